Context: an optimization exercise on an open-source flow, tuned for small area. The choices shown serve that exercise and are no tape-out recipe. Where RTL was checked, it was by simulation tests only, not by an equivalence proof against the original. Order is by start time. A run may have started before the one above it ended, and the first run may already hold edits. Some runs may be left out. An edit can pass the tests and still lose a function that they never use. The RTL of runs 1, 4, 5 and 11 was laid out without a check of its function. Power is estimated from default activity; no workload was simulated. No driver is modelled on the clock port, so clocking that relies on it looks cheaper here than on a real chip.

===== flow/config.mk =====
export PLATFORM = sky130hd
export DESIGN_NAME = busmux
export DESIGN_NICKNAME = busmux
export VERILOG_FILES = /design/flow/design.v
export SDC_FILE = /design/flow/constraint.sdc
export NUM_CORES = 4
export LEC_CHECK = 0
export CAP_MARGIN = 20
export CORE_MARGIN = 2
export CORE_UTILIZATION = 40
export SLEW_MARGIN = 20

===== flow/run.sh =====
#!/bin/bash
# synth_recipe.tcl (not shown) runs the flow's synth.tcl, then flattens the netlist and writes it again
# the make line also repeats each setting of config.mk as NAME=value (left out here)
make -C /OpenROAD-flow-scripts/flow DESIGN_CONFIG=/design/flow/config.mk WORK_HOME=/design/flow/orfs CLKGATE_MAP_FILE= SYNTH_SCRIPT=/design/flow/synth_recipe.tcl finish

===== flow/constraint.sdc =====
create_clock -name core_clock -period 6.0 [get_ports {i_clk}]
set_input_delay 1.2000 -clock core_clock [delete_from_list [all_inputs] [get_ports {i_clk}]]
set_output_delay 1.2000 -clock core_clock [all_outputs]
set_load 0.01 [all_outputs]

===== flow/design.v =====
module tworegs #(
    parameter DATAW = 8
) (
    input  wire               i_clk,
    input  wire               i_rst,
    input  wire               i_we,
    input  wire [7:0]         i_addr,
    input  wire [(DATAW-1):0] i_data,
    output wire [(DATAW-1):0] o_data,
    output wire               o_xor
);
    reg [(DATAW-1):0] reg0;
    reg [(DATAW-1):0] reg1;
    reg [(DATAW-1):0] r_data;
    assign o_data[(DATAW-1):0] = r_data[(DATAW-1):0];
    assign o_xor = ^{reg1, reg0};
    always @(posedge i_clk) begin
        if (i_rst) begin
            reg0 <= 32'h0;
            reg1 <= 32'h0;
        end
        else if (i_we) begin
            case(i_addr[0])
            2'h0: reg0 <= i_data;
            2'h1: reg1 <= i_data;
            default: begin end
            endcase
        end
    end
    always @(posedge i_clk) begin
        case(i_addr[0])
        2'h0:    r_data <= reg0;
        default: r_data <= reg1;
        endcase
    end
endmodule
module threeregs #(
    parameter DATAW = 8
) (
    input  wire               i_clk,
    input  wire               i_rst,
    input  wire               i_we,
    input  wire [7:0]         i_addr,
    input  wire [(DATAW-1):0] i_data,
    output wire [(DATAW-1):0] o_data,
    output wire               o_xor
);
    reg [(DATAW-1):0] reg0;
    reg [(DATAW-1):0] reg1;
    reg [(DATAW-1):0] reg2;
    reg [(DATAW-1):0] r_data;
    assign o_data[(DATAW-1):0] = r_data[(DATAW-1):0];
    assign o_xor = ^{reg2, reg1, reg0};
    always @(posedge i_clk) begin
        if (i_rst) begin
            reg0 <= 32'h0;
            reg1 <= 32'h0;
            reg2 <= 32'h0;
        end
        else if (i_we) begin
            case(i_addr[1:0])
            2'h0: reg0 <= i_data;
            2'h1: reg1 <= i_data;
            2'h2: reg2 <= i_data;
            default: begin end
            endcase
        end
    end
    always @(posedge i_clk) begin
        case(i_addr[1:0])
        2'h0:    r_data <= reg0;
        2'h1:    r_data <= reg1;
        default: r_data <= reg2;
        endcase
    end
endmodule
module fourregs #(
    parameter DATAW = 8
) (
    input  wire               i_clk,
    input  wire               i_rst,
    input  wire               i_we,
    input  wire [7:0]         i_addr,
    input  wire [(DATAW-1):0] i_data,
    output wire [(DATAW-1):0] o_data,
    output wire               o_xor
);
    reg [(DATAW-1):0] reg0;
    reg [(DATAW-1):0] reg1;
    reg [(DATAW-1):0] reg2;
    reg [(DATAW-1):0] reg3;
    reg [(DATAW-1):0] r_data;
    assign o_data[(DATAW-1):0] = r_data[(DATAW-1):0];
    assign o_xor = ^{reg3, reg2, reg1, reg0};
    always @(posedge i_clk) begin
        if (i_rst) begin
            reg0 <= 32'h0;
            reg1 <= 32'h0;
            reg2 <= 32'h0;
            reg3 <= 32'h0;
        end
        else if (i_we) begin
            case(i_addr[1:0])
            2'h0: reg0 <= i_data;
            2'h1: reg1 <= i_data;
            2'h2: reg2 <= i_data;
            2'h3: reg3 <= i_data;
            default: begin end
            endcase
        end
    end
    always @(posedge i_clk) begin
        case(i_addr[1:0])
        2'h0:    r_data <= reg0;
        2'h1:    r_data <= reg1;
        2'h2:    r_data <= reg2;
        default: r_data <= reg3;
        endcase
    end
endmodule
module fiveregs #(
    parameter DATAW = 8
) (
    input  wire               i_clk,
    input  wire               i_rst,
    input  wire               i_we,
    input  wire [7:0]         i_addr,
    input  wire [(DATAW-1):0] i_data,
    output wire [(DATAW-1):0] o_data,
    output wire               o_xor
);
    reg [(DATAW-1):0] reg0;
    reg [(DATAW-1):0] reg1;
    reg [(DATAW-1):0] reg2;
    reg [(DATAW-1):0] reg3;
    reg [(DATAW-1):0] reg4;
    reg [(DATAW-1):0] r_data;
    assign o_data[(DATAW-1):0] = r_data[(DATAW-1):0];
    assign o_xor = ^{reg4, reg3, reg2, reg1, reg0};
    always @(posedge i_clk) begin
        if (i_rst) begin
            reg0 <= 32'h0;
            reg1 <= 32'h0;
            reg2 <= 32'h0;
            reg3 <= 32'h0;
            reg4 <= 32'h0;
        end
        else if (i_we) begin
            case(i_addr[2:0])
            3'h0: reg0 <= i_data;
            3'h1: reg1 <= i_data;
            3'h2: reg2 <= i_data;
            3'h3: reg3 <= i_data;
            3'h4: reg4 <= i_data;
            default: begin end
            endcase
        end
    end
    always @(posedge i_clk) begin
        case(i_addr[2:0])
        3'h0:    r_data <= reg0;
        3'h1:    r_data <= reg1;
        3'h2:    r_data <= reg2;
        3'h3:    r_data <= reg3;
        default: r_data <= reg4;
        endcase
    end
endmodule
module busmux #(
    parameter DATAW = 32
) (
    input  wire               i_clk,
    input  wire               i_rst,
    input  wire               i_stb,
    input  wire               i_we,
    input  wire [7:0]         i_addr,
    input  wire [(DATAW-1):0] i_data,
    output wire               o_ack,
    output wire [(DATAW-1):0] o_data, 
    output wire               o_xor
);
    wire [(DATAW-1):0] r2_data;
    wire [(DATAW-1):0] r3_data;
    wire [(DATAW-1):0] r4_data;
    wire [(DATAW-1):0] r5_data;
    wire              xor2;
    wire              xor3;
    wire              xor4;
    wire              xor5;
    reg               r2_we;
    reg               r3_we;
    reg               r4_we;
    reg               r5_we;
    reg               r_stb;
    reg               r_ack;
    reg [(DATAW-1):0] r_data;
    assign o_ack = r_ack;
    assign o_data = r_data;
    assign o_xor = ^{xor5, xor4, xor3, xor2};
    tworegs #(.DATAW(DATAW)) r2 (
        .i_clk (i_clk),
        .i_rst (i_rst),
        .i_we  (r2_we),
        .i_addr (i_addr),
        .i_data (i_data),
        .o_data (r2_data),
        .o_xor (xor2)
    );
    threeregs #(.DATAW(DATAW)) r3 (
        .i_clk (i_clk),
        .i_rst (i_rst),
        .i_we  (r3_we),
        .i_addr (i_addr),
        .i_data (i_data),
        .o_data (r3_data),
        .o_xor (xor3)
    );
    fourregs #(.DATAW(DATAW)) r4 (
        .i_clk (i_clk),
        .i_rst (i_rst),
        .i_we  (r4_we),
        .i_addr (i_addr),
        .i_data (i_data),
        .o_data (r4_data),
        .o_xor (xor4)
    );
    fiveregs #(.DATAW(DATAW)) r5 (
        .i_clk (i_clk),
        .i_rst (i_rst),
        .i_we  (r5_we),
        .i_addr (i_addr),
        .i_data (i_data),
        .o_data (r5_data),
        .o_xor (xor5)
    );
    always @(posedge i_clk) begin
        if (i_stb && i_we) begin
            r2_we <= (i_addr[6:4]==3'h0);
            r3_we <= (i_addr[6:4]==3'h1);
            r4_we <= (i_addr[6:4]==3'h2);
            r5_we <= (i_addr[6:4]==3'h3);
        end else begin
            r2_we <= 1'b0;
            r3_we <= 1'b0;
            r4_we <= 1'b0;
            r5_we <= 1'b0;
        end
    end
    always @(posedge i_clk) begin
        case(i_addr[6:4])
        3'h0:    r_data <= r2_data;
        3'h1:    r_data <= r3_data;
        3'h2:    r_data <= r4_data;
        default: r_data <= r5_data;
        endcase
    end   
    always @(posedge i_clk) begin
        r_stb <= i_stb;
    end
    always @(posedge i_clk) begin
        if (!r_ack) begin
            r_ack <= r_stb;
        end else begin
            r_ack <= 1'b0;
        end
    end
endmodule

==> impl_summary.txt, run 1 <==
----------------------------------------------------
[Run status]
  Outcome ... timing/DRC/antenna clean

[STA]
  Final cycle utilization of the critical path ... 88.3%
  Max-Slew Margin vs Limit ... 23.1%
  Final setup viols ... 0
  Worst Tran Pin Value ... 1.15 ns
  Sum of negative setup slack ... 0 ns
  Skew final ... 0.0169 ns
  Achievable clock frequency ... 189 MHz
  Unrepaired setup endpoints after global routing ... no
  Final worst slack ... 0.702 ns
  Shortest clock period the worst path allows after layout ... 5.30 ns
  Final Slew Violations ... 0
  Post-Route Hold Slack ... 0.412 ns
  Final hold viol count ... 0

[Logic synthesis]
  Mean instance size in the synthesized netlist ... 8.75 sq um
  Sequential area share after synthesis ... 45.9%
  Post-synthesis instance area ... 26800 sq um
  Warnings from Yosys ... 5
  Gate Count Post-Synth ... 3064
  Flip-flop and latch count after synthesis ... 614
  Library cells used by synthesis ... 24
  Net count after synthesis ... 3108

[Global routing]
  Antenna violations before repair ... 6
  Wire length of the first global-routing pass ... 127000 um
  Total grt overflow ... 0
  Via count of the first global-routing pass ... 20100
  Overall fraction of global-route tracks in use ... 24.0%
  Pin count of the biggest net entering global routing ... 168

[Route]
  Ratio of routed vias to standard cells ... 5.41
  Router iterations before antenna repair ... 7
  Drt wl/cell ... 21.6 um
  # DRC ... 0
  Total Wirelength ... 84300 um
  Initial detailed-routing violation count ... 2136
  Count of vias placed by the detailed router ... 21200
  Post-route ant nets ... 0

[Clock tree]
  Post-CTS resize count ... 0
  Clock Latency Late Sink ... 0.60 ns
  Count of clock tree sinks ... 614
  CTS H-tree depth ... 3
  Num CTS Buffers ... 67
  Hold_buf cts ... 0
  Total setup buffers inserted after CTS ... 0
  Maximum root-to-sink buffer count ... 3
  Clock tree from TritonCTS ... yes
  Clock edge transition at the registers on the reported setup and hold paths ... 0.06 ns
  Clock root buffer ... sky130_fd_sc_hd__clkbuf_16

[Min path]
  Tightest Hold Check Type ... flop to flop

[Setup path]
  Critical Path AT ... 4.10 ns
  CP max FO ... 3
  Critical path start-end classification ... flop to output port
  Most repeated library cell on the critical path ... sky130_fd_sc_hd__xnor2_1
  Type of destination of the critical path ... output port
  Crit path max-delay cell type ... sky130_fd_sc_hd__clkdlybuf4s50_1
  Kind of launch point of the worst setup path ... flop
  Buf/Inv on CP ... 1
  Largest incremental delay on the critical path ... 0.59 ns
  Data required time of the critical path ... 4.80 ns
  Crit-path cells ... xor2_1 -> xnor2_1 -> xnor2_1 -> xnor2_1 -> xnor3_1 -> xnor2_1 -> xnor3_1 -> xnor3_1 -> clkdlybuf4s50_1
  Cell class contributing the biggest share of worst-path delay ... XOR/XNOR gates

[Floorplan]
  Die outline height ... 263 um
  Die area ... 69100 sq um
  Placeable core region ... 66100 sq um
  Initial Util ... 40.6%
  Horizontal die dimension ... 263 um
  Standard-cell row count ... 94
  Top-level port count ... 78

[Place]
  PortBufs ... 75
  RD Place Congestion ... 0.867
  DPL Wire Length ... 55800 um
  Cell area after placement ... 28000 sq um
  Worst setup timing slack at the placement stage ... 1.38 ns

[Finish]
  Final nets ... 3047
  Area growth from synthesis to layout ... 12.7%
  Inserted Diodes ... 0
  Final std cell area, no fill ... 30200 sq um
  Fraction of layout cells with a size suffix above 1 ... 9.05%
  Fraction of the core area covered by cells at the end of the flow ... 45.7%

[Power and ir drop]
  Power density normalized to cell area ... 289 nW/um^2
  Leak Pwr ... 9.95 nW
  Maximum VDD drop ... 0.188 mV

[Flow run]
  Number of max-cap violations ... 0

----------------------------------------------------
==> path summary, 6_finish.rpt <==
kind               start         end  slack, ns  cells after the start
min                r_ack       r_ack       0.41                      1
max reg2reg        r5_we  r5.reg1[7]       4.26                      5
min reg2reg        r_ack       r_ack       0.41                      1
max          r5.reg0[23]       o_xor       0.70                      9
==> synth_stat cells (all sizes together) <==
master | n | area share, %
a21oi | 448 | 8.4
a22o | 32 | 1.0
and2 | 10 | 0.23
and3 | 4 | 0.093
buf | 15 | 0.24
clkbuf | 222 | 3.1
dfxtp | 614 | 46
mux2 | 64 | 2.7
mux2i | 64 | 2.4
mux4 | 64 | 5.4
nand2 | 1005 | 14
nand2b | 1 | 0.023
nand3 | 3 | 0.056
nor2 | 5 | 0.070
nor2b | 5 | 0.12
nor4 | 1 | 0.023
o211ai | 32 | 0.90
o21ai | 32 | 0.60
or2 | 1 | 0.023
xnor2 | 389 | 13
xnor3 | 5 | 0.42
xor2 | 48 | 1.6
==> layer usage <==
layer	wire length (um)	GRT usage [%]	up-vias
met4	3280	10.2	4
met5	23	0	-
met2	39800	39.3	843
li1	-	-	9903
met1	35100	31.7	10300
met3	6090	3.47	168
==> area by class of cell <==
type	instances	area, sq um
multi-input combinational	2213	13600
sequential	614	12300
tap	864	1080
fill	6206	35900
timing repair buffer	107	1010
clock buffer	92	1920
clock inverter	24	262
==> kinds of logic after synthesis <==
kind of cell | count (synthesis) | synth area share (%)
compound gates | 544 | 10.9
xor+xnor | 442 | 14.7
buf+inv | 237 | 3.35
flops | 614 | 45.9
mux | 192 | 10.5
simple gates | 1035 | 14.7
==> power by group <==
group          total, mW  internal, mW  switching, mW
Clock               4.13          2.45           1.68
Combinational      0.498         0.177          0.321
Sequential          4.11          4.10         0.0152
==> cells in the final DEF (no fill, tap or decap), drive strengths merged, types with 5 or more instances in the layout <==
| master | Yosys | routed |
|---|---|---|
| nor2 | 5 | 5 |
| o211ai | 32 | 32 |
| dfxtp | 614 | 614 |
| and2 | 10 | 10 |
| xnor3 | 5 | 5 |
| mux4 | 64 | 64 |
| buf | 15 | 36 |
| xor2 | 48 | 48 |
| clkbuf | 222 | 93 |
| nand2 | 1005 | 1005 |
| a21oi | 448 | 448 |
| bufinv | 0 | 5 |
| nor2b | 5 | 5 |
| mux2 | 64 | 64 |
| o21ai | 32 | 32 |
| clkdlybuf4s50 | 0 | 70 |
| mux2i | 64 | 64 |
| a22o | 32 | 32 |
| clkinv | 0 | 16 |
| xnor2 | 389 | 389 |
==> metrics by stage <==
| step | cells | power (mW) |
|---|---|---|
| after floorplan | 3064 | 4.49 |
| after detailed placement | 3797 | 4.69 |
| after global placement | 3797 | 4.69 |
| after global routing | 3914 | 8.98 |
| after CTS | 3913 | 8.79 |
| final | 3914 | 8.74 |
==> run 2, diff against run 1 <==
==> flow/design.v (replaced) <==
module busmux #(
    parameter DATAW = 32
) (
    input  wire               i_clk,
    input  wire               i_rst,
    input  wire               i_stb,
    input  wire               i_we,
    input  wire [7:0]         i_addr,
    input  wire [(DATAW-1):0] i_data,
    output wire               o_ack,
    output wire [(DATAW-1):0] o_data,
    output wire               o_xor
);
    localparam NREG = 14;
    function automatic [(NREG-1):0] wsel(input [1:0] g, input [2:0] s);
        begin
            wsel = {NREG{1'b0}};
            case (g)
            2'd0: wsel[s[0]] = 1'b1;
            2'd1: if (s[1:0] != 2'd3) wsel[2 + s[1:0]] = 1'b1;
            2'd2: wsel[5 + s[1:0]] = 1'b1;
            2'd3: if (s <= 3'd4) wsel[9 + s] = 1'b1;
            endcase
        end
    endfunction
    function automatic [(NREG-1):0] rsel(input [2:0] g, input [2:0] s);
        begin
            rsel = {NREG{1'b0}};
            case (g)
            3'd0: rsel[s[0]] = 1'b1;
            3'd1: rsel[(s[1:0] == 2'd3) ? 4 : 2 + s[1:0]] = 1'b1;
            3'd2: rsel[5 + s[1:0]] = 1'b1;
            default: rsel[(s > 3'd4) ? 13 : 9 + s] = 1'b1;
            endcase
        end
    endfunction
    reg               r_wreq;
    reg [1:0]         r_wgrp;
    reg               c_we;
    reg [1:0]         c_grp;
    reg [2:0]         c_slot;
    reg               c_rst;
    reg [(DATAW-1):0] c_data;
    reg [(NREG*DATAW-1):0] mem;
    reg [(NREG-1):0]       par;
    reg               r_stb;
    reg               r_ack;
    reg [(DATAW-1):0] r_data;
    assign o_ack  = r_ack;
    assign o_data = r_data;
    assign o_xor  = ^par;
    always @(posedge i_clk) begin
        r_wreq <= i_stb && i_we && !i_addr[6];
        r_wgrp <= i_addr[5:4];
        c_we   <= r_wreq;
        c_grp  <= r_wgrp;
        c_slot <= i_addr[2:0];
        c_rst  <= i_rst;
        c_data <= i_data;
    end
    wire [(NREG-1):0] a_en  = i_rst ? {NREG{1'b1}} : (r_wreq ? wsel(r_wgrp, i_addr[2:0]) : {NREG{1'b0}});
    wire              a_par = ^i_data & !i_rst;
    wire [(NREG-1):0] par_d;
    genvar i;
    generate
        for (i = 0; i < NREG; i = i + 1) begin : g_par
            bm_hold #(.W(1)) u_par (
                .i_en  (a_en[i]),
                .i_enb (!a_en[i]),
                .i_d   (a_par),
                .i_q   (par[i]),
                .o_d   (par_d[i])
            );
        end
    endgenerate
    always @(posedge i_clk) begin
        par <= par_d;
    end
    wire [(NREG-1):0]      c_en = c_rst ? {NREG{1'b1}} : (c_we ? wsel(c_grp, c_slot) : {NREG{1'b0}});
    wire [(DATAW-1):0]     c_wd = c_data & {DATAW{!c_rst}};
    wire [(NREG*DATAW-1):0] mem_d;
    generate
        for (i = 0; i < NREG; i = i + 1) begin : g_mem
            bm_hold #(.W(DATAW)) u_mem (
                .i_en  (c_en[i]),
                .i_enb (!c_en[i]),
                .i_d   (c_wd),
                .i_q   (mem[i*DATAW +: DATAW]),
                .o_d   (mem_d[i*DATAW +: DATAW])
            );
        end
    endgenerate
    always @(posedge i_clk) begin
        mem <= mem_d;
    end
    wire [(DATAW-1):0] rd;
    bm_rmux #(.W(DATAW), .N(NREG)) u_rmux (
        .i_sel  (rsel(i_addr[6:4], c_slot)),
        .i_d    (mem),
        .o_d    (rd)
    );
    always @(posedge i_clk) begin
        r_data <= rd;
    end
    always @(posedge i_clk) begin
        r_stb <= i_stb;
        if (!r_ack)
            r_ack <= r_stb;
        else
            r_ack <= 1'b0;
    end
endmodule
module bm_hold #(
    parameter W = 32
) (
    input  wire           i_en,
    input  wire           i_enb,
    input  wire [(W-1):0] i_d,
    input  wire [(W-1):0] i_q,
    output wire [(W-1):0] o_d
);
    assign o_d = ({W{i_en}} & i_d) | ({W{i_enb}} & i_q);
endmodule
module bm_rmux #(
    parameter W = 32,
    parameter N = 14
) (
    input  wire [(N-1):0]   i_sel,
    input  wire [(N*W-1):0] i_d,
    output reg  [(W-1):0]   o_d
);
    integer k;
    always @(*) begin
        o_d = {W{1'b0}};
        for (k = 0; k < N; k = k + 1)
            o_d = o_d | ({W{i_sel[k]}} & i_d[k*W +: W]);
    end
endmodule
--- a/flow/config.mk
+++ b/flow/config.mk
@@ -9,3 +9,4 @@
 export CORE_MARGIN = 2
 export CORE_UTILIZATION = 40
 export SLEW_MARGIN = 20
+export SYNTH_HIERARCHICAL = 1
==> run 2 against run 1 <==
Against the previous run: wire length down 23%; final area is 23% lower; largest power group is now sequential cells; still clean on timing, DRC and antenna; combinational power grew to 2.6 times the previous value; cell count down 37%; via count shrank 27%; clock power fell by 13%; sequential power about the same; non-clock buffer count is 15 higher.
==> impl_summary.txt, run 2 <==
----------------------------------------------------
[Run status]
  Outcome ... timing/DRC/antenna clean (unchanged)

[Floorplan]
  Standard-cell row count ... 82 (was 94)
  Horizontal die dimension ... 230 um (was 263 um)
  Placeable core region ... 50300 sq um (was 66100 sq um)
  Die outline height ... 230 um (was 263 um)
  Initial Util ... 40.7% (was 40.6%)
  Top-level port count ... 78 (unchanged)
  Die area ... 52900 sq um (was 69100 sq um)

[Route]
  Count of vias placed by the detailed router ... 15400 (was 21200)
  Initial detailed-routing violation count ... 1672 (was 2136)
  # DRC ... 0 (unchanged)
  Ratio of routed vias to standard cells ... 6.24 (was 5.41)
  Total Wirelength ... 65000 um (was 84300 um)
  Post-route ant nets ... 0 (unchanged)
  Router iterations before antenna repair ... 5 (was 7)
  Drt wl/cell ... 26.3 um (was 21.6 um)

[Finish]
  Multi-input gate area ... 8570 sq um (was 13600 sq um)
  Fraction of layout cells with a size suffix above 1 ... 13.4% (was 9.05%)
  Most common library cell in the layout ignoring fill and taps ... sky130_fd_sc_hd__dfxtp_1 (was sky130_fd_sc_hd__nand2_1)
  Commonest cells after routing, fill and taps aside ... sky130_fd_sc_hd__dfxtp_1, sky130_fd_sc_hd__a22o_1, sky130_fd_sc_hd__a22oi_1 (was sky130_fd_sc_hd__nand2_1, sky130_fd_sc_hd__dfxtp_1, sky130_fd_sc_hd__a21oi_1)
  Area growth from synthesis to layout ... 14.4% (was 12.7%)
  Number of flip-flops under the largest register name ... 448
  Reg with most FFs ... mem
  Seq. cell area ... 10800 sq um (was 12300 sq um)
  Filler instances ... 4569 (was 6206)
  Largest registers ... mem: 448 flops, c_data: 32 flops, r_data: 32 flops
  Final nets ... 1820 (was 3047)
  Inserted Diodes ... 0 (unchanged)
  Fraction of the core area covered by cells at the end of the flow ... 46.5% (was 45.7%)
  Post-Layout Cell Count ... 2473 (was 3914)

[Clock tree]
  Total setup buffers inserted after CTS ... 0 (unchanged)
  Maximum root-to-sink buffer count ... 3 (unchanged)
  Hold_buf cts ... 0 (unchanged)
  Clock edge transition at the registers on the reported setup and hold paths ... 0.06 ns (about the same)
  Clock tree from TritonCTS ... yes (unchanged)
  Post-CTS resize count ... 0 (unchanged)
  Clock root buffer ... sky130_fd_sc_hd__clkbuf_16 (unchanged)
  Clock Latency Late Sink ... 0.61 ns (was 0.60 ns)
  Num CTS Buffers ... 54 (was 67)
  CTS H-tree depth ... 2 (was 3)
  Count of clock tree sinks ... 538 (was 614)

[Global routing]
  GRT busiest layer ... met2 (unchanged)
  GR met1 Demand/Resource ... 32.9% (was 31.7%)
  Total grt overflow ... 0 (unchanged)
  Wire length of the first global-routing pass ... 97500 um (was 127000 um)
  Antenna violations before repair ... 0 (was 6)
  Met3 routing resource usage after global routing ... 5.05% (was 3.47%)
  Overall fraction of global-route tracks in use ... 24.0% (about the same)
  Via count of the first global-routing pass ... 15400 (was 20100)
  Met2 routing resource usage after global routing ... 37.3% (was 39.3%)
  Pin count of the biggest net entering global routing ... 34 (was 168)

[STA]
  Shortest clock period the worst path allows after layout ... 4.39 ns (was 5.30 ns)
  Final Slew Violations ... 0 (unchanged)
  Final cycle utilization of the critical path ... 73.1% (was 88.3%)
  Final hold viol count ... 0 (unchanged)
  Final setup viols ... 0 (unchanged)
  Max-Slew Margin vs Limit ... 18.1% (was 23.1%)
  Worst Tran Pin Value ... 1.23 ns (was 1.15 ns)
  Skew final ... 0.0183 ns (was 0.0169 ns)
  Achievable clock frequency ... 228 MHz (was 189 MHz)
  Unrepaired setup endpoints after global routing ... no (unchanged)
  Sum of negative setup slack ... 0 ns (unchanged)

[Logic synthesis]
  Net count after synthesis ... 1783 (was 3108)
  Library cells used by synthesis ... 59 (was 24)
  Synth async-reset ratio ... 0% (unchanged)
  Top cells by instance count after synthesis ... sky130_fd_sc_hd__dfxtp_1, sky130_fd_sc_hd__a22o_1, sky130_fd_sc_hd__a22oi_1 (was sky130_fd_sc_hd__nand2_1, sky130_fd_sc_hd__dfxtp_1, sky130_fd_sc_hd__a21oi_1)
  Most frequently used flop master after synthesis ... sky130_fd_sc_hd__dfxtp_1 (unchanged)
  Cell type contributing the most total cell area after synthesis ... sky130_fd_sc_hd__dfxtp_1 (unchanged)
  Warnings from Yosys ... 8 (was 5)
  Yosys top cell area share ... 52.7% (was 45.9%)
  Post-synthesis instance area ... 20400 sq um (was 26800 sq um)
  Mean instance size in the synthesized netlist ... 11.9 sq um (was 8.75 sq um)
  Number of synthesized flops with an enable pin ... 0 (unchanged)
  Sequential area share after synthesis ... 52.7% (was 45.9%)
  Most common cell in the netlist ... sky130_fd_sc_hd__dfxtp_1 (was sky130_fd_sc_hd__nand2_1)
  Top cells by area in the synthesized netlist ... sky130_fd_sc_hd__dfxtp_1, sky130_fd_sc_hd__a22o_1, sky130_fd_sc_hd__a22oi_1 (was sky130_fd_sc_hd__dfxtp_1, sky130_fd_sc_hd__nand2_1, sky130_fd_sc_hd__xnor2_1)
  Gate Count Post-Synth ... 1720 (was 3064)
  Flip-flop and latch count after synthesis ... 538 (was 614)

[Setup path]
  Kind of launch point of the worst setup path ... flop (unchanged)
  Type of destination of the critical path ... flop (was output port)
  Crit path max-delay cell type ... sky130_fd_sc_hd__o21ai_4 (was sky130_fd_sc_hd__clkdlybuf4s50_1)
  Minimum setup slack among reg-to-reg paths ... 1.61 ns (was 4.26 ns)
  Largest incremental delay on the critical path ... 0.91 ns (was 0.59 ns)
  Data required time of the critical path ... 6.52 ns (was 4.80 ns)
  Crit-path cells ... inv_1 -> ha_1 -> o21ai_0 -> ha_1 -> nand3_1 -> nor4_1 -> ha_1 -> o2111ai_1 -> nand2_1 -> nand2_1 -> o21ai_4 -> buf_4 -> a22oi_1 -> nand4_1 (was xor2_1 -> xnor2_1 -> xnor2_1 -> xnor2_1 -> xnor3_1 -> xnor2_1 -> xnor3_1 -> xnor3_1 -> clkdlybuf4s50_1)
  Critical path start-end classification ... flop to flop (was flop to output port)
  Most repeated library cell on the critical path ... sky130_fd_sc_hd__ha_1 (was sky130_fd_sc_hd__xnor2_1)
  Critical Path AT ... 4.90 ns (was 4.10 ns)
  CP max FO ... 20 (was 3)

[Place]
  DPL Wire Length ... 36000 um (was 55800 um)
  RD Place Congestion ... 0.786 (was 0.867)
  Number of cells after detailed placement ... 2372 (was 3797)
  PortBufs ... 75 (unchanged)

[Min path]
  Tightest Hold Check Type ... flop to flop (unchanged)

[Power and ir drop]
  Total power consumption of the routed design ... 8.96 mW (was 8.74 mW)
  Maximum VDD drop ... 0.208 mV (was 0.188 mV)
  Leak Pwr ... 9.11 nW (was 9.95 nW)
  Power density normalized to cell area ... 383 nW/um^2 (was 289 nW/um^2)

[Flow run]
  Number of max-cap violations ... 0 (unchanged)

----------------------------------------------------
==> run 2: area by class of cell <==
cell class              instances  area share, %
flip-flops and latches        538           46.0
repair buffers                122           5.11
inverters                      30          0.492
clock buffers                  84           7.09
multi-input cells            1011           36.6
clock inverters                16           1.02
well taps                     672           3.59
==> run 2: cells by family after synthesis <==
group | Yosys count | synth area share (%)
compound gates | 754 | 31.8
xor+xnor | 46 | 1.97
fa+ha+maj | 19 | 1.16
buf+inv | 171 | 6.69
flops | 538 | 52.7
mux | 4 | 0.263
simple gates | 188 | 5.40
==> run 2: critical path: cells and delay by family, from the launching register on <==
family          cells  cell delay (ns)
compound gates      4             1.40
simple gates        5             0.88
buf+inv             2             0.65
flops               1             0.59
fa+ha+maj           3             0.76
==> run 2: report_power, final <==
group	total [mW]	internal (mW)	leakage, nW	switching, mW
logic	1.27	0.593	3.71	0.674
clock network	3.58	2.15	0.925	1.43
registers	4.11	3.92	4.47	0.196
==> run 2: routing by layer <==
metal  routed length, um  vias up
met4                2150        0
met1               28800     7733
met5                   0        -
met2               28600      761
li1                    -     6793
met3                5540      140
==> run 2: final timing paths <==
| path | from | endpoint | cells past startpoint |
|---|---|---|---|
| worst min-delay path | r_wgrp[1] | c_grp[1] | 0 |
| worst max-delay path | c_slot[1] | r_data[14] | 14 |
| worst min register to register | r_wgrp[1] | c_grp[1] | 0 |
| worst max register to register | c_slot[1] | r_data[14] | 14 |
==> run 2: stage by stage <==
step                setup WS (ns)  instance area, sq um  hold WS, ns
finish                       1.61                 23400        0.397
global route                 1.39                 23400        0.418
CTS                          1.70                 23400        0.400
detailed placement           1.40                 21500        0.392
global placement             1.45                 21400        0.393
floorplan                    2.70                 20400        0.368
==> run 3, diff against run 2 <==
--- a/flow/config.mk
+++ b/flow/config.mk
@@ -8,5 +8,6 @@
 export CAP_MARGIN = 20
 export CORE_MARGIN = 2
 export CORE_UTILIZATION = 40
+export CTS_BUF_LIST = sky130_fd_sc_hd__clkbuf_4 sky130_fd_sc_hd__clkbuf_8
 export SLEW_MARGIN = 20
 export SYNTH_HIERARCHICAL = 1
==> run 3 against run 2 <==
Against the previous run: sequential cell count stayed put; core utilization is 0.20 points higher; via count is 2.0% higher; critical path type unchanged; wire length up 0.65%; die area stayed put; synthesized area unchanged; combinational power hardly changed; cell count rose by 2.5%; still clean on timing, DRC and antenna; synthesized cell count stayed put; global-route usage is 0.19 points higher; hold slack better by 0.0045 ns.
==> impl_summary.txt, run 3 <==
----------------------------------------------------
[Route]
  Drt wl/cell ... 25.8 um (was 26.3 um)
  Router iterations before antenna repair ... 6 (was 5)
  Count of vias placed by the detailed router ... 15700 (was 15400)
  Post-route ant nets ... 0 (unchanged)
  Initial detailed-routing violation count ... 1686 (was 1672)
  Ratio of routed vias to standard cells ... 6.21 (was 6.24)
  # DRC ... 0 (unchanged)
  Total Wirelength ... 65500 um (was 65000 um)

[Logic synthesis]
  Simple-gate share of the synthesized area ... 5.40% (unchanged)
  Gate Count Post-Synth ... 1720 (unchanged)
  Flip-flop and latch count after synthesis ... 538 (unchanged)
  Compound-cell area share of the yosys netlist ... 31.8% (unchanged)
  Library cells used by synthesis ... 59 (unchanged)
  Adder-cell share of the synthesized area ... 1.16% (unchanged)
  Yosys top cell area share ... 52.7% (unchanged)
  Post-synthesis instance area ... 20400 sq um (unchanged)
  Sequential area share after synthesis ... 52.7% (unchanged)
  Most frequently used flop master after synthesis ... sky130_fd_sc_hd__dfxtp_1 (unchanged)
  Mean instance size in the synthesized netlist ... 11.9 sq um (unchanged)
  Top cells by area in the synthesized netlist ... sky130_fd_sc_hd__dfxtp_1, sky130_fd_sc_hd__a22o_1, sky130_fd_sc_hd__a22oi_1 (unchanged)
  Synth Area in XOR/XNOR ... 1.97% (unchanged)
  Combinational family with the most area after synthesis ... compound AO/OA/AOI/OAI gates (unchanged)
  Net count after synthesis ... 1783 (unchanged)
  Warnings from Yosys ... 8 (unchanged)
  Share of cell area taken by muxes after synthesis ... 0.263% (unchanged)
  Number of synthesized flops with an enable pin ... 0 (unchanged)
  Most common cell in the netlist ... sky130_fd_sc_hd__dfxtp_1 (unchanged)
  Synth async-reset ratio ... 0% (unchanged)
  Top cells by instance count after synthesis ... sky130_fd_sc_hd__dfxtp_1, sky130_fd_sc_hd__a22o_1, sky130_fd_sc_hd__a22oi_1 (unchanged)
  Cell type contributing the most total cell area after synthesis ... sky130_fd_sc_hd__dfxtp_1 (unchanged)

[Place]
  RD Place Congestion ... 0.786 (unchanged)
  Worst setup timing slack at the placement stage ... 1.40 ns (unchanged)
  DPL Wire Length ... 36000 um (unchanged)
  PortBufs ... 75 (unchanged)

[STA]
  Final hold viol count ... 0 (unchanged)
  Skew final ... 0.0277 ns (was 0.0183 ns)
  Max-Slew Margin vs Limit ... 17.5% (was 18.1%)
  Unrepaired setup endpoints after global routing ... no (unchanged)
  Shortest clock period the worst path allows after layout ... 4.38 ns (was 4.39 ns)
  Final cycle utilization of the critical path ... 72.9% (was 73.1%)
  Sum of negative setup slack ... 0 ns (unchanged)
  Worst Tran Pin Value ... 1.24 ns (was 1.23 ns)
  Final setup viols ... 0 (unchanged)
  Final Slew Violations ... 0 (unchanged)
  Final worst slack ... 1.62 ns (was 1.61 ns)
  Achievable clock frequency ... 229 MHz (was 228 MHz)

[Floorplan]
  Placeable core region ... 50300 sq um (unchanged)
  Standard-cell row count ... 82 (unchanged)
  Die area ... 52900 sq um (unchanged)
  Initial Util ... 40.7% (unchanged)
  Horizontal die dimension ... 230 um (unchanged)
  Die outline height ... 230 um (unchanged)
  Top-level port count ... 78 (unchanged)

[Clock tree]
  Num CTS Buffers ... 90 (was 54)
  Total setup buffers inserted after CTS ... 0 (unchanged)
  Maximum root-to-sink buffer count ... 3 (unchanged)
  Clock tree from TritonCTS ... yes (unchanged)
  Clock root buffer ... sky130_fd_sc_hd__clkbuf_8 (was sky130_fd_sc_hd__clkbuf_16)
  Hold_buf cts ... 0 (unchanged)
  Clock Latency Late Sink ... 0.67 ns (was 0.61 ns)
  Post-CTS resize count ... 0 (unchanged)
  Clock edge transition at the registers on the reported setup and hold paths ... 0.06 ns (about the same)
  CTS H-tree depth ... 3 (was 2)
  Count of clock tree sinks ... 538 (unchanged)

[Min path]
  Startpoint of the most critical hold path ... r_wgrp[1] (unchanged)
  Tightest Hold Check Type ... flop to flop (unchanged)
  Hold Path Stages ... 0 (unchanged)
  Hold path endpoint ... c_grp[1] (unchanged)

[Setup path]
  CP max FO ... 20 (unchanged)
  Endpoint of the lowest-slack register-to-register path ... r_data[14] (unchanged)
  Data required time of the critical path ... 6.57 ns (was 6.52 ns)
  Critical path start-end classification ... flop to flop (unchanged)
  Length in cells of the worst reg-to-reg path ... 14 (unchanged)
  Kind of launch point of the worst setup path ... flop (unchanged)
  Minimum setup slack among reg-to-reg paths ... 1.62 ns (was 1.61 ns)
  Reg-to-Reg Start ... c_slot[1] (unchanged)
  Type of destination of the critical path ... flop (unchanged)
  Critical Path AT ... 4.95 ns (was 4.90 ns)

[Power and ir drop]
  Power density normalized to cell area ... 380 nW/um^2 (was 383 nW/um^2)
  Maximum VDD drop ... 0.192 mV (was 0.208 mV)
  Leak Pwr ... 9.25 nW (was 9.11 nW)

[Finish]
  Reg with most FFs ... mem (unchanged)
  Most common library cell in the layout ignoring fill and taps ... sky130_fd_sc_hd__dfxtp_1 (unchanged)
  Fraction of layout cells with a size suffix above 1 ... 16.9% (was 13.4%)
  Largest registers ... mem: 448 flops, c_data: 32 flops, r_data: 32 flops (unchanged)
  Commonest cells after routing, fill and taps aside ... sky130_fd_sc_hd__dfxtp_1, sky130_fd_sc_hd__a22o_1, sky130_fd_sc_hd__a22oi_1 (unchanged)
  Area growth from synthesis to layout ... 14.9% (was 14.4%)
  Final nets ... 1856 (was 1820)
  Number of flip-flops under the largest register name ... 448 (unchanged)

[Global routing]
  Overall fraction of global-route tracks in use ... 24.2% (was 24.0%)
  Total grt overflow ... 0 (unchanged)
  Via count of the first global-routing pass ... 15600 (was 15400)
  Pin count of the biggest net entering global routing ... 34 (unchanged)
  Wire length of the first global-routing pass ... 98000 um (was 97500 um)
  Antenna violations before repair ... 1 (was 0)

[Flow run]
  Number of max-cap violations ... 0 (unchanged)

[Run status]
  Outcome ... timing/DRC/antenna clean (unchanged)

----------------------------------------------------
run 3: cell types whose count changed in the layout (fill, tap and decap cells not counted), sizes merged:
cell	change
bufinv	-3
clkinvlp	-1
clkinv	+1
inv	+1
clkbuf	+63
diode	+1
run 3: final cells by class:
type,instances,area [sq um]
Antenna cell,1,2.50
Inverter,30,115
Clock inverter,14,165
Sequential cell,538,10800
Clock buffer,147,1830
Tap cell,672,841
Multi-Input combinational cell,1011,8570
Timing Repair Buffer,122,1200
Fill cell,4591,26800
run 3: through the flow:
stage               area [sq um]  hold slack [ns]  std cells  utilization, %  power (mW)
finish                     23500            0.402       2535            46.7        8.92
global route               23500            0.416       2535            46.7        9.25
CTS                        23500            0.402       2533            46.7        8.96
detailed placement         21500            0.392       2372            42.7        5.43
global placement           21400            0.393       2369            42.5        5.40
floorplan                  20400            0.368       1720               -        4.95
run 3: kinds of logic after synthesis:
group,after synthesis
and+or+nand+nor,188
DFF,538
buffers and inverters,171
AOI/OAI and AO/OA,754
xor gates and xnor gates,46
muxes,4
adders and majority gates,19
run 3: worst max-delay path by stage:
stage                      end  startpoint  slack [ns]  cells past startpoint
floorplan           r_data[12]   c_slot[0]        2.70                     17
global placement    r_data[14]   i_addr[6]        1.45                      9
detailed placement  r_data[14]   i_addr[6]        1.40                      9
CTS                 r_data[14]   c_slot[1]        1.69                     14
global route        r_data[14]   c_slot[1]        1.38                     14
finish              r_data[14]   c_slot[1]        1.62                     14
run 3: per-layer routing:
metal  wire (um)  up-vias  global-route usage, %  share of wire (%)
met1       28400     7868                   32.9                 43
met2       29100      851                   37.5                 44
met5           0        -                      0                  0
li1            -     6884                      -                  -
met3        6060      131                   5.26                9.3
met4        1920        0                   9.29                2.9
run 3: power by group:
group          total (mW)  leakage, nW  switching [mW]  internal (mW)
combinational        1.27         3.71           0.676          0.593
clock                3.53         1.06            1.48           2.05
sequential           4.12         4.47           0.197           3.92
total                8.92         9.25            2.35           6.56
run 3: critical path, stage by stage (launching register included):
cell and delay [ns]:
sky130_fd_sc_hd__dfxtp_1 0.59, sky130_fd_sc_hd__inv_1 0.21, sky130_fd_sc_hd__ha_1 0.35, sky130_fd_sc_hd__o21ai_0 0.20, sky130_fd_sc_hd__ha_1 0.21, sky130_fd_sc_hd__nand3_1 0.09
sky130_fd_sc_hd__nor4_1 0.21, sky130_fd_sc_hd__ha_1 0.19, sky130_fd_sc_hd__o2111ai_1 0.14, sky130_fd_sc_hd__nand2_1 0.09, sky130_fd_sc_hd__nand2_1 0.26, sky130_fd_sc_hd__o21ai_4 0.92
sky130_fd_sc_hd__buf_4 0.43, sky130_fd_sc_hd__a22oi_1 0.14, sky130_fd_sc_hd__nand4_1 0.23
==> run 4, diff against run 3 <==
--- a/flow/design.v
+++ b/flow/design.v
@@ -40,7 +40,8 @@
     reg [1:0]         c_grp;
     reg [2:0]         c_slot;
     reg               c_rst;
-    reg [(DATAW-1):0] c_data;
+    reg [(DATAW-1):0] c_data;    
+    reg               ph;        
     reg [(NREG*DATAW-1):0] mem;
     reg [(NREG-1):0]       par;
     reg               r_stb;
@@ -56,7 +57,12 @@
         c_grp  <= r_wgrp;
         c_slot <= i_addr[2:0];
         c_rst  <= i_rst;
-        c_data <= i_data;
+        c_data <= i_data ^ {DATAW{ph_d}};
+    end
+    wire ph_n = !c_rst && !ph;
+    wire ph_d = !ph_n;
+    always @(posedge i_clk) begin
+        ph <= ph_n;
     end
     wire [(NREG-1):0] a_en  = i_rst ? {NREG{1'b1}} : (r_wreq ? wsel(r_wgrp, i_addr[2:0]) : {NREG{1'b0}});
     wire              a_par = ^i_data & !i_rst;
@@ -77,14 +83,14 @@
         par <= par_d;
     end
     wire [(NREG-1):0]      c_en = c_rst ? {NREG{1'b1}} : (c_we ? wsel(c_grp, c_slot) : {NREG{1'b0}});
-    wire [(DATAW-1):0]     c_wd = c_data & {DATAW{!c_rst}};
+    wire [(DATAW-1):0]     c_wn = ~c_data | {DATAW{c_rst}};
     wire [(NREG*DATAW-1):0] mem_d;
     generate
         for (i = 0; i < NREG; i = i + 1) begin : g_mem
-            bm_hold #(.W(DATAW)) u_mem (
+            bm_tog #(.W(DATAW)) u_mem (
                 .i_en  (c_en[i]),
                 .i_enb (!c_en[i]),
-                .i_d   (c_wd),
+                .i_dn  (c_wn),
                 .i_q   (mem[i*DATAW +: DATAW]),
                 .o_d   (mem_d[i*DATAW +: DATAW])
             );
@@ -100,7 +106,7 @@
         .o_d    (rd)
     );
     always @(posedge i_clk) begin
-        r_data <= rd;
+        r_data <= rd ^ {DATAW{ph}};
     end
     always @(posedge i_clk) begin
         r_stb <= i_stb;
@@ -121,6 +127,17 @@
 );
     assign o_d = ({W{i_en}} & i_d) | ({W{i_enb}} & i_q);
 endmodule
+module bm_tog #(
+    parameter W = 32
+) (
+    input  wire           i_en,
+    input  wire           i_enb,
+    input  wire [(W-1):0] i_dn,
+    input  wire [(W-1):0] i_q,
+    output wire [(W-1):0] o_d
+);
+    assign o_d = ~((i_q | {W{i_en}}) & (i_dn | {W{i_enb}}));
+endmodule
 module bm_rmux #(
     parameter W = 32,
     parameter N = 14
--- a/flow/config.mk
+++ b/flow/config.mk
@@ -8,6 +8,5 @@
 export CAP_MARGIN = 20
 export CORE_MARGIN = 2
 export CORE_UTILIZATION = 40
-export CTS_BUF_LIST = sky130_fd_sc_hd__clkbuf_4 sky130_fd_sc_hd__clkbuf_8
 export SLEW_MARGIN = 20
 export SYNTH_HIERARCHICAL = 1
==> run 4 against run 3 <==
Against the previous run: still clean; first-iteration DRC count shrank 14%; die area fell by 4.0%; clock skew down 0.011 ns; power up 4.1%; final area down 4.4%; register-to-register slack worse by 0.49 ns; fmax shrank 10%; wire length down 4.4%; largest cell class unchanged; largest power group unchanged.
==> impl_summary.txt, run 4 <==
----------------------------------------------------
[Setup path]
  Buf/Inv on CP ... 2 (unchanged)
  Largest incremental delay on the critical path ... 0.72 ns (was 0.92 ns)
  Critical Path AT ... 5.39 ns (was 4.95 ns)
  Data required time of the critical path ... 6.52 ns (was 6.57 ns)
  CP max FO ... 19 (was 20)
  Crit-path cells ... inv_2 -> ha_1 -> and2b_4 -> nor2_4 -> ha_1 -> and3_1 -> ha_1 -> mux2_4 -> a31oi_1 -> and2_1 -> nand2b_1 -> o21ai_4 -> buf_4 -> a22oi_1 -> and3_1 -> nand4_1 -> xor2_1 (was inv_1 -> ha_1 -> o21ai_0 -> ha_1 -> nand3_1 -> nor4_1 -> ha_1 -> o2111ai_1 -> nand2_1 -> nand2_1 -> o21ai_4 -> buf_4 -> a22oi_1 -> nand4_1)
  Length in cells of the worst reg-to-reg path ... 17 (was 14)
  Crit path max-delay cell type ... sky130_fd_sc_hd__o21ai_4 (unchanged)
  Critical path depth ... 17 (was 14)
  Critical path start-end classification ... flop to flop (unchanged)
  Type of destination of the critical path ... flop (unchanged)
  Cell class contributing the biggest share of worst-path delay ... simple AND/OR/NAND/NOR gates (was compound AO/OA/AOI/OAI gates)
  Kind of launch point of the worst setup path ... flop (unchanged)
  Most repeated library cell on the critical path ... sky130_fd_sc_hd__ha_1 (unchanged)

[Logic synthesis]
  Gate Count Post-Synth ... 1786 (was 1720)
  Sequential area share after synthesis ... 55.0% (was 52.7%)
  Top cells by instance count after synthesis ... sky130_fd_sc_hd__dfxtp_1, sky130_fd_sc_hd__o22ai_1, sky130_fd_sc_hd__a22oi_1 (was sky130_fd_sc_hd__dfxtp_1, sky130_fd_sc_hd__a22o_1, sky130_fd_sc_hd__a22oi_1)
  Share of cell area taken by muxes after synthesis ... 0.0765% (was 0.263%)
  Warnings from Yosys ... 8 (unchanged)
  Synth Area in XOR/XNOR ... 4.91% (was 1.97%)
  Combinational family with the most area after synthesis ... compound AO/OA/AOI/OAI gates (unchanged)
  Flip-flop and latch count after synthesis ... 539 (was 538)
  Post-synthesis instance area ... 19600 sq um (was 20400 sq um)
  Simple-gate share of the synthesized area ... 5.53% (was 5.40%)
  Yosys top cell area share ... 55.0% (was 52.7%)
  Net count after synthesis ... 1849 (was 1783)
  Adder-cell share of the synthesized area ... 1.21% (was 1.16%)
  Number of synthesized flops with an enable pin ... 0 (unchanged)
  Library cells used by synthesis ... 58 (was 59)
  Most common cell in the netlist ... sky130_fd_sc_hd__dfxtp_1 (unchanged)
  Most frequently used flop master after synthesis ... sky130_fd_sc_hd__dfxtp_1 (unchanged)
  Mean instance size in the synthesized netlist ... 11.0 sq um (was 11.9 sq um)
  Cell type contributing the most total cell area after synthesis ... sky130_fd_sc_hd__dfxtp_1 (unchanged)
  Top cells by area in the synthesized netlist ... sky130_fd_sc_hd__dfxtp_1, sky130_fd_sc_hd__o22ai_1, sky130_fd_sc_hd__a22oi_1 (was sky130_fd_sc_hd__dfxtp_1, sky130_fd_sc_hd__a22o_1, sky130_fd_sc_hd__a22oi_1)
  Compound-cell area share of the yosys netlist ... 27.4% (was 31.8%)
  Synth async-reset ratio ... 0% (unchanged)

[Floorplan]
  Horizontal die dimension ... 225 um (was 230 um)
  Placeable core region ... 48600 sq um (was 50300 sq um)
  Initial Util ... 40.3% (was 40.7%)
  Die outline height ... 225 um (was 230 um)
  Standard-cell row count ... 81 (was 82)
  Top-level port count ... 78 (unchanged)
  Die area ... 50800 sq um (was 52900 sq um)

[Clock tree]
  Post-CTS resize count ... 0 (unchanged)
  Num CTS Buffers ... 55 (was 90)
  Maximum root-to-sink buffer count ... 3 (unchanged)
  CTS H-tree depth ... 2 (was 3)
  Clock Latency Late Sink ... 0.61 ns (was 0.67 ns)
  Count of clock tree sinks ... 539 (was 538)
  Hold_buf cts ... 0 (unchanged)
  Clock root buffer ... sky130_fd_sc_hd__clkbuf_16 (was sky130_fd_sc_hd__clkbuf_8)
  Clock tree from TritonCTS ... yes (unchanged)
  Clock edge transition at the registers on the reported setup and hold paths ... 0.06 ns (about the same)
  Total setup buffers inserted after CTS ... 0 (unchanged)

[Route]
  Ratio of routed vias to standard cells ... 6.31 (was 6.21)
  Router iterations before antenna repair ... 6 (unchanged)
  # DRC ... 0 (unchanged)
  Count of vias placed by the detailed router ... 15700 (about the same)
  Initial detailed-routing violation count ... 1455 (was 1686)
  Drt wl/cell ... 25.2 um (was 25.8 um)
  Total Wirelength ... 62600 um (was 65500 um)
  Post-route ant nets ... 0 (unchanged)

[Finish]
  Number of flip-flops under the largest register name ... 448 (unchanged)
  Final std cell area, no fill ... 22500 sq um (was 23500 sq um)
  Filler instances ... 4521 (was 4591)
  Final nets ... 1881 (was 1856)
  Post-Layout Cell Count ... 2481 (was 2535)
  Area growth from synthesis to layout ... 14.4% (was 14.9%)
  Fraction of the core area covered by cells at the end of the flow ... 46.2% (was 46.7%)
  Largest registers ... mem: 448 flops, c_data: 32 flops, r_data: 32 flops (unchanged)
  Seq. cell area ... 10800 sq um (about the same)
  Commonest cells after routing, fill and taps aside ... sky130_fd_sc_hd__dfxtp_1, sky130_fd_sc_hd__o22ai_1, sky130_fd_sc_hd__a22oi_1 (was sky130_fd_sc_hd__dfxtp_1, sky130_fd_sc_hd__a22o_1, sky130_fd_sc_hd__a22oi_1)
  Reg with most FFs ... mem (unchanged)
  Inserted Diodes ... 0 (was 1)
  Fraction of layout cells with a size suffix above 1 ... 10.3% (was 16.9%)
  Multi-input gate area ... 7880 sq um (was 8570 sq um)
  Most common library cell in the layout ignoring fill and taps ... sky130_fd_sc_hd__dfxtp_1 (unchanged)

[STA]
  Final cycle utilization of the critical path ... 81.1% (was 72.9%)
  Final Slew Violations ... 0 (unchanged)
  Post-Route Hold Slack ... 0.416 ns (was 0.402 ns)
  Skew final ... 0.0170 ns (was 0.0277 ns)
  Final setup viols ... 0 (unchanged)
  Final hold viol count ... 0 (unchanged)
  Sum of negative setup slack ... 0 ns (unchanged)
  Worst Tran Pin Value ... 1.09 ns (was 1.24 ns)
  Shortest clock period the worst path allows after layout ... 4.87 ns (was 4.38 ns)
  Unrepaired setup endpoints after global routing ... no (unchanged)
  Achievable clock frequency ... 205 MHz (was 229 MHz)
  Max-Slew Margin vs Limit ... 27.5% (was 17.5%)

[Power and ir drop]
  Power density normalized to cell area ... 413 nW/um^2 (was 380 nW/um^2)
  Maximum VDD drop ... 0.230 mV (was 0.192 mV)
  Leak Pwr ... 8.32 nW (was 9.25 nW)

[Flow run]
  Number of max-cap violations ... 0 (unchanged)

[Global routing]
  Via count of the first global-routing pass ... 15700 (was 15600)
  Wire length of the first global-routing pass ... 94500 um (was 98000 um)
  Pin count of the biggest net entering global routing ... 50 (was 34)
  Antenna violations before repair ... 0 (was 1)
  Total grt overflow ... 0 (unchanged)
  Overall fraction of global-route tracks in use ... 24.5% (was 24.2%)

[Run status]
  Outcome ... timing/DRC/antenna clean (unchanged)

[Place]
  Number of cells after detailed placement ... 2383 (was 2372)
  DPL Wire Length ... 35000 um (was 36000 um)
  PortBufs ... 75 (unchanged)
  RD Place Congestion ... 0.808 (was 0.786)
  Cell area after placement ... 20700 sq um (was 21500 sq um)

[Min path]
  Hold Path Stages ... 0 (unchanged)
  Tightest Hold Check Type ... flop to flop (unchanged)

----------------------------------------------------
[run 4: cell count changes after synthesis, sizes merged, moves of 4 or more]
cell    delta
a21o       +6
a22o     -444
inv        +4
nand2b    +32
nor2b     -30
nor4       -5
o22ai    +451
xnor2     +33
xor2      +31
[run 4: power breakdown]
group          switching [mW]  internal (mW)
Combinational           0.837          0.722
Sequential              0.274           4.11
Clock                    1.40           1.94
Total                    2.51           6.77
[run 4: worst paths after layout]
kind,startpoint,end,slack [ns]
worst max-delay path,c_slot[0],r_data[25],1.13
worst min-delay path,r_wgrp[1],c_grp[1],0.42
worst max register to register,c_slot[0],r_data[25],1.13
worst min register to register,r_wgrp[1],c_grp[1],0.42
[run 4: area by class of cell]
| class | instances | share of cell area [%] |
|---|---|---|
| clock buffers | 87 | 7.25 |
| well taps | 622 | 3.47 |
| inverters | 34 | 0.568 |
| clock inverters | 11 | 0.552 |
| flip-flops and latches | 539 | 48.1 |
| multi-input cells | 1070 | 35.1 |
| repair buffers | 118 | 5.04 |
[run 4: cells by family (layout without fill, tap and decap cells)]
group,count (synthesis),in the layout
AND/OR/NAND/NOR,184,184
adder cells (fa/ha/maj),19,19
AO/OA/AOI/OAI,756,756
buffers and inverters,177,250
flip-flops,539,539
multiplexers,1,1
XOR/XNOR,110,110
[run 4: per-stage QoR]
step / worst slack (ns) / total power [mW]
2_1_floorplan: 2.54 / 5.37
3_3_place_gp: 1.22 / 5.95
3_5_place_dp: 1.14 / 6.01
4_1_cts: 1.16 / 9.33
5_1_grt: 0.885 / 9.63
6_report: 1.13 / 9.28
[run 4: routing by layer]
layer  GRT usage, %  share of wire (%)  up-vias
met5              0                  0        -
met4           11.8                4.7        0
met3           4.35                8.8      177
met2           39.3                 45      761
met1           31.8                 42     7703
li1               -                  -     7014
==> run 5, diff against run 4 <==
--- a/flow/config.mk
+++ b/flow/config.mk
@@ -8,5 +8,7 @@
 export CAP_MARGIN = 20
 export CORE_MARGIN = 2
 export CORE_UTILIZATION = 40
+export CTS_CLUSTER_DIAMETER = 150
+export CTS_CLUSTER_SIZE = 30
 export SLEW_MARGIN = 20
 export SYNTH_HIERARCHICAL = 1
==> run 5 against run 4 <==
Against the previous run: synthesized cell count did not move; register-to-register slack is essentially flat; non-clock buffer count unchanged; setup slack got worse by 0.0065 ns; wire length shrank 1.5%; first-iteration DRC count fell by 4.1%; clock skew grew 0.0069 ns; die area stayed put.
==> impl_summary.txt, run 5 <==
----------------------------------------------------
[Run status]
  Outcome ... timing/DRC/antenna clean (unchanged)

[Logic synthesis]
  Gate Count Post-Synth ... 1786 (unchanged)
  Number of synthesized flops with an enable pin ... 0 (unchanged)
  Warnings from Yosys ... 8 (unchanged)
  Mean instance size in the synthesized netlist ... 11.0 sq um (unchanged)
  Simple-gate share of the synthesized area ... 5.53% (unchanged)
  Share of cell area taken by muxes after synthesis ... 0.0765% (unchanged)
  Compound-cell area share of the yosys netlist ... 27.4% (unchanged)
  Library cells used by synthesis ... 58 (unchanged)
  Most frequently used flop master after synthesis ... sky130_fd_sc_hd__dfxtp_1 (unchanged)
  Top cells by area in the synthesized netlist ... sky130_fd_sc_hd__dfxtp_1, sky130_fd_sc_hd__o22ai_1, sky130_fd_sc_hd__a22oi_1 (unchanged)
  Top cells by instance count after synthesis ... sky130_fd_sc_hd__dfxtp_1, sky130_fd_sc_hd__o22ai_1, sky130_fd_sc_hd__a22oi_1 (unchanged)
  Post-synthesis instance area ... 19600 sq um (unchanged)
  Combinational family with the most area after synthesis ... compound AO/OA/AOI/OAI gates (unchanged)
  Yosys top cell area share ... 55.0% (unchanged)
  Net count after synthesis ... 1849 (unchanged)
  Cell type contributing the most total cell area after synthesis ... sky130_fd_sc_hd__dfxtp_1 (unchanged)
  Adder-cell share of the synthesized area ... 1.21% (unchanged)
  Synth async-reset ratio ... 0% (unchanged)
  Most common cell in the netlist ... sky130_fd_sc_hd__dfxtp_1 (unchanged)
  Synth Area in XOR/XNOR ... 4.91% (unchanged)
  Sequential area share after synthesis ... 55.0% (unchanged)
  Flip-flop and latch count after synthesis ... 539 (unchanged)

[Power and ir drop]
  Clock network fraction of design power ... 22.5% (was 36.0%)
  Cell Int Power ... 5.46 mW (was 6.77 mW)
  Leak Pwr ... 7.72 nW (was 8.32 nW)
  Total power consumption of the routed design ... 7.66 mW (was 9.28 mW)
  Maximum VDD drop ... 0.167 mV (was 0.230 mV)
  Fraction of power consumed by sequential logic ... 57.1% (was 47.2%)
  Switching fraction of total power ... 28.6% (was 27.1%)
  Power density normalized to cell area ... 360 nW/um^2 (was 413 nW/um^2)
  NetSw ... 2.19 mW (was 2.51 mW)
  Combinational group share of total power ... 20.3% (was 16.8%)

[Place]
  RD Place Congestion ... 0.808 (unchanged)
  PortBufs ... 75 (unchanged)
  Number of cells after detailed placement ... 2383 (unchanged)
  Cell area after placement ... 20700 sq um (unchanged)
  DPL Wire Length ... 35000 um (unchanged)

[Floorplan]
  Die area ... 50800 sq um (unchanged)
  Placeable core region ... 48600 sq um (unchanged)
  Die outline height ... 225 um (unchanged)
  Standard-cell row count ... 81 (unchanged)
  Horizontal die dimension ... 225 um (unchanged)
  Top-level port count ... 78 (unchanged)
  Initial Util ... 40.3% (unchanged)

[Setup path]
  Most repeated library cell on the critical path ... sky130_fd_sc_hd__ha_1 (unchanged)
  Data required time of the critical path ... 6.49 ns (was 6.52 ns)
  CP max FO ... 19 (unchanged)
  Crit-path cells ... inv_2 -> ha_1 -> and2b_4 -> nor2_4 -> ha_1 -> and3_1 -> ha_1 -> mux2_4 -> a31oi_1 -> and2_1 -> nand2b_1 -> o21ai_4 -> buf_4 -> a22oi_1 -> and3_1 -> nand4_1 -> xor2_1 (unchanged)
  Critical Path AT ... 5.36 ns (was 5.39 ns)
  Largest incremental delay on the critical path ... 0.72 ns (about the same)
  Critical path start-end classification ... flop to flop (unchanged)
  Type of destination of the critical path ... flop (unchanged)
  Kind of launch point of the worst setup path ... flop (unchanged)
  Crit path max-delay cell type ... sky130_fd_sc_hd__o21ai_4 (unchanged)

[STA]
  Unrepaired setup endpoints after global routing ... no (unchanged)
  Max-Slew Margin vs Limit ... 27.9% (was 27.5%)
  Skew final ... 0.0240 ns (was 0.0170 ns)
  Final setup viols ... 0 (unchanged)
  Post-Route Hold Slack ... 0.427 ns (was 0.416 ns)
  Final Slew Violations ... 0 (unchanged)
  Final hold viol count ... 0 (unchanged)
  Achievable clock frequency ... 205 MHz (about the same)
  Shortest clock period the worst path allows after layout ... 4.87 ns (about the same)
  Worst Tran Pin Value ... 1.08 ns (was 1.09 ns)
  Sum of negative setup slack ... 0 ns (unchanged)
  Final cycle utilization of the critical path ... 81.2% (was 81.1%)

[Clock tree]
  Num CTS Buffers ... 21 (was 55)
  Clock edge transition at the registers on the reported setup and hold paths ... 0.11 ns (was 0.06 ns)
  Post-CTS resize count ... 0 (unchanged)
  CTS H-tree depth ... 1 (was 2)
  Count of clock tree sinks ... 539 (unchanged)
  Clock Latency Late Sink ... 0.58 ns (was 0.61 ns)
  Clock tree from TritonCTS ... yes (unchanged)
  Maximum root-to-sink buffer count ... 3 (unchanged)
  Clock root buffer ... sky130_fd_sc_hd__clkbuf_16 (unchanged)
  Hold_buf cts ... 0 (unchanged)
  Total setup buffers inserted after CTS ... 0 (unchanged)

[Finish]
  Reg with most FFs ... mem (unchanged)
  Final nets ... 1847 (was 1881)
  Number of flip-flops under the largest register name ... 448 (unchanged)
  Fraction of layout cells with a size suffix above 1 ... 7.57% (was 10.3%)
  Most common library cell in the layout ignoring fill and taps ... sky130_fd_sc_hd__dfxtp_1 (unchanged)
  Area growth from synthesis to layout ... 8.26% (was 14.4%)
  Filler instances ... 4609 (was 4521)
  Commonest cells after routing, fill and taps aside ... sky130_fd_sc_hd__dfxtp_1, sky130_fd_sc_hd__o22ai_1, sky130_fd_sc_hd__a22oi_1 (unchanged)
  Final std cell area, no fill ... 21200 sq um (was 22500 sq um)
  Inserted Diodes ... 0 (unchanged)
  Largest registers ... mem: 448 flops, c_data: 32 flops, r_data: 32 flops (unchanged)
  Post-Layout Cell Count ... 2406 (was 2481)

[Route]
  Initial detailed-routing violation count ... 1395 (was 1455)
  Total Wirelength ... 61600 um (was 62600 um)
  Post-route ant nets ... 0 (unchanged)
  Ratio of routed vias to standard cells ... 6.38 (was 6.31)
  Drt wl/cell ... 25.6 um (was 25.2 um)
  # DRC ... 0 (unchanged)
  Count of vias placed by the detailed router ... 15300 (was 15700)
  Router iterations before antenna repair ... 5 (was 6)

[Global routing]
  Wire length of the first global-routing pass ... 93000 um (was 94500 um)
  Total grt overflow ... 0 (unchanged)
  Antenna violations before repair ... 0 (unchanged)
  Overall fraction of global-route tracks in use ... 23.9% (was 24.5%)
  Via count of the first global-routing pass ... 15400 (was 15700)
  Pin count of the biggest net entering global routing ... 50 (unchanged)

[Min path]
  Tightest Hold Check Type ... flop to flop (unchanged)

[Flow run]
  Number of max-cap violations ... 0 (unchanged)

----------------------------------------------------
-- run 5: cell counts after synthesis --
No cell type changed its count.
-- run 5: logic make-up (layout without fill, tap and decap cells) --
kind of cell,Yosys count,after routing
AO/OA/AOI/OAI,756,756
XOR/XNOR,110,110
adder cells (fa/ha/maj),19,19
buffers and inverters,177,175
flip-flops,539,539
multiplexers,1,1
AND/OR/NAND/NOR,184,184
-- run 5: metal layers --
| layer | routed length [um] | track usage, % | share of wire, % |
|---|---|---|---|
| met4 | 2600 | 10.3 | 4.2 |
| met5 | 0 | 0 | 0 |
| met3 | 5060 | 3.49 | 8.2 |
| met2 | 28000 | 38.8 | 45 |
| met1 | 26000 | 31.8 | 42 |
-- run 5: area by class of cell --
| cell class | count | area (sq um) | area share [%] |
|---|---|---|---|
| clock inverters | 1 | 8.76 | 0.0412 |
| repair buffers | 118 | 1130 | 5.32 |
| multi-input cells | 1070 | 7880 | 37.1 |
| flip-flops and latches | 539 | 10800 | 50.8 |
| well taps | 622 | 778 | 3.66 |
| clock buffers | 22 | 529 | 2.49 |
| inverters | 34 | 128 | 0.601 |
-- run 5: path summary, 6_finish.rpt --
| kind | start | to | cells past startpoint | slack (ns) |
|---|---|---|---|---|
| worst max-delay path | c_slot[0] | r_data[25] | 17 | 1.13 |
| worst max register to register | c_slot[0] | r_data[25] | 17 | 1.13 |
| worst min-delay path | r_wgrp[1] | c_grp[1] | 0 | 0.43 |
| worst min register to register | r_wgrp[1] | c_grp[1] | 0 | 0.43 |
-- run 5: critical path, delay by kind of cell (launching register included) --
family	cells	cell delay, ns
buffers and inverters	2	0.59
muxes	1	0.26
xor gates and xnor gates	1	0.19
and+or+nand+nor	7	1.33
adders and majority gates	3	0.79
DFF	1	0.63
AOI/OAI and AO/OA	3	0.99
-- run 5: power groups by stage --
stage               registers [mW]  logic, mW  clock network, mW
floorplan                     4.42      0.957                  0
global placement              4.43       1.52                  0
detailed placement            4.45       1.56                  0
CTS                           4.37       1.56               1.75
global route                  4.43       1.67               1.87
finish                        4.37       1.56               1.73
-- run 5: stage by stage --
step	utilization, %	setup slack [ns]
detailed placement	42.6	1.14
global placement	42.5	1.22
global route	43.7	0.870
CTS	43.7	1.15
finish	43.7	1.13
floorplan	-	2.54
==> run 6, diff against run 5 <==
--- a/flow/design.v
+++ b/flow/design.v
@@ -14,24 +14,43 @@
     localparam NREG = 14;
     function automatic [(NREG-1):0] wsel(input [1:0] g, input [2:0] s);
         begin
-            wsel = {NREG{1'b0}};
-            case (g)
-            2'd0: wsel[s[0]] = 1'b1;
-            2'd1: if (s[1:0] != 2'd3) wsel[2 + s[1:0]] = 1'b1;
-            2'd2: wsel[5 + s[1:0]] = 1'b1;
-            2'd3: if (s <= 3'd4) wsel[9 + s] = 1'b1;
-            endcase
+            wsel[0]  = (g == 2'd0) && !s[0];
+            wsel[1]  = (g == 2'd0) &&  s[0];
+            wsel[2]  = (g == 2'd1) && (s[1:0] == 2'd0);
+            wsel[3]  = (g == 2'd1) && (s[1:0] == 2'd1);
+            wsel[4]  = (g == 2'd1) && (s[1:0] == 2'd2);
+            wsel[5]  = (g == 2'd2) && (s[1:0] == 2'd0);
+            wsel[6]  = (g == 2'd2) && (s[1:0] == 2'd1);
+            wsel[7]  = (g == 2'd2) && (s[1:0] == 2'd2);
+            wsel[8]  = (g == 2'd2) && (s[1:0] == 2'd3);
+            wsel[9]  = (g == 2'd3) && (s == 3'd0);
+            wsel[10] = (g == 2'd3) && (s == 3'd1);
+            wsel[11] = (g == 2'd3) && (s == 3'd2);
+            wsel[12] = (g == 2'd3) && (s == 3'd3);
+            wsel[13] = (g == 2'd3) && (s == 3'd4);
         end
     endfunction
     function automatic [(NREG-1):0] rsel(input [2:0] g, input [2:0] s);
+        reg g0, g1, g2, g3;
         begin
-            rsel = {NREG{1'b0}};
-            case (g)
-            3'd0: rsel[s[0]] = 1'b1;
-            3'd1: rsel[(s[1:0] == 2'd3) ? 4 : 2 + s[1:0]] = 1'b1;
-            3'd2: rsel[5 + s[1:0]] = 1'b1;
-            default: rsel[(s > 3'd4) ? 13 : 9 + s] = 1'b1;
-            endcase
+            g0 = (g == 3'd0);
+            g1 = (g == 3'd1);
+            g2 = (g == 3'd2);
+            g3 = g[2] || (g[1:0] == 2'd3);
+            rsel[0]  = g0 && !s[0];
+            rsel[1]  = g0 &&  s[0];
+            rsel[2]  = g1 && (s[1:0] == 2'd0);
+            rsel[3]  = g1 && (s[1:0] == 2'd1);
+            rsel[4]  = g1 &&  s[1];
+            rsel[5]  = g2 && (s[1:0] == 2'd0);
+            rsel[6]  = g2 && (s[1:0] == 2'd1);
+            rsel[7]  = g2 && (s[1:0] == 2'd2);
+            rsel[8]  = g2 && (s[1:0] == 2'd3);
+            rsel[9]  = g3 && (s == 3'd0);
+            rsel[10] = g3 && (s == 3'd1);
+            rsel[11] = g3 && (s == 3'd2);
+            rsel[12] = g3 && (s == 3'd3);
+            rsel[13] = g3 && s[2];
         end
     endfunction
     reg               r_wreq;
==> run 6 against run 5 <==
Against the previous run: global-route usage is 0.13 points higher; die area decreased by 4.2%; critical path depth is 8 lower; clock skew decreased by 0.011 ns; count of clock-buffer cells in the layout unchanged; combinational power shrank 15%; sequential power about the same; critical endpoint is now r_data[29]; largest cell class unchanged.
==> impl_summary.txt, run 6 <==
----------------------------------------------------
[Global routing]
  Pin count of the biggest net entering global routing ... 48 (was 50)
  GRT busiest layer ... met2 (unchanged)
  Antenna violations before repair ... 0 (unchanged)
  Overall fraction of global-route tracks in use ... 24.1% (was 23.9%)
  Via count of the first global-routing pass ... 14100 (was 15400)
  Total grt overflow ... 0 (unchanged)
  Met2 routing resource usage after global routing ... 36.9% (was 38.8%)
  GR met1 Demand/Resource ... 34.4% (was 31.8%)
  Wire length of the first global-routing pass ... 88500 um (was 93000 um)
  Met3 routing resource usage after global routing ... 3.95% (was 3.49%)

[Clock tree]
  Num CTS Buffers ... 21 (unchanged)
  Maximum root-to-sink buffer count ... 3 (unchanged)
  Clock Latency Late Sink ... 0.57 ns (was 0.58 ns)
  CTS H-tree depth ... 1 (unchanged)
  Clock tree from TritonCTS ... yes (unchanged)
  Post-CTS resize count ... 0 (unchanged)
  Clock edge transition at the registers on the reported setup and hold paths ... 0.12 ns (was 0.11 ns)
  Count of clock tree sinks ... 539 (unchanged)
  Clock root buffer ... sky130_fd_sc_hd__clkbuf_16 (unchanged)
  Total setup buffers inserted after CTS ... 0 (unchanged)
  Hold_buf cts ... 0 (unchanged)

[STA]
  Unrepaired setup endpoints after global routing ... no (unchanged)
  Final Slew Violations ... 0 (unchanged)
  Final cycle utilization of the critical path ... 60.0% (was 81.2%)
  Achievable clock frequency ... 278 MHz (was 205 MHz)
  Skew final ... 0.0134 ns (was 0.0240 ns)
  Final hold viol count ... 0 (unchanged)
  Max-Slew Margin vs Limit ... 29.8% (was 27.9%)
  Sum of negative setup slack ... 0 ns (unchanged)
  Shortest clock period the worst path allows after layout ... 3.60 ns (was 4.87 ns)
  Worst Tran Pin Value ... 1.05 ns (was 1.08 ns)
  Final setup viols ... 0 (unchanged)

[Finish]
  Final nets ... 1716 (was 1847)
  Fraction of the core area covered by cells at the end of the flow ... 43.6% (was 43.7%)
  Inserted Diodes ... 0 (unchanged)
  Area growth from synthesis to layout ... 7.89% (was 8.26%)
  Commonest cells after routing, fill and taps aside ... sky130_fd_sc_hd__dfxtp_1, sky130_fd_sc_hd__o22ai_1, sky130_fd_sc_hd__a22oi_1 (unchanged)
  Most common library cell in the layout ignoring fill and taps ... sky130_fd_sc_hd__dfxtp_1 (unchanged)
  Fraction of layout cells with a size suffix above 1 ... 7.60% (was 7.57%)
  Largest registers ... mem: 448 flops, c_data: 32 flops, r_data: 32 flops (unchanged)
  Post-Layout Cell Count ... 2278 (was 2406)
  Reg with most FFs ... mem (unchanged)
  Number of flip-flops under the largest register name ... 448 (unchanged)
  Final std cell area, no fill ... 20300 sq um (was 21200 sq um)
  Filler instances ... 4376 (was 4609)

[Logic synthesis]
  Net count after synthesis ... 1720 (was 1849)
  Cell type contributing the most total cell area after synthesis ... sky130_fd_sc_hd__dfxtp_1 (unchanged)
  Library cells used by synthesis ... 34 (was 58)
  Top cells by instance count after synthesis ... sky130_fd_sc_hd__dfxtp_1, sky130_fd_sc_hd__o22ai_1, sky130_fd_sc_hd__a22oi_1 (unchanged)
  Most common cell in the netlist ... sky130_fd_sc_hd__dfxtp_1 (unchanged)
  Top cells by area in the synthesized netlist ... sky130_fd_sc_hd__dfxtp_1, sky130_fd_sc_hd__o22ai_1, sky130_fd_sc_hd__a22oi_1 (unchanged)
  Warnings from Yosys ... 8 (unchanged)
  Gate Count Post-Synth ... 1676 (was 1786)
  Yosys top cell area share ... 57.5% (was 55.0%)
  Flip-flop and latch count after synthesis ... 539 (unchanged)
  Post-synthesis instance area ... 18800 sq um (was 19600 sq um)
  Synth async-reset ratio ... 0% (unchanged)
  Sequential area share after synthesis ... 57.5% (was 55.0%)
  Most frequently used flop master after synthesis ... sky130_fd_sc_hd__dfxtp_1 (unchanged)
  Number of synthesized flops with an enable pin ... 0 (unchanged)
  Mean instance size in the synthesized netlist ... 11.2 sq um (was 11.0 sq um)

[Setup path]
  Buf/Inv on CP ... 2 (unchanged)
  Kind of launch point of the worst setup path ... input pin (was flop)
  Data required time of the critical path ... 6.44 ns (was 6.49 ns)
  Critical path start-end classification ... input pin to flop (was flop to flop)
  Critical Path AT ... 4.04 ns (was 5.36 ns)
  CP max FO ... 17 (was 19)
  Largest incremental delay on the critical path ... 0.62 ns (was 0.72 ns)
  Type of destination of the critical path ... flop (unchanged)
  Minimum setup slack among reg-to-reg paths ... 2.72 ns (was 1.13 ns)
  Cell class contributing the biggest share of worst-path delay ... simple AND/OR/NAND/NOR gates (unchanged)
  Crit path max-delay cell type ... sky130_fd_sc_hd__clkdlybuf4s50_1 (was sky130_fd_sc_hd__o21ai_4)
  Crit-path cells ... clkdlybuf4s50_1 -> a21oi_1 -> or2_2 -> nor2_4 -> buf_4 -> a22oi_1 -> and3_1 -> nand4_1 -> xor2_1 (was inv_2 -> ha_1 -> and2b_4 -> nor2_4 -> ha_1 -> and3_1 -> ha_1 -> mux2_4 -> a31oi_1 -> and2_1 -> nand2b_1 -> o21ai_4 -> buf_4 -> a22oi_1 -> and3_1 -> nand4_1 -> xor2_1)

[Floorplan]
  Standard-cell row count ... 79 (was 81)
  Placeable core region ... 46500 sq um (was 48600 sq um)
  Top-level port count ... 78 (unchanged)
  Die outline height ... 221 um (was 225 um)
  Horizontal die dimension ... 221 um (was 225 um)
  Die area ... 48700 sq um (was 50800 sq um)
  Initial Util ... 40.4% (was 40.3%)

[Place]
  PortBufs ... 75 (unchanged)
  Cell area after placement ... 19700 sq um (was 20700 sq um)
  Number of cells after detailed placement ... 2256 (was 2383)
  RD Place Congestion ... 0.776 (was 0.808)
  DPL Wire Length ... 33000 um (was 35000 um)

[Route]
  Router iterations before antenna repair ... 6 (was 5)
  Count of vias placed by the detailed router ... 14700 (was 15300)
  # DRC ... 0 (unchanged)
  Post-route ant nets ... 0 (unchanged)
  Drt wl/cell ... 26.2 um (was 25.6 um)
  Initial detailed-routing violation count ... 1479 (was 1395)
  Total Wirelength ... 59600 um (was 61600 um)
  Ratio of routed vias to standard cells ... 6.47 (was 6.38)

[Flow run]
  Number of max-cap violations ... 0 (unchanged)

[Run status]
  Outcome ... timing/DRC/antenna clean (unchanged)

[Min path]
  Tightest Hold Check Type ... flop to flop (unchanged)

[Power and ir drop]
  Leak Pwr ... 7.26 nW (was 7.72 nW)
  Total power consumption of the routed design ... 7.39 mW (was 7.66 mW)
  Power density normalized to cell area ... 365 nW/um^2 (was 360 nW/um^2)
  Maximum VDD drop ... 0.515 mV (was 0.167 mV)

----------------------------------------------------
run 6: cell types whose count changed in the layout (fill, tap and decap cells not counted), moves of 5 or more:
| cell | before | now |
|---|---|---|
| sky130_fd_sc_hd__a22o_1 | 50 | 45 |
| sky130_fd_sc_hd__a21o_1 | 23 | 10 |
| sky130_fd_sc_hd__ha_1 | 19 | 0 |
| sky130_fd_sc_hd__o21ai_4 | 9 | 0 |
| sky130_fd_sc_hd__inv_1 | 24 | 17 |
| sky130_fd_sc_hd__nand2_1 | 21 | 5 |
| sky130_fd_sc_hd__nor2_1 | 18 | 9 |
run 6: logic make-up (layout without fill, tap and decap cells):
group,count (synthesis),in the layout,share of synthesized area [%]
buffers and inverters,171,166,6.02
AOI/OAI and AO/OA,715,715,27.0
and+or+nand+nor,143,143,4.48
xor gates and xnor gates,108,108,5.04
DFF,539,539,57.5
run 6: path summary, 6_finish.rpt:
kind,from,to,cells past startpoint
worst max register to register,c_slot[0],mem[382],6
worst min-delay path,r_wgrp[1],c_grp[1],0
worst min register to register,r_wgrp[1],c_grp[1],0
worst max-delay path,i_addr[4],r_data[29],9
run 6: where the power goes:
group | internal [mW] | switching, mW
clock network | 0.639 | 1.08
registers | 4.08 | 0.265
logic | 0.621 | 0.710
run 6: metrics by stage:
| step | setup WS [ns] | hold slack [ns] |
|---|---|---|
| detailed placement | 1.83 | 0.408 |
| CTS | 2.40 | 0.427 |
| global placement | 1.89 | 0.409 |
| global route | 2.35 | 0.443 |
| floorplan | 3.34 | 0.380 |
| finish | 2.40 | 0.425 |
run 6: routing by layer:
metal / share of wire, % / routed length [um] / up-vias
met5: 0 / 0 / -
met4: 3.3 / 1950 / 0
met3: 9.8 / 5850 / 126
met2: 43 / 25900 / 757
met1: 43 / 25900 / 7369
li1: - / - / 6487
run 6: layout make-up:
cell class,instances,area [sq um],share of cell area [%]
well taps,607,759,3.75
inverters,29,109,0.537
repair buffers,115,1060,5.25
multi-input cells,966,7000,34.6
flip-flops and latches,539,10800,53.3
clock buffers,22,529,2.61
==> run 7, diff against run 6 <==
--- a/flow/config.mk
+++ b/flow/config.mk
@@ -7,7 +7,7 @@
 export LEC_CHECK = 0
 export CAP_MARGIN = 20
 export CORE_MARGIN = 2
-export CORE_UTILIZATION = 40
+export CORE_UTILIZATION = 65
 export CTS_CLUSTER_DIAMETER = 150
 export CTS_CLUSTER_SIZE = 30
 export SLEW_MARGIN = 20
==> run 7 against run 6 <==
Against the previous run: critical path type unchanged; still clean; cell count down 9.9%; register-to-register slack better by 0.07 ns; synthesized cell count unchanged; synthesized area unchanged; fmax down 0.29%; setup slack worse by 0.010 ns; critical endpoint is now r_data[15]; core utilization up 26 points; largest power group unchanged.
==> impl_summary.txt, run 7 <==
----------------------------------------------------
[Run status]
  Outcome ... timing/DRC/antenna clean (unchanged)

[Global routing]
  Wire length of the first global-routing pass ... 87700 um (was 88500 um)
  Total grt overflow ... 0 (unchanged)
  Overall fraction of global-route tracks in use ... 37.6% (was 24.1%)
  Antenna violations before repair ... 0 (unchanged)
  Via count of the first global-routing pass ... 14500 (was 14100)
  Pin count of the biggest net entering global routing ... 47 (was 48)

[Finish]
  Filler instances ... 2214 (was 4376)
  Area growth from synthesis to layout ... 6.52% (was 7.89%)
  Fraction of layout cells with a size suffix above 1 ... 7.43% (was 7.60%)
  Largest registers ... mem: 448 flops, c_data: 32 flops, r_data: 32 flops (unchanged)
  Number of flip-flops under the largest register name ... 448 (unchanged)
  Final nets ... 1714 (was 1716)
  Reg with most FFs ... mem (unchanged)
  Most common library cell in the layout ignoring fill and taps ... sky130_fd_sc_hd__dfxtp_1 (unchanged)
  Inserted Diodes ... 0 (unchanged)
  Commonest cells after routing, fill and taps aside ... sky130_fd_sc_hd__dfxtp_1, sky130_fd_sc_hd__o22ai_1, sky130_fd_sc_hd__a22oi_1 (unchanged)

[STA]
  Skew final ... 0.0179 ns (was 0.0134 ns)
  Max-Slew Margin vs Limit ... 20.7% (was 29.8%)
  Final cycle utilization of the critical path ... 60.2% (was 60.0%)
  Shortest clock period the worst path allows after layout ... 3.61 ns (was 3.60 ns)
  Worst Tran Pin Value ... 1.19 ns (was 1.05 ns)
  Final Slew Violations ... 0 (unchanged)
  Final setup viols ... 0 (unchanged)
  Final hold viol count ... 0 (unchanged)
  Post-Route Hold Slack ... 0.425 ns (about the same)
  Achievable clock frequency ... 277 MHz (was 278 MHz)
  Unrepaired setup endpoints after global routing ... no (unchanged)
  Sum of negative setup slack ... 0 ns (unchanged)

[Setup path]
  Largest incremental delay on the critical path ... 0.87 ns (was 0.62 ns)
  Data required time of the critical path ... 6.45 ns (was 6.44 ns)
  Minimum setup slack among reg-to-reg paths ... 2.79 ns (was 2.72 ns)
  Crit-path cells ... clkdlybuf4s50_1 -> a21oi_1 -> or2_2 -> nor2_4 -> a22oi_1 -> and3_1 -> nand4_1 -> xor2_1 (was clkdlybuf4s50_1 -> a21oi_1 -> or2_2 -> nor2_4 -> buf_4 -> a22oi_1 -> and3_1 -> nand4_1 -> xor2_1)
  Type of destination of the critical path ... flop (unchanged)
  CP max FO ... 32 (was 17)
  Crit path max-delay cell type ... sky130_fd_sc_hd__nor2_4 (was sky130_fd_sc_hd__clkdlybuf4s50_1)
  Kind of launch point of the worst setup path ... input pin (unchanged)
  Critical path start-end classification ... input pin to flop (unchanged)
  Critical Path AT ... 4.06 ns (was 4.04 ns)

[Logic synthesis]
  Mean instance size in the synthesized netlist ... 11.2 sq um (unchanged)
  Synth async-reset ratio ... 0% (unchanged)
  Combinational family with the most area after synthesis ... compound AO/OA/AOI/OAI gates (unchanged)
  Post-synthesis instance area ... 18800 sq um (unchanged)
  Compound-cell area share of the yosys netlist ... 27.0% (unchanged)
  Flip-flop and latch count after synthesis ... 539 (unchanged)
  Number of synthesized flops with an enable pin ... 0 (unchanged)
  Adder-cell share of the synthesized area ... 0% (unchanged)
  Most common cell in the netlist ... sky130_fd_sc_hd__dfxtp_1 (unchanged)
  Simple-gate share of the synthesized area ... 4.48% (unchanged)
  Synth Area in XOR/XNOR ... 5.04% (unchanged)
  Share of cell area taken by muxes after synthesis ... 0% (unchanged)
  Warnings from Yosys ... 8 (unchanged)
  Yosys top cell area share ... 57.5% (unchanged)
  Sequential area share after synthesis ... 57.5% (unchanged)
  Net count after synthesis ... 1720 (unchanged)
  Most frequently used flop master after synthesis ... sky130_fd_sc_hd__dfxtp_1 (unchanged)
  Top cells by instance count after synthesis ... sky130_fd_sc_hd__dfxtp_1, sky130_fd_sc_hd__o22ai_1, sky130_fd_sc_hd__a22oi_1 (unchanged)
  Gate Count Post-Synth ... 1676 (unchanged)
  Library cells used by synthesis ... 34 (unchanged)
  Cell type contributing the most total cell area after synthesis ... sky130_fd_sc_hd__dfxtp_1 (unchanged)
  Top cells by area in the synthesized netlist ... sky130_fd_sc_hd__dfxtp_1, sky130_fd_sc_hd__o22ai_1, sky130_fd_sc_hd__a22oi_1 (unchanged)

[Clock tree]
  Num CTS Buffers ... 21 (unchanged)
  Clock tree from TritonCTS ... yes (unchanged)
  Maximum root-to-sink buffer count ... 3 (unchanged)
  Clock root buffer ... sky130_fd_sc_hd__clkbuf_16 (unchanged)
  Clock edge transition at the registers on the reported setup and hold paths ... 0.11 ns (was 0.12 ns)
  Total setup buffers inserted after CTS ... 0 (unchanged)
  CTS H-tree depth ... 1 (unchanged)
  Clock Latency Late Sink ... 0.55 ns (was 0.57 ns)
  Hold_buf cts ... 0 (unchanged)
  Post-CTS resize count ... 0 (unchanged)
  Count of clock tree sinks ... 539 (unchanged)

[Route]
  Count of vias placed by the detailed router ... 15000 (was 14700)
  Router iterations before antenna repair ... 8 (was 6)
  Drt wl/cell ... 28.3 um (was 26.2 um)
  Post-route ant nets ... 0 (unchanged)
  Total Wirelength ... 58100 um (was 59600 um)
  Initial detailed-routing violation count ... 1667 (was 1479)
  # DRC ... 0 (unchanged)
  Ratio of routed vias to standard cells ... 7.32 (was 6.47)

[Power and ir drop]
  Power density normalized to cell area ... 367 nW/um^2 (was 365 nW/um^2)
  Combinational group share of total power ... 18.1% (was 18.0%)
  Maximum VDD drop ... 0.329 mV (was 0.515 mV)
  Cell Int Power ... 5.34 mW (about the same)
  Switching fraction of total power ... 27.4% (was 27.8%)
  Clock network fraction of design power ... 22.9% (was 23.3%)
  Fraction of power consumed by sequential logic ... 59.1% (was 58.7%)
  Leak Pwr ... 7.26 nW (about the same)
  NetSw ... 2.01 mW (was 2.06 mW)

[Floorplan]
  Placeable core region ... 28500 sq um (was 46500 sq um)
  Top-level port count ... 78 (unchanged)
  Die area ... 30300 sq um (was 48700 sq um)
  Initial Util ... 65.8% (was 40.4%)
  Die outline height ... 174 um (was 221 um)
  Standard-cell row count ... 62 (was 79)
  Horizontal die dimension ... 174 um (was 221 um)

[Place]
  PortBufs ... 75 (unchanged)
  DPL Wire Length ... 31600 um (was 33000 um)
  RD Place Congestion ... 0.810 (was 0.776)

[Flow run]
  Number of max-cap violations ... 0 (unchanged)

[Min path]
  Tightest Hold Check Type ... flop to flop (unchanged)

----------------------------------------------------
run 7: cell counts after synthesis:
Identical to the previous run, type by type.
run 7: final cells by class:
class	count	area, sq um	share of cell area (%)
flip-flops and latches	539	10800	54.0
multi-input cells	966	7010	35.1
repair buffers	113	1080	5.38
clock buffers	22	529	2.65
well taps	384	480	2.40
inverters	29	109	0.544
run 7: kinds of logic after synthesis:
kind of cell / after synthesis
and+or+nand+nor: 143
DFF: 539
xor gates and xnor gates: 108
AOI/OAI and AO/OA: 715
buffers and inverters: 171
run 7: power groups by stage:
stage | Clock, mW | Combinational (mW) | Sequential, mW
after CTS | 1.68 | 1.31 | 4.33
after floorplan | 0 | 0.836 | 4.37
after detailed placement | 0 | 1.30 | 4.41
after global routing | 1.80 | 1.41 | 4.39
final | 1.68 | 1.33 | 4.34
after global placement | 0 | 1.27 | 4.39
run 7: path summary, 6_finish.rpt:
check	startpoint	to	cells after the start
setup / recovery	i_addr[4]	r_data[15]	8
hold / removal	r_wgrp[1]	c_grp[1]	0
setup reg to reg	c_slot[0]	mem[186]	5
hold reg to reg	r_wgrp[1]	c_grp[1]	0
run 7: critical path, delay by kind of cell:
kind                   cells  cell delay (ns)
AND/OR/NAND/NOR            4             1.63
buffers and inverters      1             0.62
AO/OA/AOI/OAI              2             0.31
XOR/XNOR                   1             0.24
run 7: through the flow:
stage / total power, mW / util, % / instances / worst slack, ns / instance area [sq um]
2_1_floorplan: 5.21 / - / 1676 / 3.34 / 18800
6_report: 7.35 / 70.1 / 2053 / 2.39 / 20000
3_5_place_dp: 5.72 / 68.2 / 2031 / 1.94 / 19500
5_1_grt: 7.60 / 70.1 / 2053 / 2.33 / 20000
4_1_cts: 7.32 / 70.1 / 2053 / 2.50 / 20000
3_3_place_gp: 5.66 / 68.0 / 2029 / 1.91 / 19400
run 7: metal layers:
metal | GRT usage (%) | up-vias | routed length, um
li1 | - | 6488 | -
met1 | 51.3 | 7385 | 23200
met2 | 59.3 | 920 | 26000
met3 | 6.85 | 226 | 6060
met4 | 15.6 | 0 | 2880
met5 | 0 | - | 0
==> run 8, diff against run 7 <==
==> flow/flow/run.sh (new file) <==
#!/bin/bash
set -euo pipefail
export BUFFER_PORTS_ARGS="-buffer_cell sky130_fd_sc_hd__buf_1"
bash standard.sh finish > orfs_make.log 2>&1
==> flow/standard.sh (new file) <==
#!/bin/bash
# synth_recipe.tcl (not shown) runs the flow's synth.tcl, then flattens the netlist and writes it again
# the make line also repeats each setting of config.mk as NAME=value (left out here)
make -C /OpenROAD-flow-scripts/flow DESIGN_CONFIG=/design/flow/config.mk WORK_HOME=/design/flow/orfs CLKGATE_MAP_FILE= SYNTH_SCRIPT=/design/flow/synth_recipe.tcl "${@:-finish}"
--- a/flow/config.mk
+++ b/flow/config.mk
@@ -7,7 +7,7 @@
 export LEC_CHECK = 0
 export CAP_MARGIN = 20
 export CORE_MARGIN = 2
-export CORE_UTILIZATION = 65
+export CORE_UTILIZATION = 40
 export CTS_CLUSTER_DIAMETER = 150
 export CTS_CLUSTER_SIZE = 30
 export SLEW_MARGIN = 20
removed: flow/run.sh
==> run 8 against run 7 <==
Against the previous run: still clean; register-to-register slack gained 0.13 ns; power shrank 1.4%; critical path depth is the same; via count is 2.7% lower; sequential power is essentially flat; critical path type unchanged; largest cell class unchanged; highest routed layer unchanged.
==> impl_summary.txt, run 8 <==
----------------------------------------------------
[Logic synthesis]
  Most common cell in the netlist ... sky130_fd_sc_hd__dfxtp_1 (unchanged)
  Warnings from Yosys ... 8 (unchanged)
  Post-synthesis instance area ... 18800 sq um (unchanged)
  Sequential area share after synthesis ... 57.5% (unchanged)
  Top cells by area in the synthesized netlist ... sky130_fd_sc_hd__dfxtp_1, sky130_fd_sc_hd__o22ai_1, sky130_fd_sc_hd__a22oi_1 (unchanged)
  Net count after synthesis ... 1720 (unchanged)
  Mean instance size in the synthesized netlist ... 11.2 sq um (unchanged)
  Synth async-reset ratio ... 0% (unchanged)
  Yosys top cell area share ... 57.5% (unchanged)
  Number of synthesized flops with an enable pin ... 0 (unchanged)
  Library cells used by synthesis ... 34 (unchanged)
  Most frequently used flop master after synthesis ... sky130_fd_sc_hd__dfxtp_1 (unchanged)
  Gate Count Post-Synth ... 1676 (unchanged)
  Top cells by instance count after synthesis ... sky130_fd_sc_hd__dfxtp_1, sky130_fd_sc_hd__o22ai_1, sky130_fd_sc_hd__a22oi_1 (unchanged)
  Cell type contributing the most total cell area after synthesis ... sky130_fd_sc_hd__dfxtp_1 (unchanged)
  Flip-flop and latch count after synthesis ... 539 (unchanged)

[Route]
  Drt wl/cell ... 26.3 um (was 28.3 um)
  Ratio of routed vias to standard cells ... 6.42 (was 7.32)
  Total Wirelength ... 59900 um (was 58100 um)
  Count of vias placed by the detailed router ... 14600 (was 15000)
  Detail Route met3 WL ... 4980 um (was 6060 um)
  Initial detailed-routing violation count ... 1703 (was 1667)
  Top metal layer carrying routed signals ... met4 (unchanged)
  Met2 WL ... 27400 um (was 26000 um)
  Post-route ant nets ... 0 (unchanged)
  Routed length on met1 ... 25800 um (was 23200 um)
  Router iterations before antenna repair ... 6 (was 8)
  # DRC ... 0 (unchanged)

[Finish]
  Number of flip-flops under the largest register name ... 448 (unchanged)
  Final nets ... 1715 (was 1714)
  Filler instances ... 4436 (was 2214)
  Area growth from synthesis to layout ... 5.66% (was 6.52%)
  Inserted Diodes ... 0 (unchanged)
  Fraction of layout cells with a size suffix above 1 ... 7.43% (about the same)
  Largest registers ... mem: 448 flops, c_data: 32 flops, r_data: 32 flops (unchanged)
  Commonest cells after routing, fill and taps aside ... sky130_fd_sc_hd__dfxtp_1, sky130_fd_sc_hd__o22ai_1, sky130_fd_sc_hd__a22oi_1 (unchanged)
  Most common library cell in the layout ignoring fill and taps ... sky130_fd_sc_hd__dfxtp_1 (unchanged)
  Reg with most FFs ... mem (unchanged)
  Post-Layout Cell Count ... 2277 (was 2053)
  Fraction of the core area covered by cells at the end of the flow ... 42.7% (was 70.1%)
  Final std cell area, no fill ... 19800 sq um (was 20000 sq um)

[Global routing]
  Overall fraction of global-route tracks in use ... 24.3% (was 37.6%)
  Wire length of the first global-routing pass ... 89400 um (was 87700 um)
  Via count of the first global-routing pass ... 14400 (was 14500)
  Total grt overflow ... 0 (unchanged)
  Pin count of the biggest net entering global routing ... 48 (was 47)
  Antenna violations before repair ... 0 (unchanged)

[STA]
  Achievable clock frequency ... 319 MHz (was 277 MHz)
  Max-Slew Margin vs Limit ... 29.2% (was 20.7%)
  Sum of negative setup slack ... 0 ns (unchanged)
  Final cycle utilization of the critical path ... 52.3% (was 60.2%)
  Final hold viol count ... 0 (unchanged)
  Final setup viols ... 0 (unchanged)
  Post-Route Hold Slack ... 0.428 ns (was 0.425 ns)
  Final worst slack ... 2.86 ns (was 2.39 ns)
  Shortest clock period the worst path allows after layout ... 3.14 ns (was 3.61 ns)
  Worst Tran Pin Value ... 1.06 ns (was 1.19 ns)
  Unrepaired setup endpoints after global routing ... no (unchanged)
  Skew final ... 0.0130 ns (was 0.0179 ns)
  Final Slew Violations ... 0 (unchanged)

[Clock tree]
  Clock root buffer ... sky130_fd_sc_hd__clkbuf_16 (unchanged)
  Clock tree from TritonCTS ... yes (unchanged)
  Clock Latency Late Sink ... 0.55 ns (about the same)
  Post-CTS resize count ... 0 (unchanged)
  Total setup buffers inserted after CTS ... 0 (unchanged)
  Maximum root-to-sink buffer count ... 3 (unchanged)
  CTS H-tree depth ... 1 (unchanged)
  Clock edge transition at the registers on the reported setup and hold paths ... 0.11 ns (about the same)
  Count of clock tree sinks ... 539 (unchanged)
  Num CTS Buffers ... 21 (unchanged)
  Hold_buf cts ... 0 (unchanged)

[Power and ir drop]
  Total power consumption of the routed design ... 7.24 mW (was 7.35 mW)
  Maximum VDD drop ... 0.321 mV (was 0.329 mV)
  Leak Pwr ... 7.06 nW (was 7.26 nW)
  Power density normalized to cell area ... 365 nW/um^2 (was 367 nW/um^2)

[Floorplan]
  Horizontal die dimension ... 221 um (was 174 um)
  Die outline height ... 221 um (was 174 um)
  Standard-cell row count ... 79 (was 62)
  Placeable core region ... 46500 sq um (was 28500 sq um)
  Die area ... 48700 sq um (was 30300 sq um)
  Initial Util ... 40.4% (was 65.8%)
  Top-level port count ... 78 (unchanged)

[Place]
  Cell area after placement ... 19300 sq um (was 19500 sq um)
  Worst setup timing slack at the placement stage ... 2.19 ns (was 1.94 ns)
  Number of cells after detailed placement ... 2253 (was 2031)
  RD Place Congestion ... 0.778 (was 0.810)
  DPL Wire Length ... 32300 um (was 31600 um)
  PortBufs ... 75 (unchanged)

[Setup path]
  Crit-path cells ... buf_1 -> xnor2_1 -> xnor2_1 -> xnor2_1 -> xnor2_1 -> xnor2_1 -> nor2_1 -> a22o_1 (was clkdlybuf4s50_1 -> a21oi_1 -> or2_2 -> nor2_4 -> a22oi_1 -> and3_1 -> nand4_1 -> xor2_1)
  Data required time of the critical path ... 6.50 ns (was 6.45 ns)
  Type of destination of the critical path ... flop (unchanged)
  Most repeated library cell on the critical path ... sky130_fd_sc_hd__xnor2_1
  Length in cells of the worst reg-to-reg path ... 6 (was 5)
  Critical Path AT ... 3.64 ns (was 4.06 ns)
  Start point of the critical path ... i_data[13] (was i_addr[4])
  Kind of launch point of the worst setup path ... input pin (unchanged)
  Reg-to-Reg Start ... c_rst (was c_slot[0])
  Crit path max-delay cell type ... sky130_fd_sc_hd__nor2_1 (was sky130_fd_sc_hd__nor2_4)
  Largest incremental delay on the critical path ... 0.70 ns (was 0.87 ns)
  CP max FO ... 14 (was 32)
  Critical path start-end classification ... input pin to flop (unchanged)

[Min path]
  Startpoint of the most critical hold path ... r_ack (was r_wgrp[1])
  Tightest Hold Check Type ... flop to flop (unchanged)
  Hold Path Stages ... 1 (was 0)

[Flow run]
  Number of max-cap violations ... 0 (unchanged)

[Run status]
  Outcome ... timing/DRC/antenna clean (unchanged)

----------------------------------------------------
==> run 8: cell counts after synthesis <==
Identical to the previous run, type by type.
==> run 8: logic make-up (layout without fill, tap and decap cells) <==
family	after synthesis	count (layout)	share of synthesized area (%)
and+or+nand+nor	143	143	4.48
buffers and inverters	171	165	6.02
xor gates and xnor gates	108	108	5.04
DFF	539	539	57.5
AOI/OAI and AO/OA	715	715	27.0
==> run 8: final timing paths <==
kind | to | slack, ns
worst min-delay path | r_ack | 0.43
worst max-delay path | par[4] | 2.86
worst min register to register | r_ack | 0.43
worst max register to register | mem[4] | 2.92
==> run 8: worst max-delay path, delay by kind of cell <==
kind | cells | cell delay [ns]
AO/OA/AOI/OAI | 1 | 0.27
XOR/XNOR | 5 | 1.34
buffers and inverters | 1 | 0.10
AND/OR/NAND/NOR | 1 | 0.70
==> run 8: per-layer routing <==
layer	global-route usage, %	up-vias
met5	0	-
met4	6.49	0
met3	3.26	140
met2	39.4	658
met1	33.9	7327
li1	-	6493
==> run 8: where the power goes <==
group          leakage (nW)  total, mW  internal (mW)  switching, mW
Combinational          2.26       1.20          0.495          0.709
Clock                 0.260       1.70          0.638           1.06
Sequential             4.54       4.34           4.08          0.264
==> run 8: area by class of cell <==
class | instances | area (sq um) | area share, %
clock buffer | 22 | 529 | 2.67
tap | 607 | 759 | 3.83
inverter | 29 | 109 | 0.549
sequential | 539 | 10800 | 54.4
multi-input combinational | 966 | 7010 | 35.4
timing repair buffer | 114 | 634 | 3.20
==> run 9, diff against run 8 <==
--- a/flow/config.mk
+++ b/flow/config.mk
@@ -8,7 +8,7 @@
 export CAP_MARGIN = 20
 export CORE_MARGIN = 2
 export CORE_UTILIZATION = 40
-export CTS_CLUSTER_DIAMETER = 150
-export CTS_CLUSTER_SIZE = 30
+export CTS_CLUSTER_DIAMETER = 120
+export CTS_CLUSTER_SIZE = 34
 export SLEW_MARGIN = 20
 export SYNTH_HIERARCHICAL = 1
==> run 9 against run 8 <==
Against the previous run: global-route usage hardly changed; core utilization is 0.10 points lower; combinational power hardly changed; hold slack better by 0.00090 ns; via count is 0.29% higher; first-iteration DRC count is 1.6% higher; fmax is 0.87% lower; critical path depth stayed put; count of clock-buffer cells in the layout is 3 lower; critical path type unchanged; critical endpoint is now par[7].
==> impl_summary.txt, run 9 <==
----------------------------------------------------
[Logic synthesis]
  Synth async-reset ratio ... 0% (unchanged)
  Post-synthesis instance area ... 18800 sq um (unchanged)
  Top cells by area in the synthesized netlist ... sky130_fd_sc_hd__dfxtp_1, sky130_fd_sc_hd__o22ai_1, sky130_fd_sc_hd__a22oi_1 (unchanged)
  Top cells by instance count after synthesis ... sky130_fd_sc_hd__dfxtp_1, sky130_fd_sc_hd__o22ai_1, sky130_fd_sc_hd__a22oi_1 (unchanged)
  Flip-flop and latch count after synthesis ... 539 (unchanged)
  Net count after synthesis ... 1720 (unchanged)
  Warnings from Yosys ... 8 (unchanged)
  Most common cell in the netlist ... sky130_fd_sc_hd__dfxtp_1 (unchanged)
  Sequential area share after synthesis ... 57.5% (unchanged)
  Cell type contributing the most total cell area after synthesis ... sky130_fd_sc_hd__dfxtp_1 (unchanged)
  Number of synthesized flops with an enable pin ... 0 (unchanged)
  Gate Count Post-Synth ... 1676 (unchanged)
  Mean instance size in the synthesized netlist ... 11.2 sq um (unchanged)
  Most frequently used flop master after synthesis ... sky130_fd_sc_hd__dfxtp_1 (unchanged)
  Yosys top cell area share ... 57.5% (unchanged)
  Library cells used by synthesis ... 34 (unchanged)

[Setup path]
  Type of destination of the critical path ... flop (unchanged)
  CP max FO ... 14 (unchanged)
  Crit-path cells ... buf_1 -> xnor2_1 -> xnor2_1 -> xnor2_1 -> xnor2_1 -> xnor2_1 -> nor2_1 -> a22o_1 (unchanged)
  Critical path start-end classification ... input pin to flop (unchanged)
  Largest incremental delay on the critical path ... 0.72 ns (was 0.70 ns)
  Kind of launch point of the worst setup path ... input pin (unchanged)
  Critical Path AT ... 3.67 ns (was 3.64 ns)
  Start point of the critical path ... i_data[13] (unchanged)
  Crit path max-delay cell type ... sky130_fd_sc_hd__nor2_1 (unchanged)
  Data required time of the critical path ... 6.51 ns (was 6.50 ns)
  Most repeated library cell on the critical path ... sky130_fd_sc_hd__xnor2_1 (unchanged)
  Reg-to-Reg Start ... c_rst (unchanged)

[Route]
  Total Wirelength ... 60000 um (was 59900 um)
  # DRC ... 0 (unchanged)
  Router iterations before antenna repair ... 5 (was 6)
  Drt wl/cell ... 26.4 um (was 26.3 um)
  Ratio of routed vias to standard cells ... 6.44 (was 6.42)
  Initial detailed-routing violation count ... 1731 (was 1703)
  Post-route ant nets ... 0 (unchanged)
  Count of vias placed by the detailed router ... 14700 (was 14600)

[Floorplan]
  Die area ... 48700 sq um (unchanged)
  Die outline height ... 221 um (unchanged)
  Top-level port count ... 78 (unchanged)
  Standard-cell row count ... 79 (unchanged)
  Placeable core region ... 46500 sq um (unchanged)
  Initial Util ... 40.4% (unchanged)
  Horizontal die dimension ... 221 um (unchanged)

[Clock tree]
  Post-CTS resize count ... 0 (unchanged)
  Total setup buffers inserted after CTS ... 0 (unchanged)
  Clock root buffer ... sky130_fd_sc_hd__clkbuf_16 (unchanged)
  Hold_buf cts ... 0 (unchanged)
  CTS H-tree depth ... 1 (unchanged)
  Clock Latency Late Sink ... 0.56 ns (was 0.55 ns)
  Count of clock tree sinks ... 539 (unchanged)
  Num CTS Buffers ... 19 (was 21)
  Clock tree from TritonCTS ... yes (unchanged)
  Maximum root-to-sink buffer count ... 3 (unchanged)
  Clock edge transition at the registers on the reported setup and hold paths ... 0.12 ns (was 0.11 ns)

[Flow run]
  Number of max-cap violations ... 0 (unchanged)

[Finish]
  Fraction of layout cells with a size suffix above 1 ... 7.37% (was 7.43%)
  Most common library cell in the layout ignoring fill and taps ... sky130_fd_sc_hd__dfxtp_1 (unchanged)
  Final nets ... 1713 (was 1715)
  Commonest cells after routing, fill and taps aside ... sky130_fd_sc_hd__dfxtp_1, sky130_fd_sc_hd__o22ai_1, sky130_fd_sc_hd__a22oi_1 (unchanged)
  Filler instances ... 4441 (was 4436)
  Reg with most FFs ... mem (unchanged)
  Post-Layout Cell Count ... 2275 (was 2277)
  Number of flip-flops under the largest register name ... 448 (unchanged)
  Area growth from synthesis to layout ... 5.41% (was 5.66%)
  Largest registers ... mem: 448 flops, c_data: 32 flops, r_data: 32 flops (unchanged)
  Seq. cell area ... 10800 sq um (unchanged)
  Inserted Diodes ... 0 (unchanged)
  Multi-input gate area ... 7010 sq um (unchanged)

[Place]
  Worst setup timing slack at the placement stage ... 2.19 ns (unchanged)
  RD Place Congestion ... 0.778 (unchanged)
  DPL Wire Length ... 32300 um (unchanged)
  Number of cells after detailed placement ... 2253 (unchanged)
  PortBufs ... 75 (unchanged)

[Power and ir drop]
  Fraction of power consumed by sequential logic ... 60.4% (was 59.9%)
  Maximum VDD drop ... 0.323 mV (was 0.321 mV)
  Switching fraction of total power ... 28.3% (was 28.1%)
  Power density normalized to cell area ... 363 nW/um^2 (was 365 nW/um^2)
  Combinational group share of total power ... 16.8% (was 16.6%)
  Total power consumption of the routed design ... 7.19 mW (was 7.24 mW)
  Leak Pwr ... 7.03 nW (was 7.06 nW)
  NetSw ... 2.03 mW (about the same)
  Clock network fraction of design power ... 22.8% (was 23.5%)
  Cell Int Power ... 5.15 mW (was 5.21 mW)

[STA]
  Sum of negative setup slack ... 0 ns (unchanged)
  Final hold viol count ... 0 (unchanged)
  Final worst slack ... 2.83 ns (was 2.86 ns)
  Achievable clock frequency ... 316 MHz (was 319 MHz)
  Final cycle utilization of the critical path ... 52.8% (was 52.3%)
  Max-Slew Margin vs Limit ... 27.4% (was 29.2%)
  Final Slew Violations ... 0 (unchanged)
  Worst Tran Pin Value ... 1.09 ns (was 1.06 ns)
  Shortest clock period the worst path allows after layout ... 3.17 ns (was 3.14 ns)
  Skew final ... 0.0179 ns (was 0.0130 ns)
  Final setup viols ... 0 (unchanged)
  Unrepaired setup endpoints after global routing ... no (unchanged)

[Run status]
  Outcome ... timing/DRC/antenna clean (unchanged)

[Global routing]
  Pin count of the biggest net entering global routing ... 48 (unchanged)
  Via count of the first global-routing pass ... 14400 (about the same)
  Total grt overflow ... 0 (unchanged)
  Overall fraction of global-route tracks in use ... 24.3% (about the same)
  Wire length of the first global-routing pass ... 89400 um (unchanged)
  Antenna violations before repair ... 0 (unchanged)

[Min path]
  Tightest Hold Check Type ... flop to flop (unchanged)
  Startpoint of the most critical hold path ... r_ack (unchanged)

----------------------------------------------------
run 9: cell counts after synthesis:
No cell type changed its count.
run 9: metrics by stage:
stage / hold slack [ns] / area [sq um] / utilization [%]
6_report: 0.428 / 19800 / 42.6
5_1_grt: 0.441 / 19800 / 42.6
4_1_cts: 0.430 / 19700 / 42.5
3_5_place_dp: 0.404 / 19300 / 41.4
3_3_place_gp: 0.403 / 19200 / 41.4
2_1_floorplan: 0.380 / 18800 / -
run 9: critical path, delay by kind of cell:
kind / cells / cell delay [ns]
xor+xnor: 5 / 1.37
simple gates: 1 / 0.72
compound gates: 1 / 0.27
buf+inv: 1 / 0.10
run 9: cells by family after synthesis:
group | count (synthesis) | synth area share, %
simple gates | 143 | 4.48
flops | 539 | 57.5
compound gates | 715 | 27.0
buf+inv | 171 | 6.02
xor+xnor | 108 | 5.04
run 9: per-layer routing:
layer / share of wire, % / track usage (%)
met2: 46 / 39.4
met4: 2.9 / 6.96
met5: 0 / 0
met1: 43 / 33.9
met3: 8.0 / 2.89
run 9: final cells by class:
| class | instances | share of cell area [%] |
|---|---|---|
| clock buffer | 19 | 2.40 |
| clock inverter | 1 | 0.0379 |
| inverter | 29 | 0.550 |
| multi-input combinational | 966 | 35.4 |
| sequential | 539 | 54.5 |
| tap | 607 | 3.84 |
| timing repair buffer | 114 | 3.21 |
run 9: worst paths after layout:
path / to / slack, ns / cells past startpoint
worst max-delay path: par[7] / 2.83 / 8
worst min-delay path: r_ack / 0.43 / 1
worst max register to register: mem[4] / 2.90 / 6
worst min register to register: r_ack / 0.43 / 1
run 9: power by group through the flow:
stage                     Clock (mW)  Combinational [mW]  Sequential (mW)
after floorplan                    0               0.836             4.37
after global placement             0                1.16             4.40
after detailed placement           0                1.19             4.42
after CTS                       1.66                1.20             4.34
after global routing            1.78                1.29             4.40
final                           1.64                1.20             4.34
==> run 10, diff against run 9 <==
==> flow/flow/run.sh (replaced) <==
#!/bin/bash
set -euo pipefail
export BUFFER_PORTS_ARGS="-buffer_cell sky130_fd_sc_hd__buf_1"
export RECOVER_POWER=100
bash standard.sh finish > orfs_make.log 2>&1
--- a/flow/config.mk
+++ b/flow/config.mk
@@ -8,7 +8,7 @@
 export CAP_MARGIN = 20
 export CORE_MARGIN = 2
 export CORE_UTILIZATION = 40
-export CTS_CLUSTER_DIAMETER = 120
-export CTS_CLUSTER_SIZE = 34
+export CTS_CLUSTER_DIAMETER = 150
+export CTS_CLUSTER_SIZE = 30
 export SLEW_MARGIN = 20
 export SYNTH_HIERARCHICAL = 1
==> run 10 against run 9 <==
Against the previous run: the layout now fails its checks (max-capacitance violations, max-slew violations); die area did not move; power rose by 0.86%; global-route usage barely moved; non-clock buffer count did not move; setup slack got worse by 1.4 ns; via count rose by 0.69%; critical endpoint is now r_data[1]; largest cell class unchanged; largest power group unchanged.
==> impl_summary.txt, run 10 <==
----------------------------------------------------
[Run status]
  Outcome ... complete, but fails checks (was timing/DRC/antenna clean)
  Layout Check Failures ... max-capacitance violations, max-slew violations

[Finish]
  Fraction of layout cells with a size suffix above 1 ... 6.23% (was 7.37%)
  Largest registers ... mem: 448 flops, c_data: 32 flops, r_data: 32 flops (unchanged)
  Number of flip-flops under the largest register name ... 448 (unchanged)
  Commonest cells after routing, fill and taps aside ... sky130_fd_sc_hd__dfxtp_1, sky130_fd_sc_hd__o22ai_1, sky130_fd_sc_hd__a22oi_1 (unchanged)
  Reg with most FFs ... mem (unchanged)
  Inserted Diodes ... 0 (unchanged)
  Seq. cell area ... 10800 sq um (about the same)
  Area growth from synthesis to layout ... 5.41% (unchanged)
  Final nets ... 1715 (was 1713)
  Final std cell area, no fill ... 19800 sq um (unchanged)
  Multi-input gate area ... 7010 sq um (about the same)
  Most common library cell in the layout ignoring fill and taps ... sky130_fd_sc_hd__dfxtp_1 (unchanged)
  Filler instances ... 4443 (was 4441)

[Logic synthesis]
  Mean instance size in the synthesized netlist ... 11.2 sq um (unchanged)
  Share of cell area taken by muxes after synthesis ... 0% (unchanged)
  Synth async-reset ratio ... 0% (unchanged)
  Most common cell in the netlist ... sky130_fd_sc_hd__dfxtp_1 (unchanged)
  Yosys top cell area share ... 57.5% (unchanged)
  Sequential area share after synthesis ... 57.5% (unchanged)
  Adder-cell share of the synthesized area ... 0% (unchanged)
  Compound-cell area share of the yosys netlist ... 27.0% (unchanged)
  Most frequently used flop master after synthesis ... sky130_fd_sc_hd__dfxtp_1 (unchanged)
  Library cells used by synthesis ... 34 (unchanged)
  Synth Area in XOR/XNOR ... 5.04% (unchanged)
  Net count after synthesis ... 1720 (unchanged)
  Simple-gate share of the synthesized area ... 4.48% (unchanged)
  Flip-flop and latch count after synthesis ... 539 (unchanged)
  Number of synthesized flops with an enable pin ... 0 (unchanged)
  Post-synthesis instance area ... 18800 sq um (unchanged)
  Warnings from Yosys ... 8 (unchanged)
  Gate Count Post-Synth ... 1676 (unchanged)
  Top cells by instance count after synthesis ... sky130_fd_sc_hd__dfxtp_1, sky130_fd_sc_hd__o22ai_1, sky130_fd_sc_hd__a22oi_1 (unchanged)
  Cell type contributing the most total cell area after synthesis ... sky130_fd_sc_hd__dfxtp_1 (unchanged)
  Top cells by area in the synthesized netlist ... sky130_fd_sc_hd__dfxtp_1, sky130_fd_sc_hd__o22ai_1, sky130_fd_sc_hd__a22oi_1 (unchanged)
  Combinational family with the most area after synthesis ... compound AO/OA/AOI/OAI gates (unchanged)

[STA]
  Final Slew Violations ... 439 (was 0)
  Post-Route Hold Slack ... 0.428 ns (about the same)
  Worst Tran Pin Value ... 2.77 ns (was 1.09 ns)
  Final setup viols ... 0 (unchanged)
  Unrepaired setup endpoints after global routing ... no (unchanged)
  Final hold viol count ... 0 (unchanged)
  Max-Slew Margin vs Limit ... -84.3% (was 27.4%)
  Achievable clock frequency ... 218 MHz (was 316 MHz)
  Sum of negative setup slack ... 0 ns (unchanged)
  Skew final ... 0.0155 ns (was 0.0179 ns)
  Shortest clock period the worst path allows after layout ... 4.59 ns (was 3.17 ns)
  Final cycle utilization of the critical path ... 76.5% (was 52.8%)

[Setup path]
  Critical Path AT ... 5.07 ns (was 3.67 ns)
  Start point of the critical path ... i_addr[4] (was i_data[13])
  Minimum setup slack among reg-to-reg paths ... 1.90 ns (was 2.90 ns)
  Length in cells of the worst reg-to-reg path ... 7 (was 6)
  Crit path capture ... r_data[1] (was par[7])
  Reg-to-Reg Start ... c_grp[0] (was c_rst)
  CP max FO ... 32 (was 14)
  Endpoint of the lowest-slack register-to-register path ... mem[414] (was mem[4])
  Data required time of the critical path ... 6.48 ns (was 6.51 ns)
  Type of destination of the critical path ... flop (unchanged)
  Critical path start-end classification ... input pin to flop (unchanged)
  Kind of launch point of the worst setup path ... input pin (unchanged)

[Flow run]
  Number of max-cap violations ... 16 (was 0)

[Global routing]
  Pin count of the biggest net entering global routing ... 48 (unchanged)
  Total grt overflow ... 0 (unchanged)
  Antenna violations before repair ... 0 (unchanged)
  Overall fraction of global-route tracks in use ... 24.3% (about the same)
  Via count of the first global-routing pass ... 14400 (about the same)
  Wire length of the first global-routing pass ... 89400 um (unchanged)

[Place]
  PortBufs ... 75 (unchanged)
  Cell area after placement ... 19300 sq um (unchanged)
  RD Place Congestion ... 0.778 (unchanged)
  DPL Wire Length ... 32300 um (unchanged)

[Power and ir drop]
  Power density normalized to cell area ... 366 nW/um^2 (was 363 nW/um^2)
  Leak Pwr ... 7.02 nW (was 7.03 nW)
  Total power consumption of the routed design ... 7.25 mW (was 7.19 mW)
  Maximum VDD drop ... 0.321 mV (was 0.323 mV)

[Route]
  Post-route ant nets ... 0 (unchanged)
  # DRC ... 0 (unchanged)
  Ratio of routed vias to standard cells ... 6.48 (was 6.44)
  Router iterations before antenna repair ... 6 (was 5)
  Drt wl/cell ... 26.4 um (about the same)
  Total Wirelength ... 60100 um (was 60000 um)
  Initial detailed-routing violation count ... 1793 (was 1731)
  Count of vias placed by the detailed router ... 14800 (was 14700)

[Floorplan]
  Die outline height ... 221 um (unchanged)
  Placeable core region ... 46500 sq um (unchanged)
  Horizontal die dimension ... 221 um (unchanged)
  Initial Util ... 40.4% (unchanged)
  Die area ... 48700 sq um (unchanged)
  Standard-cell row count ... 79 (unchanged)
  Top-level port count ... 78 (unchanged)

[Clock tree]
  Clock edge transition at the registers on the reported setup and hold paths ... 0.11 ns (was 0.12 ns)
  Count of clock tree sinks ... 539 (unchanged)
  Clock tree from TritonCTS ... yes (unchanged)
  Clock root buffer ... sky130_fd_sc_hd__clkbuf_16 (unchanged)
  CTS H-tree depth ... 1 (unchanged)
  Total setup buffers inserted after CTS ... 0 (unchanged)
  Post-CTS resize count ... 0 (unchanged)
  Maximum root-to-sink buffer count ... 3 (unchanged)
  Num CTS Buffers ... 21 (was 19)
  Clock Latency Late Sink ... 0.56 ns (about the same)
  Hold_buf cts ... 0 (unchanged)

[Min path]
  Tightest Hold Check Type ... flop to flop (unchanged)

----------------------------------------------------
## run 10: worst min path at each step
stage | start | to | cells after the start | slack [ns]
after CTS | r_ack | r_ack | 1 | 0.43
after floorplan | r_wgrp[0] | c_grp[0] | 0 | 0.38
final | r_ack | r_ack | 1 | 0.43
after global routing | r_ack | r_ack | 1 | 0.44
after global placement | r_ack | r_ack | 1 | 0.40
after detailed placement | r_ack | r_ack | 1 | 0.40
## run 10: layout make-up
cell class,count,share of cell area [%]
Tap cell,607,3.84
Sequential cell,539,54.5
Clock buffer,22,2.67
Timing Repair Buffer,114,3.02
Multi-Input combinational cell,966,35.4
Inverter,29,0.550
## run 10: where the power goes
group          internal [mW]  switching [mW]  leakage (nW)  total [mW]
clock                  0.639            1.06         0.260        1.70
sequential              4.08           0.264          4.54        4.34
combinational          0.494           0.710          2.23        1.20
## run 10: cell families after synthesis
kind of cell | count (synthesis)
AO/OA/AOI/OAI | 715
flip-flops | 539
AND/OR/NAND/NOR | 143
XOR/XNOR | 108
buffers and inverters | 171
## run 10: worst max-delay path, cell delays in order
cell	delay, ns
sky130_fd_sc_hd__clkbuf_1	0.27
sky130_fd_sc_hd__a21oi_1	0.19
sky130_fd_sc_hd__or2_0	0.40
sky130_fd_sc_hd__nor3_2	0.16
sky130_fd_sc_hd__clkbuf_1	1.85
sky130_fd_sc_hd__a22oi_1	0.29
sky130_fd_sc_hd__and3_1	0.32
sky130_fd_sc_hd__nand4_1	0.16
sky130_fd_sc_hd__xor2_1	0.20
## run 10: metrics by stage
step / util, % / instances / setup WS (ns)
detailed placement: 41.4 / 2253 / 2.19
CTS: 42.6 / 2275 / 2.75
floorplan: - / 1676 / 3.34
finish: 42.6 / 2277 / 1.41
global route: 42.6 / 2277 / 1.35
global placement: 41.4 / 2252 / 2.20
## run 10: layer usage
metal	GRT usage, %	part of all wire [%]	wire [um]	up-vias
met4	6.49	2.6	1540	0
met2	39.4	46	27700	706
met1	33.9	43	26000	7441
met3	3.26	8.2	4910	129
li1	-	-	-	6486
met5	0	0	0	-
==> run 11, diff against run 10 <==
--- a/flow/design.v
+++ b/flow/design.v
@@ -163,12 +163,41 @@
 ) (
     input  wire [(N-1):0]   i_sel,
     input  wire [(N*W-1):0] i_d,
-    output reg  [(W-1):0]   o_d
-);
-    integer k;
-    always @(*) begin
-        o_d = {W{1'b0}};
-        for (k = 0; k < N; k = k + 1)
-            o_d = o_d | ({W{i_sel[k]}} & i_d[k*W +: W]);
-    end
-endmodule
+    output wire [(W-1):0]   o_d
+);
+    genvar b;
+    generate
+        for (b = 0; b < W; b = b + 1) begin : g_bit
+            wire [4:0] n;
+            bm_aoi222 u_n0 (.a0(i_sel[0]),  .b0(i_d[0*W+b]),  .a1(i_sel[1]),  .b1(i_d[1*W+b]),
+                            .a2(i_sel[2]),  .b2(i_d[2*W+b]),  .y(n[0]));
+            bm_aoi222 u_n1 (.a0(i_sel[3]),  .b0(i_d[3*W+b]),  .a1(i_sel[4]),  .b1(i_d[4*W+b]),
+                            .a2(i_sel[5]),  .b2(i_d[5*W+b]),  .y(n[1]));
+            bm_aoi222 u_n2 (.a0(i_sel[6]),  .b0(i_d[6*W+b]),  .a1(i_sel[7]),  .b1(i_d[7*W+b]),
+                            .a2(i_sel[8]),  .b2(i_d[8*W+b]),  .y(n[2]));
+            bm_aoi222 u_n3 (.a0(i_sel[9]),  .b0(i_d[9*W+b]),  .a1(i_sel[10]), .b1(i_d[10*W+b]),
+                            .a2(i_sel[11]), .b2(i_d[11*W+b]), .y(n[3]));
+            bm_nand4  u_n4 (.i_n(n[3:0]), .y(n[4]));
+            bm_ao221  u_y  (.a0(i_sel[12]), .b0(i_d[12*W+b]), .a1(i_sel[13]), .b1(i_d[13*W+b]),
+                            .c(n[4]), .y(o_d[b]));
+        end
+    endgenerate
+endmodule
+module bm_aoi222 (
+    input  wire a0, b0, a1, b1, a2, b2,
+    output wire y
+);
+    assign y = ~((a0 & b0) | (a1 & b1) | (a2 & b2));
+endmodule
+module bm_nand4 (
+    input  wire [3:0] i_n,
+    output wire       y
+);
+    assign y = ~&i_n;
+endmodule
+module bm_ao221 (
+    input  wire a0, b0, a1, b1, c,
+    output wire y
+);
+    assign y = (a0 & b0) | (a1 & b1) | c;
+endmodule
==> flow/flow/run.sh (replaced) <==
#!/bin/bash
set -euo pipefail
export BUFFER_PORTS_ARGS="-buffer_cell sky130_fd_sc_hd__buf_1"
bash standard.sh finish > orfs_make.log 2>&1
==> run 11 against run 10 <==
Against the previous run: now clean on timing, DRC and antenna; sequential power about the same; hold slack got worse by 0.0096 ns; die area shrank 4.0%; clock skew up 0.0096 ns; sequential share of layout area is 1.8 points higher; count of clock-buffer cells in the layout unchanged; non-clock buffer count down 3; clock power is essentially flat; cell count decreased by 5.0%; first-iteration DRC count grew 8.5%; setup slack improved by 0.73 ns; global-route usage fell by 0.77 points; critical path type is now flop to flop; largest cell class unchanged.
==> impl_summary.txt, run 11 <==
----------------------------------------------------
[Place]
  PortBufs ... 75 (unchanged)
  DPL Wire Length ... 31400 um (was 32300 um)
  RD Place Congestion ... 0.758 (was 0.778)
  Number of cells after detailed placement ... 2141 (was 2253)
  Worst setup timing slack at the placement stage ... 1.96 ns (was 2.19 ns)
  Cell area after placement ... 18600 sq um (was 19300 sq um)

[Power and ir drop]
  Power density normalized to cell area ... 376 nW/um^2 (was 366 nW/um^2)
  Maximum VDD drop ... 0.352 mV (was 0.321 mV)
  Total power consumption of the routed design ... 7.20 mW (was 7.25 mW)
  Leak Pwr ... 6.94 nW (was 7.02 nW)

[Min path]
  Hold path endpoint ... r_ack (unchanged)
  Tightest Hold Check Type ... flop to flop (unchanged)
  Startpoint of the most critical hold path ... r_ack (unchanged)
  Hold Path Stages ... 1 (unchanged)

[Clock tree]
  Num CTS Buffers ... 21 (unchanged)
  Post-CTS resize count ... 0 (unchanged)
  Maximum root-to-sink buffer count ... 3 (unchanged)
  CTS H-tree depth ... 1 (unchanged)
  Clock tree from TritonCTS ... yes (unchanged)
  Clock Latency Late Sink ... 0.56 ns (about the same)
  Hold_buf cts ... 0 (unchanged)
  Count of clock tree sinks ... 539 (unchanged)
  Clock root buffer ... sky130_fd_sc_hd__clkbuf_16 (unchanged)
  Total setup buffers inserted after CTS ... 0 (unchanged)
  Clock edge transition at the registers on the reported setup and hold paths ... 0.11 ns (about the same)

[STA]
  Skew final ... 0.0251 ns (was 0.0155 ns)
  Worst Tran Pin Value ... 1.17 ns (was 2.77 ns)
  Sum of negative setup slack ... 0 ns (unchanged)
  Shortest clock period the worst path allows after layout ... 3.85 ns (was 4.59 ns)
  Unrepaired setup endpoints after global routing ... no (unchanged)
  Max-Slew Margin vs Limit ... 21.9% (was -84.3%)
  Achievable clock frequency ... 259 MHz (was 218 MHz)
  Final hold viol count ... 0 (unchanged)
  Final worst slack ... 2.15 ns (was 1.41 ns)
  Final setup viols ... 0 (unchanged)
  Final cycle utilization of the critical path ... 64.2% (was 76.5%)
  Post-Route Hold Slack ... 0.418 ns (was 0.428 ns)
  Final Slew Violations ... 0 (was 439)

[Setup path]
  Minimum setup slack among reg-to-reg paths ... 2.15 ns (was 1.90 ns)
  Length in cells of the worst reg-to-reg path ... 5 (was 7)
  Type of destination of the critical path ... flop (unchanged)
  Endpoint of the lowest-slack register-to-register path ... mem[139] (was mem[414])
  Critical path start-end classification ... flop to flop (was input pin to flop)
  Kind of launch point of the worst setup path ... flop (was input pin)
  Critical Path AT ... 4.32 ns (was 5.07 ns)
  CP max FO ... 33 (was 32)
  Data required time of the critical path ... 6.46 ns (was 6.48 ns)
  Reg-to-Reg Start ... c_slot[1] (was c_grp[0])

[Logic synthesis]
  Sequential area share after synthesis ... 59.9% (was 57.5%)
  Most common cell in the netlist ... sky130_fd_sc_hd__dfxtp_1 (unchanged)
  Synth async-reset ratio ... 0% (unchanged)
  Cell type contributing the most total cell area after synthesis ... sky130_fd_sc_hd__dfxtp_1 (unchanged)
  Gate Count Post-Synth ... 1538 (was 1676)
  Post-synthesis instance area ... 18000 sq um (was 18800 sq um)
  Flip-flop and latch count after synthesis ... 539 (unchanged)
  Most frequently used flop master after synthesis ... sky130_fd_sc_hd__dfxtp_1 (unchanged)
  Warnings from Yosys ... 7 (was 8)
  Yosys top cell area share ... 59.9% (was 57.5%)
  Mean instance size in the synthesized netlist ... 11.7 sq um (was 11.2 sq um)
  Net count after synthesis ... 1582 (was 1720)
  Top cells by instance count after synthesis ... sky130_fd_sc_hd__dfxtp_1, sky130_fd_sc_hd__o22ai_1, sky130_fd_sc_hd__a222oi_1 (was sky130_fd_sc_hd__dfxtp_1, sky130_fd_sc_hd__o22ai_1, sky130_fd_sc_hd__a22oi_1)
  Number of synthesized flops with an enable pin ... 0 (unchanged)
  Top cells by area in the synthesized netlist ... sky130_fd_sc_hd__dfxtp_1, sky130_fd_sc_hd__o22ai_1, sky130_fd_sc_hd__a222oi_1 (was sky130_fd_sc_hd__dfxtp_1, sky130_fd_sc_hd__o22ai_1, sky130_fd_sc_hd__a22oi_1)
  Library cells used by synthesis ... 32 (was 34)

[Global routing]
  Wire length of the first global-routing pass ... 84800 um (was 89400 um)
  Overall fraction of global-route tracks in use ... 23.5% (was 24.3%)
  Total grt overflow ... 0 (unchanged)
  Antenna violations before repair ... 0 (unchanged)
  Pin count of the biggest net entering global routing ... 48 (unchanged)
  Via count of the first global-routing pass ... 13800 (was 14400)

[Route]
  Count of vias placed by the detailed router ... 14300 (was 14800)
  Post-route ant nets ... 0 (unchanged)
  Drt wl/cell ... 26.2 um (was 26.4 um)
  Router iterations before antenna repair ... 9 (was 6)
  Ratio of routed vias to standard cells ... 6.61 (was 6.48)
  # DRC ... 0 (unchanged)
  Total Wirelength ... 56700 um (was 60100 um)
  Initial detailed-routing violation count ... 1945 (was 1793)

[Run status]
  Outcome ... timing/DRC/antenna clean (was complete, but fails checks)

[Finish]
  Post-Layout Cell Count ... 2163 (was 2277)
  Commonest cells after routing, fill and taps aside ... sky130_fd_sc_hd__dfxtp_1, sky130_fd_sc_hd__o22ai_1, sky130_fd_sc_hd__a222oi_1 (was sky130_fd_sc_hd__dfxtp_1, sky130_fd_sc_hd__o22ai_1, sky130_fd_sc_hd__a22oi_1)
  Final nets ... 1616 (was 1715)
  Fraction of the core area covered by cells at the end of the flow ... 43.3% (was 42.6%)
  Fraction of layout cells with a size suffix above 1 ... 5.79% (was 6.23%)
  Filler instances ... 4222 (was 4443)
  Number of flip-flops under the largest register name ... 448 (unchanged)
  Largest registers ... mem: 448 flops, c_data: 32 flops, r_data: 32 flops (unchanged)
  Final std cell area, no fill ... 19200 sq um (was 19800 sq um)
  Inserted Diodes ... 0 (unchanged)
  Area growth from synthesis to layout ... 6.44% (was 5.41%)
  Reg with most FFs ... mem (unchanged)
  Most common library cell in the layout ignoring fill and taps ... sky130_fd_sc_hd__dfxtp_1 (unchanged)

[Floorplan]
  Die area ... 46800 sq um (was 48700 sq um)
  Die outline height ... 216 um (was 221 um)
  Placeable core region ... 44300 sq um (was 46500 sq um)
  Top-level port count ... 78 (unchanged)
  Horizontal die dimension ... 216 um (was 221 um)
  Initial Util ... 40.7% (was 40.4%)
  Standard-cell row count ... 77 (was 79)

[Flow run]
  Number of max-cap violations ... 0 (was 16)

----------------------------------------------------
-- run 11: cell types whose count changed after synthesis, moves of 27 or more --
cell / before / now
sky130_fd_sc_hd__a22oi_1: 160 / 0
sky130_fd_sc_hd__buf_2: 63 / 31
sky130_fd_sc_hd__and3_1: 33 / 1
sky130_fd_sc_hd__a221oi_2: 27 / 0
sky130_fd_sc_hd__a221o_1: 0 / 32
sky130_fd_sc_hd__a222oi_1: 0 / 128
sky130_fd_sc_hd__a22o_1: 45 / 14
-- run 11: worst max-delay path by stage --
stage / end / depth (start not counted) / start / slack, ns
after detailed placement: r_data[1] / 9 / i_addr[4] / 1.96
after global placement: r_data[1] / 9 / i_addr[4] / 2.02
final: mem[139] / 5 / c_slot[1] / 2.15
after CTS: mem[139] / 4 / c_rst / 2.19
after floorplan: r_data[0] / 5 / i_addr[6] / 1.52
after global routing: mem[106] / 5 / c_slot[0] / 2.16
-- run 11: logic make-up (layout without fill, tap and decap cells) --
logic type             Yosys count  in the layout  share of synthesized area (%)
AO/OA/AOI/OAI                  651            651                           26.3
XOR/XNOR                       108            108                           5.25
buffers and inverters          129            162                           5.01
flip-flops                     539            539                           59.9
AND/OR/NAND/NOR                111            111                           3.56
-- run 11: final cells by class --
| cell class | instances | area, sq um | area share (%) |
|---|---|---|---|
| Clock buffer | 22 | 529 | 2.76 |
| Inverter | 29 | 109 | 0.568 |
| Multi-Input combinational cell | 870 | 6450 | 33.6 |
| Sequential cell | 539 | 10800 | 56.3 |
| Tap cell | 592 | 741 | 3.86 |
| Timing Repair Buffer | 111 | 552 | 2.88 |
-- run 11: per-layer routing --
layer  global-route usage (%)  vias to the layer above  routed length, um
li1                         -                     6267                  -
met1                     30.9                     7111              23000
met2                     38.7                      768              26200
met3                     3.65                      152               5180
met4                     9.47                        0               2260
met5                        0                        -                  0
-- run 11: Yosys stat by module, one instance, submodules excluded, a selection --
module / cells / flops+latches
busmux: 800 / 539
bm_ao221: 1 / 0
bm_aoi222: 1 / 0
bm_nand4: 1 / 0
-- run 11: power by group --
group / internal (mW) / total [mW] / switching [mW] / leakage (nW)
Combinational: 0.495 / 1.17 / 0.679 / 2.14
Clock: 0.639 / 1.69 / 1.05 / 0.260
Sequential: 4.08 / 4.34 / 0.263 / 4.54
-- run 11: critical path, stage by stage (launching register included) --
cell                       delay (ns)
sky130_fd_sc_hd__dfxtp_1         0.65
sky130_fd_sc_hd__nor2b_1         0.38
sky130_fd_sc_hd__a31o_2          1.00
sky130_fd_sc_hd__clkinv_1        1.00
sky130_fd_sc_hd__buf_4           0.52
sky130_fd_sc_hd__o22ai_1         0.18
==> run 12, diff against run 11 <==
--- a/flow/design.v
+++ b/flow/design.v
@@ -58,7 +58,7 @@
     reg               c_we;
     reg [1:0]         c_grp;
     reg [2:0]         c_slot;
-    reg               c_rst;
+    reg               c_rstn;    
     reg [(DATAW-1):0] c_data;    
     reg               ph;        
     reg [(NREG*DATAW-1):0] mem;
@@ -75,9 +75,10 @@
         c_we   <= r_wreq;
         c_grp  <= r_wgrp;
         c_slot <= i_addr[2:0];
-        c_rst  <= i_rst;
+        c_rstn <= !i_rst;
         c_data <= i_data ^ {DATAW{ph_d}};
     end
+    wire c_rst = !c_rstn;
     wire ph_n = !c_rst && !ph;
     wire ph_d = !ph_n;
     always @(posedge i_clk) begin
@@ -102,7 +103,7 @@
         par <= par_d;
     end
     wire [(NREG-1):0]      c_en = c_rst ? {NREG{1'b1}} : (c_we ? wsel(c_grp, c_slot) : {NREG{1'b0}});
-    wire [(DATAW-1):0]     c_wn = ~c_data | {DATAW{c_rst}};
+    wire [(DATAW-1):0]     c_wn = ~(c_data & {DATAW{c_rstn}});
     wire [(NREG*DATAW-1):0] mem_d;
     generate
         for (i = 0; i < NREG; i = i + 1) begin : g_mem
==> run 12 against run 11 <==
Against the previous run: sequential cell count is the same; wire length grew 0.86%; highest routed layer unchanged; critical path depth grew 4; critical endpoint is now r_data[26]; register-to-register slack gained 0.76 ns.
==> impl_summary.txt, run 12 <==
----------------------------------------------------
[STA]
  Final Slew Violations ... 0 (unchanged)
  Shortest clock period the worst path allows after layout ... 3.26 ns (was 3.85 ns)
  Post-Route Hold Slack ... 0.419 ns (was 0.418 ns)
  Sum of negative setup slack ... 0 ns (unchanged)
  Final setup viols ... 0 (unchanged)
  Final hold viol count ... 0 (unchanged)
  Skew final ... 0.0256 ns (was 0.0251 ns)
  Unrepaired setup endpoints after global routing ... no (unchanged)
  Max-Slew Margin vs Limit ... 23.7% (was 21.9%)
  Achievable clock frequency ... 307 MHz (was 259 MHz)
  Worst Tran Pin Value ... 1.14 ns (was 1.17 ns)
  Final cycle utilization of the critical path ... 54.3% (was 64.2%)

[Route]
  Ratio of routed vias to standard cells ... 6.54 (was 6.61)
  Count of vias placed by the detailed router ... 14300 (about the same)
  Initial detailed-routing violation count ... 1724 (was 1945)
  Drt wl/cell ... 26.2 um (about the same)
  Router iterations before antenna repair ... 6 (was 9)
  # DRC ... 0 (unchanged)
  Total Wirelength ... 57200 um (was 56700 um)
  Post-route ant nets ... 0 (unchanged)

[Logic synthesis]
  Cell type contributing the most total cell area after synthesis ... sky130_fd_sc_hd__dfxtp_1 (unchanged)
  Warnings from Yosys ... 7 (unchanged)
  Synth async-reset ratio ... 0% (unchanged)
  Gate Count Post-Synth ... 1545 (was 1538)
  Post-synthesis instance area ... 17900 sq um (was 18000 sq um)
  Most frequently used flop master after synthesis ... sky130_fd_sc_hd__dfxtp_1 (unchanged)
  Net count after synthesis ... 1589 (was 1582)
  Library cells used by synthesis ... 30 (was 32)
  Flip-flop and latch count after synthesis ... 539 (unchanged)
  Most common cell in the netlist ... sky130_fd_sc_hd__dfxtp_1 (unchanged)
  Top cells by instance count after synthesis ... sky130_fd_sc_hd__dfxtp_1, sky130_fd_sc_hd__o22ai_1, sky130_fd_sc_hd__a222oi_1 (unchanged)
  Yosys top cell area share ... 60.3% (was 59.9%)
  Mean instance size in the synthesized netlist ... 11.6 sq um (was 11.7 sq um)
  Number of synthesized flops with an enable pin ... 0 (unchanged)
  Top cells by area in the synthesized netlist ... sky130_fd_sc_hd__dfxtp_1, sky130_fd_sc_hd__o22ai_1, sky130_fd_sc_hd__a222oi_1 (unchanged)
  Sequential area share after synthesis ... 60.3% (was 59.9%)

[Floorplan]
  Top-level port count ... 78 (unchanged)
  Die outline height ... 216 um (about the same)
  Horizontal die dimension ... 216 um (about the same)
  Initial Util ... 40.5% (was 40.7%)
  Standard-cell row count ... 77 (unchanged)
  Placeable core region ... 44200 sq um (was 44300 sq um)
  Die area ... 46500 sq um (was 46800 sq um)

[Setup path]
  Start point of the critical path ... i_addr[5] (was c_slot[1])
  CP max FO ... 18 (was 33)
  Critical path start-end classification ... input pin to flop (was flop to flop)
  Kind of launch point of the worst setup path ... input pin (was flop)
  Reg-to-Reg Start ... c_slot[0] (was c_slot[1])
  Type of destination of the critical path ... flop (unchanged)
  Data required time of the critical path ... 6.50 ns (was 6.46 ns)
  Critical Path AT ... 3.76 ns (was 4.32 ns)

[Run status]
  Outcome ... timing/DRC/antenna clean (unchanged)

[Min path]
  Tightest Hold Check Type ... flop to flop (unchanged)
  Startpoint of the most critical hold path ... r_wreq (was r_ack)

[Global routing]
  Via count of the first global-routing pass ... 14100 (was 13800)
  Antenna violations before repair ... 0 (unchanged)
  GR met1 Demand/Resource ... 31.7% (was 30.9%)
  Overall fraction of global-route tracks in use ... 23.7% (was 23.5%)
  Total grt overflow ... 0 (unchanged)
  Met3 routing resource usage after global routing ... 3.45% (was 3.65%)
  GRT busiest layer ... met2 (unchanged)
  Pin count of the biggest net entering global routing ... 34 (was 48)
  Met2 routing resource usage after global routing ... 39.3% (was 38.7%)
  Wire length of the first global-routing pass ... 86000 um (was 84800 um)

[Clock tree]
  Num CTS Buffers ... 21 (unchanged)
  CTS H-tree depth ... 1 (unchanged)
  Total setup buffers inserted after CTS ... 0 (unchanged)
  Clock edge transition at the registers on the reported setup and hold paths ... 0.11 ns (about the same)
  Clock Latency Late Sink ... 0.57 ns (was 0.56 ns)
  Clock tree from TritonCTS ... yes (unchanged)
  Count of clock tree sinks ... 539 (unchanged)
  Maximum root-to-sink buffer count ... 3 (unchanged)
  Clock root buffer ... sky130_fd_sc_hd__clkbuf_16 (unchanged)
  Post-CTS resize count ... 0 (unchanged)
  Hold_buf cts ... 0 (unchanged)

[Finish]
  Reg with most FFs ... mem (unchanged)
  Final nets ... 1632 (was 1616)
  Most common library cell in the layout ignoring fill and taps ... sky130_fd_sc_hd__dfxtp_1 (unchanged)
  Number of flip-flops under the largest register name ... 448 (unchanged)
  Fraction of layout cells with a size suffix above 1 ... 6.05% (was 5.79%)
  Area growth from synthesis to layout ... 7.06% (was 6.44%)
  Commonest cells after routing, fill and taps aside ... sky130_fd_sc_hd__dfxtp_1, sky130_fd_sc_hd__o22ai_1, sky130_fd_sc_hd__a222oi_1 (unchanged)
  Fraction of the core area covered by cells at the end of the flow ... 43.3% (about the same)
  Inserted Diodes ... 0 (unchanged)
  Largest registers ... mem: 448 flops, c_data: 32 flops, r_data: 32 flops (unchanged)

[Place]
  RD Place Congestion ... 0.757 (was 0.758)
  PortBufs ... 75 (unchanged)
  DPL Wire Length ... 31700 um (was 31400 um)

[Power and ir drop]
  Power density normalized to cell area ... 377 nW/um^2 (was 376 nW/um^2)
  Leak Pwr ... 6.94 nW (about the same)
  Maximum VDD drop ... 0.379 mV (was 0.352 mV)

[Flow run]
  Number of max-cap violations ... 0 (unchanged)

----------------------------------------------------
run 12: worst max-delay path: stages:
cell and delay (ns):
sky130_fd_sc_hd__buf_1 0.15, sky130_fd_sc_hd__nor2_1 0.16, sky130_fd_sc_hd__nand2_1 0.11, sky130_fd_sc_hd__nor2_2 0.88
sky130_fd_sc_hd__buf_4 0.49, sky130_fd_sc_hd__a222oi_1 0.18, sky130_fd_sc_hd__nand4_1 0.14, sky130_fd_sc_hd__a221o_1 0.26
sky130_fd_sc_hd__xor2_1 0.17
run 12: cell families after synthesis:
logic type / after synthesis / synth area share, %
AOI/OAI and AO/OA: 643 / 26.0
and+or+nand+nor: 125 / 3.42
xor gates and xnor gates: 108 / 5.28
DFF: 539 / 60.3
buffers and inverters: 130 / 5.03
run 12: path summary, 6_finish.rpt:
| path | endpoint | slack [ns] | cells past startpoint |
|---|---|---|---|
| setup reg to reg | r_data[26] | 2.91 | 7 |
| hold reg to reg | c_we | 0.42 | 0 |
| setup / recovery | r_data[26] | 2.74 | 9 |
| hold / removal | c_we | 0.42 | 0 |
run 12: area by class of cell:
class | count | area (sq um)
fillers | 4165 | 25100
inverters | 32 | 120
flip-flops and latches | 539 | 10800
multi-input cells | 876 | 6350
clock buffers | 22 | 529
well taps | 592 | 741
repair buffers | 118 | 624
run 12: report_power, final:
group	leakage [nW]	internal, mW	switching, mW	total [mW]
combinational	2.15	0.502	0.692	1.19
sequential	4.54	4.08	0.254	4.33
clock	0.260	0.638	1.06	1.69
run 12: per-stage QoR:
stage | area, sq um | cells | worst slack (ns) | total power [mW]
floorplan | 17900 | 1545 | 1.55 | 5.18
global placement | 18600 | 2155 | 2.07 | 5.53
detailed placement | 18600 | 2156 | 2.04 | 5.58
CTS | 19100 | 2178 | 2.62 | 7.23
global route | 19200 | 2179 | 2.62 | 7.52
finish | 19200 | 2179 | 2.74 | 7.22
run 12: metal layers:
layer  vias up  routed length (um)
met4         0                1850
met5         -                   0
li1       6288                   -
met1      7096               23700
met2       732               26600
met3       136                5070
run 12: modules after synthesis, one instance, submodules excluded, excerpt:
module / cells / flops+latches
busmux: 807 / 539
bm_ao221: 1 / 0
bm_aoi222: 1 / 0
bm_nand4: 1 / 0
==> run 13, diff against run 12 <==
--- a/flow/design.v
+++ b/flow/design.v
@@ -85,15 +85,15 @@
         ph <= ph_n;
     end
     wire [(NREG-1):0] a_en  = i_rst ? {NREG{1'b1}} : (r_wreq ? wsel(r_wgrp, i_addr[2:0]) : {NREG{1'b0}});
-    wire              a_par = ^i_data & !i_rst;
+    wire              a_pn  = i_rst | (^i_data ^ ph_n);
     wire [(NREG-1):0] par_d;
     genvar i;
     generate
         for (i = 0; i < NREG; i = i + 1) begin : g_par
-            bm_hold #(.W(1)) u_par (
+            bm_tog #(.W(1)) u_par (
                 .i_en  (a_en[i]),
                 .i_enb (!a_en[i]),
-                .i_d   (a_par),
+                .i_dn  (a_pn),
                 .i_q   (par[i]),
                 .o_d   (par_d[i])
             );
@@ -135,17 +135,6 @@
         else
             r_ack <= 1'b0;
     end
-endmodule
-module bm_hold #(
-    parameter W = 32
-) (
-    input  wire           i_en,
-    input  wire           i_enb,
-    input  wire [(W-1):0] i_d,
-    input  wire [(W-1):0] i_q,
-    output wire [(W-1):0] o_d
-);
-    assign o_d = ({W{i_en}} & i_d) | ({W{i_enb}} & i_q);
 endmodule
 module bm_tog #(
     parameter W = 32
--- a/flow/config.mk
+++ b/flow/config.mk
@@ -5,10 +5,10 @@
 export SDC_FILE = /design/flow/constraint.sdc
 export NUM_CORES = 4
 export LEC_CHECK = 0
-export CAP_MARGIN = 20
+export CAP_MARGIN = 0
 export CORE_MARGIN = 2
 export CORE_UTILIZATION = 40
 export CTS_CLUSTER_DIAMETER = 150
 export CTS_CLUSTER_SIZE = 30
-export SLEW_MARGIN = 20
+export SLEW_MARGIN = 0
 export SYNTH_HIERARCHICAL = 1
==> run 13 against run 12 <==
Against the previous run: still clean on timing, DRC and antenna; core utilization barely moved; sequential share of layout area is 0.051 points higher; global-route usage rose by 0.088 points; hold slack worse by 0.011 ns; clock power is essentially flat; die area is essentially flat; critical path type is now flop to flop.
==> impl_summary.txt, run 13 <==
----------------------------------------------------
[Power and ir drop]
  Leak Pwr ... 6.95 nW (was 6.94 nW)
  Power density normalized to cell area ... 381 nW/um^2 (was 377 nW/um^2)
  Maximum VDD drop ... 0.447 mV (was 0.379 mV)

[STA]
  Worst Tran Pin Value ... 1.11 ns (was 1.14 ns)
  Final Slew Violations ... 0 (unchanged)
  Shortest clock period the worst path allows after layout ... 3.74 ns (was 3.26 ns)
  Achievable clock frequency ... 267 MHz (was 307 MHz)
  Max-Slew Margin vs Limit ... 23.7% (about the same)
  Final setup viols ... 0 (unchanged)
  Post-Route Hold Slack ... 0.407 ns (was 0.419 ns)
  Skew final ... 0.0119 ns (was 0.0256 ns)
  Final hold viol count ... 0 (unchanged)
  Sum of negative setup slack ... 0 ns (unchanged)
  Final cycle utilization of the critical path ... 62.4% (was 54.3%)
  Final worst slack ... 2.26 ns (was 2.74 ns)
  Unrepaired setup endpoints after global routing ... no (unchanged)

[Floorplan]
  Horizontal die dimension ... 215 um (was 216 um)
  Die outline height ... 215 um (was 216 um)
  Die area ... 46400 sq um (was 46500 sq um)
  Placeable core region ... 44200 sq um (unchanged)
  Standard-cell row count ... 77 (unchanged)
  Top-level port count ... 78 (unchanged)
  Initial Util ... 40.4% (was 40.5%)

[Logic synthesis]
  Top cells by area in the synthesized netlist ... sky130_fd_sc_hd__dfxtp_1, sky130_fd_sc_hd__o22ai_1, sky130_fd_sc_hd__a222oi_1 (unchanged)
  Most common cell in the netlist ... sky130_fd_sc_hd__dfxtp_1 (unchanged)
  Yosys top cell area share ... 60.3% (about the same)
  Warnings from Yosys ... 7 (unchanged)
  Library cells used by synthesis ... 32 (was 30)
  Sequential area share after synthesis ... 60.3% (about the same)
  Net count after synthesis ... 1593 (was 1589)
  Top cells by instance count after synthesis ... sky130_fd_sc_hd__dfxtp_1, sky130_fd_sc_hd__o22ai_1, sky130_fd_sc_hd__a222oi_1 (unchanged)
  Most frequently used flop master after synthesis ... sky130_fd_sc_hd__dfxtp_1 (unchanged)
  Flip-flop and latch count after synthesis ... 539 (unchanged)
  Mean instance size in the synthesized netlist ... 11.5 sq um (was 11.6 sq um)
  Gate Count Post-Synth ... 1549 (was 1545)
  Cell type contributing the most total cell area after synthesis ... sky130_fd_sc_hd__dfxtp_1 (unchanged)
  Post-synthesis instance area ... 17900 sq um (about the same)
  Synth async-reset ratio ... 0% (unchanged)
  Number of synthesized flops with an enable pin ... 0 (unchanged)

[Finish]
  Multi-input gate area ... 6370 sq um (was 6350 sq um)
  Commonest cells after routing, fill and taps aside ... sky130_fd_sc_hd__dfxtp_1, sky130_fd_sc_hd__o22ai_1, sky130_fd_sc_hd__a222oi_1 (unchanged)
  Fraction of layout cells with a size suffix above 1 ... 6.23% (was 6.05%)
  Post-Layout Cell Count ... 2181 (was 2179)
  Number of flip-flops under the largest register name ... 448 (unchanged)
  Fraction of the core area covered by cells at the end of the flow ... 43.3% (about the same)
  Final nets ... 1633 (was 1632)
  Filler instances ... 4176 (was 4165)
  Most common library cell in the layout ignoring fill and taps ... sky130_fd_sc_hd__dfxtp_1 (unchanged)
  Seq. cell area ... 10800 sq um (unchanged)
  Area growth from synthesis to layout ... 7.05% (was 7.06%)
  Largest registers ... mem: 448 flops, c_data: 32 flops, r_data: 32 flops (unchanged)
  Reg with most FFs ... mem (unchanged)

[Min path]
  Tightest Hold Check Type ... flop to flop (unchanged)

[Clock tree]
  Clock tree from TritonCTS ... yes (unchanged)
  Total setup buffers inserted after CTS ... 0 (unchanged)
  Clock Latency Late Sink ... 0.56 ns (was 0.57 ns)
  Post-CTS resize count ... 0 (unchanged)
  Clock root buffer ... sky130_fd_sc_hd__clkbuf_16 (unchanged)
  CTS H-tree depth ... 1 (unchanged)
  Maximum root-to-sink buffer count ... 3 (unchanged)
  Clock edge transition at the registers on the reported setup and hold paths ... 0.11 ns (about the same)
  Num CTS Buffers ... 21 (unchanged)
  Count of clock tree sinks ... 539 (unchanged)
  Hold_buf cts ... 0 (unchanged)

[Global routing]
  Pin count of the biggest net entering global routing ... 34 (unchanged)
  Antenna violations before repair ... 0 (unchanged)
  Via count of the first global-routing pass ... 13900 (was 14100)
  Overall fraction of global-route tracks in use ... 23.8% (was 23.7%)
  Total grt overflow ... 0 (unchanged)
  Wire length of the first global-routing pass ... 85500 um (was 86000 um)

[Route]
  Drt wl/cell ... 26.4 um (was 26.2 um)
  # DRC ... 0 (unchanged)
  Count of vias placed by the detailed router ... 14300 (about the same)
  Ratio of routed vias to standard cells ... 6.56 (was 6.54)
  Initial detailed-routing violation count ... 1622 (was 1724)
  Router iterations before antenna repair ... 9 (was 6)
  Total Wirelength ... 57500 um (was 57200 um)
  Post-route ant nets ... 0 (unchanged)

[Setup path]
  Critical path start-end classification ... flop to flop (was input pin to flop)
  CP max FO ... 26 (was 18)
  Data required time of the critical path ... 6.40 ns (was 6.50 ns)
  Type of destination of the critical path ... flop (unchanged)
  Kind of launch point of the worst setup path ... flop (was input pin)
  Critical Path AT ... 4.14 ns (was 3.76 ns)

[Place]
  DPL Wire Length ... 32100 um (was 31700 um)
  RD Place Congestion ... 0.817 (was 0.757)
  Number of cells after detailed placement ... 2158 (was 2156)
  Worst setup timing slack at the placement stage ... 2.24 ns (was 2.04 ns)
  PortBufs ... 75 (unchanged)

[Flow run]
  Number of max-cap violations ... 0 (unchanged)

[Run status]
  Outcome ... timing/DRC/antenna clean (unchanged)

----------------------------------------------------
run 13: cell count changes after synthesis, sizes merged, moves of 2 or more:
cell | previous run | this run
a21oi | 5 | 1
a22o | 14 | 0
buf | 91 | 93
nand2 | 52 | 63
nor2b | 8 | 5
o21a | 4 | 0
o21ai | 9 | 12
o22ai | 448 | 462
xnor2 | 71 | 65
xnor3 | 0 | 2
run 13: per-stage QoR:
step                instance area, sq um  power (mW)
floorplan                          17900        5.25
global placement                   18600        5.61
detailed placement                 18600        5.67
CTS                                19100        7.32
global route                       19100        7.62
finish                             19100        7.30
run 13: worst max-delay path, stage by stage, from the launching register on:
cell and delay, ns:
sky130_fd_sc_hd__dfxtp_2 0.84, sky130_fd_sc_hd__buf_4 0.49, sky130_fd_sc_hd__nor2b_4 0.23, sky130_fd_sc_hd__xnor2_1 0.20, sky130_fd_sc_hd__xnor2_1 0.51, sky130_fd_sc_hd__xnor3_1 0.30, sky130_fd_sc_hd__mux2i_1 0.85, sky130_fd_sc_hd__o22ai_1 0.14
run 13: cell families (layout without fill, tap and decap cells):
kind of cell	after synthesis	count (layout)	synth area share, %
other	0	1	0
DFF	539	539	60.3
buffers and inverters	131	170	5.07
and+or+nand+nor	136	136	3.63
xor gates and xnor gates	105	105	5.34
AOI/OAI and AO/OA	637	637	25.6
muxes	1	1	0.0560
run 13: power breakdown:
| part | switching, mW | leakage, nW | internal, mW |
|---|---|---|---|
| clock network | 1.06 | 0.260 | 0.639 |
| logic | 0.728 | 2.15 | 0.521 |
| registers | 0.263 | 4.54 | 4.09 |
| total | 2.05 | 6.95 | 5.25 |
run 13: routing by layer:
| metal | global-route usage, % | part of all wire [%] | vias up |
|---|---|---|---|
| met2 | 38.6 | 45 | 746 |
| met1 | 32.5 | 42 | 7142 |
| met3 | 3.54 | 9.2 | 147 |
| met5 | 0 | 0 | - |
| li1 | - | - | 6283 |
| met4 | 8.37 | 3.5 | 0 |
run 13: worst paths after layout:
kind	to	depth (start not counted)	from	slack, ns
setup / recovery	par[0]	7	c_rstn	2.26
hold / removal	c_we	0	r_wreq	0.41
setup reg to reg	par[0]	7	c_rstn	2.26
hold reg to reg	c_we	0	r_wreq	0.41
run 13: cell type report:
class                           instances  share of cell area [%]
Timing Repair Buffer                  116                    3.08
Clock buffer                           22                    2.76
Tap cell                              592                    3.87
Sequential cell                       539                    56.4
Antenna cell                            1                  0.0131
Inverter                               32                   0.627
Multi-Input combinational cell        879                    33.3
run 13: modules after synthesis, one instance, submodules excluded, excerpt:
module | cells | area (sq um) | flip-flops and latches | times used
busmux | 811 | 12500 | 539 | 1
bm_aoi222 | 1 | 10.0 | 0 | 128
bm_nand4 | 1 | 6.26 | 0 | 32
bm_ao221 | 1 | 10.0 | 0 | 32
==> run 14, diff against run 13 <==
--- a/flow/config.mk
+++ b/flow/config.mk
@@ -5,10 +5,10 @@
 export SDC_FILE = /design/flow/constraint.sdc
 export NUM_CORES = 4
 export LEC_CHECK = 0
-export CAP_MARGIN = 0
+export CAP_MARGIN = 20
 export CORE_MARGIN = 2
 export CORE_UTILIZATION = 40
 export CTS_CLUSTER_DIAMETER = 150
 export CTS_CLUSTER_SIZE = 30
-export SLEW_MARGIN = 0
+export SLEW_MARGIN = 20
 export SYNTH_HIERARCHICAL = 1
==> run 14 against run 13 <==
Against the previous run: fmax rose by 6.5%; setup slack improved by 0.23 ns; sequential share of layout area barely moved; still clean; largest cell class unchanged; combinational power barely moved.
==> impl_summary.txt, run 14 <==
----------------------------------------------------
[Setup path]
  Critical path start-end classification ... flop to flop (unchanged)
  Crit path max-delay cell type ... sky130_fd_sc_hd__dfxtp_2 (was sky130_fd_sc_hd__mux2i_1)
  Critical Path AT ... 3.93 ns (was 4.14 ns)
  Kind of launch point of the worst setup path ... flop (unchanged)
  Type of destination of the critical path ... flop (unchanged)
  Largest incremental delay on the critical path ... 0.84 ns (was 0.85 ns)
  Crit-path cells ... buf_4 -> nor2b_4 -> xnor2_1 -> xnor2_1 -> xnor3_1 -> mux2i_2 -> o22ai_1 (was buf_4 -> nor2b_4 -> xnor2_1 -> xnor2_1 -> xnor3_1 -> mux2i_1 -> o22ai_1)
  Data required time of the critical path ... 6.42 ns (was 6.40 ns)
  Most repeated library cell on the critical path ... sky130_fd_sc_hd__xnor2_1 (unchanged)
  CP max FO ... 26 (unchanged)

[Power and ir drop]
  Leak Pwr ... 6.95 nW (about the same)
  Power density normalized to cell area ... 381 nW/um^2 (about the same)
  Maximum VDD drop ... 0.453 mV (was 0.447 mV)

[Logic synthesis]
  Most common cell in the netlist ... sky130_fd_sc_hd__dfxtp_1 (unchanged)
  Mean instance size in the synthesized netlist ... 11.5 sq um (unchanged)
  Flip-flop and latch count after synthesis ... 539 (unchanged)
  Gate Count Post-Synth ... 1549 (unchanged)
  Top cells by area in the synthesized netlist ... sky130_fd_sc_hd__dfxtp_1, sky130_fd_sc_hd__o22ai_1, sky130_fd_sc_hd__a222oi_1 (unchanged)
  Cell type contributing the most total cell area after synthesis ... sky130_fd_sc_hd__dfxtp_1 (unchanged)
  Number of synthesized flops with an enable pin ... 0 (unchanged)
  Post-synthesis instance area ... 17900 sq um (unchanged)
  Top cells by instance count after synthesis ... sky130_fd_sc_hd__dfxtp_1, sky130_fd_sc_hd__o22ai_1, sky130_fd_sc_hd__a222oi_1 (unchanged)
  Most frequently used flop master after synthesis ... sky130_fd_sc_hd__dfxtp_1 (unchanged)
  Yosys top cell area share ... 60.3% (unchanged)
  Net count after synthesis ... 1593 (unchanged)
  Warnings from Yosys ... 7 (unchanged)
  Sequential area share after synthesis ... 60.3% (unchanged)
  Library cells used by synthesis ... 32 (unchanged)
  Synth async-reset ratio ... 0% (unchanged)

[Finish]
  Largest registers ... mem: 448 flops, c_data: 32 flops, r_data: 32 flops (unchanged)
  Most common library cell in the layout ignoring fill and taps ... sky130_fd_sc_hd__dfxtp_1 (unchanged)
  Filler instances ... 4175 (was 4176)
  Reg with most FFs ... mem (unchanged)
  Multi-input gate area ... 6370 sq um (about the same)
  Fraction of layout cells with a size suffix above 1 ... 6.30% (was 6.23%)
  Number of flip-flops under the largest register name ... 448 (unchanged)
  Area growth from synthesis to layout ... 7.06% (was 7.05%)
  Seq. cell area ... 10800 sq um (unchanged)
  Commonest cells after routing, fill and taps aside ... sky130_fd_sc_hd__dfxtp_1, sky130_fd_sc_hd__o22ai_1, sky130_fd_sc_hd__a222oi_1 (unchanged)
  Final nets ... 1633 (unchanged)
  Inserted Diodes ... 0 (was 1)
  Final std cell area, no fill ... 19100 sq um (about the same)
  Fraction of the core area covered by cells at the end of the flow ... 43.3% (about the same)

[Min path]
  Tightest Hold Check Type ... flop to flop (unchanged)

[Clock tree]
  Clock tree from TritonCTS ... yes (unchanged)
  Clock root buffer ... sky130_fd_sc_hd__clkbuf_16 (unchanged)
  Post-CTS resize count ... 0 (unchanged)
  Count of clock tree sinks ... 539 (unchanged)
  Maximum root-to-sink buffer count ... 3 (unchanged)
  Hold_buf cts ... 0 (unchanged)
  Total setup buffers inserted after CTS ... 0 (unchanged)
  Clock edge transition at the registers on the reported setup and hold paths ... 0.11 ns (about the same)
  Clock Latency Late Sink ... 0.56 ns (about the same)
  CTS H-tree depth ... 1 (unchanged)
  Num CTS Buffers ... 21 (unchanged)

[STA]
  Worst Tran Pin Value ... 1.05 ns (was 1.11 ns)
  Skew final ... 0.0128 ns (was 0.0119 ns)
  Post-Route Hold Slack ... 0.407 ns (about the same)
  Achievable clock frequency ... 284 MHz (was 267 MHz)
  Final hold viol count ... 0 (unchanged)
  Sum of negative setup slack ... 0 ns (unchanged)
  Shortest clock period the worst path allows after layout ... 3.52 ns (was 3.74 ns)
  Unrepaired setup endpoints after global routing ... no (unchanged)
  Final setup viols ... 0 (unchanged)
  Final cycle utilization of the critical path ... 58.6% (was 62.4%)
  Final worst slack ... 2.48 ns (was 2.26 ns)
  Final Slew Violations ... 0 (unchanged)
  Max-Slew Margin vs Limit ... 30.0% (was 23.7%)

[Floorplan]
  Initial Util ... 40.4% (unchanged)
  Top-level port count ... 78 (unchanged)
  Die outline height ... 215 um (unchanged)
  Horizontal die dimension ... 215 um (unchanged)
  Die area ... 46400 sq um (unchanged)
  Placeable core region ... 44200 sq um (unchanged)
  Standard-cell row count ... 77 (unchanged)

[Flow run]
  Number of max-cap violations ... 0 (unchanged)

[Global routing]
  Total grt overflow ... 0 (unchanged)
  Overall fraction of global-route tracks in use ... 23.8% (unchanged)
  Wire length of the first global-routing pass ... 85500 um (unchanged)
  GR met1 Demand/Resource ... 32.5% (unchanged)
  Antenna violations before repair ... 0 (unchanged)
  GRT busiest layer ... met2 (unchanged)
  Pin count of the biggest net entering global routing ... 34 (unchanged)
  Via count of the first global-routing pass ... 13900 (unchanged)
  Met2 routing resource usage after global routing ... 38.6% (unchanged)
  Met3 routing resource usage after global routing ... 3.54% (unchanged)

[Run status]
  Outcome ... timing/DRC/antenna clean (unchanged)

[Place]
  Worst setup timing slack at the placement stage ... 2.24 ns (unchanged)
  RD Place Congestion ... 0.817 (unchanged)
  Cell area after placement ... 18600 sq um (unchanged)
  PortBufs ... 75 (unchanged)
  DPL Wire Length ... 32100 um (unchanged)

[Route]
  Total Wirelength ... 57500 um (about the same)
  Post-route ant nets ... 0 (unchanged)
  Router iterations before antenna repair ... 7 (was 9)
  Initial detailed-routing violation count ... 1638 (was 1622)
  Ratio of routed vias to standard cells ... 6.57 (was 6.56)
  # DRC ... 0 (unchanged)
  Drt wl/cell ... 26.4 um (about the same)
  Count of vias placed by the detailed router ... 14300 (about the same)

----------------------------------------------------
-- run 14: cell count changes in the layout (fill, tap and decap cells not counted) --
cell,previous run,this run
sky130_fd_sc_hd__diode_2,1,0
sky130_fd_sc_hd__mux2i_2,0,1
sky130_fd_sc_hd__mux2i_1,1,0
-- run 14: modules after synthesis, one instance, submodules excluded, excerpt --
module | flops+latches | times used
bm_ao221 | 0 | 32
bm_aoi222 | 0 | 128
bm_nand4 | 0 | 32
busmux | 539 | 1
-- run 14: cell type report --
type	instances	area share, %
Sequential cell	539	56.4
Clock buffer	22	2.76
Tap cell	592	3.87
Inverter	32	0.627
Multi-Input combinational cell	879	33.3
Timing Repair Buffer	116	3.08
-- run 14: metrics by stage --
step	total power, mW	cells
2_1_floorplan	5.25	1549
3_3_place_gp	5.61	2158
3_5_place_dp	5.67	2158
4_1_cts	7.32	2180
5_1_grt	7.62	2180
6_report	7.30	2180
-- run 14: per-layer routing --
metal | vias up | wire length, um
met5 | - | 0
met1 | 7191 | 24400
met4 | 0 | 1980
met3 | 138 | 4820
met2 | 695 | 26300
li1 | 6290 | -
-- run 14: power by group --
part           internal, mW  switching, mW  total, mW
Sequential             4.09          0.263       4.35
Clock                 0.639           1.06       1.69
Combinational         0.525          0.731       1.26
-- run 14: path summary, 6_finish.rpt --
kind | from | endpoint | slack (ns) | cells after the start
max | c_rstn | par[9] | 2.48 | 7
min | r_wreq | c_we | 0.41 | 0
max reg2reg | c_rstn | par[9] | 2.48 | 7
min reg2reg | r_wreq | c_we | 0.41 | 0
-- run 14: cell families after synthesis --
kind of cell | count (synthesis) | share of synthesized area, %
compound gates | 637 | 25.6
simple gates | 136 | 3.63
xor+xnor | 105 | 5.34
flops | 539 | 60.3
buf+inv | 131 | 5.07
mux | 1 | 0.0560
-- run 14: worst max-delay path: cells and delay by family (launching register included) --
kind	cells	cell delay [ns]
xor+xnor	3	1.03
flops	1	0.84
mux	1	0.62
buf+inv	1	0.49
simple gates	1	0.24
compound gates	1	0.14
==> run 15, diff against run 14 <==
--- a/flow/config.mk
+++ b/flow/config.mk
@@ -7,7 +7,7 @@
 export LEC_CHECK = 0
 export CAP_MARGIN = 20
 export CORE_MARGIN = 2
-export CORE_UTILIZATION = 40
+export CORE_UTILIZATION = 55
 export CTS_CLUSTER_DIAMETER = 150
 export CTS_CLUSTER_SIZE = 30
 export SLEW_MARGIN = 20
==> run 15 against run 14 <==
Against the previous run: sequential cell count unchanged; final area shrank 0.46%; cell count decreased by 7.0%; power hardly changed; register-to-register slack gained 0.56 ns; setup slack better by 0.17 ns; still clean on timing, DRC and antenna; synthesized cell count did not move; sequential share of layout area up 0.26 points.
==> impl_summary.txt, run 15 <==
----------------------------------------------------
[Setup path]
  Data required time of the critical path ... 6.46 ns (was 6.42 ns)
  Critical path start-end classification ... input pin to flop (was flop to flop)
  CP max FO ... 24 (was 26)
  Length in cells of the worst reg-to-reg path ... 6 (was 7)
  Type of destination of the critical path ... flop (unchanged)
  Critical Path AT ... 3.80 ns (was 3.93 ns)
  Kind of launch point of the worst setup path ... input pin (was flop)

[Flow run]
  Number of max-cap violations ... 0 (unchanged)

[Finish]
  Fraction of layout cells with a size suffix above 1 ... 6.12% (was 6.30%)
  Most common library cell in the layout ignoring fill and taps ... sky130_fd_sc_hd__dfxtp_1 (unchanged)
  Final std cell area, no fill ... 19100 sq um (about the same)
  Filler instances ... 2755 (was 4175)
  Largest registers ... mem: 448 flops, c_data: 32 flops, r_data: 32 flops (unchanged)
  Post-Layout Cell Count ... 2028 (was 2180)
  Number of flip-flops under the largest register name ... 448 (unchanged)
  Reg with most FFs ... mem (unchanged)
  Final nets ... 1631 (was 1633)
  Multi-input gate area ... 6440 sq um (was 6370 sq um)
  Area growth from synthesis to layout ... 6.57% (was 7.06%)
  Commonest cells after routing, fill and taps aside ... sky130_fd_sc_hd__dfxtp_1, sky130_fd_sc_hd__o22ai_1, sky130_fd_sc_hd__a222oi_1 (unchanged)
  Fraction of the core area covered by cells at the end of the flow ... 59.0% (was 43.3%)
  Seq. cell area ... 10800 sq um (unchanged)
  Inserted Diodes ... 0 (unchanged)

[Place]
  Cell area after placement ... 18400 sq um (was 18600 sq um)
  PortBufs ... 75 (unchanged)
  Number of cells after detailed placement ... 2002 (was 2158)
  Worst setup timing slack at the placement stage ... 1.98 ns (was 2.24 ns)
  RD Place Congestion ... 0.773 (was 0.817)
  DPL Wire Length ... 32000 um (was 32100 um)

[Global routing]
  Pin count of the biggest net entering global routing ... 47 (was 34)
  Antenna violations before repair ... 0 (unchanged)
  Via count of the first global-routing pass ... 13700 (was 13900)
  Overall fraction of global-route tracks in use ... 33.7% (was 23.8%)
  Total grt overflow ... 0 (unchanged)
  Wire length of the first global-routing pass ... 86000 um (was 85500 um)

[STA]
  Shortest clock period the worst path allows after layout ... 3.35 ns (was 3.52 ns)
  Max-Slew Margin vs Limit ... 17.0% (was 30.0%)
  Final worst slack ... 2.65 ns (was 2.48 ns)
  Achievable clock frequency ... 299 MHz (was 284 MHz)
  Worst Tran Pin Value ... 1.24 ns (was 1.05 ns)
  Final setup viols ... 0 (unchanged)
  Final cycle utilization of the critical path ... 55.8% (was 58.6%)
  Final hold viol count ... 0 (unchanged)
  Skew final ... 0.0146 ns (was 0.0128 ns)
  Post-Route Hold Slack ... 0.397 ns (was 0.407 ns)
  Final Slew Violations ... 0 (unchanged)
  Unrepaired setup endpoints after global routing ... no (unchanged)
  Sum of negative setup slack ... 0 ns (unchanged)

[Route]
  Top metal layer carrying routed signals ... met4 (unchanged)
  Routed length on met1 ... 25200 um (was 24400 um)
  Ratio of routed vias to standard cells ... 7.18 (was 6.57)
  # DRC ... 0 (unchanged)
  Initial detailed-routing violation count ... 2079 (was 1638)
  Met2 WL ... 24700 um (was 26300 um)
  Post-route ant nets ... 0 (unchanged)
  Drt wl/cell ... 28.8 um (was 26.4 um)
  Detail Route met3 WL ... 5890 um (was 4820 um)
  Total Wirelength ... 58400 um (was 57500 um)
  Count of vias placed by the detailed router ... 14600 (was 14300)
  Router iterations before antenna repair ... 7 (unchanged)

[Floorplan]
  Die area ... 34000 sq um (was 46400 sq um)
  Standard-cell row count ... 66 (was 77)
  Horizontal die dimension ... 184 um (was 215 um)
  Initial Util ... 55.4% (was 40.4%)
  Placeable core region ... 32300 sq um (was 44200 sq um)
  Die outline height ... 184 um (was 215 um)
  Top-level port count ... 78 (unchanged)

[Power and ir drop]
  Fraction of power consumed by sequential logic ... 59.5% (was 59.6%)
  NetSw ... 2.05 mW (about the same)
  Power density normalized to cell area ... 383 nW/um^2 (was 381 nW/um^2)
  Switching fraction of total power ... 28.0% (was 28.1%)
  Cell Int Power ... 5.26 mW (was 5.25 mW)
  Maximum VDD drop ... 0.441 mV (was 0.453 mV)
  Leak Pwr ... 6.96 nW (was 6.95 nW)
  Total power consumption of the routed design ... 7.30 mW (about the same)
  Combinational group share of total power ... 17.3% (was 17.2%)
  Clock network fraction of design power ... 23.2% (about the same)

[Logic synthesis]
  Number of synthesized flops with an enable pin ... 0 (unchanged)
  Most common cell in the netlist ... sky130_fd_sc_hd__dfxtp_1 (unchanged)
  Yosys top cell area share ... 60.3% (unchanged)
  Mean instance size in the synthesized netlist ... 11.5 sq um (unchanged)
  Most frequently used flop master after synthesis ... sky130_fd_sc_hd__dfxtp_1 (unchanged)
  Cell type contributing the most total cell area after synthesis ... sky130_fd_sc_hd__dfxtp_1 (unchanged)
  Warnings from Yosys ... 7 (unchanged)
  Post-synthesis instance area ... 17900 sq um (unchanged)
  Gate Count Post-Synth ... 1549 (unchanged)
  Library cells used by synthesis ... 32 (unchanged)
  Top cells by instance count after synthesis ... sky130_fd_sc_hd__dfxtp_1, sky130_fd_sc_hd__o22ai_1, sky130_fd_sc_hd__a222oi_1 (unchanged)
  Flip-flop and latch count after synthesis ... 539 (unchanged)
  Top cells by area in the synthesized netlist ... sky130_fd_sc_hd__dfxtp_1, sky130_fd_sc_hd__o22ai_1, sky130_fd_sc_hd__a222oi_1 (unchanged)
  Synth async-reset ratio ... 0% (unchanged)
  Net count after synthesis ... 1593 (unchanged)
  Sequential area share after synthesis ... 60.3% (unchanged)

[Clock tree]
  CTS H-tree depth ... 1 (unchanged)
  Clock root buffer ... sky130_fd_sc_hd__clkbuf_16 (unchanged)
  Clock Latency Late Sink ... 0.56 ns (about the same)
  Clock edge transition at the registers on the reported setup and hold paths ... 0.11 ns (about the same)
  Clock tree from TritonCTS ... yes (unchanged)
  Maximum root-to-sink buffer count ... 3 (unchanged)
  Total setup buffers inserted after CTS ... 0 (unchanged)
  Count of clock tree sinks ... 539 (unchanged)
  Num CTS Buffers ... 21 (unchanged)
  Hold_buf cts ... 0 (unchanged)
  Post-CTS resize count ... 0 (unchanged)

[Min path]
  Hold Path Stages ... 0 (unchanged)
  Tightest Hold Check Type ... flop to flop (unchanged)

[Run status]
  Outcome ... timing/DRC/antenna clean (unchanged)

----------------------------------------------------
[run 15: modules after synthesis, one instance, submodules excluded, a selection]
module	times used	cells inside	flops+latches	area (sq um)
bm_aoi222	128	1	0	10.0
bm_ao221	32	1	0	10.0
busmux	1	811	539	12500
bm_nand4	32	1	0	6.26
[run 15: layer usage]
layer	GRT usage (%)	up-vias
li1	-	6290
met1	48.5	7262
met2	50.8	872
met3	5.43	135
met4	13.5	0
met5	0	-
[run 15: kinds of logic (layout without fill, tap and decap cells)]
| logic type | count (synthesis) | in the layout | share of synthesized area, % |
|---|---|---|---|
| multiplexers | 1 | 1 | 0.0560 |
| AND/OR/NAND/NOR | 136 | 136 | 3.63 |
| buffers and inverters | 131 | 168 | 5.07 |
| XOR/XNOR | 105 | 105 | 5.34 |
| flip-flops | 539 | 539 | 60.3 |
| AO/OA/AOI/OAI | 637 | 637 | 25.6 |
[run 15: power groups by stage]
stage,Combinational (mW),Sequential (mW),Clock [mW]
global placement,1.22,4.40,0
detailed placement,1.24,4.42,0
finish,1.26,4.34,1.70
global route,1.36,4.40,1.83
floorplan,0.866,4.38,0
CTS,1.24,4.34,1.72
[run 15: worst max-delay path, stage by stage]
cell and delay, ns:
sky130_fd_sc_hd__buf_1 0.26, sky130_fd_sc_hd__a21oi_1 0.20, sky130_fd_sc_hd__or2_2 0.40, sky130_fd_sc_hd__nor2_2 0.49, sky130_fd_sc_hd__buf_4 0.50, sky130_fd_sc_hd__a222oi_1 0.18
sky130_fd_sc_hd__nand4_1 0.13, sky130_fd_sc_hd__a221o_1 0.14, sky130_fd_sc_hd__xor2_1 0.27
[run 15: layout make-up]
| cell class | count | share of cell area, % |
|---|---|---|
| clock buffers | 22 | 2.78 |
| well taps | 442 | 2.90 |
| repair buffers | 114 | 3.29 |
| multi-input cells | 879 | 33.8 |
| flip-flops and latches | 539 | 56.6 |
| inverters | 32 | 0.630 |
[run 15: path summary, 6_finish.rpt]
kind,startpoint,endpoint,slack [ns]
setup reg to reg,c_slot[0],r_data[11],3.04
setup / recovery,i_addr[4],r_data[11],2.65
hold reg to reg,r_wgrp[0],c_grp[0],0.40
hold / removal,r_wgrp[0],c_grp[0],0.40
==> run 16, diff against run 15 <==
--- a/flow/config.mk
+++ b/flow/config.mk
@@ -7,8 +7,8 @@
 export LEC_CHECK = 0
 export CAP_MARGIN = 20
 export CORE_MARGIN = 2
-export CORE_UTILIZATION = 55
+export CORE_UTILIZATION = 40
 export CTS_CLUSTER_DIAMETER = 150
-export CTS_CLUSTER_SIZE = 30
+export CTS_CLUSTER_SIZE = 32
 export SLEW_MARGIN = 20
 export SYNTH_HIERARCHICAL = 1
==> run 16 against run 15 <==
Against the previous run: register-to-register slack lost 0.61 ns; still clean; final area grew 0.48%; fmax shrank 6.4%; wire length shrank 1.5%; critical endpoint is now par[11]; die area grew 37%; cell count grew 7.5%; via count shrank 0.94%; setup slack lost 0.23 ns; critical path depth shrank 2; global-route usage shrank 10 points; hold slack gained 0.0071 ns; clock skew shrank 0.0042 ns.
==> impl_summary.txt, run 16 <==
----------------------------------------------------
[Run status]
  Outcome ... timing/DRC/antenna clean (unchanged)

[Place]
  RD Place Congestion ... 0.817 (was 0.773)
  PortBufs ... 75 (unchanged)
  Cell area after placement ... 18600 sq um (was 18400 sq um)
  DPL Wire Length ... 32100 um (was 32000 um)
  Number of cells after detailed placement ... 2158 (was 2002)

[Finish]
  Fraction of layout cells with a size suffix above 1 ... 6.36% (was 6.12%)
  Largest registers ... mem: 448 flops, c_data: 32 flops, r_data: 32 flops (unchanged)
  Number of flip-flops under the largest register name ... 448 (unchanged)
  Final nets ... 1632 (was 1631)
  Fraction of the core area covered by cells at the end of the flow ... 43.3% (was 59.0%)
  Area growth from synthesis to layout ... 7.08% (was 6.57%)
  Post-Layout Cell Count ... 2180 (was 2028)
  Inserted Diodes ... 0 (unchanged)
  Reg with most FFs ... mem (unchanged)
  Most common library cell in the layout ignoring fill and taps ... sky130_fd_sc_hd__dfxtp_1 (unchanged)
  Final std cell area, no fill ... 19100 sq um (about the same)
  Commonest cells after routing, fill and taps aside ... sky130_fd_sc_hd__dfxtp_1, sky130_fd_sc_hd__o22ai_1, sky130_fd_sc_hd__a222oi_1 (unchanged)

[Clock tree]
  Maximum root-to-sink buffer count ... 3 (unchanged)
  Clock root buffer ... sky130_fd_sc_hd__clkbuf_16 (unchanged)
  Clock Latency Late Sink ... 0.56 ns (about the same)
  Total setup buffers inserted after CTS ... 0 (unchanged)
  CTS H-tree depth ... 1 (unchanged)
  Clock edge transition at the registers on the reported setup and hold paths ... 0.11 ns (about the same)
  Post-CTS resize count ... 0 (unchanged)
  Count of clock tree sinks ... 539 (unchanged)
  Num CTS Buffers ... 20 (was 21)
  Clock tree from TritonCTS ... yes (unchanged)
  Hold_buf cts ... 0 (unchanged)

[Route]
  # DRC ... 0 (unchanged)
  Router iterations before antenna repair ... 7 (unchanged)
  Total Wirelength ... 57600 um (was 58400 um)
  Drt wl/cell ... 26.4 um (was 28.8 um)
  Count of vias placed by the detailed router ... 14400 (was 14600)
  Initial detailed-routing violation count ... 1818 (was 2079)
  Post-route ant nets ... 0 (unchanged)
  Ratio of routed vias to standard cells ... 6.62 (was 7.18)

[STA]
  Shortest clock period the worst path allows after layout ... 3.57 ns (was 3.35 ns)
  Achievable clock frequency ... 280 MHz (was 299 MHz)
  Final hold viol count ... 0 (unchanged)
  Worst Tran Pin Value ... 1.05 ns (was 1.24 ns)
  Final cycle utilization of the critical path ... 59.6% (was 55.8%)
  Max-Slew Margin vs Limit ... 30.2% (was 17.0%)
  Final setup viols ... 0 (unchanged)
  Final Slew Violations ... 0 (unchanged)
  Unrepaired setup endpoints after global routing ... no (unchanged)
  Sum of negative setup slack ... 0 ns (unchanged)
  Skew final ... 0.0104 ns (was 0.0146 ns)

[Power and ir drop]
  Leak Pwr ... 6.95 nW (was 6.96 nW)
  Maximum VDD drop ... 0.445 mV (was 0.441 mV)
  Power density normalized to cell area ... 382 nW/um^2 (was 383 nW/um^2)
  Total power consumption of the routed design ... 7.31 mW (was 7.30 mW)

[Floorplan]
  Standard-cell row count ... 77 (was 66)
  Die outline height ... 215 um (was 184 um)
  Top-level port count ... 78 (unchanged)
  Initial Util ... 40.4% (was 55.4%)
  Die area ... 46400 sq um (was 34000 sq um)
  Horizontal die dimension ... 215 um (was 184 um)
  Placeable core region ... 44200 sq um (was 32300 sq um)

[Logic synthesis]
  Top cells by instance count after synthesis ... sky130_fd_sc_hd__dfxtp_1, sky130_fd_sc_hd__o22ai_1, sky130_fd_sc_hd__a222oi_1 (unchanged)
  Yosys top cell area share ... 60.3% (unchanged)
  Warnings from Yosys ... 7 (unchanged)
  Top cells by area in the synthesized netlist ... sky130_fd_sc_hd__dfxtp_1, sky130_fd_sc_hd__o22ai_1, sky130_fd_sc_hd__a222oi_1 (unchanged)
  Number of synthesized flops with an enable pin ... 0 (unchanged)
  Mean instance size in the synthesized netlist ... 11.5 sq um (unchanged)
  Synth async-reset ratio ... 0% (unchanged)
  Flip-flop and latch count after synthesis ... 539 (unchanged)
  Sequential area share after synthesis ... 60.3% (unchanged)
  Net count after synthesis ... 1593 (unchanged)
  Cell type contributing the most total cell area after synthesis ... sky130_fd_sc_hd__dfxtp_1 (unchanged)
  Library cells used by synthesis ... 32 (unchanged)
  Most common cell in the netlist ... sky130_fd_sc_hd__dfxtp_1 (unchanged)
  Gate Count Post-Synth ... 1549 (unchanged)
  Most frequently used flop master after synthesis ... sky130_fd_sc_hd__dfxtp_1 (unchanged)
  Post-synthesis instance area ... 17900 sq um (unchanged)

[Min path]
  Hold Path Stages ... 0 (unchanged)
  Tightest Hold Check Type ... flop to flop (unchanged)
  Startpoint of the most critical hold path ... r_wgrp[1] (was r_wgrp[0])

[Global routing]
  Antenna violations before repair ... 0 (unchanged)
  Wire length of the first global-routing pass ... 85500 um (was 86000 um)
  Via count of the first global-routing pass ... 13900 (was 13700)
  Total grt overflow ... 0 (unchanged)
  Pin count of the biggest net entering global routing ... 34 (was 47)
  Overall fraction of global-route tracks in use ... 23.8% (was 33.7%)

[Flow run]
  Number of max-cap violations ... 0 (unchanged)

[Setup path]
  Kind of launch point of the worst setup path ... flop (was input pin)
  Type of destination of the critical path ... flop (unchanged)
  Critical Path AT ... 3.99 ns (was 3.80 ns)
  Reg-to-Reg Start ... c_rstn (was c_slot[0])
  Length in cells of the worst reg-to-reg path ... 7 (was 6)
  Data required time of the critical path ... 6.41 ns (was 6.46 ns)
  Critical path start-end classification ... flop to flop (was input pin to flop)
  Start point of the critical path ... c_rstn (was i_addr[4])
  CP max FO ... 26 (was 24)

----------------------------------------------------
-- run 16: cell count changes in the layout (fill, tap and decap cells not counted), moves of 2 or more --
cell / before / now
sky130_fd_sc_hd__nor2_2: 1 / 9
sky130_fd_sc_hd__nor2_4: 9 / 1
sky130_fd_sc_hd__buf_4: 35 / 41
sky130_fd_sc_hd__o21ai_2: 0 / 3
sky130_fd_sc_hd__o21ai_4: 12 / 9
sky130_fd_sc_hd__buf_12: 2 / 0
-- run 16: kinds of logic (layout without fill, tap and decap cells) --
logic type / after synthesis / in the layout / synth area share (%)
buffers and inverters: 131 / 170 / 5.07
AOI/OAI and AO/OA: 637 / 637 / 25.6
muxes: 1 / 1 / 0.0560
and+or+nand+nor: 136 / 136 / 3.63
DFF: 539 / 539 / 60.3
xor gates and xnor gates: 105 / 105 / 5.34
-- run 16: critical path, stage by stage (launching register included) --
cell	delay, ns
sky130_fd_sc_hd__dfxtp_2	0.85
sky130_fd_sc_hd__buf_4	0.49
sky130_fd_sc_hd__nor2b_4	0.24
sky130_fd_sc_hd__xnor2_1	0.20
sky130_fd_sc_hd__xnor2_1	0.53
sky130_fd_sc_hd__xnor3_1	0.32
sky130_fd_sc_hd__mux2i_2	0.64
sky130_fd_sc_hd__o22ai_1	0.14
-- run 16: routing by layer --
| metal | wire length (um) | vias up | global-route usage, % |
|---|---|---|---|
| met5 | 0 | - | 0 |
| met4 | 1970 | 0 | 7.79 |
| met2 | 26200 | 759 | 38.7 |
| li1 | - | 6274 | - |
| met1 | 24300 | 7260 | 32.7 |
| met3 | 5080 | 129 | 3.21 |
-- run 16: path summary, 6_finish.rpt --
| path | to | slack, ns |
|---|---|---|
| worst min-delay path | c_grp[1] | 0.40 |
| worst min register to register | c_grp[1] | 0.40 |
| worst max register to register | par[11] | 2.43 |
| worst max-delay path | par[11] | 2.43 |
-- run 16: through the flow --
stage          hold WS (ns)  setup WS, ns
2_1_floorplan         0.363          1.55
3_3_place_gp          0.384          2.28
3_5_place_dp          0.385          2.24
4_1_cts               0.407          2.23
5_1_grt               0.415          2.32
6_report              0.405          2.43
-- run 16: final cells by class --
cell class	count	area [sq um]
fillers	4172	25100
repair buffers	116	589
clock buffers	21	526
flip-flops and latches	539	10800
inverters	32	120
multi-input cells	879	6370
well taps	592	741
clock inverters	1	7.51
-- run 16: where the power goes --
group          switching, mW  internal [mW]  total [mW]  leakage (nW)
clock                   1.06          0.637        1.70         0.259
sequential             0.264           4.09        4.35          4.54
combinational          0.734          0.525        1.26          2.15
total                   2.06           5.25        7.31          6.95
-- run 16: modules after synthesis, one instance, submodules excluded, excerpt --
module	times used	flops+latches	cells inside	area, sq um
busmux	1	539	811	12500
bm_nand4	32	0	1	6.26
bm_ao221	32	0	1	10.0
bm_aoi222	128	0	1	10.0
==> run 17, diff against run 16 <==
--- a/flow/config.mk
+++ b/flow/config.mk
@@ -9,6 +9,8 @@
 export CORE_MARGIN = 2
 export CORE_UTILIZATION = 40
 export CTS_CLUSTER_DIAMETER = 150
-export CTS_CLUSTER_SIZE = 32
+export CTS_CLUSTER_SIZE = 30
+export GPL_ROUTABILITY_DRIVEN = 0
+export GPL_TIMING_DRIVEN = 0
 export SLEW_MARGIN = 20
 export SYNTH_HIERARCHICAL = 1
==> run 17 against run 16 <==
Against the previous run: core utilization up 1.8 points; sequential power about the same; first-iteration DRC count up 6.7%; clock power about the same; critical path depth up 2; wire length down 2.5%; die area unchanged; global-route usage down 0.083 points; count of clock-buffer cells in the layout up 1; combinational power up 3%.
==> impl_summary.txt, run 17 <==
----------------------------------------------------
[Run status]
  Outcome ... timing/DRC/antenna clean (unchanged)

[Min path]
  Tightest Hold Check Type ... flop to flop (unchanged)
  Startpoint of the most critical hold path ... r_wgrp[1] (unchanged)
  Hold path endpoint ... c_grp[1] (unchanged)
  Hold Path Stages ... 0 (unchanged)

[Global routing]
  Met3 routing resource usage after global routing ... 4.09% (was 3.21%)
  GR met1 Demand/Resource ... 32.5% (was 32.7%)
  Wire length of the first global-routing pass ... 86000 um (was 85500 um)
  Overall fraction of global-route tracks in use ... 23.7% (was 23.8%)
  GRT busiest layer ... met2 (unchanged)
  Pin count of the biggest net entering global routing ... 31 (was 34)
  Met2 routing resource usage after global routing ... 38.0% (was 38.7%)
  Total grt overflow ... 0 (unchanged)
  Via count of the first global-routing pass ... 14100 (was 13900)
  Antenna violations before repair ... 0 (unchanged)

[Clock tree]
  Post-CTS resize count ... 0 (unchanged)
  Clock tree from TritonCTS ... yes (unchanged)
  Num CTS Buffers ... 21 (was 20)
  CTS H-tree depth ... 1 (unchanged)
  Clock root buffer ... sky130_fd_sc_hd__clkbuf_16 (unchanged)
  Count of clock tree sinks ... 539 (unchanged)
  Maximum root-to-sink buffer count ... 3 (unchanged)
  Total setup buffers inserted after CTS ... 0 (unchanged)
  Clock edge transition at the registers on the reported setup and hold paths ... 0.11 ns (about the same)
  Clock Latency Late Sink ... 0.57 ns (was 0.56 ns)
  Hold_buf cts ... 0 (unchanged)

[STA]
  Final hold viol count ... 0 (unchanged)
  Worst Tran Pin Value ... 1.11 ns (was 1.05 ns)
  Max-Slew Margin vs Limit ... 25.2% (was 30.2%)
  Unrepaired setup endpoints after global routing ... no (unchanged)
  Skew final ... 0.0147 ns (was 0.0104 ns)
  Achievable clock frequency ... 316 MHz (was 280 MHz)
  Final cycle utilization of the critical path ... 52.8% (was 59.6%)
  Final setup viols ... 0 (unchanged)
  Final Slew Violations ... 0 (unchanged)
  Post-Route Hold Slack ... 0.410 ns (was 0.405 ns)
  Shortest clock period the worst path allows after layout ... 3.17 ns (was 3.57 ns)

[Route]
  Total Wirelength ... 56100 um (was 57600 um)
  Count of vias placed by the detailed router ... 14400 (about the same)
  # DRC ... 0 (unchanged)
  Drt wl/cell ... 24.8 um (was 26.4 um)
  Ratio of routed vias to standard cells ... 6.39 (was 6.62)
  Router iterations before antenna repair ... 7 (unchanged)
  Initial detailed-routing violation count ... 1939 (was 1818)
  Post-route ant nets ... 0 (unchanged)

[Setup path]
  Critical Path AT ... 3.62 ns (was 3.99 ns)
  Minimum setup slack among reg-to-reg paths ... 2.99 ns (was 2.43 ns)
  Data required time of the critical path ... 6.45 ns (was 6.41 ns)
  Kind of launch point of the worst setup path ... input pin (was flop)
  Critical path start-end classification ... input pin to flop (was flop to flop)
  Crit path max-delay cell type ... sky130_fd_sc_hd__a222oi_1 (was sky130_fd_sc_hd__dfxtp_2)
  Length in cells of the worst reg-to-reg path ... 8 (was 7)
  Type of destination of the critical path ... flop (unchanged)
  Largest incremental delay on the critical path ... 0.50 ns (was 0.85 ns)
  Reg-to-Reg Start ... c_slot[0] (was c_rstn)
  Endpoint of the lowest-slack register-to-register path ... r_data[24] (was par[11])
  CP max FO ... 19 (was 26)
  Crit-path cells ... buf_1 -> nor2_1 -> nand2_1 -> nor2_4 -> buf_16 -> a222oi_1 -> nand4_1 -> a221o_1 -> xor2_1 (was buf_4 -> nor2b_4 -> xnor2_1 -> xnor2_1 -> xnor3_1 -> mux2i_2 -> o22ai_1)

[Finish]
  Final std cell area, no fill ... 19900 sq um (was 19100 sq um)
  Filler instances ... 4176 (was 4172)
  Inserted Diodes ... 0 (unchanged)
  Largest registers ... mem: 448 flops, c_data: 32 flops, r_data: 32 flops (unchanged)
  Commonest cells after routing, fill and taps aside ... sky130_fd_sc_hd__dfxtp_1, sky130_fd_sc_hd__o22ai_1, sky130_fd_sc_hd__a222oi_1 (unchanged)
  Fraction of the core area covered by cells at the end of the flow ... 45.1% (was 43.3%)
  Post-Layout Cell Count ... 2260 (was 2180)
  Most common library cell in the layout ignoring fill and taps ... sky130_fd_sc_hd__dfxtp_1 (unchanged)
  Reg with most FFs ... mem (unchanged)
  Fraction of layout cells with a size suffix above 1 ... 9.29% (was 6.36%)
  Area growth from synthesis to layout ... 11.4% (was 7.08%)
  Number of flip-flops under the largest register name ... 448 (unchanged)
  Final nets ... 1713 (was 1632)

[Power and ir drop]
  Maximum VDD drop ... 0.371 mV (was 0.445 mV)
  Power density normalized to cell area ... 369 nW/um^2 (was 382 nW/um^2)
  Total power consumption of the routed design ... 7.34 mW (was 7.31 mW)
  Leak Pwr ... 7.41 nW (was 6.95 nW)

[Logic synthesis]
  Warnings from Yosys ... 7 (unchanged)
  Gate Count Post-Synth ... 1549 (unchanged)
  Net count after synthesis ... 1593 (unchanged)
  Most frequently used flop master after synthesis ... sky130_fd_sc_hd__dfxtp_1 (unchanged)
  Number of synthesized flops with an enable pin ... 0 (unchanged)
  Post-synthesis instance area ... 17900 sq um (unchanged)
  Synth async-reset ratio ... 0% (unchanged)
  Flip-flop and latch count after synthesis ... 539 (unchanged)
  Yosys top cell area share ... 60.3% (unchanged)
  Most common cell in the netlist ... sky130_fd_sc_hd__dfxtp_1 (unchanged)
  Mean instance size in the synthesized netlist ... 11.5 sq um (unchanged)
  Sequential area share after synthesis ... 60.3% (unchanged)
  Top cells by area in the synthesized netlist ... sky130_fd_sc_hd__dfxtp_1, sky130_fd_sc_hd__o22ai_1, sky130_fd_sc_hd__a222oi_1 (unchanged)
  Library cells used by synthesis ... 32 (unchanged)
  Cell type contributing the most total cell area after synthesis ... sky130_fd_sc_hd__dfxtp_1 (unchanged)
  Top cells by instance count after synthesis ... sky130_fd_sc_hd__dfxtp_1, sky130_fd_sc_hd__o22ai_1, sky130_fd_sc_hd__a222oi_1 (unchanged)

[Place]
  DPL Wire Length ... 39200 um (was 32100 um)
  Number of cells after detailed placement ... 2238 (was 2158)
  PortBufs ... 75 (unchanged)
  Cell area after placement ... 19400 sq um (was 18600 sq um)

[Floorplan]
  Initial Util ... 40.4% (unchanged)
  Die outline height ... 215 um (unchanged)
  Top-level port count ... 78 (unchanged)
  Horizontal die dimension ... 215 um (unchanged)
  Placeable core region ... 44200 sq um (unchanged)
  Standard-cell row count ... 77 (unchanged)
  Die area ... 46400 sq um (unchanged)

[Flow run]
  Number of max-cap violations ... 0 (unchanged)

----------------------------------------------------
-- run 17: how the worst max path moves through the flow --
stage	from	to	slack (ns)	depth (start not counted)
final	i_addr[6]	r_data[24]	2.83	9
after global routing	i_addr[6]	r_data[27]	2.76	9
after CTS	i_data[28]	par[1]	2.82	7
after detailed placement	i_data[28]	par[1]	2.22	7
after global placement	i_addr[5]	r_data[24]	-2.65	6
after floorplan	i_addr[5]	r_data[0]	1.55	5
-- run 17: through the flow --
step                      setup slack, ns  TNS, ns
after CTS                            2.82        0
after detailed placement             2.22        0
final                                2.83        0
after global routing                 2.76        0
after global placement              -2.65   -77.25
after floorplan                      1.55        0
-- run 17: per-module statistics from Yosys (local to each module, per instance), excerpt --
| module | flip-flops and latches | times used | cell area (sq um) | cells |
|---|---|---|---|---|
| busmux | 539 | 1 | 12500 | 811 |
| bm_ao221 | 0 | 32 | 10.0 | 1 |
| bm_aoi222 | 0 | 128 | 10.0 | 1 |
| bm_nand4 | 0 | 32 | 6.26 | 1 |
-- run 17: cell families after synthesis --
kind of cell    synth area share, %
mux                          0.0560
simple gates                   3.63
xor+xnor                       5.34
buf+inv                        5.07
flops                          60.3
compound gates                 25.6
-- run 17: power breakdown --
part / internal (mW) / total (mW) / switching [mW] / leakage [nW]
combinational: 0.565 / 1.30 / 0.732 / 2.61
sequential: 4.09 / 4.34 / 0.254 / 4.54
clock: 0.639 / 1.70 / 1.07 / 0.260
total: 5.29 / 7.34 / 2.05 / 7.41
-- run 17: critical path, delay by kind of cell --
family / cells / cell delay, ns
AOI/OAI and AO/OA: 2 / 0.86
xor gates and xnor gates: 1 / 0.14
buffers and inverters: 2 / 0.49
and+or+nand+nor: 4 / 0.92
-- run 17: final cells by class --
cell class	count	area, sq um	area share [%]
Inverter	32	120	0.603
Clock buffer	22	529	2.66
Timing Repair Buffer	97	667	3.35
Multi-Input combinational cell	879	6290	31.6
Buffer	99	787	3.95
Sequential cell	539	10800	54.2
Tap cell	592	741	3.72
-- run 17: metal layers --
layer,vias up,part of all wire (%)
met5,-,0
met4,0,2.9
met3,94,8.1
met2,655,46
met1,7217,43
li1,6472,-
==> run 18, diff against run 17 <==
--- a/flow/config.mk
+++ b/flow/config.mk
@@ -10,7 +10,6 @@
 export CORE_UTILIZATION = 40
 export CTS_CLUSTER_DIAMETER = 150
 export CTS_CLUSTER_SIZE = 30
-export GPL_ROUTABILITY_DRIVEN = 0
-export GPL_TIMING_DRIVEN = 0
+export PLACE_DENSITY = 0.6
 export SLEW_MARGIN = 20
 export SYNTH_HIERARCHICAL = 1
==> run 18 against run 17 <==
Against the previous run: register-to-register slack got worse by 0.51 ns; count of clock-buffer cells in the layout did not move; largest cell class unchanged; final area fell by 3.9%; die area did not move; sequential share of layout area rose by 2.2 points; first-iteration DRC count fell by 16%; combinational power fell by 3%; synthesized cell count did not move; fmax fell by 9.9%; sequential power barely moved; via count fell by 0.86%; non-clock buffer count fell by 80.
==> impl_summary.txt, run 18 <==
----------------------------------------------------
[Min path]
  Startpoint of the most critical hold path ... r_wreq (was r_wgrp[1])
  Tightest Hold Check Type ... flop to flop (unchanged)
  Hold Path Stages ... 0 (unchanged)
  Hold path endpoint ... c_we (was c_grp[1])

[Logic synthesis]
  Yosys top cell area share ... 60.3% (unchanged)
  Flip-flop and latch count after synthesis ... 539 (unchanged)
  Gate Count Post-Synth ... 1549 (unchanged)
  Library cells used by synthesis ... 32 (unchanged)
  Sequential area share after synthesis ... 60.3% (unchanged)
  Number of synthesized flops with an enable pin ... 0 (unchanged)
  Warnings from Yosys ... 7 (unchanged)
  Cell type contributing the most total cell area after synthesis ... sky130_fd_sc_hd__dfxtp_1 (unchanged)
  Most common cell in the netlist ... sky130_fd_sc_hd__dfxtp_1 (unchanged)
  Post-synthesis instance area ... 17900 sq um (unchanged)
  Top cells by area in the synthesized netlist ... sky130_fd_sc_hd__dfxtp_1, sky130_fd_sc_hd__o22ai_1, sky130_fd_sc_hd__a222oi_1 (unchanged)
  Top cells by instance count after synthesis ... sky130_fd_sc_hd__dfxtp_1, sky130_fd_sc_hd__o22ai_1, sky130_fd_sc_hd__a222oi_1 (unchanged)
  Most frequently used flop master after synthesis ... sky130_fd_sc_hd__dfxtp_1 (unchanged)
  Mean instance size in the synthesized netlist ... 11.5 sq um (unchanged)
  Net count after synthesis ... 1593 (unchanged)
  Synth async-reset ratio ... 0% (unchanged)

[Route]
  Router iterations before antenna repair ... 7 (unchanged)
  Total Wirelength ... 57500 um (was 56100 um)
  Drt wl/cell ... 26.4 um (was 24.8 um)
  Initial detailed-routing violation count ... 1638 (was 1939)
  Post-route ant nets ... 0 (unchanged)
  Ratio of routed vias to standard cells ... 6.57 (was 6.39)
  # DRC ... 0 (unchanged)
  Count of vias placed by the detailed router ... 14300 (was 14400)

[Clock tree]
  Num CTS Buffers ... 21 (unchanged)
  Clock Latency Late Sink ... 0.56 ns (was 0.57 ns)
  Maximum root-to-sink buffer count ... 3 (unchanged)
  Total setup buffers inserted after CTS ... 0 (unchanged)
  Count of clock tree sinks ... 539 (unchanged)
  Hold_buf cts ... 0 (unchanged)
  Clock tree from TritonCTS ... yes (unchanged)
  Post-CTS resize count ... 0 (unchanged)
  Clock root buffer ... sky130_fd_sc_hd__clkbuf_16 (unchanged)
  CTS H-tree depth ... 1 (unchanged)
  Clock edge transition at the registers on the reported setup and hold paths ... 0.11 ns (about the same)

[STA]
  Final setup viols ... 0 (unchanged)
  Max-Slew Margin vs Limit ... 30.0% (was 25.2%)
  Sum of negative setup slack ... 0 ns (unchanged)
  Unrepaired setup endpoints after global routing ... no (unchanged)
  Final hold viol count ... 0 (unchanged)
  Worst Tran Pin Value ... 1.05 ns (was 1.11 ns)
  Final cycle utilization of the critical path ... 58.6% (was 52.8%)
  Skew final ... 0.0128 ns (was 0.0147 ns)
  Final Slew Violations ... 0 (unchanged)
  Shortest clock period the worst path allows after layout ... 3.52 ns (was 3.17 ns)
  Final worst slack ... 2.48 ns (was 2.83 ns)
  Achievable clock frequency ... 284 MHz (was 316 MHz)

[Floorplan]
  Die area ... 46400 sq um (unchanged)
  Horizontal die dimension ... 215 um (unchanged)
  Top-level port count ... 78 (unchanged)
  Die outline height ... 215 um (unchanged)
  Placeable core region ... 44200 sq um (unchanged)
  Standard-cell row count ... 77 (unchanged)
  Initial Util ... 40.4% (unchanged)

[Global routing]
  Total grt overflow ... 0 (unchanged)
  Wire length of the first global-routing pass ... 85500 um (was 86000 um)
  GRT busiest layer ... met2 (unchanged)
  Antenna violations before repair ... 0 (unchanged)
  GR met1 Demand/Resource ... 32.5% (about the same)
  Overall fraction of global-route tracks in use ... 23.8% (was 23.7%)
  Via count of the first global-routing pass ... 13900 (was 14100)
  Met2 routing resource usage after global routing ... 38.6% (was 38.0%)
  Pin count of the biggest net entering global routing ... 34 (was 31)
  Met3 routing resource usage after global routing ... 3.54% (was 4.09%)

[Power and ir drop]
  Power density normalized to cell area ... 381 nW/um^2 (was 369 nW/um^2)
  Total power consumption of the routed design ... 7.30 mW (was 7.34 mW)
  Leak Pwr ... 6.95 nW (was 7.41 nW)
  Maximum VDD drop ... 0.453 mV (was 0.371 mV)

[Setup path]
  Endpoint of the lowest-slack register-to-register path ... par[9] (was r_data[24])
  Type of destination of the critical path ... flop (unchanged)
  Critical Path AT ... 3.93 ns (was 3.62 ns)
  Reg-to-Reg Start ... c_rstn (was c_slot[0])
  Minimum setup slack among reg-to-reg paths ... 2.48 ns (was 2.99 ns)
  CP max FO ... 26 (was 19)
  Critical path start-end classification ... flop to flop (was input pin to flop)
  Data required time of the critical path ... 6.42 ns (was 6.45 ns)
  Kind of launch point of the worst setup path ... flop (was input pin)
  Length in cells of the worst reg-to-reg path ... 7 (was 8)

[Finish]
  Final nets ... 1633 (was 1713)
  Area growth from synthesis to layout ... 7.06% (was 11.4%)
  Fraction of layout cells with a size suffix above 1 ... 6.30% (was 9.29%)
  Number of flip-flops under the largest register name ... 448 (unchanged)
  Reg with most FFs ... mem (unchanged)
  Final std cell area, no fill ... 19100 sq um (was 19900 sq um)
  Largest registers ... mem: 448 flops, c_data: 32 flops, r_data: 32 flops (unchanged)
  Most common library cell in the layout ignoring fill and taps ... sky130_fd_sc_hd__dfxtp_1 (unchanged)
  Inserted Diodes ... 0 (unchanged)
  Fraction of the core area covered by cells at the end of the flow ... 43.3% (was 45.1%)
  Commonest cells after routing, fill and taps aside ... sky130_fd_sc_hd__dfxtp_1, sky130_fd_sc_hd__o22ai_1, sky130_fd_sc_hd__a222oi_1 (unchanged)

[Place]
  DPL Wire Length ... 32100 um (was 39200 um)
  Worst setup timing slack at the placement stage ... 2.24 ns (was 2.22 ns)
  Cell area after placement ... 18600 sq um (was 19400 sq um)
  RD Place Congestion ... 0.817
  PortBufs ... 75 (unchanged)

[Flow run]
  Number of max-cap violations ... 0 (unchanged)

[Run status]
  Outcome ... timing/DRC/antenna clean (unchanged)

----------------------------------------------------
[run 18: how the worst max path moves through the flow]
stage	to	startpoint	slack, ns
6_report	par[9]	c_rstn	2.48
3_5_place_dp	par[0]	i_data[28]	2.24
3_3_place_gp	par[11]	i_data[17]	2.28
2_1_floorplan	r_data[0]	i_addr[5]	1.55
4_1_cts	par[0]	c_rstn	2.23
5_1_grt	par[6]	c_rstn	2.31
[run 18: worst max-delay path, stage by stage (launching register included)]
cell and delay, ns:
sky130_fd_sc_hd__dfxtp_2 0.84, sky130_fd_sc_hd__buf_4 0.49, sky130_fd_sc_hd__nor2b_4 0.24, sky130_fd_sc_hd__xnor2_1 0.20
sky130_fd_sc_hd__xnor2_1 0.51, sky130_fd_sc_hd__xnor3_1 0.32, sky130_fd_sc_hd__mux2i_2 0.62, sky130_fd_sc_hd__o22ai_1 0.14
[run 18: cell type report]
cell class              instances  area (sq um)
inverters                      32           120
fillers                      4175         25100
repair buffers                116           589
clock buffers                  22           529
flip-flops and latches        539         10800
well taps                     592           741
multi-input cells             879          6370
[run 18: through the flow]
step                      hold slack [ns]  cells
after floorplan                     0.363   1549
after global placement              0.384   2158
after detailed placement            0.385   2158
after CTS                           0.407   2180
after global routing                0.416   2180
final                               0.407   2180
[run 18: logic make-up (layout without fill, tap and decap cells)]
logic type,after synthesis,in the layout,share of synthesized area [%]
and+or+nand+nor,136,136,3.63
DFF,539,539,60.3
xor gates and xnor gates,105,105,5.34
AOI/OAI and AO/OA,637,637,25.6
muxes,1,1,0.0560
buffers and inverters,131,170,5.07
[run 18: metal layers]
metal	up-vias	wire length, um
met5	-	0
met4	0	1980
met3	138	4820
met2	695	26300
met1	7191	24400
li1	6290	-
[run 18: Yosys stat by module (local to each module, per instance), a selection]
module     flip-flops and latches  times used  cells inside
busmux                        539           1           811
bm_ao221                        0          32             1
bm_aoi222                       0         128             1
bm_nand4                        0          32             1
[run 18: power by group]
| part | switching, mW | total [mW] | internal [mW] |
|---|---|---|---|
| logic | 0.731 | 1.26 | 0.525 |
| clock network | 1.06 | 1.69 | 0.639 |
| registers | 0.263 | 4.35 | 4.09 |
==> run 19, diff against run 18 <==
--- a/flow/config.mk
+++ b/flow/config.mk
@@ -10,6 +10,6 @@
 export CORE_UTILIZATION = 40
 export CTS_CLUSTER_DIAMETER = 150
 export CTS_CLUSTER_SIZE = 30
-export PLACE_DENSITY = 0.6
+export PLACE_DENSITY = 0.9
 export SLEW_MARGIN = 20
 export SYNTH_HIERARCHICAL = 1
==> run 19 against run 18 <==
Against the previous run: still clean; register-to-register slack better by 0.75 ns; sequential power about the same; non-clock buffer count up 3; die area unchanged; sequential share of layout area up 0.16 points; setup slack better by 0.36 ns; hold slack better by 0.0035 ns; global-route usage down 1.7 points; sequential cell count unchanged; clock skew up 0.0026 ns; clock power about the same.
==> impl_summary.txt, run 19 <==
----------------------------------------------------
[Setup path]
  Reg-to-Reg Start ... c_rstn (unchanged)
  Length in cells of the worst reg-to-reg path ... 6 (was 7)
  Endpoint of the lowest-slack register-to-register path ... mem[389] (was par[9])
  CP max FO ... 18 (was 26)
  Kind of launch point of the worst setup path ... input pin (was flop)
  Type of destination of the critical path ... flop (unchanged)
  Critical path start-end classification ... input pin to flop (was flop to flop)
  Start point of the critical path ... i_addr[4] (was c_rstn)
  Crit path capture ... r_data[18] (was par[9])
  Minimum setup slack among reg-to-reg paths ... 3.23 ns (was 2.48 ns)
  Data required time of the critical path ... 6.48 ns (was 6.42 ns)
  Critical Path AT ... 3.63 ns (was 3.93 ns)

[Logic synthesis]
  Synth async-reset ratio ... 0% (unchanged)
  Simple-gate share of the synthesized area ... 3.63% (unchanged)
  Net count after synthesis ... 1593 (unchanged)
  Gate Count Post-Synth ... 1549 (unchanged)
  Mean instance size in the synthesized netlist ... 11.5 sq um (unchanged)
  Adder-cell share of the synthesized area ... 0% (unchanged)
  Yosys top cell area share ... 60.3% (unchanged)
  Sequential area share after synthesis ... 60.3% (unchanged)
  Synth Area in XOR/XNOR ... 5.34% (unchanged)
  Compound-cell area share of the yosys netlist ... 25.6% (unchanged)
  Library cells used by synthesis ... 32 (unchanged)
  Share of cell area taken by muxes after synthesis ... 0.0560% (unchanged)
  Flip-flop and latch count after synthesis ... 539 (unchanged)
  Post-synthesis instance area ... 17900 sq um (unchanged)
  Number of synthesized flops with an enable pin ... 0 (unchanged)
  Most common cell in the netlist ... sky130_fd_sc_hd__dfxtp_1 (unchanged)
  Combinational family with the most area after synthesis ... compound AO/OA/AOI/OAI gates (unchanged)
  Most frequently used flop master after synthesis ... sky130_fd_sc_hd__dfxtp_1 (unchanged)
  Top cells by area in the synthesized netlist ... sky130_fd_sc_hd__dfxtp_1, sky130_fd_sc_hd__o22ai_1, sky130_fd_sc_hd__a222oi_1 (unchanged)
  Top cells by instance count after synthesis ... sky130_fd_sc_hd__dfxtp_1, sky130_fd_sc_hd__o22ai_1, sky130_fd_sc_hd__a222oi_1 (unchanged)
  Cell type contributing the most total cell area after synthesis ... sky130_fd_sc_hd__dfxtp_1 (unchanged)
  Warnings from Yosys ... 7 (unchanged)

[Finish]
  Multi-input gate area ... 6300 sq um (was 6370 sq um)
  Filler instances ... 3984 (was 4175)
  Fraction of the core area covered by cells at the end of the flow ... 43.2% (was 43.3%)
  Final nets ... 1636 (was 1633)
  Post-Layout Cell Count ... 2183 (was 2180)
  Inserted Diodes ... 0 (unchanged)
  Commonest cells after routing, fill and taps aside ... sky130_fd_sc_hd__dfxtp_1, sky130_fd_sc_hd__o22ai_1, sky130_fd_sc_hd__a222oi_1 (unchanged)
  Area growth from synthesis to layout ... 6.76% (was 7.06%)
  Reg with most FFs ... mem (unchanged)
  Number of flip-flops under the largest register name ... 448 (unchanged)
  Fraction of layout cells with a size suffix above 1 ... 6.29% (was 6.30%)
  Most common library cell in the layout ignoring fill and taps ... sky130_fd_sc_hd__dfxtp_1 (unchanged)
  Largest registers ... mem: 448 flops, c_data: 32 flops, r_data: 32 flops (unchanged)
  Seq. cell area ... 10800 sq um (unchanged)

[Power and ir drop]
  Combinational group share of total power ... 17.1% (was 17.2%)
  Fraction of power consumed by sequential logic ... 59.9% (was 59.6%)
  NetSw ... 2.05 mW (about the same)
  Cell Int Power ... 5.25 mW (about the same)
  Switching fraction of total power ... 28.1% (about the same)
  Clock network fraction of design power ... 22.9% (was 23.2%)
  Leak Pwr ... 6.97 nW (was 6.95 nW)
  Power density normalized to cell area ... 383 nW/um^2 (was 381 nW/um^2)
  Total power consumption of the routed design ... 7.30 mW (about the same)
  Maximum VDD drop ... 0.405 mV (was 0.453 mV)

[STA]
  Post-Route Hold Slack ... 0.411 ns (was 0.407 ns)
  Achievable clock frequency ... 317 MHz (was 284 MHz)
  Final Slew Violations ... 0 (unchanged)
  Unrepaired setup endpoints after global routing ... no (unchanged)
  Sum of negative setup slack ... 0 ns (unchanged)
  Max-Slew Margin vs Limit ... 21.6% (was 30.0%)
  Final cycle utilization of the critical path ... 52.5% (was 58.6%)
  Final hold viol count ... 0 (unchanged)
  Final setup viols ... 0 (unchanged)
  Skew final ... 0.0154 ns (was 0.0128 ns)
  Shortest clock period the worst path allows after layout ... 3.15 ns (was 3.52 ns)
  Worst Tran Pin Value ... 1.17 ns (was 1.05 ns)

[Route]
  Drt wl/cell ... 24.9 um (was 26.4 um)
  Total Wirelength ... 54400 um (was 57500 um)
  Router iterations before antenna repair ... 9 (was 7)
  Post-route ant nets ... 0 (unchanged)
  Ratio of routed vias to standard cells ... 6.83 (was 6.57)
  # DRC ... 0 (unchanged)
  Initial detailed-routing violation count ... 2900 (was 1638)
  Count of vias placed by the detailed router ... 14900 (was 14300)

[Clock tree]
  Total setup buffers inserted after CTS ... 0 (unchanged)
  Num CTS Buffers ... 21 (unchanged)
  CTS H-tree depth ... 1 (unchanged)
  Count of clock tree sinks ... 539 (unchanged)
  Clock tree from TritonCTS ... yes (unchanged)
  Clock root buffer ... sky130_fd_sc_hd__clkbuf_16 (unchanged)
  Hold_buf cts ... 0 (unchanged)
  Clock Latency Late Sink ... 0.55 ns (was 0.56 ns)
  Maximum root-to-sink buffer count ... 3 (unchanged)
  Clock edge transition at the registers on the reported setup and hold paths ... 0.12 ns (was 0.11 ns)
  Post-CTS resize count ... 0 (unchanged)

[Floorplan]
  Top-level port count ... 78 (unchanged)
  Standard-cell row count ... 77 (unchanged)
  Die outline height ... 215 um (unchanged)
  Die area ... 46400 sq um (unchanged)
  Initial Util ... 40.4% (unchanged)
  Placeable core region ... 44200 sq um (unchanged)
  Horizontal die dimension ... 215 um (unchanged)

[Global routing]
  Total grt overflow ... 0 (unchanged)
  Wire length of the first global-routing pass ... 82100 um (was 85500 um)
  Antenna violations before repair ... 1 (was 0)
  Pin count of the biggest net entering global routing ... 48 (was 34)
  Via count of the first global-routing pass ... 14700 (was 13900)
  Overall fraction of global-route tracks in use ... 22.2% (was 23.8%)

[Place]
  DPL Wire Length ... 31900 um (was 32100 um)
  PortBufs ... 75 (unchanged)
  RD Place Congestion ... 0.853 (was 0.817)
  Number of cells after detailed placement ... 2161 (was 2158)

[Run status]
  Outcome ... timing/DRC/antenna clean (unchanged)

[Flow run]
  Number of max-cap violations ... 0 (unchanged)

[Min path]
  Tightest Hold Check Type ... flop to flop (unchanged)
  Startpoint of the most critical hold path ... r_wreq (unchanged)

----------------------------------------------------
==> run 19: worst min-delay path by stage <==
stage	end	slack, ns	cells past startpoint
final	c_we	0.41	0
after global placement	c_we	0.39	0
after floorplan	c_we	0.36	0
after CTS	c_we	0.41	0
after detailed placement	c_we	0.40	0
after global routing	c_we	0.43	0
==> run 19: critical path: stages <==
cell and delay, ns:
sky130_fd_sc_hd__buf_1 0.25, sky130_fd_sc_hd__a21oi_1 0.14, sky130_fd_sc_hd__or2_2 0.36, sky130_fd_sc_hd__nor2_2 0.90, sky130_fd_sc_hd__buf_4 0.40, sky130_fd_sc_hd__a221o_1 0.21
sky130_fd_sc_hd__xor2_1 0.16
==> run 19: metrics by stage <==
step                instance area, sq um  setup slack, ns
CTS                                19100             2.78
global route                       19100             2.76
global placement                   18600             2.35
finish                             19100             2.85
floorplan                          17900             1.55
detailed placement                 18600             2.21
==> run 19: cell families after synthesis <==
group / after synthesis
mux: 1
buf+inv: 131
compound gates: 637
flops: 539
xor+xnor: 105
simple gates: 136
==> run 19: cell type report <==
| type | instances | area share (%) |
|---|---|---|
| Multi-Input combinational cell | 879 | 33.0 |
| Inverter | 32 | 0.629 |
| Timing Repair Buffer | 119 | 3.20 |
| Sequential cell | 539 | 56.5 |
| Clock buffer | 22 | 2.77 |
| Tap cell | 592 | 3.88 |
==> run 19: routing by layer <==
metal | share of wire, % | wire, um | track usage (%)
met1 | 37 | 19900 | 27.9
met2 | 44 | 23800 | 34.8
met3 | 13 | 7110 | 4.86
met4 | 6.6 | 3580 | 13.5
met5 | 0.024 | 13 | 0
==> run 19: per-module statistics from Yosys (local to each module, per instance), a selection <==
| module | copies in the design | cell area (sq um) |
|---|---|---|
| bm_nand4 | 32 | 6.26 |
| busmux | 1 | 12500 |
| bm_ao221 | 32 | 10.0 |
| bm_aoi222 | 128 | 10.0 |
==> run 19: power groups by stage <==
stage                     clock network, mW  registers, mW  logic (mW)
after floorplan                           0           4.38       0.866
after global placement                    0           4.41        1.16
after detailed placement                  0           4.45        1.22
after CTS                              1.67           4.37        1.22
after global routing                   1.79           4.43        1.35
final                                  1.67           4.38        1.25
==> run 20, diff against run 19 <==
--- a/flow/config.mk
+++ b/flow/config.mk
@@ -10,6 +10,6 @@
 export CORE_UTILIZATION = 40
 export CTS_CLUSTER_DIAMETER = 150
 export CTS_CLUSTER_SIZE = 30
-export PLACE_DENSITY = 0.9
+export PLACE_DENSITY = 0.75
 export SLEW_MARGIN = 20
 export SYNTH_HIERARCHICAL = 1
==> run 20 against run 19 <==
Against the previous run: still clean; non-clock buffer count up 1; die area unchanged; clock power about the same; final area about the same; fmax up 2.6%; hold slack worse by 0.0014 ns; critical path type is now flop to flop; critical endpoint is now mem[420]; highest routed layer is now met4.
==> impl_summary.txt, run 20 <==
----------------------------------------------------
[Logic synthesis]
  Compound-cell area share of the yosys netlist ... 25.6% (unchanged)
  Flip-flop and latch count after synthesis ... 539 (unchanged)
  Mean instance size in the synthesized netlist ... 11.5 sq um (unchanged)
  Library cells used by synthesis ... 32 (unchanged)
  Top cells by instance count after synthesis ... sky130_fd_sc_hd__dfxtp_1, sky130_fd_sc_hd__o22ai_1, sky130_fd_sc_hd__a222oi_1 (unchanged)
  Simple-gate share of the synthesized area ... 3.63% (unchanged)
  Synth Area in XOR/XNOR ... 5.34% (unchanged)
  Adder-cell share of the synthesized area ... 0% (unchanged)
  Most common cell in the netlist ... sky130_fd_sc_hd__dfxtp_1 (unchanged)
  Warnings from Yosys ... 7 (unchanged)
  Combinational family with the most area after synthesis ... compound AO/OA/AOI/OAI gates (unchanged)
  Sequential area share after synthesis ... 60.3% (unchanged)
  Gate Count Post-Synth ... 1549 (unchanged)
  Number of synthesized flops with an enable pin ... 0 (unchanged)
  Share of cell area taken by muxes after synthesis ... 0.0560% (unchanged)
  Most frequently used flop master after synthesis ... sky130_fd_sc_hd__dfxtp_1 (unchanged)
  Cell type contributing the most total cell area after synthesis ... sky130_fd_sc_hd__dfxtp_1 (unchanged)
  Synth async-reset ratio ... 0% (unchanged)
  Net count after synthesis ... 1593 (unchanged)
  Post-synthesis instance area ... 17900 sq um (unchanged)
  Top cells by area in the synthesized netlist ... sky130_fd_sc_hd__dfxtp_1, sky130_fd_sc_hd__o22ai_1, sky130_fd_sc_hd__a222oi_1 (unchanged)
  Yosys top cell area share ... 60.3% (unchanged)

[Power and ir drop]
  Switching fraction of total power ... 28.0% (was 28.1%)
  Cell Int Power ... 5.25 mW (about the same)
  Combinational group share of total power ... 17.1% (about the same)
  Power density normalized to cell area ... 382 nW/um^2 (was 383 nW/um^2)
  Clock network fraction of design power ... 23.1% (was 22.9%)
  Fraction of power consumed by sequential logic ... 59.7% (was 59.9%)
  NetSw ... 2.05 mW (about the same)
  Leak Pwr ... 6.97 nW (about the same)
  Maximum VDD drop ... 0.490 mV (was 0.405 mV)

[Finish]
  Largest registers ... mem: 448 flops, c_data: 32 flops, r_data: 32 flops (unchanged)
  Number of flip-flops under the largest register name ... 448 (unchanged)
  Inserted Diodes ... 0 (unchanged)
  Filler instances ... 4049 (was 3984)
  Final nets ... 1637 (was 1636)
  Reg with most FFs ... mem (unchanged)
  Fraction of layout cells with a size suffix above 1 ... 6.34% (was 6.29%)
  Most common library cell in the layout ignoring fill and taps ... sky130_fd_sc_hd__dfxtp_1 (unchanged)
  Commonest cells after routing, fill and taps aside ... sky130_fd_sc_hd__dfxtp_1, sky130_fd_sc_hd__o22ai_1, sky130_fd_sc_hd__a222oi_1 (unchanged)
  Area growth from synthesis to layout ... 6.84% (was 6.76%)
  Post-Layout Cell Count ... 2185 (was 2183)

[Global routing]
  Overall fraction of global-route tracks in use ... 22.8% (was 22.2%)
  Total grt overflow ... 0 (unchanged)
  Via count of the first global-routing pass ... 14600 (was 14700)
  Wire length of the first global-routing pass ... 83700 um (was 82100 um)
  Pin count of the biggest net entering global routing ... 48 (unchanged)
  Antenna violations before repair ... 0 (was 1)

[Flow run]
  Number of max-cap violations ... 0 (unchanged)

[Clock tree]
  Count of clock tree sinks ... 539 (unchanged)
  Clock tree from TritonCTS ... yes (unchanged)
  Hold_buf cts ... 0 (unchanged)
  Clock root buffer ... sky130_fd_sc_hd__clkbuf_16 (unchanged)
  Total setup buffers inserted after CTS ... 0 (unchanged)
  Num CTS Buffers ... 21 (unchanged)
  Post-CTS resize count ... 0 (unchanged)
  Clock edge transition at the registers on the reported setup and hold paths ... 0.11 ns (was 0.12 ns)
  Maximum root-to-sink buffer count ... 3 (unchanged)
  CTS H-tree depth ... 1 (unchanged)
  Clock Latency Late Sink ... 0.57 ns (was 0.55 ns)

[Setup path]
  Crit path max-delay cell type ... sky130_fd_sc_hd__clkinv_1 (was sky130_fd_sc_hd__nor2_2)
  Critical Path AT ... 3.54 ns (was 3.63 ns)
  Data required time of the critical path ... 6.47 ns (was 6.48 ns)
  Cell class contributing the biggest share of worst-path delay ... buffers and inverters (was simple AND/OR/NAND/NOR gates)
  Most repeated library cell on the critical path ... sky130_fd_sc_hd__buf_4
  Crit-path cells ... or2_2 -> nor2_1 -> nand4_1 -> nand2_1 -> buf_4 -> clkinv_1 -> buf_4 -> o22ai_1 (was buf_1 -> a21oi_1 -> or2_2 -> nor2_2 -> buf_4 -> a221o_1 -> xor2_1)
  Largest incremental delay on the critical path ... 0.69 ns (was 0.90 ns)
  CP max FO ... 33 (was 18)
  Type of destination of the critical path ... flop (unchanged)
  Critical path start-end classification ... flop to flop (was input pin to flop)
  Kind of launch point of the worst setup path ... flop (was input pin)
  Buf/Inv on CP ... 3 (was 2)
  Minimum setup slack among reg-to-reg paths ... 2.93 ns (was 3.23 ns)

[Route]
  Ratio of routed vias to standard cells ... 6.69 (was 6.83)
  Total Wirelength ... 55400 um (was 54400 um)
  Drt wl/cell ... 25.4 um (was 24.9 um)
  # DRC ... 0 (unchanged)
  Initial detailed-routing violation count ... 2162 (was 2900)
  Router iterations before antenna repair ... 8 (was 9)
  Count of vias placed by the detailed router ... 14600 (was 14900)
  Post-route ant nets ... 0 (unchanged)

[STA]
  Final Slew Violations ... 0 (unchanged)
  Achievable clock frequency ... 326 MHz (was 317 MHz)
  Max-Slew Margin vs Limit ... 43.3% (was 21.6%)
  Shortest clock period the worst path allows after layout ... 3.07 ns (was 3.15 ns)
  Final cycle utilization of the critical path ... 51.2% (was 52.5%)
  Final setup viols ... 0 (unchanged)
  Unrepaired setup endpoints after global routing ... no (unchanged)
  Final hold viol count ... 0 (unchanged)
  Skew final ... 0.0247 ns (was 0.0154 ns)
  Sum of negative setup slack ... 0 ns (unchanged)
  Worst Tran Pin Value ... 0.849 ns (was 1.17 ns)

[Min path]
  Tightest Hold Check Type ... flop to flop (unchanged)

[Floorplan]
  Placeable core region ... 44200 sq um (unchanged)
  Initial Util ... 40.4% (unchanged)
  Die outline height ... 215 um (unchanged)
  Die area ... 46400 sq um (unchanged)
  Top-level port count ... 78 (unchanged)
  Horizontal die dimension ... 215 um (unchanged)
  Standard-cell row count ... 77 (unchanged)

[Place]
  PortBufs ... 75 (unchanged)
  Number of cells after detailed placement ... 2162 (was 2161)
  DPL Wire Length ... 31500 um (was 31900 um)
  RD Place Congestion ... 0.813 (was 0.853)

[Run status]
  Outcome ... timing/DRC/antenna clean (unchanged)

----------------------------------------------------
[run 20: kinds of logic (layout without fill, tap and decap cells)]
logic type	after synthesis	in the layout
xor+xnor	105	105
compound gates	637	637
flops	539	539
buf+inv	131	175
mux	1	1
simple gates	136	136
[run 20: power by group through the flow]
stage               logic, mW  registers [mW]  clock network [mW]
finish                   1.25            4.36                1.69
floorplan               0.866            4.38                   0
detailed placement       1.23            4.44                   0
CTS                      1.23            4.36                1.70
global route             1.35            4.42                1.82
global placement         1.18            4.41                   0
[run 20: layout make-up]
| cell class | count | area, sq um | share of cell area [%] |
|---|---|---|---|
| Clock buffer | 22 | 529 | 2.77 |
| Clock inverter | 1 | 8.76 | 0.0458 |
| Inverter | 32 | 120 | 0.629 |
| Multi-Input combinational cell | 879 | 6300 | 33.0 |
| Sequential cell | 539 | 10800 | 56.5 |
| Tap cell | 592 | 741 | 3.88 |
| Timing Repair Buffer | 120 | 619 | 3.24 |
[run 20: routing by layer]
metal	part of all wire, %	vias up	GRT usage, %
li1	-	6288	-
met1	39	7143	29.2
met2	46	971	37.2
met3	12	208	4.72
met4	4.3	0	9.91
met5	0	-	0
[run 20: worst paths after layout]
kind / to / from / depth (start not counted)
worst min register to register: c_grp[1] / r_wgrp[1] / 0
worst min-delay path: c_grp[1] / r_wgrp[1] / 0
worst max register to register: mem[420] / c_slot[0] / 8
worst max-delay path: mem[420] / c_slot[0] / 8
[run 20: metrics by stage]
stage	hold WS, ns	setup slack [ns]	power, mW	cell area (sq um)	util [%]
finish	0.409	2.93	7.30	19100	43.2
global route	0.434	2.80	7.59	19100	43.2
CTS	0.413	2.85	7.29	19100	43.2
detailed placement	0.392	2.25	5.67	18600	42.0
global placement	0.390	2.34	5.59	18600	42.0
floorplan	0.363	1.55	5.25	17900	-
[run 20: Yosys stat by module, one instance, submodules excluded, excerpt]
| module | copies in the design | area, sq um | cells |
|---|---|---|---|
| bm_nand4 | 32 | 6.26 | 1 |
| bm_aoi222 | 128 | 10.0 | 1 |
| bm_ao221 | 32 | 10.0 | 1 |
| busmux | 1 | 12500 | 811 |

==> re-timing with driven ports <==
How much do the figures lean on ideal ports? The routed layouts below were timed once more, with nothing changed but the port constraints.
Step 1, drivers: a clkbuf_16 drives i_clk and a buf_2 each remaining input, both assumed.
Step 2 adds t to the input delays and takes it off the output delays; t is the mean of the earliest and latest rising clock arrival at the registers after step 1. Input paths then give back, and output paths get back, about the clock's delay inside the block.
a / b / c = no drivers / after step 1 / after step 2; a / b = the first two.
run	t (ns)	slack for setup (ns)	latest minus earliest clock arrival (ns)
run 1	0.665	0.702 / 0.633 / 1.298	0.021 / 0.021
run 2	0.655	1.615 / 1.615 / 1.298	0.019 / 0.019
run 3	0.710	1.624 / 1.624 / 1.295	0.031 / 0.031
run 4	0.656	1.133 / 1.133 / 1.112	0.020 / 0.020
run 5	0.625	1.126 / 1.126 / 1.101	0.027 / 0.028
run 6	0.615	2.400 / 2.426 / 1.810	0.015 / 0.015
run 7	0.597	2.390 / 2.419 / 1.822	0.019 / 0.018
run 8	0.602	2.861 / 2.895 / 2.293	0.013 / 0.014
run 9	0.609	2.834 / 2.871 / 2.262	0.024 / 0.023
run 10	0.603	1.412 / 1.439 / 0.836	0.016 / 0.016
run 11	0.613	2.146 / 2.146 / 1.893	0.026 / 0.025
run 12	0.608	2.742 / 2.767 / 2.159	0.028 / 0.028
run 13	0.614	2.256 / 2.256 / 2.185	0.015 / 0.014
run 14	0.612	2.485 / 2.485 / 2.215	0.014 / 0.014
run 15	0.603	2.655 / 2.683 / 2.080	0.015 / 0.015
run 16	0.608	2.426 / 2.426 / 2.210	0.014 / 0.014
run 17	0.617	2.831 / 2.848 / 2.232	0.018 / 0.017
run 18	0.612	2.485 / 2.485 / 2.215	0.014 / 0.014
run 19	0.604	2.849 / 2.868 / 2.264	0.017 / 0.016
run 20	0.612	2.928 / 2.919 / 2.415	0.026 / 0.026
The setup slack of run 17, which loses most, moves by +0.017 ns with the drivers and by -0.599 ns with both steps.
